This is an optimization exercise on Yosys and OpenROAD, whose aim is small area, a short achievable clock period and few clock cycles, not a production implementation. Where RTL was checked, it was by simulation tests only, not by an equivalence proof against the original. The runs stand in the order in which they began. Some may have run side by side, so a run need not build on the results above it, and the first need not be the original design. Some runs may be left out. An edit can pass the tests and still lose a function that they never use. For runs 4 and 5, only the layout was checked, not whether the RTL still works.

**flow/design.v**
```verilog
module JAM (
input CLK,
input RST,
output reg [2:0] W,
output reg [2:0] J,
input [6:0] Cost,
output reg [3:0] MatchCount,
output reg [9:0] MinCost,
output reg Valid );
localparam IDLE  = 4'd0;
localparam RECV  = 4'd1;
localparam CALC  = 4'd2;
localparam TEMP   = 4'd3;
localparam SORT1 = 4'd5;
localparam SORT2 = 4'd6;
localparam SORT3 = 4'd7;
localparam SORT4 = 4'd8;
localparam OUT = 4'd9;
reg [3:0] ps, ns; 
reg [2:0] permu [0:7];  
reg [9:0] cost_acc;
wire flag;
reg [2:0] index_p;
reg [2:0] min_max;
reg [2:0] index_mm;
reg flag_fst_swap;
wire flag_done;
wire [9:0] cost_acc_temp;
reg [6:0] cost_arr [0:7][0:7];
reg [2:0] index_add;
always@(posedge CLK or posedge RST) begin
    if(RST) begin
        ps <= IDLE;
    end
    else begin
        ps <= ns;
    end
end
always@(*) begin
    case(ps)
    IDLE: ns = RECV;
    RECV: ns = ({W,J} == 6'd63) ? CALC : IDLE;
    CALC: ns = (index_add == 3'd6) ? TEMP : CALC;
    TEMP: ns = (flag_done) ? OUT : SORT1;
    SORT1: ns = (flag) ? SORT2 : SORT1;
    SORT2: ns = (index_mm == index_p) ? SORT3 : SORT2;
    SORT3: ns = SORT4;
    SORT4: ns = CALC;
    OUT: ns = OUT;
    default: ns = IDLE;
    endcase 
end
assign flag_done = (permu[0] == 3'd7 && permu[1] == 3'd6 && permu[2] == 3'd5 && permu[3] == 3'd4 && permu[4] == 3'd3 && permu[5] == 3'd2 && permu[6] == 3'd1) ? 1'd1 : 1'd0;
integer i;
always@(posedge CLK or posedge RST) begin
    if(RST) begin
        for (i = 0;i < 8;i = i + 1) begin
           permu[i] <= i; 
        end
    end
    else if(ps == SORT3)
    begin
        permu[index_p] <= permu[min_max];
        permu[min_max] <= permu[index_p];
    end
    else if(ps == SORT4)
    begin
        case (index_p)
            3'd0:
            begin
                permu[1] <= permu[7];
                permu[7] <= permu[1];
                permu[2] <= permu[6];
                permu[6] <= permu[2];
                permu[3] <= permu[5];
                permu[5] <= permu[3];
            end
            3'd1:
            begin
                permu[2] <= permu[7];
                permu[7] <= permu[2];
                permu[3] <= permu[6];
                permu[6] <= permu[3];
                permu[4] <= permu[5];
                permu[5] <= permu[4];
            end
            3'd2: 
            begin
                permu[3] <= permu[7];
                permu[7] <= permu[3];
                permu[6] <= permu[4];
                permu[4] <= permu[6];
            end
            3'd3: 
            begin
                permu[4] <= permu[7];
                permu[7] <= permu[4];
                permu[5] <= permu[6];
                permu[6] <= permu[5];
            end
            3'd4:
            begin 
                permu[5] <= permu[7];
                permu[7] <= permu[5];
            end
            3'd5:
            begin
                permu[6] <= permu[7];
                permu[7] <= permu[6];
            end 
        endcase
    end
end
always@(posedge CLK or posedge RST) begin
    if(RST) begin
        min_max <= 3'd7;
    end
    else if(ps == SORT2)
    begin
        if(flag_fst_swap)
        begin
            if(permu[index_mm] > permu[index_p] && permu[index_mm] <= permu[min_max])
            begin
                min_max <= index_mm;
            end
        end
        else
        begin
            if(permu[index_mm] > permu[index_p])
            begin
                min_max <= index_mm;
            end
        end
    end
    else if(ps == TEMP)
    begin
        min_max <= 3'd7;
    end
end
always@(posedge CLK or posedge RST) begin
    if(RST)
    begin
        flag_fst_swap <= 1'd0;
    end
    else if(ps == SORT2)
    begin
        if(permu[index_mm] > permu[index_p])
        begin
            flag_fst_swap <= 1'd1;
        end
    end
    else if(ps == TEMP)
    begin
        flag_fst_swap <= 1'd0;
    end
end
assign flag = (permu[index_p] > permu[index_p-1]) ? 1'd1 : 1'd0;
always@(posedge CLK or posedge RST) begin
    if(RST)
    begin
        index_p <= 3'd7;
    end
    else if(ps == SORT1)
    begin
        index_p <= index_p - 1'd1;
    end
    else if(ps == TEMP)
    begin
        index_p <= 3'd7;
    end
end
always@(posedge CLK or posedge RST) begin
    if(RST)
    begin
        index_mm <= 3'd7;
    end
    else if(ps == SORT2)
    begin
        index_mm <= index_mm - 1'd1;
    end
    else if(ps == TEMP)
    begin
        index_mm <= 3'd7;
    end
end
always@(posedge CLK or posedge RST) begin
    if(RST)
    begin
        {W,J} <= 6'd0;
    end
    else if(ps == RECV) 
    begin
        {W,J} <= {W,J} + 1'd1;
    end
    else if(ps == SORT1) 
    begin
        {W,J} <= 6'd0;
    end
end
integer m, n;
always@(posedge CLK or posedge RST) begin
    if(RST)
    begin
        for (m = 0;m < 8;m = m + 1) begin
            for (n = 0;n < 8;n = n + 1) begin
                cost_arr[m][n] <= 7'd0; 
            end
        end
    end
    else if(ps == RECV) 
    begin
        cost_arr[W][J] <= Cost;
    end
end
always@(posedge CLK or posedge RST) begin
    if(RST)
    begin
        index_add <= 2'd0;
    end
    else if(ps == CALC)
    begin
        index_add <= index_add + 2'd2;
    end
    else if(ps == TEMP)
    begin
        index_add <= 2'd0;
    end
end
always@(posedge CLK or posedge RST) begin
    if(RST) begin
        cost_acc <= 10'd0;
    end
    else if(ps == CALC)
    begin
        cost_acc <= cost_acc + cost_acc_temp;
    end
    else if(ps == TEMP)
    begin
        cost_acc <= 10'd0;
    end
end
assign cost_acc_temp = cost_arr[index_add][permu[index_add]] + cost_arr[index_add+1][permu[index_add+1]];
always@(posedge CLK or posedge RST) begin
    if(RST) begin
        MinCost <= {10{1'd1}};
    end
    else if(ps == TEMP)
    begin
        MinCost <= (MinCost > cost_acc) ? cost_acc : MinCost;
    end
end
always@(posedge CLK or posedge RST) begin
    if(RST) begin
        MatchCount <= 5'd1;
    end
    else if(ps == TEMP)
    begin
        if(MinCost > cost_acc)
        begin
            MatchCount <= 5'd1;
        end
        else if(MinCost == cost_acc)
        begin
            MatchCount <= MatchCount + 5'd1;
        end
    end
end
always@(posedge CLK or posedge RST) begin
    if(RST) begin
        Valid <= 1'd0;
    end
    else if(ps == OUT)
    begin
        Valid <= 1'd1;
    end
end
endmodule
```
**flow/run.sh**
```bash
#!/bin/bash
# synth_recipe.tcl (not shown) runs the flow's synth.tcl, then flattens the netlist and writes it again
# the make line also repeats each setting of config.mk as NAME=value (left out here)
make -C /OpenROAD-flow-scripts/flow DESIGN_CONFIG=/design/flow/config.mk WORK_HOME=/design/flow/orfs CLKGATE_MAP_FILE= SYNTH_SCRIPT=/design/flow/synth_recipe.tcl finish
```
**flow/config.mk**
```make
export PLATFORM = sky130hd
export DESIGN_NAME = JAM
export DESIGN_NICKNAME = JAM
export VERILOG_FILES = /design/flow/design.v
export SDC_FILE = /design/flow/constraint.sdc
export NUM_CORES = 4
export LEC_CHECK = 0
export CAP_MARGIN = 20
export CORE_MARGIN = 2
export CORE_UTILIZATION = 40
export SLEW_MARGIN = 20
```
**flow/constraint.sdc**
```tcl
create_clock -name core_clock -period 6.0 [get_ports {CLK}]
set_input_delay 1.2000 -clock core_clock [delete_from_list [all_inputs] [get_ports {CLK}]]
set_output_delay 1.2000 -clock core_clock [all_outputs]
set_load 0.01 [all_outputs]
```
==> results of run 1 <==
final cells by class:
cell class	count	area (um2)	area share, %
Tap cell	873	1090	3.55
Multi-Input combinational cell	1672	13200	43.0
Sequential cell	519	13000	42.3
Inverter	52	199	0.646
Clock inverter	19	267	0.866
Clock buffer	85	1710	5.56
Timing Repair Buffer	139	1260	4.09
per-layer routing:
metal	wire length [um]	track usage [%]
met3	8120	5.25
met4	3580	9.13
met1	40700	37.8
met5	16	0
met2	40700	39.5
registers in the layout, indices dropped and copies added, names as in the netlist, 2 cells and up:
signal	count
ps	4
index_mm	3
MatchCount	4
index_p	3
permu	24
cost_arr	448
MinCost	10
index_add	2
cost_acc	10
min_max	3
J	3
W	3
how the worst max path moves through the flow:
| stage | from | endpoint | slack [ns] | cells after the start |
|---|---|---|---|---|
| floorplan | RST | J[0]$_DFFE_PP0P_ | -2.22 | 1 |
| global placement | index_add[1]$_DFFE_PP0P_ | cost_acc[9]$_DFFE_PP0P_ | 0.24 | 22 |
| detailed placement | index_add[1]$_DFFE_PP0P_ | cost_acc[9]$_DFFE_PP0P_ | 0.24 | 21 |
| CTS | index_add[1]$_DFFE_PP0P_ | cost_acc[8]$_DFFE_PP0P_ | 0.19 | 22 |
| global route | index_add[2]$_DFFE_PP0P_ | cost_acc[9]$_DFFE_PP0P_ | 0.02 | 24 |
| finish | index_add[1]$_DFFE_PP0P_ | cost_acc[9]$_DFFE_PP0P_ | 0.28 | 24 |
per-stage QoR:
stage / area [um2] / setup TNS [ns]
after floorplan: 27200 / -1091.47
after global placement: 28700 / 0
after detailed placement: 28700 / 0
after CTS: 30700 / 0
after global routing: 30800 / 0
final: 30800 / 0
synthesized netlist by cell type (20+ instances only):
master	count	share of area, %
a211oi_1	20	0.55
a21oi_1	93	1.7
a221oi_1	38	1.2
a222oi_1	30	1.1
a22o_1	34	1.1
a22oi_1	70	1.9
a31oi_1	39	0.90
and3_1	21	0.48
buf_2	42	0.77
clkbuf_1	143	2.0
dfrtp_1	487	45
dfstp_2	32	3.1
ha_1	58	2.7
inv_1	50	0.69
mux2_2	479	20
mux2i_1	21	0.77
nand2_1	146	2.0
nand3_1	112	2.1
nand4_1	24	0.55
nor2_1	132	1.8
o21ai_0	77	1.4
cell families after synthesis:
group	synth area share (%)
xor gates and xnor gates	0.450
buffers and inverters	3.90
and+or+nand+nor	9.47
adders and majority gates	2.81
muxes	20.7
AOI/OAI and AO/OA	14.8
DFF	47.9
worst register-to-register path: cells and delay by family (launching register included):
kind,cells,cell delay (ns)
compound gates,10,2.12
fa+ha+maj,4,1.20
simple gates,5,1.01
buf+inv,3,0.52
flops,1,0.38
mux,1,0.29
xor+xnor,1,0.10
repair_timing:
item / in CTS / in global routing
gates resized for setup: 0 / 16
setup buffers: 0 / 1
setup endpoints to repair: 0 / 3
==> results.txt, run 1 <==
TritonRoute pass-1 iters=10; WL per Instance=27.7 um; hold path endpoint=Valid$_DFFE_PP0P_; final setup fails=0; Post-Place Worst Slack=0.238 ns; final core occ=45.8%; Critical Path Source Type=flip-flop; Max-Cap Viols=0; number of diodes=0; Setup CP Type=flip-flop to flip-flop; GRT overflow=0; Sink Count=519; Die ar.=70200 um2; WP buf/inv=3; Mapped Cells=2451; outcome=no timing/DRC/antenna violations; hold_buf cts=0; R2R setup slack=0.28 ns; final wirelength=93.2 mm; hpwl dp=61.6 mm; Synth Warn #=3; IO buf count=29; DRC viols=0; RSZ-0062 raised after global routing=false; number of synthesized flops with an enable pin=0; min-delay src=Valid$_DFFE_PP0P_; Vias=21335; nets@finish=2511; Reg2Reg Capture Point=cost_acc[9]$_DFFE_PP0P_; asr flop ratio synth=100%; Worst path slowest cell=fa_1; routability cong.=0.973; Overall Global Routing Usage=26.3%; crit-path most repeated cell=a21oi_1; Clk Tree Root Cell=clkbuf_16; Avg Inst Size Synth=11.1 um2; fill count=6187; Setup WS post-layout=0.279 ns; CTS Buffer Depth=3; Final Cycle Share=95.3%; mapped cell area=27200 um2; most common cell after layout, fill and taps aside=dfrtp_1; Antenna Nets Post-Route=0; CTS tree=yes; ys flop type=dfrtp_1; first-pass GRT wire length=140 mm; Die Y=265 um; Cell Chain, Critical Path=inv_1 -> ha_2 -> buf_6 -> a221o_1 -> o21ai_4 -> buf_12 -> a21oi_1 -> o21ai_0 -> nand3_1 -> a221oi_1 -> nand4_1 -> ha_1 -> fa_1 -> a21oi_1 -> nor2_1 -> nor2_1 -> o21bai_1 -> a21oi_1 -> xnor2_1 -> ha_1 -> or3_1 -> o221ai_1 -> o32ai_1 -> mux2_2; core box area=67300 um2; vias in the first global route=21223; layout cells sized above 1=30.9%; skew final=0.0411 ns; Slew Viols, Final=0; Cell variety after synth=85; worst-case reg-to-reg path depth=24; critical path required time=6.54 ns; hold depth=1; most frequent cells in the layout=dfrtp_1 (487), mux2_2 (479), nand2_1 (146), nor2_1 (130), nand3_1 (112); syn_nets=2520; Iteration-0 DRC Markers=2588; initial antenna violation count=1; worst-margin pin slew=1.11 ns; initial core utilization=40.5%; worst min path class=flip-flop to flip-flop; register area share after synthesis=47.9%; crit path capture type=flip-flop; Post-Place Cells=3253; Area Growth Syn to Fin=13.1%; Die Width=265 um; Slew HR=25.8%; largest net degree at the start of global routing=125; maximum fanout along the worst path=21; num rows=95; fin cells=3359; fmax=175 MHz; Reg clk slew, reported paths=0.07 ns; Worst EP arrival=6.26 ns; critical path's top delay family=compound AO/OA/AOI/OAI gates; FF+latch count, synth=519; Crit Reg-Reg Startpoint=index_add[1]$_DFFE_PP0P_; worst-case hold slack=0.466 ns; Final Hold Fails=0; IO Count=30; vias per inst=6.35; CP peak stage delay=0.46 ns; cts bufs inserted=58; htree depth=2; Final Critical Period=5.72 ns; clock latency on the worst-skew pair=0.65 ns
Testbench counts, summed over its fixed seeds: cycles 11,069,592.
Power of run 1 is not shown: the default activity estimate is doubtful for this run.
==> inputs of run 2 (changes only) <==
==> flow/design.v (replaced) <==
module JAM (
input CLK,
input RST,
output reg [2:0] W,
output reg [2:0] J,
input [6:0] Cost,
output reg [3:0] MatchCount,
output reg [9:0] MinCost,
output reg Valid );
localparam P1 = 2'd0, P2 = 2'd1, SRCH = 2'd2, START = 2'd3;
reg [1:0]  ph;
reg [2:0]  kd, jd;       
reg        sk;           
reg [7:0]  Ud;           
reg [10:0] Bd;           
reg [6:0]  cd;           
reg [9:0]  T;
reg        found;
reg [2:0]  js [0:6];     
reg [10:0] X  [0:6];     
reg [6:0]  r  [0:7];
reg [6:0]  c  [0:7];
wire [10:0] thr  = Bd + {4'd0, cd};
wire        hi   = |thr[10:7];
wire        le   = hi | (Cost <= thr[6:0]);
wire        lt   = hi | (Cost <  thr[6:0]);
wire        srch = (ph == SRCH) & ~Valid;
wire        ev   = srch & ~sk;
wire        leaf = (kd == 3'd7);
wire        desc = ev & le & ~leaf;
wire        hit  = ev & le & leaf;
wire        impr = hit & lt;
function [2:0] pe;        
    input [7:0] m;
    begin
        casez (m)
        8'b???????1: pe = 3'd0;
        8'b??????10: pe = 3'd1;
        8'b?????100: pe = 3'd2;
        8'b????1000: pe = 3'd3;
        8'b???10000: pe = 3'd4;
        8'b??100000: pe = 3'd5;
        8'b?1000000: pe = 3'd6;
        default:     pe = 3'd7;
        endcase
    end
endfunction
wire [7:0] ohj  = 8'd1 << jd;
wire [7:0] Uc   = Ud | ohj;
wire [2:0] fc   = pe(~Uc);
wire [7:0] sibm = ~Ud & (8'hFE << jd);
wire       hsib = |sibm;
wire [2:0] jsib = pe(sibm);
wire [2:0] kl   = kd - 3'd1;
wire [2:0] jl   = js[kl];
wire [7:0] Ul   = Ud & ~(8'd1 << jl);
wire [7:0] popm = ~Ul & (8'hFE << jl);
wire       hpop = |popm;
wire [2:0] jpop = pe(popm);
wire       k0   = (kd == 3'd0);
wire       lastd = (kd == 3'd7) & (jd == 3'd7);
reg [2:0] Wn, Jn;
always @(*) begin
    if (ph == P2 && lastd) begin
        Wn = 3'd7; Jn = 3'd7;
    end else if (ph == P1 || ph == P2) begin
        {Wn, Jn} = {kd, jd} + 6'd1;
    end else if (ph == START) begin
        Wn = 3'd0; Jn = 3'd0;
    end else if (hsib) begin
        Wn = kd; Jn = jsib;
    end else if (!k0) begin
        Wn = kl; Jn = hpop ? jpop : jl;
    end else begin
        Wn = 3'd7; Jn = 3'd7;
    end
end
always @(*) begin
    if (desc) begin
        W = kd + 3'd1; J = fc;
    end else begin
        W = Wn; J = Jn;
    end
end
wire [6:0] rmin = (Cost < cd) ? Cost : cd;
wire [6:0] val  = Cost - Bd[6:0];
wire [6:0] cmin = (val < cd) ? val : cd;
wire [9:0] s    = T - thr[9:0] + {3'd0, Cost};
wire [6:0] rnext = r[kd + 3'd1];
always @(posedge CLK or posedge RST) begin
    if (RST) begin
        ph <= P1;
        kd <= 3'd7;
        jd <= 3'd7;
        sk <= 1'b1;
        Valid <= 1'b0;
    end else if (!Valid) begin
        if (impr) begin
            sk <= 1'b1;
        end else begin
            kd <= W;
            jd <= J;
            sk <= 1'b0;
            case (ph)
            P1:    if (!sk && lastd) ph <= P2;
            P2:    if (lastd) begin ph <= START; sk <= 1'b1; end
            START: ph <= SRCH;
            default: begin
                if (!desc && !hsib) begin
                    if (!k0) sk <= !hpop;
                    else if (found) Valid <= 1'b1;
                    else begin ph <= START; sk <= 1'b1; end
                end
            end
            endcase
        end
    end
end
integer i;
always @(posedge CLK) begin
    if (!Valid) begin
        case (ph)
        P1: begin
            T <= 10'd15;
            found <= 1'b0;
            if (!sk) begin
                cd <= (jd == 3'd0) ? Cost : rmin;
                if (jd == 3'd7) begin
                    r[kd] <= rmin;
                    MinCost <= ((kd == 3'd0) ? 10'd0 : MinCost) + {3'd0, rmin};
                end
            end
            if (lastd) Bd <= {4'd0, rnext};
        end
        P2: begin
            cd <= c[J];
            c[jd] <= (kd == 3'd0) ? val : cmin;
            if (kd == 3'd7) MinCost <= MinCost + {3'd0, cmin};
            if (jd == 3'd7) Bd <= {4'd0, rnext};
        end
        START: begin
            cd <= c[J];
            Ud <= 8'd0;
            Bd <= {1'b0, T} + {4'd0, rnext};
        end
        default: begin
            cd <= c[J];
            if (hit) begin
                found <= 1'b1;
                MatchCount <= (lt | ~found) ? 4'd1 : MatchCount + 4'd1;
                if (lt) T <= s;
            end
            if (!impr) begin
                if (desc) begin
                    Ud <= Uc;
                    Bd <= thr - {4'd0, Cost} + {4'd0, rnext};
                    js[kd] <= jd;
                    X[kd] <= Bd - {1'b0, T};
                end else if (!hsib) begin
                    if (!k0) begin
                        Ud <= Ul;
                        Bd <= {1'b0, T} + X[kl];
                    end else begin
                        if (found) MinCost <= MinCost + T;
                        else T <= {T[8:0], 1'b1};
                    end
                end
            end
        end
        endcase
    end
end
endmodule
==> results.txt, run 2 <==
FF+latch count, synth=271 (-48%); Critical Path Source Type=flip-flop; count leader, synth=edfxtp_1; htree depth=1 (-1); WL per Instance=20.6 um (-26%); Worst EP arrival=4.61 ns (-1.65 ns); routability cong.=0.901 (-7.5%); post-synthesis simple-gate area fraction=9.79% (+0.32 points); Largest Register=X; main combinational cell family by area after synthesis=compound AO/OA/AOI/OAI gates; Die ar.=42900 um2 (-39%); skew final=0.0251 ns (-0.0160 ns); Final Critical Period=5.81 ns (+0.0873 ns); initial core utilization=40.5% (about the same); register area share after synthesis=49.0% (+1.2 points); maximum fanout along the worst path=6 (-71%); Vias=11484 (-46%); Slew HR=28.7% (+2.9 points); Compound-Gate Fraction of Synth Area=12.6% (-2.3 points); Final Hold Fails=0 (unchanged); CTS tree=yes; Max-Cap Viols=0 (unchanged); post-synth top area cell=edfxtp_1; GRT overflow=0 (unchanged); share of the synthesized area in the top cell type=47.4% (+2.7 points); Avg Inst Size Synth=11.6 um2 (+4.4%); Synth Area in Adders=11.9% (+9.1 points); Post-Synth XOR/XNOR Area=3.80% (+3.4 points); syn_nets=1579 (-37%); core box area=40800 um2 (-39%); Overall Global Routing Usage=19.7% (-6.6 points); Die Width=207 um (-22%); critical path required time=4.80 ns (-1.74 ns); Setup CP Type=flip-flop to output pin; Post-Place Cells=1997 (-39%); Area Growth Syn to Fin=14.8%; most frequent cells in the layout=edfxtp_1 (261), ha_1 (122), nor2_1 (120), a21oi_1 (109), inv_1 (100); hpwl dp=31.1 mm (-50%); Reg clk slew, reported paths=0.07 ns (about the same); final wirelength=42.5 mm (-54%); Area after DPL=17800 um2 (-38%); DRC viols=0 (unchanged); first-pass GRT wire length=66.7 mm (-53%); asr flop ratio synth=3.69% (-96 points); post-synthesis mux area share=9.10% (-12 points); Clk Tree Root Cell=clkbuf_16; most frequent cells after synthesis=edfxtp_1 (261), ha_1 (125), nor2_1 (122); Largest register FFs=77 (-83%); initial antenna violation count=0 (-1); Final Cycle Share=96.8% (+1.5 points); Die Y=207 um (-22%); Worst Setup SP=cd[0]$_DFFE_PP_; fill count=3709 (-40%); IO Count=30 (unchanged); vias per inst=5.57 (-12%); Cell variety after synth=73 (-14%); final core occ=46.4% (+0.69 points); worst-margin pin slew=1.06 ns (-0.0479 ns); Iteration-0 DRC Markers=974 (-62%); Crit Reg-Reg Startpoint=kd[0]$_DFFE_PP1P_; cell area after layout=19000 um2 (-38%); ys flop type=edfxtp_1; largest net degree at the start of global routing=31 (-75%); TritonRoute pass-1 iters=5 (-5); Synth area leaders=edfxtp_1 (47%), ha_1 (9.5%), mux4_2 (3.8%); vias in the first global route=11541 (-46%); Top Registers=X x77, c x56, r x56; Sink Count=271 (-48%); nets@finish=1662 (-34%); worst min path class=flip-flop to flip-flop; Synth Warn #=1 (-2); Slew Viols, Final=0 (unchanged); mapped cell area=16500 um2 (-39%); RSZ-0062 raised after global routing=true; CTS Buffer Depth=3 (unchanged); cts bufs inserted=30 (-48%); fmax=172 MHz (-1.5%); IO buf count=29 (unchanged); min-delay src=sk$_DFFE_PP1N_; Mapped Cells=1425 (-42%); final setup fails=0 (unchanged); crit path capture type=output pin; most common cell after layout, fill and taps aside=edfxtp_1; outcome=no timing/DRC/antenna violations; layout cells sized above 1=14.6% (-16 points); number of synthesized flops with an enable pin=261 (+261); fin cells=2063 (-39%); Antenna Nets Post-Route=0 (unchanged); number of diodes=0 (unchanged); clock latency on the worst-skew pair=0.59 ns (-0.06 ns); num rows=74 (-22%)
==> run 2: changes by cell type after synthesis, moves of 43 or more <==
cell / before / now
mux2_2: 479 / 25
nand2_1: 146 / 74
a22oi_1: 70 / 5
nand3_1: 112 / 17
ha_1: 58 / 125
clkbuf_1: 143 / 47
edfxtp_1: 0 / 261
xnor2_1: 8 / 51
inv_1: 50 / 100
dfrtp_1: 487 / 3
==> run 2: timing repair <==
action / in CTS / in global routing
buffers inserted: 4 / 7
gates resized for setup: 25 / 18
gates cloned: 0 / 0
endpoints found under the setup margin: 6 / 7
pin swaps: 6 / 9
hold buffers: 0 / 0
==> run 2: kinds of logic (layout without fill, tap and decap cells) <==
kind of cell | count (synthesis) | count (layout)
fa+ha+maj | 145 | 145
buf+inv | 161 | 267
simple gates | 340 | 340
xor+xnor | 70 | 70
compound gates | 326 | 326
mux | 112 | 112
flops | 271 | 271
==> run 2: area by class of cell <==
| type | count | area, um2 | area share (%) |
|---|---|---|---|
| sequential | 271 | 8100 | 42.7 |
| inverter | 101 | 379 | 2.00 |
| clock buffer | 35 | 769 | 4.06 |
| tap | 532 | 666 | 3.51 |
| timing repair buffer | 111 | 911 | 4.80 |
| clock inverter | 20 | 215 | 1.13 |
| multi-input combinational | 993 | 7920 | 41.8 |
==> run 2: worst paths after layout <==
kind	slack (ns)	end	depth (start not counted)
setup reg to reg	0.67	Bd[10]$_DFFE_PP_	16
max in group asynchronous	4.66	sk$_DFFE_PP1N_	2
setup / recovery	0.19	J[2]	21
min in group asynchronous	0.96	ph[0]$_DFFE_PP0P_	2
hold reg to reg	0.51	sk$_DFFE_PP1N_	2
hold / removal	0.51	sk$_DFFE_PP1N_	2
==> run 2: through the flow <==
step | setup slack, ns | setup TNS, ns | hold slack, ns
floorplan | 0.0447 | 0 | 0.477
global placement | -0.102 | -0.276 | 0.501
detailed placement | -0.201 | -0.483 | 0.500
CTS | 0.00121 | 0 | 0.511
global route | -0.0526 | -0.0969 | 0.540
finish | 0.192 | 0 | 0.511
==> run 2: layer usage <==
layer,track usage (%),part of all wire [%],vias up
li1,-,-,5455
met1,27.4,45,5638
met2,32.5,47,323
met3,2.68,5.4,68
met4,5.47,2.3,0
met5,0,0,-
==> run 2: critical path: stages, from the launching register on <==
cell	delay [ns]
edfxtp_1	0.44
ha_4	0.16
inv_1	0.04
fa_2	0.35
nor2b_1	0.12
o21ai_1	0.07
nand2_1	0.11
a21oi_1	0.09
o21bai_1	0.21
xor2_1	0.22
ha_2	0.34
buf_4	0.14
nand2_1	0.05
nor4_1	0.05
a211o_1	0.33
nor4_2	0.31
buf_4	0.20
nand2b_4	0.17
nor2_2	0.07
a211oi_2	0.28
buf_4	0.15
buf_4	0.11
Testbench counts for the RTL of run 2, summed over its fixed seeds: cycles 14,928.
Power of run 2 is not shown: default switching activity piles up to over one toggle a cycle in this logic, so the estimate is an artifact.
==> inputs of run 3 (changes only) <==
==> flow/design.v (replaced) <==
module JAM (
input CLK,
input RST,
output reg [2:0] W,
output reg [2:0] J,
input [6:0] Cost,
output reg [3:0] MatchCount,
output reg [9:0] MinCost,
output reg Valid );
localparam PRE = 2'd0, TAIL = 2'd1, SRCH = 2'd2, START = 2'd3;
reg [1:0]  ph;
reg [2:0]  kd, jd;       
reg        sk;           
reg [7:0]  Ud;           
reg [10:0] Bd;           
reg [6:0]  cd;           
reg [9:0]  T;            
reg        found;
reg [2:0]  js [0:6];     
reg [10:0] X  [0:6];     
reg [6:0]  r  [0:7];
reg [6:0]  c  [0:7];     
wire [10:0] thr  = Bd + {4'd0, cd};
wire [7:0]  dlt  = {1'b0, thr[6:0]} - {1'b0, Cost};
wire        hi   = |thr[10:7];
wire        le   = hi | ~dlt[7];
wire        lt   = hi | (~dlt[7] & |dlt[6:0]);
wire        srch = (ph == SRCH) & ~Valid;
wire        ev   = srch & ~sk;
wire        leaf = (kd == 3'd7);
wire        desc = ev & le & ~leaf;
wire        hit  = ev & le & leaf;
wire        impr = hit & lt;
function [2:0] pe;        
    input [7:0] m;
    begin
        casez (m)
        8'b???????1: pe = 3'd0;
        8'b??????10: pe = 3'd1;
        8'b?????100: pe = 3'd2;
        8'b????1000: pe = 3'd3;
        8'b???10000: pe = 3'd4;
        8'b??100000: pe = 3'd5;
        8'b?1000000: pe = 3'd6;
        default:     pe = 3'd7;
        endcase
    end
endfunction
wire [7:0] ohj  = 8'd1 << jd;
wire [7:0] Uc   = Ud | ohj;
wire [2:0] fc   = pe(~Uc);
wire [7:0] sibm = ~Ud & (8'hFE << jd);
wire       hsib = |sibm;
wire [2:0] jsib = pe(sibm);
wire [2:0] ka   = kd - 3'd1;
wire [2:0] ja   = js[ka];
wire [7:0] Ua   = Ud & ~(8'd1 << ja);
wire [7:0] pma  = ~Ua & (8'hFE << ja);
wire       hpa  = (kd != 3'd0) & |pma;
wire [2:0] kb   = kd - 3'd2;
wire [2:0] jb   = js[kb];
wire [7:0] Ub   = Ua & ~(8'd1 << jb);
wire [7:0] pmb  = ~Ub & (8'hFE << jb);
wire       hpb  = (kd[2:1] != 2'd0) & |pmb;
wire       endp = (kd == 3'd0) | ((kd == 3'd1) & ~hpa);    
wire       lastd = (kd == 3'd7) & (jd == 3'd7);
reg [2:0] Wn, Jn;
always @(*) begin
    if (ph == PRE) begin
        {Wn, Jn} = {kd, jd} + 6'd1;
    end else if (ph == TAIL) begin
        Wn = 3'd7; Jn = jd + 3'd1;
    end else if (ph == START) begin
        Wn = 3'd0; Jn = 3'd0;
    end else if (hsib) begin
        Wn = kd; Jn = pe(sibm);
    end else if (hpa) begin
        Wn = ka; Jn = pe(pma);
    end else if (hpb) begin
        Wn = kb; Jn = pe(pmb);
    end else if (!endp) begin
        Wn = kb; Jn = jb;
    end else begin
        Wn = 3'd7; Jn = 3'd7;
    end
end
always @(*) begin
    if (desc) begin
        W = kd + 3'd1; J = fc;
    end else begin
        W = Wn; J = Jn;
    end
end
wire [6:0]  rmin  = (Cost < cd) ? Cost : cd;
wire [6:0]  rowv  = (jd == 3'd0) ? Cost : rmin;           
wire [6:0]  val   = X[0][6:0] - Bd[6:0];                  
wire [6:0]  cmin  = (kd == 3'd1 && ph == PRE) ? val : ((val < c[0]) ? val : c[0]);
wire [9:0]  s     = (T - thr[9:0]) + {3'd0, Cost};
wire [6:0]  rnext = r[kd + 3'd1];
wire [10:0] xsel  = hpa ? X[ka] : X[kb];
wire [10:0] badd  = {1'b0, T} + ((ph == SRCH) ? xsel : {4'd0, rnext});
wire        colp  = (ph == TAIL) | (kd != 3'd0);         
wire        rowe  = (ph == PRE) & ~sk & (jd == 3'd7);     
wire [9:0]  madd  = (ph == SRCH) ? T : (rowe ? {3'd0, rowv} : {3'd0, cmin});
always @(posedge CLK or posedge RST) begin
    if (RST) begin
        ph <= PRE;
        kd <= 3'd7;
        jd <= 3'd7;
        sk <= 1'b1;
        Valid <= 1'b0;
    end else if (!Valid) begin
        if (impr) begin
            sk <= 1'b1;
        end else begin
            kd <= W;
            jd <= J;
            sk <= 1'b0;
            case (ph)
            PRE:   if (!sk && lastd) ph <= TAIL;
            TAIL:  if (jd == 3'd7) begin ph <= START; sk <= 1'b1; end
            START: ph <= SRCH;
            default: begin
                if (!desc && !hsib && !hpa && !hpb) begin
                    if (!endp) sk <= 1'b1;
                    else if (found) Valid <= 1'b1;
                    else begin ph <= START; sk <= 1'b1; end
                end
            end
            endcase
        end
    end
end
integer i;
always @(posedge CLK) begin
    if (!Valid) begin
        case (ph)
        PRE, TAIL: begin
            found <= 1'b0;
            if (!sk || ph == TAIL) begin
                if (ph == TAIL && jd == 3'd7) T <= 10'd15;
                else T[6:0] <= Cost;
                for (i = 0; i < 6; i = i + 1) X[i][6:0] <= X[i+1][6:0];
                X[6][6:0] <= T[6:0];
                cd <= rowv;
                for (i = 0; i < 7; i = i + 1) c[i] <= c[i+1];
                c[7] <= colp ? cmin : c[0];
                if (rowe) begin
                    r[kd] <= rowv;
                    Bd <= {4'd0, rowv};
                end
                if (rowe || (ph == TAIL))
                    MinCost <= ((kd == 3'd0 && ph == PRE) ? 10'd0 : MinCost) + madd;
            end
        end
        START: begin
            cd <= c[J];
            Ud <= 8'd0;
            Bd <= badd;
        end
        default: begin
            cd <= c[J];
            if (hit) begin
                found <= 1'b1;
                MatchCount <= (lt | ~found) ? 4'd1 : MatchCount + 4'd1;
                if (lt) T <= s;
            end
            if (!impr) begin
                if (desc) begin
                    Ud <= Uc;
                    Bd <= thr + {4'd0, rnext} - {4'd0, Cost};
                    js[kd] <= jd;
                    X[kd] <= Bd - {1'b0, T};
                end else if (!hsib) begin
                    Ud <= hpa ? Ua : Ub;
                    Bd <= badd;
                    if (endp) begin
                        if (found) MinCost <= MinCost + madd;
                        else T <= {T[8:0], 1'b1};
                    end
                end
            end
        end
        endcase
    end
end
endmodule
--- a/flow/config.mk
+++ b/flow/config.mk
@@ -8,4 +8,5 @@
 export CAP_MARGIN = 20
 export CORE_MARGIN = 2
 export CORE_UTILIZATION = 40
+export SETUP_SLACK_MARGIN = 2.0
 export SLEW_MARGIN = 20
==> results.txt, run 3 <==
routability cong.=0.937 (+4.1%); fmax=169 MHz (-1.6%); vias in the first global route=13923 (+21%); RSZ-0062 raised after global routing=true; register area share after synthesis=45.9% (-3.1 points); most frequent cells in the layout=edfxtp_1 (272), inv_1 (122), nor2_1 (122), buf_4 (121), a21oi_1 (109); R2R setup slack=0.33 ns (-0.34 ns); GRT overflow=0 (unchanged); worst-case reg-to-reg path depth=42 (+26); Final Cycle Share=98.4% (+1.6 points); Die Y=218 um (+5.3%); FF+latch count, synth=282 (+4.1%); nets@finish=1952 (+17%); Synth area leaders=edfxtp_1 (44%), mux4_2 (8.0%), ha_1 (7.0%); hold path endpoint=c[5][6]$_DFFE_PP_; Area Growth Syn to Fin=26.4%; Synth Warn #=2 (+1); mapped cell area=18400 um2 (+11%); number of synthesized flops with an enable pin=272 (+4.2%); Die ar.=47700 um2 (+11%); count leader, synth=edfxtp_1; CTS Buffer Depth=3 (unchanged); CTS tree=yes; Setup CP Type=flip-flop to output pin; most common cell after layout, fill and taps aside=edfxtp_1; Vias=14262 (+24%); first-pass GRT wire length=86.4 mm (+30%); initial antenna violation count=0 (unchanged); outcome=no timing/DRC/antenna violations; Largest Register=X; Area after DPL=20000 um2 (+12%); Setup WS post-layout=0.0980 ns (-0.0939 ns); final wirelength=57.9 mm (+36%); Reg clk slew, reported paths=0.07 ns (about the same); maximum fanout along the worst path=3 (-3); Sink Count=282 (+4.1%); Final Hold Fails=0 (unchanged); number of diodes=0 (unchanged); largest net degree at the start of global routing=60 (+94%); Cell Chain, Critical Path=ha_2 -> inv_2 -> fa_2 -> inv_2 -> a21oi_2 -> o21bai_1 -> a21oi_1 -> o21bai_1 -> a21o_1 -> nand2_2 -> nor2_2 -> xnor2_1 -> ha_2 -> nand3b_1 -> or4_4 -> o211ai_1 -> buf_4 -> nor2_4 -> or3_1 -> a21oi_1 -> a21oi_1 -> a21oi_2 -> a21oi_2 -> buf_2; post-synth top area cell=edfxtp_1; vias per inst=5.83 (+4.7%); hold_buf cts=0 (unchanged); Slew HR=35.9% (+7.2 points); hold depth=0 (-2); num rows=78 (+5.4%); worst-margin pin slew=0.959 ns (-0.102 ns); CP peak stage delay=0.45 ns (about the same); ys flop type=edfxtp_1; Max-Cap Viols=0 (unchanged); clock latency on the worst-skew pair=0.57 ns (-0.02 ns); core box area=45400 um2 (+11%); final core occ=51.1% (+4.7 points); critical path required time=4.80 ns (about the same); cts bufs inserted=35 (+17%); final setup fails=0 (unchanged); crit path capture type=output pin; Worst EP arrival=4.70 ns (+0.09 ns); Largest register FFs=88 (+14%); cell area after layout=23200 um2 (+22%); Iteration-0 DRC Markers=1370 (+41%); Final Critical Period=5.90 ns (+0.0939 ns); Reg2Reg Capture Point=Bd[10]$_DFFE_PP_; worst min path class=flip-flop to flip-flop; Clk Tree Root Cell=clkbuf_16; Top Registers=X x88, c x56, r x56; htree depth=2 (+1); Avg Inst Size Synth=11.2 um2 (-3.4%); skew final=0.0307 ns (+0.00559 ns); min-delay src=c[6][6]$_DFFE_PP_; share of the synthesized area in the top cell type=44.5% (-3.0 points); Overall Global Routing Usage=24.2% (+4.5 points); initial core utilization=40.5% (about the same); IO buf count=29 (unchanged); WL per Instance=23.7 um (+15%); DRC viols=0 (unchanged); Mapped Cells=1640 (+15%); fin cells=2447 (+19%); asr flop ratio synth=3.55% (-0.14 points); layout cells sized above 1=29.3% (+15 points); hpwl dp=40.3 mm (+30%); IO Count=30 (unchanged); syn_nets=1772 (+12%); Die Width=218 um (+5.3%); Post-Place Worst Slack=0.109 ns (+0.310 ns); most frequent cells after synthesis=edfxtp_1 (272), a21oi_1 (148), inv_1 (136); Crit Reg-Reg Startpoint=Bd[0]$_DFFE_PP_; Slew Viols, Final=0 (unchanged); TritonRoute pass-1 iters=6 (+1); Worst path slowest cell=or4_4; Critical Path Source Type=flip-flop; Post-Place Cells=2264 (+13%); Antenna Nets Post-Route=0 (unchanged); Cell variety after synth=90 (+23%)
## run 3: cell types whose count changed after synthesis, moves of 12 or more
cell,previous run,this run
inv_1,100,136
mux4_2,28,65
a21oi_1,110,148
buf_1,2,14
nand2_1,74,117
and3_1,2,16
ha_1,125,103
## run 3: area by class of cell
class / count / area, um2
Clock inverter: 25 / 228
Fill cell: 3993 / 22200
Multi-Input combinational cell: 1137 / 10000
Inverter: 140 / 536
Timing Repair Buffer: 224 / 2350
Clock buffer: 39 / 901
Sequential cell: 282 / 8430
Tap cell: 600 / 751
## run 3: critical path, delay by kind of cell (launching register included)
family                     cells  cell delay, ns
xor gates and xnor gates       1            0.13
and+or+nand+nor                6            1.08
adders and majority gates      3            0.74
buffers and inverters          4            0.41
AOI/OAI and AO/OA             10            1.40
DFF                            1            0.35
## run 3: cells by family after synthesis
logic type | after synthesis | share of synthesized area, %
buffers and inverters | 221 | 4.81
and+or+nand+nor | 403 | 10.2
AOI/OAI and AO/OA | 413 | 14.8
xor gates and xnor gates | 55 | 2.66
adders and majority gates | 123 | 9.20
muxes | 143 | 12.5
DFF | 282 | 45.9
## run 3: worst max path at each step
stage                                  from              endpoint  slack, ns
after floorplan           kd[0]$_DFFE_PP1P_      Bd[10]$_DFFE_PP_       0.04
final                       Bd[0]$_DFFE_PP_                  W[0]        0.1
after global placement              Cost[1]  MinCost[8]$_DFFE_PP_       0.13
after detailed placement    cd[1]$_DFFE_PP_                  J[0]       0.11
after global routing        Bd[0]$_DFFE_PP_                  W[0]      -0.16
after CTS                   cd[0]$_DFFE_PP_                  J[0]       0.05
## run 3: layer usage
metal  vias up  part of all wire (%)  GRT usage [%]  routed length (um)
met4         0                   4.0           9.23                2320
li1       6470                     -              -                   -
met3       126                   6.3           3.95                3650
met1      7121                    42           32.5               24400
met5         -                     0              0                   0
met2       545                    48           39.3               27500
## run 3: what timing repair did
action	CTS	global route
cloned	6	1
setup endpoints to repair	265	297
setup buffers	67	45
pin swaps	49	84
gates resized for setup	132	145
## run 3: stage by stage
step / setup TNS (ns) / hold WS, ns
global route: -0.517 / 0.443
finish: 0 / 0.438
floorplan: 0 / 0.419
CTS: 0 / 0.438
detailed placement: 0 / 0.434
global placement: 0 / 0.426
Testbench counts for the RTL of run 3, summed over its fixed seeds: cycles 12,906.
Power of run 3 is left out for the same reason.
==> inputs of run 4 (changes only) <==
==> flow/design.v (replaced) <==
module JAM (
input CLK,
input RST,
output reg [2:0] W,
output reg [2:0] J,
input [6:0] Cost,
output reg [3:0] MatchCount,
output reg [9:0] MinCost,
output reg Valid );
localparam PRE = 2'd0, SRCH = 2'd2;
reg [1:0]  ph;
reg        qc;           
reg [2:0]  kd, jd;
reg        sk;           
reg [7:0]  Ud;           
reg [10:0] Xd;           
reg [10:0] thr;          
reg [2:0]  Ws, Js;
reg [7:0]  Us;
reg [10:0] Xs;
reg        ss;           
reg        se;           
reg [9:0]  T;            
reg        found;
reg [2:0]  js [0:6];     
reg [10:0] X  [0:6];     
reg [6:0]  r  [0:7];
reg [6:0]  c  [0:7];     
function [2:0] pe;        
    input [7:0] m;
    begin
        casez (m)
        8'b???????1: pe = 3'd0;
        8'b??????10: pe = 3'd1;
        8'b?????100: pe = 3'd2;
        8'b????1000: pe = 3'd3;
        8'b???10000: pe = 3'd4;
        8'b??100000: pe = 3'd5;
        8'b?1000000: pe = 3'd6;
        default:     pe = 3'd7;
        endcase
    end
endfunction
wire        hi   = |thr[10:7];
wire [7:0]  dlt  = {1'b0, thr[6:0]} - {1'b0, Cost};
wire        le   = hi | ~dlt[7];
wire        lt   = hi | (~dlt[7] & |dlt[6:0]);
wire        ev   = (ph == SRCH) & ~Valid & ~sk;
wire        leaf = (kd == 3'd7);
wire        desc = ev & ~leaf & le;
wire        hit  = ev & leaf & le;
wire        impr = hit & lt;
wire [7:0]  Uc   = Ud | (8'd1 << jd);
wire [2:0]  fc   = pe(~Uc);
wire [2:0]  sf   = pe(~(Uc | (8'd1 << fc)));
wire [2:0]  kc   = kd + 3'd1;
always @(*) begin
    if (desc) begin
        W = kc; J = fc;
    end else begin
        W = Ws; J = Js;
    end
end
wire [6:0]  rn   = r[kc];
wire [10:0] thrc = thr + {4'd0, rn} + {4'd0, c[fc]} - {4'd0, Cost};
wire [10:0] Xc   = thr + {4'd0, rn} - {1'b0, T} - {4'd0, Cost};
wire [7:0]  sibm = ~Us & (8'hFE << Js);
wire        hs   = |sibm;
wire [2:0]  ka   = Ws - 3'd1;
wire [2:0]  ja   = js[ka];
wire [7:0]  Ua   = Us & ~(8'd1 << ja);
wire [7:0]  pma  = ~Ua & (8'hFE << ja);
wire        ha   = (Ws != 3'd0) & |pma;
wire [2:0]  kb   = Ws - 3'd2;
wire [2:0]  jb   = js[kb];
wire [7:0]  Ub   = Ua & ~(8'd1 << jb);
wire [7:0]  pmb  = ~Ub & (8'hFE << jb);
wire        hb   = (Ws[2:1] != 2'd0) & |pmb;
reg [2:0]  nW, nJ;
reg [7:0]  nU;
reg [10:0] nX;
reg        nss, nse;
always @(*) begin
    nss = 1'b0; nse = 1'b0;
    nW = Ws; nJ = pe(sibm); nU = Us; nX = Xs;
    if (!hs) begin
        if (ha) begin
            nW = ka; nJ = pe(pma); nU = Ua; nX = X[ka];
        end else begin
            nW = kb; nJ = hb ? pe(pmb) : jb; nU = Ub; nX = X[kb];
            if (!hb) begin
                if (Ws[2:1] == 2'd0 || Ws == 3'd2) nse = 1'b1;
                else nss = 1'b1;
            end
        end
    end
end
wire [10:0] thrs = {1'b0, T} + Xs + {4'd0, c[Js]};
wire [9:0]  s    = (T - thr[9:0]) + {3'd0, Cost};
wire [6:0]  q     = {qc, Ws, Js};
wire [6:0]  rowv  = (Js == 3'd2) ? T[6:0] : ((T[6:0] < thr[6:0]) ? T[6:0] : thr[6:0]);
wire        rowe  = (Js == 3'd1) & (q >= 7'd9) & ~qc | (q == 7'd65);           
wire [6:0]  val   = Xs[6:0] - r[7];                        
wire        row0  = (q >= 7'd10) & (q <= 7'd17);
wire [6:0]  cmin  = row0 ? val : ((val < c[0]) ? val : c[0]);
wire        colp  = (q >= 7'd10);
wire        fin   = (q >= 7'd66);                           
wire [9:0]  madd  = (ph == SRCH) ? T : (rowe ? {3'd0, rowv} : {3'd0, cmin});
wire        pend  = ~desc & ~impr & se;                   
always @(posedge CLK or posedge RST) begin
    if (RST) begin
        ph <= PRE;
        qc <= 1'b0;
        sk <= 1'b1;
        Ws <= 3'd0;
        Js <= 3'd0;
        Valid <= 1'b0;
    end else if (!Valid) begin
        case (ph)
        PRE: begin
            sk <= 1'b0;
            {qc, Ws, Js} <= {qc, Ws, Js} + 7'd1;
            if (q == 7'd73) begin
                ph <= SRCH;
                sk <= 1'b1;
                Ws <= 3'd0;
                Js <= 3'd0;
            end
        end
        default: begin
            if (desc) begin
                sk <= 1'b0;
                if (kd != 3'd6) begin
                    Ws <= kc; Js <= sf;
                end
            end else if (impr) begin
                sk <= 1'b1;
            end else if (se) begin
                if (found | hit) Valid <= 1'b1;
                else begin
                    sk <= 1'b1;
                    Ws <= 3'd0;
                    Js <= 3'd0;
                end
            end else begin
                sk <= ss;
                Ws <= nW; Js <= nJ;
            end
        end
        endcase
    end
end
integer i;
always @(posedge CLK) begin
    if (!Valid) begin
        case (ph)
        PRE: begin
            found <= 1'b0;
            if (!sk) begin
                T[6:0] <= Cost;
                for (i = 0; i < 6; i = i + 1) X[i][6:0] <= X[i+1][6:0];
                X[6][6:0] <= T[6:0];
                Xs[6:0] <= X[0][6:0];
                thr[6:0] <= rowv;
                for (i = 0; i < 7; i = i + 1) c[i] <= c[i+1];
                c[7] <= colp ? cmin : c[0];
                if (rowe) begin
                    for (i = 0; i < 7; i = i + 1) r[i] <= r[i+1];
                    r[7] <= rowv;
                end
                if (rowe || fin)
                    MinCost <= ((q == 7'd9) ? 10'd0 : MinCost) + madd;
            end
            if (q == 7'd73) begin
                T <= 10'd15;
                Us <= 8'd0;
                Xs <= {4'd0, r[0]};
                ss <= 1'b0;
                se <= 1'b0;
            end
        end
        default: begin
            if (hit) begin
                found <= 1'b1;
                MatchCount <= (lt | ~found) ? 4'd1 : MatchCount + 4'd1;
                if (lt) T <= s;
            end
            if (desc) begin
                kd <= kc; jd <= fc;
                Ud <= Uc; Xd <= Xc; thr <= thrc;
                js[kd] <= jd;
                X[kd] <= Xd;
                if (kd != 3'd6) begin
                    Us <= Uc; Xs <= Xc; ss <= 1'b0; se <= 1'b0;
                end
            end else if (impr) begin
            end else if (se) begin
                if (!(found | hit)) begin
                    T <= {T[8:0], 1'b1};
                    Us <= 8'd0;
                    Xs <= {4'd0, r[0]};
                    ss <= 1'b0;
                    se <= 1'b0;
                end else begin
                    MinCost <= MinCost + madd;
                end
            end else begin
                kd <= Ws; jd <= Js;
                Ud <= Us; Xd <= Xs; thr <= thrs;
                Us <= nU; Xs <= nX; ss <= nss; se <= nse;
            end
        end
        endcase
    end
end
endmodule
==> results.txt, run 4 <==
Slew Viols, Final=0 (unchanged); worst min path class=flip-flop to flip-flop; maximum fanout along the worst path=8 (+5); mapped cell area=20200 um2 (+10%); hpwl dp=44.5 mm (+10%); Overall Global Routing Usage=23.9% (-0.35 points); final setup fails=0 (unchanged); Clk Tree Root Cell=clkbuf_16; routability cong.=0.938 (about the same); initial antenna violation count=0 (unchanged); first-pass GRT wire length=96.4 mm (+12%); Reg clk slew, reported paths=0.07 ns (about the same); outcome=no timing/DRC/antenna violations; WL per Instance=24.1 um (+1.9%); Die Y=229 um (+4.9%); worst setup path endpoint=Xs[10]$_SDFFCE_PN0P_; RSZ-0062 raised after global routing=true; Largest register FFs=88 (unchanged); critical path required time=6.41 ns (+1.61 ns); number of diodes=0 (unchanged); htree depth=2 (unchanged); most common cell after layout, fill and taps aside=edfxtp_1; Sink Count=313 (+11%); layout cells sized above 1=27.7% (-1.6 points); Area Growth Syn to Fin=23.0%; Area after DPL=21800 um2 (+9.0%); Slew HR=32.9% (-3.0 points); count leader, synth=edfxtp_1; Antenna Nets Post-Route=0 (unchanged); share of the synthesized area in the top cell type=44.9% (+0.48 points); Worst Setup SP=kd[0]$_DFFE_PP_; Largest Register=X; ys flop type=edfxtp_1; FF+latch count, synth=313 (+11%); Avg Inst Size Synth=11.5 um2 (+2.5%); Synth Warn #=3 (+1); Synth area leaders=edfxtp_1 (45%), ha_1 (6.9%), mux4_2 (6.1%); Iteration-0 DRC Markers=1866 (+36%); post-synth top area cell=edfxtp_1; Cell variety after synth=88 (-2.2%); fmax=195 MHz (+15%); Setup CP Type=flip-flop to flip-flop; Max-Cap Viols=0 (unchanged); R2R setup slack=0.88 ns (+0.55 ns); Mapped Cells=1764 (+7.6%); GRT overflow=0 (unchanged); TritonRoute pass-1 iters=7 (+1); register area share after synthesis=46.2% (+0.31 points); cts bufs inserted=37 (+5.7%); largest net degree at the start of global routing=57 (-5.0%); setup TNS=0 ns (unchanged); most frequent cells after synthesis=edfxtp_1 (303), inv_1 (146), nand2_1 (131); initial core utilization=40.4% (-0.046 points); num rows=82 (+5.1%); IO buf count=29 (unchanged); asr flop ratio synth=3.19% (-0.35 points); DRC viols=0 (unchanged); hold_buf cts=0 (unchanged); vias per inst=6.04 (+3.6%); number of synthesized flops with an enable pin=303 (+11%); cell area after layout=24900 um2 (+7.3%); CTS tree=yes; clock latency on the worst-skew pair=0.56 ns (about the same); Crit Reg-Reg Startpoint=kd[0]$_DFFE_PP_; Die ar.=52400 um2 (+10%); skew final=0.0309 ns (+0.000160 ns); IO Count=30 (unchanged); Final Critical Period=5.12 ns (-0.780 ns); Die Width=229 um (+4.9%); final wirelength=63.2 mm (+9.2%); Final Cycle Share=85.4% (-13 points); nets@finish=2079 (+6.5%); Final Hold Fails=0 (unchanged); Critical Path Source Type=flip-flop; worst-case reg-to-reg path depth=24 (-43%); vias in the first global route=15859 (+14%); CTS Buffer Depth=3 (unchanged); crit path capture type=flip-flop; most frequent cells in the layout=edfxtp_1 (303), buf_4 (123), inv_1 (122), nand2_1 (118), a21oi_1 (99); Vias=15829 (+11%); worst-margin pin slew=1.00 ns (+0.0438 ns); fill count=4469 (+12%); core box area=50100 um2 (+10%); syn_nets=1918 (+8.2%); Worst EP arrival=5.53 ns (+0.83 ns); Top Registers=X x88, c x56, r x56; Reg2Reg Capture Point=Xs[10]$_SDFFCE_PN0P_
## run 4: cell types whose count changed after synthesis, sizes merged, moves of 11 or more
cell    before  now
a211oi      23   11
a21oi      149  131
a221oi       4   19
a222oi       0   35
a22o         1   12
and3        16    4
clkbuf      48   60
edfxtp     272  303
fa          20   33
nand2      117  131
nor2       134  107
nor3        34   21
o21ai       73   96
## run 4: worst min-delay path by stage
stage,cells past startpoint,start,end
final,0,r[5][2]$_DFFE_PP_,r[4][2]$_DFFE_PP_
after global routing,0,r[4][1]$_DFFE_PP_,r[3][1]$_DFFE_PP_
after CTS,0,r[5][2]$_DFFE_PP_,r[4][2]$_DFFE_PP_
after detailed placement,0,r[3][1]$_DFFE_PP_,r[2][1]$_DFFE_PP_
after global placement,0,r[6][2]$_DFFE_PP_,r[5][2]$_DFFE_PP_
after floorplan,0,r[3][0]$_DFFE_PP_,r[2][0]$_DFFE_PP_
## run 4: what timing repair did
| item | in CTS | in global routing |
|---|---|---|
| gates resized for setup | 205 | 95 |
| pin swaps | 72 | 54 |
| endpoints found under the setup margin | 269 | 104 |
| buffers inserted | 90 | 34 |
## run 4: metal layers
| layer | track usage, % | wire [um] |
|---|---|---|
| met5 | 0 | 0 |
| met1 | 33.3 | 27200 |
| met2 | 36.7 | 28500 |
| met4 | 10.1 | 2730 |
| met3 | 4.10 | 4720 |
## run 4: area by class of cell
cell class	instances	area [um2]	share of cell area (%)
Multi-Input combinational cell	1218	11100	44.6
Clock inverter	23	188	0.754
Sequential cell	313	9360	37.6
Tap cell	672	841	3.38
Clock buffer	41	941	3.78
Timing Repair Buffer	208	1880	7.54
Inverter	147	581	2.33
## run 4: cells by family after synthesis
family	synth area share (%)
muxes	11.0
buffers and inverters	4.72
adders and majority gates	10.2
xor gates and xnor gates	2.89
DFF	46.2
AOI/OAI and AO/OA	16.3
and+or+nand+nor	8.73
## run 4: worst max-delay path, cell delays in order (launching register included)
cell,delay [ns]
edfxtp_1,0.48
buf_6,0.18
buf_6,0.11
ha_4,0.20
a222oi_1,0.31
mux2i_1,0.16
a21o_1,0.21
ha_4,0.17
fa_2,0.35
a21o_1,0.17
a21o_1,0.20
a21oi_2,0.16
inv_1,0.07
a21oi_2,0.19
xnor2_2,0.15
inv_1,0.07
fa_1,0.52
inv_2,0.05
ha_4,0.16
a21oi_4,0.17
o21ai_4,0.08
a31oi_2,0.21
xor3_2,0.33
a2bb2oi_2,0.15
nor2_1,0.12
## run 4: stage by stage
step | hold WS, ns | utilization (%) | std cells | setup WS (ns)
after global routing | 0.458 | 49.7 | 2622 | 0.671
final | 0.446 | 49.7 | 2622 | 0.878
after detailed placement | 0.435 | 43.5 | 2434 | 0.414
after CTS | 0.448 | 48.4 | 2588 | 1.00
after floorplan | 0.425 | - | 1764 | 1.17
after global placement | 0.433 | 43.5 | 2434 | 0.459
Power of run 4 is not shown: the default activity estimate is doubtful for this run.
==> inputs of run 5 (changes only) <==
--- a/flow/config.mk
+++ b/flow/config.mk
@@ -8,5 +8,4 @@
 export CAP_MARGIN = 20
 export CORE_MARGIN = 2
 export CORE_UTILIZATION = 40
-export SETUP_SLACK_MARGIN = 2.0
 export SLEW_MARGIN = 20
==> results.txt, run 5 <==
outcome=no timing/DRC/antenna violations; Largest Register=X; syn_nets=1918 (unchanged); hpwl dp=45.3 mm (+1.9%); post-CTS setup buffers=0 (-100%); Die ar.=52400 um2 (unchanged); Crit Reg-Reg Startpoint=kd[1]$_DFFE_PP_; initial antenna violation count=0 (unchanged); FF+latch count, synth=313 (unchanged); RSZ-0062 raised after global routing=false; Vias=15159 (-4.2%); Critical Path Source Type=primary input; IO Count=30 (unchanged); crit path capture type=output pin; Slew Viols, Final=0 (unchanged); first-pass GRT wire length=92.5 mm (-4.1%); number of synthesized flops with an enable pin=303 (unchanged); critical path required time=4.80 ns (-1.61 ns); initial core utilization=40.4% (unchanged); asr flop ratio synth=3.19% (unchanged); hold path endpoint=r[1][1]$_DFFE_PP_; Setup CP Type=primary input to output pin; vias in the first global route=14919 (-5.9%); final setup fails=0 (unchanged); Overall Global Routing Usage=23.0% (-0.84 points); Synth area leaders=edfxtp_1 (45%), ha_1 (6.9%), mux4_2 (6.1%); num rows=82 (unchanged); Avg Inst Size Synth=11.5 um2 (unchanged); fill count=4631 (+3.6%); share of the synthesized area in the top cell type=44.9% (unchanged); worst-margin pin slew=0.982 ns (-0.0214 ns); htree depth=2 (unchanged); count leader, synth=edfxtp_1; Max-Cap Viols=0 (unchanged); layout cells sized above 1=12.8% (-15 points); Die Y=229 um (unchanged); Reg clk slew, reported paths=0.06 ns (about the same); Worst EP arrival=4.52 ns (-1.01 ns); DRC viols=0 (unchanged); post-CTS sizing=0 (-100%); Synth Warn #=3 (unchanged); min-delay src=r[2][1]$_DFFE_PP_; routability cong.=0.947 (+0.98%); Final Hold Fails=0 (unchanged); WL per Instance=24.2 um (+0.35%); register area share after synthesis=46.2% (unchanged); GRT overflow=0 (unchanged); nets@finish=1967 (-5.4%); most common cell after layout, fill and taps aside=edfxtp_1; Slew HR=34.6% (+1.7 points); Sink Count=313 (unchanged); most frequent cells after synthesis=edfxtp_1 (303), inv_1 (146), nand2_1 (131); CTS Buffer Depth=3 (unchanged); fmax=175 MHz (-10%); Final Cycle Share=95.3% (+9.9 points); Die Width=229 um (unchanged); GR Util met1=33.4% (+0.081 points); final wirelength=60.7 mm (-3.9%); cts bufs inserted=37 (unchanged); hold_buf cts=0 (unchanged); number of diodes=0 (unchanged); layer with the highest usage=met2; GR Layer Usage met3=3.73% (-0.37 points); Reg2Reg Capture Point=Xs[10]$_SDFFCE_PN0P_; core box area=50100 um2 (unchanged); mapped cell area=20200 um2 (unchanged); Clk Tree Root Cell=clkbuf_16; Top Registers=X x88, c x56, r x56; Area Growth Syn to Fin=12.1%; R2R setup slack=0.35 ns (-0.53 ns); post-synth top area cell=edfxtp_1; Antenna Nets Post-Route=0 (unchanged); skew final=0.0231 ns (-0.00772 ns); Final Critical Period=5.72 ns (+0.595 ns); largest net degree at the start of global routing=57 (unchanged); IO buf count=29 (unchanged); TritonRoute pass-1 iters=9 (+2); clock latency on the worst-skew pair=0.56 ns (about the same); maximum fanout along the worst path=13 (+5); setup TNS=0 ns (unchanged); vias per inst=6.04 (about the same); worst min path class=flip-flop to flip-flop; Mapped Cells=1764 (unchanged); most frequent cells in the layout=edfxtp_1 (303), inv_1 (145), nand2_1 (131), a21oi_1 (130), ha_1 (112); Largest register FFs=88 (unchanged); worst-case hold slack=0.444 ns (-0.00184 ns); hold depth=0 (unchanged); ys flop type=edfxtp_1; Cell variety after synth=88 (unchanged); Iteration-0 DRC Markers=2044 (+9.5%); CTS tree=yes; grt met2 use=35.2% (-1.5 points); worst-case reg-to-reg path depth=23 (-4.2%)
-- run 5: layout make-up --
cell class                      count  area [um2]  area share [%]
Tap cell                          672         841            3.71
Multi-Input combinational cell   1218        9990            44.0
Clock inverter                     21         210           0.926
Clock buffer                       43         948            4.18
Sequential cell                   313        9350            41.2
Inverter                          147         552            2.43
Timing Repair Buffer               96         793            3.50
-- run 5: worst max-delay path by stage --
stage | startpoint | endpoint | slack, ns | cells after the start
CTS | Cost[1] | W[0] | 0.40 | 10
finish | Cost[5] | J[0] | 0.28 | 11
floorplan | kd[0]$_DFFE_PP_ | Xs[10]$_SDFFCE_PN0P_ | 0.32 | 22
detailed placement | Cost[1] | W[0] | 0.40 | 10
global placement | Cost[3] | W[0] | 0.43 | 9
global route | kd[1]$_DFFE_PP_ | Xs[10]$_SDFFCE_PN0P_ | 0.0005 | 23
-- run 5: through the flow --
step                cell area [um2]  util (%)  setup slack (ns)  cells
floorplan                     20200         -             0.318   1764
global placement              21500      43.0             0.430   2446
detailed placement            21500      43.0             0.401   2446
CTS                           22700      45.3             0.402   2510
global route                  22700      45.3          0.000456   2510
finish                        22700      45.3             0.283   2510
-- run 5: metal layers --
metal | up-vias | wire length (um)
met1 | 7547 | 27100
li1 | 6814 | -
met2 | 692 | 27000
met5 | - | 0
met3 | 106 | 4650
met4 | 0 | 1960
-- run 5: cell families after synthesis --
kind of cell,after synthesis,synth area share [%]
flip-flops,313,46.2
adder cells (fa/ha/maj),145,10.2
buffers and inverters,233,4.72
multiplexers,150,11.0
AO/OA/AOI/OAI,481,16.3
AND/OR/NAND/NOR,379,8.73
XOR/XNOR,63,2.89
-- run 5: critical path: stages --
cell             delay, ns
clkdlybuf4s50_1       0.58
inv_1                 0.18
ha_1                  0.38
o21a_1                0.13
o21ai_0               0.07
a31oi_1               0.48
o31a_2                0.41
buf_4                 0.24
o21ai_0               0.10
o21ai_0               0.15
clkdlybuf4s50_1       0.59
Power of run 5 is not shown: the default activity estimate is doubtful for this run.
==> inputs of run 6 (changes only) <==
--- a/flow/design.v
+++ b/flow/design.v
@@ -13,8 +13,9 @@
 reg [2:0]  kd, jd;
 reg        sk;           
 reg [7:0]  Ud;           
-reg [10:0] Xd;           
 reg [10:0] thr;          
+reg [7:0]  ec;           
+reg [10:0] xt;           
 reg [2:0]  Ws, Js;
 reg [7:0]  Us;
 reg [10:0] Xs;
@@ -23,7 +24,7 @@
 reg [9:0]  T;            
 reg        found;
 reg [2:0]  js [0:6];     
-reg [10:0] X  [0:6];     
+reg [10:0] X  [1:6];     
 reg [6:0]  r  [0:7];
 reg [6:0]  c  [0:7];     
 function [2:0] pe;        
@@ -61,9 +62,22 @@
         W = Ws; J = Js;
     end
 end
-wire [6:0]  rn   = r[kc];
-wire [10:0] thrc = thr + {4'd0, rn} + {4'd0, c[fc]} - {4'd0, Cost};
-wire [10:0] Xc   = thr + {4'd0, rn} - {1'b0, T} - {4'd0, Cost};
+function [10:0] add3c;
+    input [10:0] a, b;
+    input [6:0]  k;
+    reg   [10:0] nk, sm, cy;
+    begin
+        nk = ~{4'd0, k};
+        sm = a ^ b ^ nk;
+        cy = (a & b) | (a & nk) | (b & nk);
+        add3c = sm + {cy[9:0], 1'b1};
+    end
+endfunction
+wire [10:0] thrc = add3c(thr, {3'd0, ec}, Cost);    
+wire [10:0] Xc   = add3c(thr, xt, Cost);            
+wire [6:0]  rc2  = r[kd + 3'd2];
+wire [7:0]  ecc  = {1'b0, rc2} + {1'b0, c[sf]};
+wire [10:0] xtc  = {4'd0, rc2} - {1'b0, T};
 wire [7:0]  sibm = ~Us & (8'hFE << Js);
 wire        hs   = |sibm;
 wire [2:0]  ka   = Ws - 3'd1;
@@ -72,6 +86,8 @@
 wire [7:0]  pma  = ~Ua & (8'hFE << ja);
 wire        ha   = (Ws != 3'd0) & |pma;
 wire [2:0]  kb   = Ws - 3'd2;
+wire [2:0]  kx   = ha ? ka : kb;
+wire [10:0] Xk   = (kx == 3'd0) ? {4'd0, r[0]} : X[kx];
 wire [2:0]  jb   = js[kb];
 wire [7:0]  Ub   = Ua & ~(8'd1 << jb);
 wire [7:0]  pmb  = ~Ub & (8'hFE << jb);
@@ -85,9 +101,9 @@
     nW = Ws; nJ = pe(sibm); nU = Us; nX = Xs;
     if (!hs) begin
         if (ha) begin
-            nW = ka; nJ = pe(pma); nU = Ua; nX = X[ka];
+            nW = ka; nJ = pe(pma); nU = Ua; nX = Xk;
         end else begin
-            nW = kb; nJ = hb ? pe(pmb) : jb; nU = Ub; nX = X[kb];
+            nW = kb; nJ = hb ? pe(pmb) : jb; nU = Ub; nX = Xk;
             if (!hb) begin
                 if (Ws[2:1] == 2'd0 || Ws == 3'd2) nse = 1'b1;
                 else nss = 1'b1;
@@ -96,6 +112,10 @@
     end
 end
 wire [10:0] thrs = {1'b0, T} + Xs + {4'd0, c[Js]};
+wire [2:0]  fs   = pe(~(Us | (8'd1 << Js)));
+wire [6:0]  rs1  = r[Ws + 3'd1];
+wire [7:0]  ecs  = {1'b0, rs1} + {1'b0, c[fs]};
+wire [10:0] xts  = {4'd0, rs1} - {1'b0, T};
 wire [9:0]  s    = (T - thr[9:0]) + {3'd0, Cost};
 wire [6:0]  q     = {qc, Ws, Js};
 wire [6:0]  rowv  = (Js == 3'd2) ? T[6:0] : ((T[6:0] < thr[6:0]) ? T[6:0] : thr[6:0]);
@@ -104,8 +124,9 @@
 wire        row0  = (q >= 7'd10) & (q <= 7'd17);
 wire [6:0]  cmin  = row0 ? val : ((val < c[0]) ? val : c[0]);
 wire        colp  = (q >= 7'd10);
-wire        fin   = (q >= 7'd66);                           
-wire [9:0]  madd  = (ph == SRCH) ? T : (rowe ? {3'd0, rowv} : {3'd0, cmin});
+wire        rowa  = (Js == 3'd2) & (q >= 7'd10) & (q <= 7'd66);   
+wire        fina  = (q >= 7'd67);                           
+wire [9:0]  madd  = (ph == SRCH) ? T : (rowa ? {3'd0, r[7]} : {3'd0, c[7]});
 wire        pend  = ~desc & ~impr & se;                   
 always @(posedge CLK or posedge RST) begin
     if (RST) begin
@@ -120,7 +141,7 @@
         PRE: begin
             sk <= 1'b0;
             {qc, Ws, Js} <= {qc, Ws, Js} + 7'd1;
-            if (q == 7'd73) begin
+            if (q == 7'd74) begin
                 ph <= SRCH;
                 sk <= 1'b1;
                 Ws <= 3'd0;
@@ -156,11 +177,12 @@
         case (ph)
         PRE: begin
             found <= 1'b0;
-            if (!sk) begin
+            if (!sk && q != 7'd74) begin
                 T[6:0] <= Cost;
-                for (i = 0; i < 6; i = i + 1) X[i][6:0] <= X[i+1][6:0];
+                for (i = 1; i < 6; i = i + 1) X[i][6:0] <= X[i+1][6:0];
                 X[6][6:0] <= T[6:0];
-                Xs[6:0] <= X[0][6:0];
+                Us[6:0] <= X[1][6:0];
+                Xs[6:0] <= Us[6:0];
                 thr[6:0] <= rowv;
                 for (i = 0; i < 7; i = i + 1) c[i] <= c[i+1];
                 c[7] <= colp ? cmin : c[0];
@@ -168,10 +190,10 @@
                     for (i = 0; i < 7; i = i + 1) r[i] <= r[i+1];
                     r[7] <= rowv;
                 end
-                if (rowe || fin)
-                    MinCost <= ((q == 7'd9) ? 10'd0 : MinCost) + madd;
-            end
-            if (q == 7'd73) begin
+            end
+            if (rowa || fina)
+                MinCost <= ((q == 7'd10) ? 10'd0 : MinCost) + madd;
+            if (q == 7'd74) begin
                 T <= 10'd15;
                 Us <= 8'd0;
                 Xs <= {4'd0, r[0]};
@@ -187,9 +209,9 @@
             end
             if (desc) begin
                 kd <= kc; jd <= fc;
-                Ud <= Uc; Xd <= Xc; thr <= thrc;
+                Ud <= Uc; thr <= thrc; ec <= ecc; xt <= xtc;
                 js[kd] <= jd;
-                X[kd] <= Xd;
+                if (kd != 3'd6) X[kc] <= Xc;
                 if (kd != 3'd6) begin
                     Us <= Uc; Xs <= Xc; ss <= 1'b0; se <= 1'b0;
                 end
@@ -206,7 +228,7 @@
                 end
             end else begin
                 kd <= Ws; jd <= Js;
-                Ud <= Us; Xd <= Xs; thr <= thrs;
+                Ud <= Us; thr <= thrs; ec <= ecs; xt <= xts;
                 Us <= nU; Xs <= nX; ss <= nss; se <= nse;
             end
         end
--- a/flow/config.mk
+++ b/flow/config.mk
@@ -8,4 +8,5 @@
 export CAP_MARGIN = 20
 export CORE_MARGIN = 2
 export CORE_UTILIZATION = 40
+export SETUP_SLACK_MARGIN = 2.0
 export SLEW_MARGIN = 20
==> results.txt, run 6 <==
vias per inst=6.19 (+2.4%); Max-Cap Viols=0 (unchanged); Avg Inst Size Synth=10.5 um2 (-8.5%); Die Width=238 um (+4.1%); Cell Chain, Critical Path=buf_12 -> inv_12 -> ha_4 -> nor2b_1 -> o21a_1 -> o21a_1 -> o31a_1 -> nor4_4 -> buf_4 -> or4_4 -> buf_6 -> buf_8 -> a21oi_4 -> buf_2; maximum fanout along the worst path=4 (-9); Final Critical Period=4.82 ns (-0.900 ns); ys flop type=edfxtp_1; final setup fails=0 (unchanged); initial antenna violation count=0 (unchanged); most frequent cells in the layout=edfxtp_1 (308), buf_4 (195), inv_1 (164), nand2_1 (157), nor2_1 (113); Reg clk slew, reported paths=0.06 ns (about the same); Setup CP Type=primary input to output pin; htree depth=2 (unchanged); Area Growth Syn to Fin=25.7%; WP buf/inv=6 (+2); GRT overflow=0 (unchanged); vias in the first global route=18027 (+21%); critical path required time=4.80 ns (about the same); Synth Warn #=3 (unchanged); CTS tree=yes; RSZ-0062 raised after global routing=true; TritonRoute pass-1 iters=9 (unchanged); core box area=54000 um2 (+7.9%); Largest register FFs=85 (-3.4%); Synth area leaders=edfxtp_1 (42%), ha_1 (7.5%), mux2_2 (4.5%); outcome=no timing/DRC/antenna violations; Clk Tree Root Cell=clkbuf_16; worst-margin pin slew=1.07 ns (+0.0868 ns); most common cell after layout, fill and taps aside=edfxtp_1; DRC viols=0 (unchanged); most frequent cells after synthesis=edfxtp_1 (308), inv_1 (183), nand2_1 (170); Die ar.=56800 um2 (+8.4%); IO Count=30 (unchanged); hold_buf cts=0 (unchanged); Worst path slowest cell=or4_4; Antenna Nets Post-Route=0 (unchanged); share of the synthesized area in the top cell type=42.1% (-2.9 points); IO buf count=29 (unchanged); Slew Viols, Final=0 (unchanged); num rows=85 (+3.7%); Cell variety after synth=93 (+5.7%); Largest Register=X; Top Registers=X x85, c x56, r x56; Mapped Cells=2093 (+19%); layout cells sized above 1=28.6% (+16 points); register area share after synthesis=43.2% (-3.0 points); critical path's top delay family=simple AND/OR/NAND/NOR gates; fmax=208 MHz (+19%); hpwl dp=54.4 mm (+20%); clock latency on the worst-skew pair=0.57 ns (about the same); WL per Instance=25.5 um (+5.5%); Final Hold Fails=0 (unchanged); mapped cell area=22000 um2 (+8.6%); Final Cycle Share=80.3% (-15 points); Overall Global Routing Usage=26.6% (+3.5 points); Sink Count=318 (+1.6%); final wirelength=77.5 mm (+28%); crit-path most repeated cell=o21a_1; number of synthesized flops with an enable pin=308 (+1.7%); routability cong.=0.938 (-0.95%); syn_nets=2271 (+18%); setup TNS=0 ns (unchanged); first-pass GRT wire length=114 mm (+23%); crit path capture type=output pin; asr flop ratio synth=3.14% (-0.050 points); Die Y=238 um (+4.1%); largest net degree at the start of global routing=68 (+19%); Critical Path Source Type=primary input; post-synth top area cell=edfxtp_1; worst min path class=flip-flop to flip-flop; nets@finish=2495 (+27%); initial core utilization=40.7% (+0.25 points); CTS Buffer Depth=3 (unchanged); Vias=18799 (+24%); Slew HR=28.5% (-6.0 points); skew final=0.0293 ns (+0.00620 ns); FF+latch count, synth=318 (+1.6%); Iteration-0 DRC Markers=2222 (+8.7%); count leader, synth=edfxtp_1; cts bufs inserted=38 (+2.7%); Worst EP arrival=3.62 ns (-0.90 ns); CP peak stage delay=0.60 ns (about the same)
-- run 6: changes by cell type in the layout (fill, tap and decap cells not counted), moves of 18 or more --
cell,before,now
mux4_2,55,12
a21oi_1,130,110
buf_6,0,38
mux2_2,27,85
a221o_1,1,19
ha_4,0,20
buf_4,67,195
inv_1,145,164
a21oi_2,1,36
nand2_1,131,157
o21ai_0,91,56
mux2i_1,62,41
-- run 6: cell type report --
| class | instances | area, um2 |
|---|---|---|
| Timing Repair Buffer | 280 | 2560 |
| Sequential cell | 318 | 9510 |
| Tap cell | 696 | 871 |
| Inverter | 184 | 733 |
| Fill cell | 4770 | 26400 |
| Clock buffer | 44 | 995 |
| Antenna cell | 1 | 2.50 |
| Multi-Input combinational cell | 1495 | 12800 |
| Clock inverter | 21 | 191 |
-- run 6: final timing paths --
kind                                   start  slack, ns                end  cells after the start
max                                  Cost[1]       1.18               W[0]                     14
min reg2reg                r[5][6]$_DFFE_PP_       0.47  r[4][6]$_DFFE_PP_                      0
max in group asynchronous                RST       4.53  Js[1]$_DFFE_PP0P_                      2
max reg2reg                 thr[0]$_DFFE_PP_       1.36   xt[10]$_DFFE_PP_                     25
min                        r[5][6]$_DFFE_PP_       0.47  r[4][6]$_DFFE_PP_                      0
min in group asynchronous                RST       1.10     qc$_DFFE_PP0P_                      2
-- run 6: cells by family after synthesis --
family          share of synthesized area (%)
compound gates                           18.4
simple gates                             11.1
flops                                    43.2
buf+inv                                  5.07
fa+ha+maj                                10.9
mux                                      8.23
xor+xnor                                 3.10
-- run 6: metal layers --
layer | track usage (%) | wire length [um] | vias to the layer above
li1 | - | - | 8318
met4 | 12.0 | 3570 | 0
met5 | 0 | 0 | -
met1 | 35.5 | 32000 | 9253
met3 | 4.14 | 5810 | 219
met2 | 42.6 | 36200 | 1009
-- run 6: metrics by stage --
step | worst slack [ns] | area [um2] | std cells | hold WS [ns] | util (%)
after floorplan | 1.21 | 22600 | 2093 | 0.443 | -
after global routing | 1.14 | 27600 | 3038 | 0.484 | 51.1
after detailed placement | 0.00416 | 23700 | 2790 | 0.460 | 43.9
after CTS | 1.23 | 26400 | 2960 | 0.461 | 48.9
after global placement | 0.0378 | 23700 | 2790 | 0.450 | 43.9
final | 1.18 | 27600 | 3039 | 0.472 | 51.1
-- run 6: timing repair --
| action | CTS | global route |
|---|---|---|
| resized for setup | 214 | 127 |
| setup endpoints to repair | 339 | 223 |
| hold endpoints to repair | 0 | 0 |
| buffers inserted | 103 | 74 |
| gates cloned | 2 | 4 |
| pin swaps | 74 | 92 |
Testbench counts for the RTL of run 6, summed over its fixed seeds: cycles 12,897.
Power of run 6 is not shown: the default activity estimate is doubtful for this run.
==> inputs of run 7 (changes only) <==
==> flow/design.v: back to that of run 3 <==
--- a/flow/config.mk
+++ b/flow/config.mk
@@ -8,5 +8,5 @@
 export CAP_MARGIN = 20
 export CORE_MARGIN = 2
 export CORE_UTILIZATION = 40
-export SETUP_SLACK_MARGIN = 2.0
+export SETUP_SLACK_MARGIN = 1.0
 export SLEW_MARGIN = 20
==> results.txt, run 7 <==
metal2 WL=26.7 mm (-26%); Die ar.=47700 um2 (-16%); IO Count=30 (unchanged); most frequent cells after synthesis=edfxtp_1 (272), a21oi_1 (148), inv_1 (136); met1 wire length=23.3 mm (-27%); num rows=78 (-8.2%); post-synth top area cell=edfxtp_1; worst-margin pin slew=0.858 ns (-0.211 ns); DRC viols=0 (unchanged); Avg Inst Size Synth=11.2 um2 (+6.7%); worst-case hold slack=0.442 ns (-0.0301 ns); Crit Reg-Reg Startpoint=cd[0]$_DFFE_PP_; share of the synthesized area in the top cell type=44.5% (+2.4 points); hold_buf cts=0 (unchanged); FF+latch count, synth=282 (-11%); DR top layer=met4; WL per Instance=23.0 um (-9.7%); IO buf count=29 (unchanged); CTS Buffer Depth=3 (unchanged); Final Critical Period=5.94 ns (+1.12 ns); Worst EP arrival=4.74 ns (+1.12 ns); Area Growth Syn to Fin=21.8%; most frequent cells in the layout=edfxtp_1 (272), buf_4 (136), inv_1 (127), nor2_1 (125), a21oi_1 (121); routability cong.=0.915 (-2.5%); Critical Path Source Type=flip-flop; Multi-input gate area=9730 um2 (-24%); Overall Global Routing Usage=23.0% (-3.5 points); fill count=4053 (-15%); initial core utilization=40.5% (-0.21 points); Max-Cap Viols=0 (unchanged); Top Registers=X x88, c x56, r x56; final setup fails=0 (unchanged); Reg clk slew, reported paths=0.06 ns (about the same); crit path capture type=output pin; layout cells sized above 1=25.9% (-2.7 points); Post-Place Worst Slack=0.126 ns (+0.122 ns); Largest Register=X; Mapped Cells=1640 (-22%); ys flop type=edfxtp_1; min-delay src=c[1][5]$_DFFE_PP_; TritonRoute pass-1 iters=5 (-4); Vias=13971 (-26%); cell area after layout=22400 um2 (-19%); Final Hold Fails=0 (unchanged); Slew HR=42.6% (+14 points); Area after DPL=19800 um2 (-17%); vias per inst=5.79 (-6.4%); count leader, synth=edfxtp_1; worst min path class=flip-flop to flip-flop; RSZ-0062 raised after global routing=true; vias in the first global route=13707 (-24%); Die Y=218 um (-8.4%); worst-case reg-to-reg path depth=38 (+52%); Sink Count=282 (-11%); Antenna Nets Post-Route=0 (unchanged); Synth Warn #=2 (-1); first-pass GRT wire length=83.2 mm (-27%); register area share after synthesis=45.9% (+2.7 points); fmax=168 MHz (-19%); Cell variety after synth=90 (-3.2%); met3 WL=3.56 mm (-39%); most common cell after layout, fill and taps aside=edfxtp_1; asr flop ratio synth=3.55% (+0.40 points); hpwl dp=39.6 mm (-27%); Slew Viols, Final=0 (unchanged); hold path endpoint=c[0][5]$_DFFE_PP_; Setup CP Type=flip-flop to output pin; number of synthesized flops with an enable pin=272 (-12%); hold depth=0 (unchanged); final wirelength=55.6 mm (-28%); core box area=45400 um2 (-16%); outcome=no timing/DRC/antenna violations; initial antenna violation count=1 (+1); CTS tree=yes; Reg area=8430 um2 (-11%); Iteration-0 DRC Markers=1137 (-49%); mapped cell area=18400 um2 (-16%); Synth area leaders=edfxtp_1 (44%), mux4_2 (8.0%), ha_1 (7.0%); R2R setup slack=0.34 ns (-1.02 ns); cts bufs inserted=31 (-18%); Largest register FFs=88 (+3.5%); nets@finish=1919 (-23%); Reg2Reg Capture Point=kd[0]$_DFFE_PP1P_; skew final=0.0273 ns (-0.00205 ns); critical path required time=4.80 ns (about the same); GRT overflow=0 (unchanged); clock latency on the worst-skew pair=0.59 ns (+0.02 ns); largest net degree at the start of global routing=70 (+2.9%); htree depth=1 (-1); Post-Place Cells=2256 (-19%); Clk Tree Root Cell=clkbuf_16; Setup WS post-layout=0.0634 ns (-1.12 ns); syn_nets=1772 (-22%); maximum fanout along the worst path=4 (unchanged); Die Width=218 um (-8.4%); fin cells=2413 (-21%); Final Cycle Share=98.9% (+19 points)
-- run 7: cell count changes after synthesis, sizes merged, moves of 17 or more --
| cell | delta |
|---|---|
| fa | -17 |
| ha | -29 |
| a221o | -17 |
| clkbuf | -24 |
| o21ai | -17 |
| nand3 | -27 |
| mux2 | -70 |
| edfxtp | -36 |
| nand2 | -54 |
| a222oi | -27 |
| a221oi | -17 |
| mux4 | +53 |
| a22oi | -20 |
| inv | -44 |
-- run 7: timing repair --
action | 4_1_cts | 5_1_grt
gates resized for setup | 95 | 89
gates cloned | 2 | 2
setup buffers | 50 | 44
endpoints found under the setup margin | 39 | 111
pin swaps | 28 | 72
-- run 7: how the worst max path moves through the flow --
stage,startpoint,end,slack (ns)
6_report,Bd[0]$_DFFE_PP_,J[2],0.06
5_1_grt,cd[1]$_DFFE_PP_,J[2],-0.1
4_1_cts,Bd[0]$_DFFE_PP_,J[0],-0.04
3_5_place_dp,cd[0]$_DFFE_PP_,J[2],0.13
3_3_place_gp,Cost[1],MinCost[8]$_DFFE_PP_,0.18
2_1_floorplan,kd[0]$_DFFE_PP1P_,Bd[10]$_DFFE_PP_,0.04
-- run 7: worst max-delay path, cell delays in order, from the launching register on --
cell and delay (ns):
edfxtp_1 0.36, ha_2 0.21, inv_2 0.04, fa_2 0.35, inv_2 0.07, a21oi_2 0.05
o21bai_2 0.16, a21oi_2 0.08, o21bai_1 0.18, a21o_1 0.15, nand2_2 0.09, xnor2_2 0.16
inv_1 0.09, ha_2 0.18, nand3b_1 0.12, or4_4 0.46, o211a_4 0.27, nand4_1 0.14
o21ai_2 0.09, or4_4 0.44, o32ai_4 0.22, inv_2 0.10, buf_6 0.14
-- run 7: metal layers --
metal	up-vias	track usage (%)
li1	6406	-
met1	6943	30.9
met2	513	38.3
met3	109	3.01
met4	0	8.55
met5	-	0
-- run 7: through the flow --
| step | utilization, % | TNS (ns) |
|---|---|---|
| 2_1_floorplan | - | 0 |
| 3_3_place_gp | 43.6 | 0 |
| 3_5_place_dp | 43.6 | 0 |
| 4_1_cts | 47.6 | -0.0789 |
| 5_1_grt | 49.3 | -0.184 |
| 6_report | 49.3 | 0 |
-- run 7: final cells by class --
type,count,share of cell area [%]
Timing Repair Buffer,194,7.95
Clock buffer,33,3.50
Clock inverter,23,1.61
Inverter,140,2.37
Multi-Input combinational cell,1138,43.5
Tap cell,600,3.36
Sequential cell,282,37.7
Antenna cell,3,0.0336
-- run 7: cells by family (layout without fill, tap and decap cells) --
family,Yosys count,in the layout,synth area share [%]
other cells,0,3,0
buf+inv,221,390,4.81
simple gates,403,403,10.2
fa+ha+maj,123,123,9.20
compound gates,413,414,14.8
mux,143,143,12.5
xor+xnor,55,55,2.66
flops,282,282,45.9
Testbench counts for the RTL of run 7, summed over its fixed seeds: cycles 12,906.
Power of run 7 is left out: the tool's default activity adds up to more than one toggle a clock period on the data nets, which glitch-free logic cannot reach.
==> inputs of run 8 (changes only) <==
==> flow/design.v (replaced) <==
module JAM (
input CLK,
input RST,
output reg [2:0] W,
output reg [2:0] J,
input [6:0] Cost,
output reg [3:0] MatchCount,
output reg [9:0] MinCost,
output reg Valid );
localparam PRE = 2'd0, SRCH = 2'd2;
reg [1:0]  ph;
reg        qc;           
reg [2:0]  kd, jd;
reg        sk;           
reg [7:0]  Ud;           
reg [10:0] thr;          
reg [6:0]  rn;           
reg [6:0]  cf;           
reg        rowa, fina;   
reg [2:0]  Ws, Js;
reg [7:0]  Us;
reg [10:0] Xs;
reg        ss;           
reg        se;           
reg [9:0]  T;            
reg        found;
reg [2:0]  js [0:6];     
reg [10:0] X  [1:6];     
reg [6:0]  r  [0:7];
reg [6:0]  c  [0:7];     
function [10:0] kadd;
    input [10:0] a, b;
    input        ci;
    reg   [10:0] g, p, gg, pp, cy;
    integer i, d;
    begin
        g = a & b;
        p = a ^ b;
        gg = g;
        pp = p;
        gg[0] = g[0] | (p[0] & ci);
        for (d = 1; d < 11; d = d * 2)
            for (i = 10; i >= d; i = i - 1) begin
                gg[i] = gg[i] | (pp[i] & gg[i-d]);
                pp[i] = pp[i] & pp[i-d];
            end
        cy = {gg[9:0], ci};
        kadd = p ^ cy;
    end
endfunction
function gt7;
    input [6:0] a, b;
    reg   [6:0] g, e;
    reg         g10, e10, g32, e32, g54, e54, g30, e30, g64;
    begin
        g = a & ~b;
        e = ~(a ^ b);
        g10 = g[1] | (e[1] & g[0]);  e10 = e[1] & e[0];
        g32 = g[3] | (e[3] & g[2]);  e32 = e[3] & e[2];
        g54 = g[5] | (e[5] & g[4]);  e54 = e[5] & e[4];
        g30 = g32 | (e32 & g10);
        g64 = g[6] | (e[6] & g54);   e30 = e32 & e10;
        gt7 = g64 | (e[6] & e54 & g30);
    end
endfunction
function [2:0] pe;        
    input [7:0] m;
    begin
        casez (m)
        8'b???????1: pe = 3'd0;
        8'b??????10: pe = 3'd1;
        8'b?????100: pe = 3'd2;
        8'b????1000: pe = 3'd3;
        8'b???10000: pe = 3'd4;
        8'b??100000: pe = 3'd5;
        8'b?1000000: pe = 3'd6;
        default:     pe = 3'd7;
        endcase
    end
endfunction
wire        hi   = |thr[10:7];
wire        le   = hi | ~gt7(Cost, thr[6:0]);
wire        lt   = hi | gt7(thr[6:0], Cost);
reg         dp, dl;      
wire        desc = dp & le;
wire        hit  = dl & le;
wire        impr = hit & lt;
wire [7:0]  Uc   = Ud | (8'd1 << jd);
wire [2:0]  fc   = pe(~Uc);
wire [2:0]  sf   = pe(~(Uc | (8'd1 << fc)));
wire [2:0]  kc   = kd + 3'd1;
always @(*) begin
    if (desc) begin
        W = kc; J = fc;
    end else begin
        W = Ws; J = Js;
    end
end
function [10:0] add4c;
    input [10:0] a, b, d;
    input [6:0]  k;
    reg   [10:0] nk, s1, c1, s2, c2;
    begin
        nk = ~{4'd0, k};
        s1 = a ^ b ^ d;
        c1 = {((a & b) | (a & d) | (b & d)), 1'b0};
        s2 = s1 ^ c1 ^ nk;
        c2 = {((s1 & c1) | (s1 & nk) | (c1 & nk)), 1'b1};
        add4c = kadd(s2, {c2[10:1], 1'b0}, 1'b1);
    end
endfunction
wire [10:0] thrc = add4c(thr, {4'd0, rn}, {4'd0, cf}, Cost);    
wire [10:0] Xc   = add4c(thr, {4'd0, rn}, ~{1'b0, T}, Cost) + 11'd1;   
wire [6:0]  rc2  = r[kd + 3'd2];
wire [6:0]  cc2  = c[sf];
wire [7:0]  sibm = ~Us & (8'hFE << Js);
wire        hs   = |sibm;
wire [2:0]  ka   = Ws - 3'd1;
wire [2:0]  ja   = js[ka];
wire [7:0]  Ua   = Us & ~(8'd1 << ja);
wire [7:0]  pma  = ~Ua & (8'hFE << ja);
wire        ha   = (Ws != 3'd0) & |pma;
wire [2:0]  kb   = Ws - 3'd2;
wire [2:0]  kx   = ha ? ka : kb;
wire [10:0] Xk   = (kx == 3'd0) ? {4'd0, r[0]} : X[kx];
wire [2:0]  jb   = js[kb];
wire [7:0]  Ub   = Ua & ~(8'd1 << jb);
wire [7:0]  pmb  = ~Ub & (8'hFE << jb);
wire        hb   = (Ws[2:1] != 2'd0) & |pmb;
reg [2:0]  nW, nJ;
reg [7:0]  nU;
reg [10:0] nX;
reg        nss, nse;
always @(*) begin
    nss = 1'b0; nse = 1'b0;
    nW = Ws; nJ = pe(sibm); nU = Us; nX = Xs;
    if (!hs) begin
        if (ha) begin
            nW = ka; nJ = pe(pma); nU = Ua; nX = Xk;
        end else begin
            nW = kb; nJ = hb ? pe(pmb) : jb; nU = Ub; nX = Xk;
            if (!hb) begin
                if (Ws[2:1] == 2'd0 || Ws == 3'd2) nse = 1'b1;
                else nss = 1'b1;
            end
        end
    end
end
wire [6:0]  cjs  = c[Js];
wire [10:0] ts1  = {1'b0, T} ^ Xs ^ {4'd0, cjs};
wire [10:0] tc1  = ({1'b0, T} & Xs) | ({1'b0, T} & {4'd0, cjs}) | (Xs & {4'd0, cjs});
wire [10:0] thrs = kadd(ts1, {tc1[9:0], 1'b0}, 1'b0);
wire [2:0]  fs   = pe(~(Us | (8'd1 << Js)));
wire [6:0]  rs1  = r[Ws + 3'd1];
wire [6:0]  cs1  = c[fs];
wire [10:0] ss1  = {1'b0, T} ^ ~thr ^ {4'd0, Cost};
wire [10:0] sc1  = ({1'b0, T} & ~thr) | ({1'b0, T} & {4'd0, Cost}) | (~thr & {4'd0, Cost});
wire [10:0] sfull = kadd(ss1, {sc1[9:0], 1'b0}, 1'b1);
wire [9:0]  s    = sfull[9:0];           
wire [6:0]  q     = {qc, Ws, Js};
wire [6:0]  rowv  = (Js == 3'd2) ? T[6:0] : ((T[6:0] < thr[6:0]) ? T[6:0] : thr[6:0]);
wire        rowe  = (Js == 3'd1) & (q >= 7'd9) & ~qc | (q == 7'd65);           
wire [6:0]  val   = Xs[6:0] - r[7];                        
wire        row0  = (q >= 7'd10) & (q <= 7'd17);
wire [6:0]  cmin  = row0 ? val : ((val < c[0]) ? val : c[0]);
wire        colp  = (q >= 7'd10);
wire [9:0]  madd  = (ph == SRCH) ? T : (rowa ? {3'd0, r[7]} : {3'd0, c[7]});
wire        pend  = ~desc & ~impr & se;                   
always @(posedge CLK or posedge RST) begin
    if (RST) begin
        dp <= 1'b0;
        dl <= 1'b0;
        ph <= PRE;
        qc <= 1'b0;
        sk <= 1'b1;
        Ws <= 3'd0;
        Js <= 3'd0;
        Valid <= 1'b0;
    end else if (!Valid) begin
        case (ph)
        PRE: begin
            sk <= 1'b0;
            dp <= 1'b0;
            dl <= 1'b0;
            {qc, Ws, Js} <= {qc, Ws, Js} + 7'd1;
            if (q == 7'd74) begin
                ph <= SRCH;
                sk <= 1'b1;
                Ws <= 3'd0;
                Js <= 3'd0;
            end
        end
        default: begin
            dp <= 1'b0;
            dl <= 1'b0;
            if (desc) begin
                sk <= 1'b0;
                dp <= (kc != 3'd7);
                dl <= (kc == 3'd7);
                if (kd != 3'd6) begin
                    Ws <= kc; Js <= sf;
                end
            end else if (impr) begin
                sk <= 1'b1;
            end else if (se) begin
                if (found | hit) Valid <= 1'b1;
                else begin
                    sk <= 1'b1;
                    Ws <= 3'd0;
                    Js <= 3'd0;
                end
            end else begin
                sk <= ss;
                dp <= ~ss & (Ws != 3'd7);
                dl <= ~ss & (Ws == 3'd7);
                Ws <= nW; Js <= nJ;
            end
        end
        endcase
    end
end
integer i;
always @(posedge CLK) begin
    if (!Valid) begin
        case (ph)
        PRE: begin
            found <= 1'b0;
            if (!sk && q != 7'd74) begin
                T[6:0] <= Cost;
                for (i = 1; i < 6; i = i + 1) X[i][6:0] <= X[i+1][6:0];
                X[6][6:0] <= T[6:0];
                Us[6:0] <= X[1][6:0];
                Xs[6:0] <= Us[6:0];
                thr[6:0] <= rowv;
                for (i = 0; i < 7; i = i + 1) c[i] <= c[i+1];
                c[7] <= colp ? cmin : c[0];
                if (rowe) begin
                    for (i = 0; i < 7; i = i + 1) r[i] <= r[i+1];
                    r[7] <= rowv;
                end
            end
            rowa <= (Js == 3'd1) & (q >= 7'd9) & (q <= 7'd65);
            fina <= (q >= 7'd66);
            if (rowa || fina)
                MinCost <= ((q == 7'd10) ? 10'd0 : MinCost) + madd;
            if (q == 7'd74) begin
                T <= 10'd15;
                Us <= 8'd0;
                Xs <= {4'd0, r[0]};
                ss <= 1'b0;
                se <= 1'b0;
            end
        end
        default: begin
            if (hit) begin
                found <= 1'b1;
                MatchCount <= (lt | ~found) ? 4'd1 : MatchCount + 4'd1;
                if (lt) T <= s;
            end
            if (desc) begin
                kd <= kc; jd <= fc;
                Ud <= Uc; thr <= thrc; rn <= rc2; cf <= cc2;
                js[kd] <= jd;
                if (kd != 3'd6) X[kc] <= Xc;
                if (kd != 3'd6) begin
                    Us <= Uc; Xs <= Xc; ss <= 1'b0; se <= 1'b0;
                end
            end else if (impr) begin
            end else if (se) begin
                if (!(found | hit)) begin
                    T <= {T[8:0], 1'b1};
                    Us <= 8'd0;
                    Xs <= {4'd0, r[0]};
                    ss <= 1'b0;
                    se <= 1'b0;
                end else begin
                    MinCost <= MinCost + madd;
                end
            end else begin
                kd <= Ws; jd <= Js;
                Ud <= Us; thr <= thrs; rn <= rs1; cf <= cs1;
                Us <= nU; Xs <= nX; ss <= nss; se <= nse;
            end
        end
        endcase
    end
end
endmodule
--- a/flow/config.mk
+++ b/flow/config.mk
@@ -8,5 +8,5 @@
 export CAP_MARGIN = 20
 export CORE_MARGIN = 2
 export CORE_UTILIZATION = 40
-export SETUP_SLACK_MARGIN = 1.0
+export SETUP_SLACK_MARGIN = 2.0
 export SLEW_MARGIN = 20
==> results.txt, run 8 <==
outcome=no timing/DRC/antenna violations; GRT overflow=0 (unchanged); Cell variety after synth=91 (+1.1%); CTS Buffer Depth=3 (unchanged); number of diodes=0 (-3); Avg Inst Size Synth=10.4 um2 (-7.0%); IO Count=30 (unchanged); hpwl dp=52.1 mm (+32%); CP peak stage delay=0.30 ns (-0.16 ns); initial core utilization=40.6% (+0.10 points); setup TNS=0 ns (unchanged); Vias=18112 (+30%); IO buf count=29 (unchanged); Die Y=238 um (+9.0%); Final Critical Period=4.23 ns (-1.71 ns); nets@finish=2418 (+26%); fin cells=2962 (+23%); Area Growth Syn to Fin=20.9%; vias in the first global route=17729 (+29%); Sink Count=317 (+12%); core box area=53900 um2 (+19%); crit-path most repeated cell=buf_6; Synth Warn #=3 (+1); Area after DPL=23300 um2 (+18%); ys flop type=edfxtp_1; Top Registers=X x85, c x56, r x56; htree depth=2 (+1); Reg clk slew, reported paths=0.06 ns (about the same); vias per inst=6.11 (+5.6%); final wirelength=73.6 mm (+32%); Critical Path Source Type=primary input; syn_nets=2283 (+29%); WP buf/inv=5 (unchanged); first-pass GRT wire length=110 mm (+33%); largest net degree at the start of global routing=57 (-19%); Iteration-0 DRC Markers=2423 (+110%); Slew Viols, Final=0 (unchanged); asr flop ratio synth=3.79% (+0.24 points); crit path capture type=output pin; fmax=237 MHz (+40%); skew final=0.0179 ns (-0.00943 ns); routability cong.=0.936 (+2.3%); number of synthesized flops with an enable pin=305 (+12%); Worst path slowest cell=a21o_2; Slew HR=21.3% (-21 points); most common cell after layout, fill and taps aside=edfxtp_1; Mapped Cells=2101 (+28%); Largest register FFs=85 (-3.4%); Post-Place Cells=2779 (+23%); mapped cell area=21900 um2 (+19%); clock latency on the worst-skew pair=0.56 ns (-0.03 ns); critical path required time=4.80 ns (about the same); FF+latch count, synth=317 (+12%); num rows=85 (+9.0%); fill count=4773 (+18%); worst-margin pin slew=1.18 ns (+0.323 ns); post-synth top area cell=edfxtp_1; Die ar.=56600 um2 (+19%); final setup fails=0 (unchanged); Synth area leaders=edfxtp_1 (42%), ha_1 (7.3%), mux2i_1 (5.2%); Die Width=238 um (+9.0%); most frequent cells in the layout=edfxtp_1 (305), inv_1 (175), nand2_1 (145), buf_4 (144), nor2_1 (129); Max-Cap Viols=0 (unchanged); RSZ-0062 raised after global routing=true; Antenna Nets Post-Route=0 (unchanged); DRC viols=0 (unchanged); Final Cycle Share=70.4% (-29 points); register area share after synthesis=43.2% (-2.6 points); Worst EP arrival=3.03 ns (-1.71 ns); Overall Global Routing Usage=25.7% (+2.7 points); maximum fanout along the worst path=5 (+1); TritonRoute pass-1 iters=9 (+4); Final Hold Fails=0 (unchanged); WL per Instance=24.9 um (+7.9%); Clk Tree Root Cell=clkbuf_16; critical path's top delay family=compound AO/OA/AOI/OAI gates; CTS tree=yes; hold_buf cts=0 (unchanged); Cell Chain, Critical Path=buf_12 -> inv_12 -> ha_4 -> and3b_1 -> o21a_1 -> o2111ai_1 -> a21o_2 -> and2_4 -> buf_6 -> buf_6 -> o21ai_4 -> buf_6; cell area after layout=26500 um2 (+18%); count leader, synth=edfxtp_1; Largest Register=X; worst min path class=flip-flop to flip-flop; layout cells sized above 1=20.3% (-5.6 points); most frequent cells after synthesis=edfxtp_1 (305), inv_1 (191), nand2_1 (159); share of the synthesized area in the top cell type=41.9% (-2.6 points); cts bufs inserted=39 (+26%); Setup CP Type=primary input to output pin; initial antenna violation count=0 (-1)
==> run 8: cell count changes in the layout (fill, tap and decap cells not counted), sizes merged, moves of 20 or more <==
cell    delta
inv       +49
a222oi    +22
ha        +24
edfxtp    +33
mux4      -47
nand3     +20
mux2i     +61
fa        +26
nand2     +44
o22ai     +22
o21ai     +70
a22oi     +38
==> run 8: kinds of logic after synthesis <==
kind of cell	count (synthesis)	synth area share, %
mux	153	8.15
simple gates	484	10.2
buf+inv	301	5.43
fa+ha+maj	173	11.5
flops	317	43.2
xor+xnor	60	2.40
compound gates	613	19.1
==> run 8: cell type report <==
type	count	area [um2]	share of cell area (%)
sequential	317	9470	35.8
tap	696	871	3.29
inverter	194	776	2.93
clock inverter	22	310	1.17
clock buffer	49	1060	3.99
timing repair inverter	1	8.76	0.0331
multi-input combinational	1485	12300	46.3
timing repair buffer	198	1720	6.48
==> run 8: per-layer routing <==
layer,GRT usage [%],routed length (um)
met1,34.7,30000
met2,41.0,33800
met3,4.16,6400
met4,11.2,3420
met5,0,0
==> run 8: final timing paths <==
check | to | cells after the start | slack [ns] | start
hold / removal | r[0][3]$_DFFE_PP_ | 0 | 0.48 | r[1][3]$_DFFE_PP_
setup reg to reg | thr[4]$_DFFE_PP_ | 22 | 1.97 | Js[1]$_DFFE_PP0P_
setup / recovery | W[1] | 12 | 1.77 | Cost[1]
hold reg to reg | r[0][3]$_DFFE_PP_ | 0 | 0.48 | r[1][3]$_DFFE_PP_
max in group asynchronous | Ws[2]$_DFFE_PP0P_ | 2 | 4.44 | RST
min in group asynchronous | Valid$_DFF_PP0_ | 2 | 1.15 | RST
==> run 8: repair_timing <==
action                                  4_1_cts  5_1_grt
cloned                                        2        1
setup buffers                                68       41
resized for setup                           187       85
pin swaps                                    43       37
endpoints found under the setup margin      422      191
==> run 8: through the flow <==
stage | setup slack, ns | hold WS (ns) | utilization [%]
after detailed placement | 0.434 | 0.462 | 43.1
after global placement | 0.465 | 0.458 | 43.1
after global routing | 1.74 | 0.483 | 49.1
after CTS | 1.74 | 0.476 | 47.8
final | 1.77 | 0.479 | 49.1
after floorplan | 1.96 | 0.444 | -
==> run 8: worst reg2reg max path: cells and delay by family, from the launching register on <==
family	cells	cell delay, ns
xor gates and xnor gates	1	0.05
AOI/OAI and AO/OA	7	1.19
adders and majority gates	4	1.07
DFF	1	0.46
and+or+nand+nor	3	0.37
buffers and inverters	7	0.64
Testbench counts for the RTL of run 8, summed over its fixed seeds: cycles 12,897.
Power of run 8 is not shown: the default activity estimate is doubtful for this run.
==> inputs of run 9 (changes only) <==
--- a/flow/config.mk
+++ b/flow/config.mk
@@ -5,8 +5,9 @@
 export SDC_FILE = /design/flow/constraint.sdc
 export NUM_CORES = 4
 export LEC_CHECK = 0
+export ABC_AREA = 1
 export CAP_MARGIN = 20
 export CORE_MARGIN = 2
-export CORE_UTILIZATION = 40
+export CORE_UTILIZATION = 60
 export SETUP_SLACK_MARGIN = 2.0
 export SLEW_MARGIN = 20
==> results.txt, run 9 <==
maximum fanout along the worst path=5 (unchanged); first-pass GRT wire length=105 mm (-4.9%); GRT overflow=0 (unchanged); Top Registers=X x87, c x56, r x56; Area Growth Syn to Fin=17.3%; Mapped Cells=2433 (+16%); IO buf count=29 (unchanged); Synth Area in Adders=11.8% (+0.38 points); Final Hold Fails=0 (unchanged); hpwl dp=51.0 mm (-2.0%); fmax=247 MHz (+4.4%); routability cong.=1.02 (+8.8%); outcome=no timing/DRC/antenna violations; Synth Warn #=3 (unchanged); cts bufs inserted=38 (-2.6%); cell area after layout=24800 um2 (-6.1%); crit path capture type=output pin; Slew HR=21.4% (+0.15 points); most frequent cells in the layout=nand2_1 (478), inv_1 (414), edfxtp_1 (307), o21ai_0 (194), nand3_1 (152); initial antenna violation count=1 (+1); CTS Buffer Depth=3 (unchanged); clock latency on the worst-skew pair=0.55 ns (about the same); Reg2Reg Capture Point=Xs[9]$_SDFFCE_PN0P_; FF+latch count, synth=319 (+0.63%); Die Y=192 um (-19%); critical path required time=4.80 ns (about the same); Vias=19284 (+6.5%); skew final=0.0176 ns (-0.000220 ns); Sink Count=319 (+0.63%); vias per inst=6.33 (+3.6%); final setup fails=0 (unchanged); initial core utilization=61.2% (+21 points); hold path endpoint=r[1][6]$_DFFE_PP_; htree depth=2 (unchanged); share of the synthesized area in the top cell type=43.5% (+1.7 points); mapped cell area=21200 um2 (-3.2%); Reg clk slew, reported paths=0.07 ns (about the same); nets@finish=2746 (+14%); Avg Inst Size Synth=8.71 um2 (-16%); most common cell after layout, fill and taps aside=nand2_1; worst-margin pin slew=1.17 ns (-0.00624 ns); main combinational cell family by area after synthesis=simple AND/OR/NAND/NOR gates; Worst EP arrival=2.85 ns (-0.18 ns); Slew Viols, Final=0 (unchanged); CTS tree=yes; number of synthesized flops with an enable pin=307 (+0.66%); WL per Instance=23.7 um (-4.5%); GR Util met1=51.2% (+16 points); layer with the highest usage=met2; IO Count=30 (unchanged); Compound-Gate Fraction of Synth Area=14.4% (-4.7 points); Max-Cap Viols=0 (unchanged); Largest Register=X; post-synthesis mux area share=0% (-8.2 points); DRC viols=0 (unchanged); hold_buf cts=0 (unchanged); setup TNS=0 ns (unchanged); Setup CP Type=primary input to output pin; Cell variety after synth=58 (-36%); hold depth=0 (unchanged); register area share after synthesis=44.9% (+1.7 points); Final Cycle Share=67.5% (-3.0 points); final wirelength=72.2 mm (-1.9%); vias in the first global route=18007 (+1.6%); min-delay src=r[2][6]$_DFFE_PP_; largest net degree at the start of global routing=57 (unchanged); GR Layer Usage met3=9.03% (+4.9 points); count leader, synth=nand2_1; worst-case reg-to-reg path depth=17 (-23%); Overall Global Routing Usage=38.4% (+13 points); Largest register FFs=87 (+2.4%); Die ar.=36800 um2 (-35%); post-synthesis simple-gate area fraction=17.4% (+7.2 points); Critical Path Source Type=primary input; layout cells sized above 1=13.8% (-6.5 points); RSZ-0062 raised after global routing=true; R2R setup slack=1.98 ns (about the same); syn_nets=2615 (+15%); post-synth top area cell=edfxtp_1; worst min path class=flip-flop to flip-flop; Iteration-0 DRC Markers=2585 (+6.7%); ys flop type=edfxtp_1; Die Width=192 um (-19%); Final Critical Period=4.05 ns (-0.177 ns); Clk Tree Root Cell=clkbuf_16; Synth area leaders=edfxtp_1 (44%), nand2_1 (8.6%), inv_1 (7.7%); most frequent cells after synthesis=nand2_1 (488), inv_1 (437), edfxtp_1 (307); fill count=2558 (-46%); grt met2 use=59.4% (+18 points); Crit Reg-Reg Startpoint=thr[3]$_DFFE_PP_; num rows=68 (-20%); Area after DPL=22200 um2 (-4.7%); asr flop ratio synth=3.76% (-0.024 points); Antenna Nets Post-Route=0 (unchanged); core box area=34600 um2 (-36%); Post-Synth XOR/XNOR Area=2.15% (-0.25 points); TritonRoute pass-1 iters=6 (-3)
-- run 9: cell count changes after synthesis, moves of 26 or more --
cell / before / now
inv_1: 191 / 437
a22oi_1: 43 / 8
and2_1: 33 / 4
nand2_1: 159 / 488
nand3_1: 35 / 153
nor2b_1: 26 / 0
mux2i_1: 113 / 0
o21ai_0: 140 / 219
clkbuf_1: 74 / 31
xnor2_1: 45 / 16
-- run 9: worst max path at each step --
| stage | startpoint | cells after the start | to |
|---|---|---|---|
| 5_1_grt | thr[3]$_DFFE_PP_ | 17 | Xs[9]$_SDFFCE_PN0P_ |
| 4_1_cts | Cost[5] | 12 | W[2] |
| 2_1_floorplan | Cost[1] | 10 | J[2] |
| 3_5_place_dp | Cost[2] | 10 | W[2] |
| 3_3_place_gp | Cost[2] | 10 | W[2] |
| 6_report | Cost[1] | 13 | J[1] |
-- run 9: final cells by class --
class                           count  area, um2  share of cell area (%)
Timing Repair Buffer              147       1240                    4.98
Timing Repair inverter              2       21.3                  0.0856
Multi-Input combinational cell   1610      10500                    42.3
Clock buffer                       44       1040                    4.18
Inverter                          446       1730                    6.96
Tap cell                          455        569                    2.29
Sequential cell                   319       9530                    38.4
Clock inverter                     21        204                   0.821
Antenna cell                        1       2.50                  0.0101
-- run 9: layer usage --
| metal | vias to the layer above | wire length, um |
|---|---|---|
| met5 | - | 0 |
| met4 | 0 | 3830 |
| met3 | 266 | 9110 |
| met2 | 1380 | 32400 |
| met1 | 9142 | 26900 |
| li1 | 8496 | - |
-- run 9: through the flow --
| step | setup WS, ns | std cells | utilization [%] | hold slack, ns |
|---|---|---|---|---|
| after CTS | 1.97 | 3008 | 69.7 | 0.449 |
| final | 1.95 | 3045 | 71.7 | 0.450 |
| after detailed placement | 0.0797 | 2906 | 64.0 | 0.433 |
| after global routing | 1.80 | 3044 | 71.7 | 0.466 |
| after floorplan | 1.89 | 2433 | - | 0.423 |
| after global placement | 0.0981 | 2906 | 64.0 | 0.434 |
-- run 9: repair_timing --
action | 4_1_cts | 5_1_grt
buffers inserted | 36 | 35
gates cloned | 1 | 1
setup endpoints to repair | 335 | 127
hold endpoints to repair | 0 | 0
resized for setup | 189 | 92
pin swaps | 19 | 31
-- run 9: logic make-up after synthesis --
logic type / Yosys count
compound gates: 514
xor+xnor: 52
fa+ha+maj: 173
buf+inv: 504
flops: 319
simple gates: 871
-- run 9: critical path, cell delays in order --
cell      delay (ns)
buf_8           0.10
inv_4           0.05
ha_4            0.19
a31o_4          0.23
nand3_2         0.06
a21boi_2        0.06
o21ai_4         0.23
nand2_4         0.16
buf_12          0.16
clkinv_8        0.06
o211ai_1        0.08
o21ai_1         0.09
buf_2           0.15
Power of run 9 is not shown: the default activity estimate is doubtful for this run.
==> inputs of run 10 (changes only) <==
--- a/flow/design.v
+++ b/flow/design.v
@@ -25,7 +25,10 @@
 reg [9:0]  T;            
 reg        found;
 reg [2:0]  js [0:6];     
-reg [10:0] X  [1:6];     
+reg [10:0] X  [0:6];     
+reg [2:0]  ord [0:7];    
+reg [3:0]  sky [0:7];    
+reg [9:0]  sm;           
 reg [6:0]  r  [0:7];
 reg [6:0]  c  [0:7];     
 function [10:0] kadd;
@@ -89,11 +92,14 @@
 wire [2:0]  fc   = pe(~Uc);
 wire [2:0]  sf   = pe(~(Uc | (8'd1 << fc)));
 wire [2:0]  kc   = kd + 3'd1;
+wire [2:0]  oc   = ord[kc];
+wire [2:0]  os   = (ph == PRE) ? Ws : ord[Ws];
+wire [6:0]  r0   = r[ord[0]];
 always @(*) begin
     if (desc) begin
-        W = kc; J = fc;
+        W = oc; J = fc;
     end else begin
-        W = Ws; J = Js;
+        W = os; J = Js;
     end
 end
 function [10:0] add4c;
@@ -111,7 +117,7 @@
 endfunction
 wire [10:0] thrc = add4c(thr, {4'd0, rn}, {4'd0, cf}, Cost);    
 wire [10:0] Xc   = add4c(thr, {4'd0, rn}, ~{1'b0, T}, Cost) + 11'd1;   
-wire [6:0]  rc2  = r[kd + 3'd2];
+wire [6:0]  rc2  = r[ord[kd + 3'd2]];
 wire [6:0]  cc2  = c[sf];
 wire [7:0]  sibm = ~Us & (8'hFE << Js);
 wire        hs   = |sibm;
@@ -122,7 +128,7 @@
 wire        ha   = (Ws != 3'd0) & |pma;
 wire [2:0]  kb   = Ws - 3'd2;
 wire [2:0]  kx   = ha ? ka : kb;
-wire [10:0] Xk   = (kx == 3'd0) ? {4'd0, r[0]} : X[kx];
+wire [10:0] Xk   = X[kx];
 wire [2:0]  jb   = js[kb];
 wire [7:0]  Ub   = Ua & ~(8'd1 << jb);
 wire [7:0]  pmb  = ~Ub & (8'hFE << jb);
@@ -151,7 +157,7 @@
 wire [10:0] tc1  = ({1'b0, T} & Xs) | ({1'b0, T} & {4'd0, cjs}) | (Xs & {4'd0, cjs});
 wire [10:0] thrs = kadd(ts1, {tc1[9:0], 1'b0}, 1'b0);
 wire [2:0]  fs   = pe(~(Us | (8'd1 << Js)));
-wire [6:0]  rs1  = r[Ws + 3'd1];
+wire [6:0]  rs1  = r[ord[Ws + 3'd1]];
 wire [6:0]  cs1  = c[fs];
 wire [10:0] ss1  = {1'b0, T} ^ ~thr ^ {4'd0, Cost};
 wire [10:0] sc1  = ({1'b0, T} & ~thr) | ({1'b0, T} & {4'd0, Cost}) | (~thr & {4'd0, Cost});
@@ -165,7 +171,9 @@
 wire [6:0]  cmin  = row0 ? val : ((val < c[0]) ? val : c[0]);
 wire        colp  = (q >= 7'd10);
 wire [9:0]  madd  = (ph == SRCH) ? T : (rowa ? {3'd0, r[7]} : {3'd0, c[7]});
-wire        pend  = ~desc & ~impr & se;                   
+wire [9:0]  rsum  = sm + {3'd0, T[6:0]};
+wire [9:0]  sprd  = rsum - {rowv, 3'd0};                  
+wire        srt   = (q >= 7'd66) & (q <= 7'd73);         
 always @(posedge CLK or posedge RST) begin
     if (RST) begin
         dp <= 1'b0;
@@ -234,9 +242,23 @@
                 thr[6:0] <= rowv;
                 for (i = 0; i < 7; i = i + 1) c[i] <= c[i+1];
                 c[7] <= colp ? cmin : c[0];
+                sm <= (Js == 3'd2) ? {3'd0, T[6:0]} : rsum;
                 if (rowe) begin
-                    for (i = 0; i < 7; i = i + 1) r[i] <= r[i+1];
+                    for (i = 0; i < 7; i = i + 1) begin
+                        r[i] <= r[i+1];
+                        sky[i] <= sky[i+1];
+                        ord[i] <= ord[i+1];
+                    end
                     r[7] <= rowv;
+                    sky[7] <= sprd[9:6];
+                    ord[7] <= Ws - 3'd1;
+                end
+                if (srt) begin
+                    for (i = 0; i < 7; i = i + 1)
+                        if ((i % 2) == q[0] && sky[i] < sky[i+1]) begin
+                            sky[i] <= sky[i+1]; sky[i+1] <= sky[i];
+                            ord[i] <= ord[i+1]; ord[i+1] <= ord[i];
+                        end
                 end
             end
             rowa <= (Js == 3'd1) & (q >= 7'd9) & (q <= 7'd65);
@@ -246,7 +268,8 @@
             if (q == 7'd74) begin
                 T <= 10'd15;
                 Us <= 8'd0;
-                Xs <= {4'd0, r[0]};
+                X[0] <= {4'd0, r0};
+                Xs <= {4'd0, r0};
                 ss <= 1'b0;
                 se <= 1'b0;
             end
@@ -270,7 +293,7 @@
                 if (!(found | hit)) begin
                     T <= {T[8:0], 1'b1};
                     Us <= 8'd0;
-                    Xs <= {4'd0, r[0]};
+                    Xs <= X[0];
                     ss <= 1'b0;
                     se <= 1'b0;
                 end else begin
==> results.txt, run 10 <==
outcome=no timing/DRC/antenna violations; worst min path class=flip-flop to flip-flop; final core occ=70.6% (-1.2 points); Avg Inst Size Synth=8.27 um2 (-5.0%); WL per Instance=23.5 um (-1.1%); Sink Count=386 (+21%); IO buf count=29 (unchanged); Vias=26292 (+36%); Reg area=11500 um2 (+21%); min-delay src=c[7][6]$_DFFE_PP_; RSZ-0062 raised after global routing=true; clock latency on the worst-skew pair=0.60 ns (+0.05 ns); final wirelength=96.7 mm (+34%); GRT overflow=0 (unchanged); Slew Viols, Final=0 (unchanged); vias in the first global route=25259 (+40%); Slew HR=20.0% (-1.4 points); most frequent cells in the layout=nand2_1 (650), inv_1 (569), edfxtp_1 (374), o21ai_0 (317), nor2_1 (202); Overall Global Routing Usage=39.8% (+1.4 points); initial core utilization=61.1% (-0.13 points); worst-margin pin slew=1.18 ns (+0.00863 ns); Final Hold Fails=0 (unchanged); Largest Register=X; IO Count=30 (unchanged); crit path capture type=output pin; Max-Cap Viols=0 (unchanged); number of synthesized flops with an enable pin=374 (+22%); cts bufs inserted=46 (+21%); fill count=3510 (+37%); Synth area leaders=edfxtp_1 (40%), nand2_1 (9.1%), inv_1 (8.1%); share of the synthesized area in the top cell type=40.4% (-3.1 points); num rows=78 (+15%); FF+latch count, synth=386 (+21%); Synth Warn #=5 (+2); mapped cell area=27800 um2 (+31%); Setup CP Type=flip-flop to output pin; Final Critical Period=4.18 ns (+0.128 ns); post-synth top area cell=edfxtp_1; Die Y=219 um (+14%); Largest register FFs=88 (+1.1%); Worst Setup SP=thr[3]$_DFFE_PP_; largest net degree at the start of global routing=96 (+68%); nets@finish=3703 (+35%); initial antenna violation count=6 (+5); CTS Buffer Depth=3 (unchanged); vias per inst=6.38 (+0.82%); core box area=45500 um2 (+31%); Area Growth Syn to Fin=15.6%; syn_nets=3580 (+37%); CTS tree=yes; hold_buf cts=0 (unchanged); Top Registers=X x88, c x56, r x56; layout cells sized above 1=12.4% (-1.4 points); DRC viols=0 (unchanged); htree depth=2 (unchanged); routability cong.=1.04 (+1.7%); Cell variety after synth=65 (+12%); hpwl dp=69.0 mm (+35%); first-pass GRT wire length=144 mm (+38%); Crit Reg-Reg Startpoint=Js[0]$_DFFE_PP0P_; ys flop type=edfxtp_1; TritonRoute pass-1 iters=6 (unchanged); fmax=239 MHz (-3.1%); Clk Tree Root Cell=clkbuf_16; critical path required time=4.80 ns (about the same); final setup fails=0 (unchanged); Critical Path Source Type=flip-flop; count leader, synth=nand2_1; most frequent cells after synthesis=nand2_1 (674), inv_1 (596), edfxtp_1 (374); Worst EP arrival=2.98 ns (+0.13 ns); Iteration-0 DRC Markers=3510 (+36%); most common cell after layout, fill and taps aside=nand2_1; Final Cycle Share=69.6% (+2.1 points); Die Width=219 um (+14%); Multi-input gate area=14400 um2 (+37%); register area share after synthesis=41.5% (-3.4 points); Mapped Cells=3357 (+38%); maximum fanout along the worst path=8 (+3); skew final=0.0245 ns (+0.00689 ns); Antenna Nets Post-Route=0 (unchanged); Reg clk slew, reported paths=0.06 ns (about the same); setup TNS=0 ns (unchanged); asr flop ratio synth=3.11% (-0.65 points); Die ar.=48000 um2 (+30%)
==> run 10: changes by cell type after synthesis, moves of 10 or more <==
cell | before | now
a211oi_1 | 7 | 22
a21oi_1 | 112 | 140
clkbuf_1 | 31 | 55
edfxtp_1 | 307 | 374
ha_1 | 127 | 167
inv_1 | 437 | 596
nand2_1 | 488 | 674
nand3_1 | 153 | 202
nand3_2 | 4 | 14
nor2_1 | 148 | 210
o211ai_1 | 20 | 31
o21ai_0 | 219 | 343
o221ai_1 | 7 | 52
o22ai_1 | 29 | 93
==> run 10: logic make-up (layout without fill, tap and decap cells) <==
family | after synthesis | count (layout) | share of synthesized area, %
flip-flops | 386 | 386 | 41.5
AO/OA/AOI/OAI | 807 | 807 | 17.4
adder cells (fa/ha/maj) | 214 | 214 | 10.9
AND/OR/NAND/NOR | 1182 | 1183 | 18.1
buffers and inverters | 708 | 867 | 10.2
XOR/XNOR | 60 | 60 | 1.89
other | 0 | 1 | 0
==> run 10: repair_timing <==
item,in CTS,in global routing
hold endpoints to repair,0,0
setup buffers,62,34
pin swaps,25,47
gates resized for setup,216,107
gates cloned,2,0
endpoints found under the setup margin,387,237
==> run 10: final timing paths <==
| kind | endpoint | slack, ns | depth (start not counted) |
|---|---|---|---|
| worst max-delay path | W[1] | 1.82 | 13 |
| worst min-delay path | c[6][6]$_DFFE_PP_ | 0.45 | 0 |
| worst min register to register | c[6][6]$_DFFE_PP_ | 0.45 | 0 |
| worst max register to register | thr[10]$_DFFE_PP_ | 1.94 | 21 |
| min in group asynchronous | dl$_DFFE_PP0N_ | 1.07 | 2 |
| max in group asynchronous | Js[1]$_DFFE_PP0P_ | 4.51 | 2 |
==> run 10: worst max-delay path: stages, from the launching register on <==
cell	delay [ns]
edfxtp_1	0.49
buf_4	0.18
buf_4	0.17
ha_4	0.30
nand3_2	0.08
nand2_2	0.07
nand2_2	0.05
a21o_4	0.26
nand2_8	0.15
inv_8	0.05
buf_12	0.15
o41ai_4	0.07
o311ai_4	0.17
buf_2	0.18
==> run 10: routing by layer <==
metal	part of all wire (%)	track usage, %
met1	37	50.6
met2	46	64.0
met3	11	6.89
met4	6.4	23.2
met5	0.028	0
==> run 10: metrics by stage <==
step / instance area [um2] / setup slack [ns] / hold WS (ns) / std cells
after detailed placement: 28700 / 0.238 / 0.434 / 3934
final: 32100 / 1.82 / 0.451 / 4118
after global placement: 28700 / 0.311 / 0.431 / 3934
after floorplan: 27800 / 1.71 / 0.420 / 3357
after CTS: 31400 / 1.90 / 0.452 / 4083
after global routing: 32100 / 1.74 / 0.459 / 4117
==> run 10: layout make-up <==
type                       count  area share (%)
multi-input combinational   2264            45.0
sequential                   386            35.9
inverter                     610            7.35
timing repair buffer         172            4.67
clock buffer                  52            3.72
tap                          600            2.34
clock inverter                33           0.967
antenna                        1         0.00780
Testbench counts for the RTL of run 10, summed over its fixed seeds: cycles 6,463.
Power of run 10 is not shown: the default activity estimate is doubtful for this run.
==> inputs of run 11 (changes only) <==
--- a/flow/design.v
+++ b/flow/design.v
@@ -27,8 +27,6 @@
 reg [2:0]  js [0:6];     
 reg [10:0] X  [0:6];     
 reg [2:0]  ord [0:7];    
-reg [3:0]  sky [0:7];    
-reg [9:0]  sm;           
 reg [6:0]  r  [0:7];
 reg [6:0]  c  [0:7];     
 function [10:0] kadd;
@@ -164,16 +162,28 @@
 wire [10:0] sfull = kadd(ss1, {sc1[9:0], 1'b0}, 1'b1);
 wire [9:0]  s    = sfull[9:0];           
 wire [6:0]  q     = {qc, Ws, Js};
-wire [6:0]  rowv  = (Js == 3'd2) ? T[6:0] : ((T[6:0] < thr[6:0]) ? T[6:0] : thr[6:0]);
+wire        tlt   = T[6:0] < thr[6:0];
+wire        teq   = T[6:0] == thr[6:0];
+wire [6:0]  rowv  = (Js == 3'd2) ? T[6:0] : (tlt ? T[6:0] : thr[6:0]);
 wire        rowe  = (Js == 3'd1) & (q >= 7'd9) & ~qc | (q == 7'd65);           
 wire [6:0]  val   = Xs[6:0] - r[7];                        
 wire        row0  = (q >= 7'd10) & (q <= 7'd17);
 wire [6:0]  cmin  = row0 ? val : ((val < c[0]) ? val : c[0]);
 wire        colp  = (q >= 7'd10);
 wire [9:0]  madd  = (ph == SRCH) ? T : (rowa ? {3'd0, r[7]} : {3'd0, c[7]});
+integer i;
+wire [9:0]  sm    = {cf[2:0], rn};
+wire        dup   = cf[3];
+reg  [4:0]  sky [0:7];
+always @(*) begin
+    for (i = 0; i < 6; i = i + 1) sky[i] = {Ud[i], X[i+1][10:7]};
+    sky[6] = {Ud[6], Xs[10:7]};
+    sky[7] = {Ud[7], thr[10:7]};
+end
 wire [9:0]  rsum  = sm + {3'd0, T[6:0]};
 wire [9:0]  sprd  = rsum - {rowv, 3'd0};                  
 wire        srt   = (q >= 7'd66) & (q <= 7'd73);         
+wire        dupv  = (Js == 3'd2) ? 1'b0 : (tlt ? 1'b0 : (teq | dup));
 always @(posedge CLK or posedge RST) begin
     if (RST) begin
         dp <= 1'b0;
@@ -227,7 +237,7 @@
         endcase
     end
 end
-integer i;
+reg [4:0] skn [0:7];
 always @(posedge CLK) begin
     if (!Valid) begin
         case (ph)
@@ -242,24 +252,37 @@
                 thr[6:0] <= rowv;
                 for (i = 0; i < 7; i = i + 1) c[i] <= c[i+1];
                 c[7] <= colp ? cmin : c[0];
-                sm <= (Js == 3'd2) ? {3'd0, T[6:0]} : rsum;
+                {cf[2:0], rn} <= (Js == 3'd2) ? {3'd0, T[6:0]} : rsum;
+                cf[3] <= dupv;
                 if (rowe) begin
                     for (i = 0; i < 7; i = i + 1) begin
                         r[i] <= r[i+1];
-                        sky[i] <= sky[i+1];
+                        skn[i] = sky[i+1];
                         ord[i] <= ord[i+1];
                     end
                     r[7] <= rowv;
-                    sky[7] <= sprd[9:6];
+                    skn[7] = {~dupv, sprd[9:6]};
                     ord[7] <= Ws - 3'd1;
+                end else begin
+                    for (i = 0; i < 8; i = i + 1) skn[i] = sky[i];
                 end
                 if (srt) begin
                     for (i = 0; i < 7; i = i + 1)
                         if ((i % 2) == q[0] && sky[i] < sky[i+1]) begin
-                            sky[i] <= sky[i+1]; sky[i+1] <= sky[i];
+                            skn[i] = sky[i+1]; skn[i+1] = sky[i];
                             ord[i] <= ord[i+1]; ord[i+1] <= ord[i];
                         end
                 end
+                if (rowe || srt) begin
+                    for (i = 0; i < 6; i = i + 1) begin
+                        Ud[i] <= skn[i][4];
+                        X[i+1][10:7] <= skn[i][3:0];
+                    end
+                    Ud[6] <= skn[6][4];
+                    Xs[10:7] <= skn[6][3:0];
+                    Ud[7] <= skn[7][4];
+                    thr[10:7] <= skn[7][3:0];
+                end
             end
             rowa <= (Js == 3'd1) & (q >= 7'd9) & (q <= 7'd65);
             fina <= (q >= 7'd66);
==> results.txt, run 11 <==
number of synthesized flops with an enable pin=332 (-11%); Largest Register=X; Area Growth Syn to Fin=17.6%; asr flop ratio synth=3.49% (+0.38 points); Sink Count=344 (-11%); final wirelength=111 mm (+14%); Final Cycle Share=72.0% (+2.4 points); Critical Path Source Type=flip-flop; Slew HR=22.4% (+2.4 points); vias in the first global route=26519 (+5.0%); fmax=231 MHz (-3.3%); setup TNS=0 ns (unchanged); hold_buf cts=0 (unchanged); Final Critical Period=4.32 ns (+0.145 ns); post-synth top area cell=edfxtp_1; skew final=0.0358 ns (+0.0113 ns); final setup fails=0 (unchanged); grt met2 use=67.4% (+3.4 points); Die Y=217 um (-1.2%); Largest register FFs=88 (unchanged); maximum fanout along the worst path=6 (-2); Avg Inst Size Synth=7.85 um2 (-5.1%); TritonRoute pass-1 iters=17 (+11); hpwl dp=77.9 mm (+13%); register area share after synthesis=37.9% (-3.6 points); IO buf count=29 (unchanged); nets@finish=3862 (+4.3%); Die Width=217 um (-1.2%); CTS Buffer Depth=3 (unchanged); fill count=3253 (-7.3%); Slew Viols, Final=0 (unchanged); fin cells=4250 (+3.2%); largest net degree at the start of global routing=73 (-24%); num rows=77 (-1.3%); worst min path class=flip-flop to flip-flop; RSZ-0062 raised after global routing=true; IO Count=30 (unchanged); Synth area leaders=edfxtp_1 (37%), nand2_1 (10%), ha_1 (8.4%); Setup CP Type=flip-flop to flip-flop; core box area=44400 um2 (-2.3%); Worst EP arrival=4.67 ns (+1.69 ns); final core occ=71.7% (+1.2 points); WL per Instance=26.0 um (+11%); cts bufs inserted=40 (-13%); Overall Global Routing Usage=44.6% (+4.8 points); most frequent cells in the layout=nand2_1 (726), inv_1 (548), edfxtp_1 (332), o21ai_0 (293), nor2_1 (222); initial core utilization=61.0% (about the same); mapped cell area=27100 um2 (-2.4%); crit path capture type=flip-flop; Final Hold Fails=0 (unchanged); ys flop type=edfxtp_1; syn_nets=3689 (+3.0%); Synth Warn #=6 (+1); GR Layer Usage met3=15.8% (+9.0 points); htree depth=2 (unchanged); Reg clk slew, reported paths=0.07 ns (about the same); Iteration-0 DRC Markers=5276 (+50%); Die ar.=46900 um2 (-2.3%); Max-Cap Viols=0 (unchanged); share of the synthesized area in the top cell type=36.8% (-3.7 points); count leader, synth=nand2_1; layer with the highest usage=met2; most common cell after layout, fill and taps aside=nand2_1; Cell variety after synth=68 (+4.6%); routability cong.=1.05 (+1.7%); vias per inst=6.70 (+4.9%); first-pass GRT wire length=157 mm (+8.9%); DRC viols=0 (unchanged); initial antenna violation count=3 (-3); FF+latch count, synth=344 (-11%); Mapped Cells=3452 (+2.8%); layout cells sized above 1=14.5% (+2.1 points); clock latency on the worst-skew pair=0.60 ns (about the same); GRT overflow=0 (unchanged); Antenna Nets Post-Route=0 (unchanged); worst-case hold slack=0.428 ns (-0.0234 ns); CTS tree=yes; Top Registers=X x88, c x56, r x56; critical path required time=6.34 ns (+1.54 ns); GR Util met1=55.9% (+5.3 points); Post-Place Cells=4031 (+2.5%); Clk Tree Root Cell=clkbuf_16; worst-margin pin slew=1.15 ns (-0.0286 ns); outcome=no timing/DRC/antenna violations; Vias=28456 (+8.2%); most frequent cells after synthesis=nand2_1 (757), inv_1 (587), edfxtp_1 (332)
-- run 11: cell count changes after synthesis, moves of 10 or more --
cell / previous run / this run
nand2_1: 674 / 757
edfxtp_1: 374 / 332
nor2_1: 210 / 237
a21oi_1: 140 / 166
ha_1: 167 / 181
o211ai_1: 31 / 45
o21ai_0: 343 / 329
nor3_1: 23 / 36
a211oi_1: 22 / 12
-- run 11: cell type report --
class	count	area, um2	share of cell area (%)
Multi-Input combinational cell	2411	15300	48.0
Clock inverter	20	238	0.746
Tap cell	592	741	2.32
Clock buffer	50	1050	3.29
Antenna cell	5	12.5	0.0393
Timing Repair Buffer	221	1840	5.78
Timing Repair inverter	3	30.0	0.0942
Sequential cell	344	10300	32.3
Inverter	604	2380	7.46
-- run 11: routing by layer --
metal	wire [um]	part of all wire (%)	vias to the layer above
met1	37800	34	13195
met5	0	0	-
met3	17900	16	619
li1	-	-	12125
met2	47000	43	2517
met4	7810	7.1	0
-- run 11: final timing paths --
path / depth (start not counted) / startpoint / end / slack, ns
max reg2reg: 23 / Js[0]$_DFFE_PP0P_ / thr[7]$_DFFE_PP_ / 1.68
min reg2reg: 0 / r[3][5]$_DFFE_PP_ / r[2][5]$_DFFE_PP_ / 0.43
max: 23 / Js[0]$_DFFE_PP0P_ / thr[7]$_DFFE_PP_ / 1.68
max in group asynchronous: 2 / RST / Js[2]$_DFFE_PP0P_ / 4.41
min in group asynchronous: 2 / RST / qc$_DFFE_PP0P_ / 1.09
min: 0 / r[3][5]$_DFFE_PP_ / r[2][5]$_DFFE_PP_ / 0.43
-- run 11: per-stage QoR --
step,setup WS (ns),area (um2)
2_1_floorplan,1.97,27200
3_3_place_gp,0.273,28200
3_5_place_dp,0.241,28200
4_1_cts,1.80,30700
5_1_grt,1.60,31900
6_report,1.68,31900
-- run 11: cell families after synthesis --
| family | Yosys count | share of synthesized area, % |
|---|---|---|
| simple gates | 1302 | 20.0 |
| compound gates | 819 | 18.2 |
| buf+inv | 700 | 10.2 |
| flops | 344 | 37.9 |
| fa+ha+maj | 228 | 11.8 |
| xor+xnor | 59 | 1.91 |
-- run 11: worst max-delay path: stages (launching register included) --
cell and delay (ns):
dfrtp_2 0.55, ha_4 0.23, inv_1 0.07, nor2_2 0.07, buf_6 0.14, a2111oi_4 0.35, o221ai_2 0.16, o21ai_2 0.11
fa_1 0.45, inv_2 0.08, ha_4 0.13, inv_2 0.05, fa_2 0.38, nor2_1 0.09, o21ai_1 0.09, nand2_1 0.09
nand2_2 0.07, nand2_2 0.10, a21oi_2 0.07, or2_4 0.24, buf_4 0.13, a32o_1 0.25, nand2_1 0.08, nand2_1 0.07
-- run 11: timing repair --
action	4_1_cts	5_1_grt
pin swaps	27	71
cloned	3	4
setup endpoints to repair	372	158
resized for setup	233	158
buffers inserted	67	69
Testbench counts for the RTL of run 11, summed over its fixed seeds: cycles 5,820.
Power of run 11 is not shown: the default activity estimate is doubtful for this run.
==> inputs of run 12 (changes only) <==
--- a/flow/design.v
+++ b/flow/design.v
@@ -22,7 +22,7 @@
 reg [10:0] Xs;
 reg        ss;           
 reg        se;           
-reg [9:0]  T;            
+reg [9:0]  Tn;           
 reg        found;
 reg [2:0]  js [0:6];     
 reg [10:0] X  [0:6];     
@@ -100,22 +100,23 @@
         W = os; J = Js;
     end
 end
-function [10:0] add4c;
+function [10:0] add4c;          
     input [10:0] a, b, d;
     input [6:0]  k;
+    input        c0;
     reg   [10:0] nk, s1, c1, s2, c2;
     begin
         nk = ~{4'd0, k};
         s1 = a ^ b ^ d;
-        c1 = {((a & b) | (a & d) | (b & d)), 1'b0};
+        c1 = {((a & b) | (a & d) | (b & d)), c0};
         s2 = s1 ^ c1 ^ nk;
-        c2 = {((s1 & c1) | (s1 & nk) | (c1 & nk)), 1'b1};
-        add4c = kadd(s2, {c2[10:1], 1'b0}, 1'b1);
+        c2 = (s1 & c1) | (s1 & nk) | (c1 & nk);
+        add4c = kadd(s2, {c2[9:0], 1'b0}, 1'b1);
     end
 endfunction
-wire [10:0] thrc = add4c(thr, {4'd0, rn}, {4'd0, cf}, Cost);    
-wire [10:0] Xc   = add4c(thr, {4'd0, rn}, ~{1'b0, T}, Cost) + 11'd1;   
-wire [6:0]  rc2  = r[ord[kd + 3'd2]];
+wire [10:0] thrc = add4c(thr, {4'd0, rn}, {4'd0, cf}, Cost, 1'b0);    
+wire [10:0] Xc   = add4c(thr, {4'd0, rn}, {1'b1, Tn}, Cost, kd != 3'd7);
+wire [6:0]  rc2  = (kd == 3'd6) ? 7'd0 : r[ord[kd + 3'd2]];
 wire [6:0]  cc2  = c[sf];
 wire [7:0]  sibm = ~Us & (8'hFE << Js);
 wire        hs   = |sibm;
@@ -151,26 +152,23 @@
     end
 end
 wire [6:0]  cjs  = c[Js];
-wire [10:0] ts1  = {1'b0, T} ^ Xs ^ {4'd0, cjs};
-wire [10:0] tc1  = ({1'b0, T} & Xs) | ({1'b0, T} & {4'd0, cjs}) | (Xs & {4'd0, cjs});
+wire [10:0] Tx   = {1'b0, ~Tn};
+wire [10:0] ts1  = Tx ^ Xs ^ {4'd0, cjs};
+wire [10:0] tc1  = (Tx & Xs) | (Tx & {4'd0, cjs}) | (Xs & {4'd0, cjs});
 wire [10:0] thrs = kadd(ts1, {tc1[9:0], 1'b0}, 1'b0);
 wire [2:0]  fs   = pe(~(Us | (8'd1 << Js)));
 wire [6:0]  rs1  = r[ord[Ws + 3'd1]];
 wire [6:0]  cs1  = c[fs];
-wire [10:0] ss1  = {1'b0, T} ^ ~thr ^ {4'd0, Cost};
-wire [10:0] sc1  = ({1'b0, T} & ~thr) | ({1'b0, T} & {4'd0, Cost}) | (~thr & {4'd0, Cost});
-wire [10:0] sfull = kadd(ss1, {sc1[9:0], 1'b0}, 1'b1);
-wire [9:0]  s    = sfull[9:0];           
 wire [6:0]  q     = {qc, Ws, Js};
-wire        tlt   = T[6:0] < thr[6:0];
-wire        teq   = T[6:0] == thr[6:0];
-wire [6:0]  rowv  = (Js == 3'd2) ? T[6:0] : (tlt ? T[6:0] : thr[6:0]);
+wire        tlt   = Tn[6:0] < thr[6:0];
+wire        teq   = Tn[6:0] == thr[6:0];
+wire [6:0]  rowv  = (Js == 3'd2) ? Tn[6:0] : (tlt ? Tn[6:0] : thr[6:0]);
 wire        rowe  = (Js == 3'd1) & (q >= 7'd9) & ~qc | (q == 7'd65);           
 wire [6:0]  val   = Xs[6:0] - r[7];                        
 wire        row0  = (q >= 7'd10) & (q <= 7'd17);
 wire [6:0]  cmin  = row0 ? val : ((val < c[0]) ? val : c[0]);
 wire        colp  = (q >= 7'd10);
-wire [9:0]  madd  = (ph == SRCH) ? T : (rowa ? {3'd0, r[7]} : {3'd0, c[7]});
+wire [9:0]  madd  = (ph == SRCH) ? ~Tn : (rowa ? {3'd0, r[7]} : {3'd0, c[7]});
 integer i;
 wire [9:0]  sm    = {cf[2:0], rn};
 wire        dup   = cf[3];
@@ -180,8 +178,8 @@
     sky[6] = {Ud[6], Xs[10:7]};
     sky[7] = {Ud[7], thr[10:7]};
 end
-wire [9:0]  rsum  = sm + {3'd0, T[6:0]};
-wire [9:0]  sprd  = rsum - {rowv, 3'd0};                  
+wire [9:0]  rsum  = sm + {3'd0, Tn[6:0]};
+wire [3:0]  sprd  = rsum[9:6] - rowv[6:3];               
 wire        srt   = (q >= 7'd66) & (q <= 7'd73);         
 wire        dupv  = (Js == 3'd2) ? 1'b0 : (tlt ? 1'b0 : (teq | dup));
 always @(posedge CLK or posedge RST) begin
@@ -244,15 +242,15 @@
         PRE: begin
             found <= 1'b0;
             if (!sk && q != 7'd74) begin
-                T[6:0] <= Cost;
+                Tn[6:0] <= Cost;
                 for (i = 1; i < 6; i = i + 1) X[i][6:0] <= X[i+1][6:0];
-                X[6][6:0] <= T[6:0];
+                X[6][6:0] <= Tn[6:0];
                 Us[6:0] <= X[1][6:0];
                 Xs[6:0] <= Us[6:0];
                 thr[6:0] <= rowv;
                 for (i = 0; i < 7; i = i + 1) c[i] <= c[i+1];
                 c[7] <= colp ? cmin : c[0];
-                {cf[2:0], rn} <= (Js == 3'd2) ? {3'd0, T[6:0]} : rsum;
+                {cf[2:0], rn} <= (Js == 3'd2) ? {3'd0, Tn[6:0]} : rsum;
                 cf[3] <= dupv;
                 if (rowe) begin
                     for (i = 0; i < 7; i = i + 1) begin
@@ -261,7 +259,7 @@
                         ord[i] <= ord[i+1];
                     end
                     r[7] <= rowv;
-                    skn[7] = {~dupv, sprd[9:6]};
+                    skn[7] = {~dupv, sprd};
                     ord[7] <= Ws - 3'd1;
                 end else begin
                     for (i = 0; i < 8; i = i + 1) skn[i] = sky[i];
@@ -289,7 +287,7 @@
             if (rowa || fina)
                 MinCost <= ((q == 7'd10) ? 10'd0 : MinCost) + madd;
             if (q == 7'd74) begin
-                T <= 10'd15;
+                Tn <= ~10'd15;
                 Us <= 8'd0;
                 X[0] <= {4'd0, r0};
                 Xs <= {4'd0, r0};
@@ -301,7 +299,7 @@
             if (hit) begin
                 found <= 1'b1;
                 MatchCount <= (lt | ~found) ? 4'd1 : MatchCount + 4'd1;
-                if (lt) T <= s;
+                if (lt) Tn <= Xc[9:0];
             end
             if (desc) begin
                 kd <= kc; jd <= fc;
@@ -314,7 +312,7 @@
             end else if (impr) begin
             end else if (se) begin
                 if (!(found | hit)) begin
-                    T <= {T[8:0], 1'b1};
+                    Tn <= {Tn[8:0], 1'b0};
                     Us <= 8'd0;
                     Xs <= X[0];
                     ss <= 1'b0;
==> results.txt, run 12 <==
IO Count=30 (unchanged); main combinational cell family by area after synthesis=simple AND/OR/NAND/NOR gates; initial core utilization=60.6% (-0.43 points); final core occ=70.1% (-1.7 points); skew final=0.0357 ns (-0.0000530 ns); mapped cell area=26000 um2 (-4.1%); core box area=42900 um2 (-3.4%); htree depth=2 (unchanged); Sink Count=344 (unchanged); Post-Synth XOR/XNOR Area=1.52% (-0.39 points); Die ar.=45000 um2 (-4.0%); Largest Register=X; Crit Reg-Reg Startpoint=Js[0]$_DFFE_PP0P_; CTS Buffer Depth=3 (unchanged); post-synth top area cell=edfxtp_1; Largest register FFs=88 (unchanged); hpwl dp=76.0 mm (-2.5%); most frequent cells in the layout=nand2_1 (728), inv_1 (491), edfxtp_1 (332), o21ai_0 (302), nor2_1 (205); final setup fails=0 (unchanged); cts bufs inserted=41 (+2.5%); num rows=76 (-1.3%); first-pass GRT wire length=153 mm (-2.7%); Reg clk slew, reported paths=0.06 ns (about the same); largest net degree at the start of global routing=57 (-22%); Area Growth Syn to Fin=15.6%; Final Hold Fails=0 (unchanged); Compound-Gate Fraction of Synth Area=19.0% (+0.85 points); Die Width=212 um (-2.0%); post-synthesis mux area share=0% (unchanged); syn_nets=3478 (-5.7%); Critical Path Source Type=flip-flop; Mapped Cells=3274 (-5.2%); critical path required time=6.30 ns (-0.04 ns); Slew Viols, Final=0 (unchanged); Final Cycle Share=71.0% (-1.1 points); Iteration-0 DRC Markers=5215 (-1.2%); WP buf/inv=2 (-3); post-synthesis simple-gate area fraction=20.0% (-0.042 points); Synth Area in Adders=10.6% (-1.3 points); worst-case hold slack=0.421 ns (-0.00697 ns); Synth Warn #=6 (unchanged); outcome=no timing/DRC/antenna violations; R2R setup slack=1.74 ns (+0.06 ns); most frequent cells after synthesis=nand2_1 (745), inv_1 (519), edfxtp_1 (332); DRC viols=0 (unchanged); worst-case reg-to-reg path depth=23 (unchanged); asr flop ratio synth=3.49% (unchanged); Avg Inst Size Synth=7.94 um2 (+1.1%); clock latency on the worst-skew pair=0.61 ns (about the same); Die Y=212 um (-2.0%); vias in the first global route=25140 (-5.2%); Worst Setup SP=Js[0]$_DFFE_PP0P_; IO buf count=29 (unchanged); Cell Chain, Critical Path=ha_4 -> ha_4 -> buf_6 -> nand2_4 -> o2111ai_4 -> a2111oi_4 -> a21oi_2 -> fa_1 -> ha_2 -> inv_2 -> fa_2 -> nor2_2 -> o21ai_2 -> nand2_1 -> nand2_1 -> nand2_1 -> a21oi_2 -> o21ai_1 -> a21oi_1 -> o21ai_1 -> o21ai_1 -> nand2_1 -> o21ai_1; worst min path class=flip-flop to flip-flop; register area share after synthesis=39.5% (+1.6 points); final wirelength=105 mm (-5.4%); hold_buf cts=0 (unchanged); worst-margin pin slew=1.24 ns (+0.0891 ns); Worst EP arrival=4.56 ns (-0.11 ns); Cell variety after synth=63 (-7.4%); crit path capture type=flip-flop; Synth area leaders=edfxtp_1 (38%), nand2_1 (11%), inv_1 (7.5%); fmax=235 MHz (+1.5%); count leader, synth=nand2_1; GRT overflow=0 (unchanged); Top Registers=X x88, c x56, r x56; setup TNS=0 ns (unchanged); CTS tree=yes; FF+latch count, synth=344 (unchanged); Overall Global Routing Usage=45.8% (+1.2 points); worst setup path endpoint=thr[9]$_DFFE_PP_; number of synthesized flops with an enable pin=332 (unchanged); WL per Instance=26.1 um (+0.22%); Final Critical Period=4.26 ns (-0.0631 ns); vias per inst=6.76 (+0.98%); Vias=27126 (-4.7%); CP peak stage delay=0.56 ns (about the same); TritonRoute pass-1 iters=9 (-8); critical path's top delay family=adder cells; routability cong.=1.07 (+1.9%); Clk Tree Root Cell=clkbuf_16; nets@finish=3599 (-6.8%); initial antenna violation count=4 (+1); maximum fanout along the worst path=5 (-1); Setup CP Type=flip-flop to flip-flop; path length in cells of the critical path=23 (unchanged); ys flop type=edfxtp_1; RSZ-0062 raised after global routing=true; Slew HR=16.4% (-5.9 points); Antenna Nets Post-Route=0 (unchanged); Max-Cap Viols=0 (unchanged); Reg2Reg Capture Point=thr[9]$_DFFE_PP_; Worst path slowest cell=fa_1; layout cells sized above 1=11.7% (-2.7 points); share of the synthesized area in the top cell type=38.4% (+1.6 points); most common cell after layout, fill and taps aside=nand2_1
==> run 12: cell types whose count changed in the layout (fill, tap and decap cells not counted), sizes merged, moves of 16 or more <==
cell	previous run	this run
o211ai	45	66
ha	181	154
nor2	242	223
xor2	47	31
buf	202	149
inv	589	514
nand2	773	757
==> run 12: worst min path at each step <==
stage                      start                 to  slack [ns]  cells after the start
6_report       r[3][0]$_DFFE_PP_  r[2][0]$_DFFE_PP_        0.42                      0
5_1_grt        r[3][0]$_DFFE_PP_  r[2][0]$_DFFE_PP_        0.43                      0
4_1_cts        r[3][0]$_DFFE_PP_  r[2][0]$_DFFE_PP_        0.43                      0
3_5_place_dp   c[4][1]$_DFFE_PP_  c[3][1]$_DFFE_PP_        0.43                      0
3_3_place_gp   r[6][6]$_DFFE_PP_  r[5][6]$_DFFE_PP_        0.43                      0
2_1_floorplan  c[2][0]$_DFFE_PP_  c[1][0]$_DFFE_PP_        0.43                      0
==> run 12: layout make-up <==
class | instances | area [um2]
clock inverter | 32 | 363
fill | 3348 | 12800
timing repair inverter | 2 | 12.5
inverter | 530 | 2070
antenna | 1 | 2.50
clock buffer | 42 | 1050
multi-input combinational | 2310 | 14100
timing repair buffer | 166 | 1420
sequential | 344 | 10300
tap | 585 | 732
==> run 12: worst register-to-register path, delay by kind of cell, from the launching register on <==
| family | cells | cell delay [ns] |
|---|---|---|
| buf+inv | 2 | 0.18 |
| compound gates | 10 | 1.31 |
| fa+ha+maj | 5 | 1.52 |
| simple gates | 6 | 0.48 |
| flops | 1 | 0.49 |
==> run 12: what timing repair did <==
item | CTS | global route
pin swaps | 25 | 31
endpoints found under the setup margin | 361 | 107
buffers inserted | 51 | 39
gates cloned | 2 | 1
gates resized for setup | 184 | 101
==> run 12: per-stage QoR <==
stage                     cells  setup WS [ns]  cell area [um2]
after global placement     3844          0.442            27000
after floorplan            3274           1.90            26100
after CTS                  3971           1.85            29300
final                      4012           1.74            30000
after detailed placement   3844          0.417            27000
after global routing       4011           1.58            30000
==> run 12: cell families after synthesis <==
group / after synthesis
simple gates: 1247
compound gates: 823
buf+inv: 620
flops: 344
fa+ha+maj: 195
xor+xnor: 45
==> run 12: layer usage <==
metal  routed length [um]  vias up  GRT usage [%]  part of all wire [%]
met4                 7300        4           25.7                   7.0
met1                36700    12478           59.7                    35
met5                   27        -              0                 0.026
met2                44200     2484           67.7                    42
met3                16300      604           14.1                    16
li1                     -    11556              -                     -
Testbench counts for the RTL of run 12, summed over its fixed seeds: cycles 5,693.
Power of run 12 is not shown: the default activity estimate is doubtful for this run.
==> inputs of run 13 (changes only) <==
--- a/flow/design.v
+++ b/flow/design.v
@@ -25,7 +25,7 @@
 reg [9:0]  Tn;           
 reg        found;
 reg [2:0]  js [0:6];     
-reg [10:0] X  [0:6];     
+reg [10:0] X  [1:6];     
 reg [2:0]  ord [0:7];    
 reg [6:0]  r  [0:7];
 reg [6:0]  c  [0:7];     
@@ -127,7 +127,7 @@
 wire        ha   = (Ws != 3'd0) & |pma;
 wire [2:0]  kb   = Ws - 3'd2;
 wire [2:0]  kx   = ha ? ka : kb;
-wire [10:0] Xk   = X[kx];
+wire [10:0] Xk   = (kx == 3'd0) ? {4'd0, r0} : X[kx];
 wire [2:0]  jb   = js[kb];
 wire [7:0]  Ub   = Ua & ~(8'd1 << jb);
 wire [7:0]  pmb  = ~Ub & (8'hFE << jb);
@@ -237,6 +237,19 @@
 end
 reg [4:0] skn [0:7];
 always @(posedge CLK) begin
+    if (ph == PRE) begin
+        thr[6:0] <= rowv;
+        {cf[2:0], rn} <= (Js == 3'd2) ? {3'd0, Tn[6:0]} : rsum;
+        cf[3] <= dupv;
+    end else if (desc) begin
+        kd <= kc; jd <= fc;
+        thr[6:0] <= thrc[6:0]; rn <= rc2; cf <= cc2;
+    end else begin
+        kd <= Ws; jd <= Js;
+        thr[6:0] <= thrs[6:0]; rn <= rs1; cf <= cs1;
+    end
+end
+always @(posedge CLK) begin
     if (!Valid) begin
         case (ph)
         PRE: begin
@@ -247,11 +260,8 @@
                 X[6][6:0] <= Tn[6:0];
                 Us[6:0] <= X[1][6:0];
                 Xs[6:0] <= Us[6:0];
-                thr[6:0] <= rowv;
                 for (i = 0; i < 7; i = i + 1) c[i] <= c[i+1];
                 c[7] <= colp ? cmin : c[0];
-                {cf[2:0], rn} <= (Js == 3'd2) ? {3'd0, Tn[6:0]} : rsum;
-                cf[3] <= dupv;
                 if (rowe) begin
                     for (i = 0; i < 7; i = i + 1) begin
                         r[i] <= r[i+1];
@@ -289,7 +299,6 @@
             if (q == 7'd74) begin
                 Tn <= ~10'd15;
                 Us <= 8'd0;
-                X[0] <= {4'd0, r0};
                 Xs <= {4'd0, r0};
                 ss <= 1'b0;
                 se <= 1'b0;
@@ -302,8 +311,7 @@
                 if (lt) Tn <= Xc[9:0];
             end
             if (desc) begin
-                kd <= kc; jd <= fc;
-                Ud <= Uc; thr <= thrc; rn <= rc2; cf <= cc2;
+                Ud <= Uc; thr[10:7] <= thrc[10:7];
                 js[kd] <= jd;
                 if (kd != 3'd6) X[kc] <= Xc;
                 if (kd != 3'd6) begin
@@ -314,15 +322,14 @@
                 if (!(found | hit)) begin
                     Tn <= {Tn[8:0], 1'b0};
                     Us <= 8'd0;
-                    Xs <= X[0];
+                    Xs <= {4'd0, r0};
                     ss <= 1'b0;
                     se <= 1'b0;
                 end else begin
                     MinCost <= MinCost + madd;
                 end
             end else begin
-                kd <= Ws; jd <= Js;
-                Ud <= Us; thr <= thrs; rn <= rs1; cf <= cs1;
+                Ud <= Us; thr[10:7] <= thrs[10:7];
                 Us <= nU; Xs <= nX; ss <= nss; se <= nse;
             end
         end
==> results.txt, run 13 <==
setup TNS=0 ns (unchanged); maximum fanout along the worst path=3 (-2); Synth Warn #=6 (unchanged); first-pass GRT wire length=147 mm (-4.1%); CTS tree=yes; IO buf count=29 (unchanged); post-synth top area cell=edfxtp_1; Mapped Cells=3201 (-2.2%); Reg clk slew, reported paths=0.06 ns (about the same); Slew HR=25.4% (+9.0 points); worst-case reg-to-reg path depth=13 (-43%); Largest Register=X; outcome=no timing/DRC/antenna violations; Final Hold Fails=0 (unchanged); cts bufs inserted=42 (+2.4%); hold path endpoint=c[6][4]$_DFFE_PP_; initial core utilization=60.9% (+0.31 points); mapped cell area=25600 um2 (-1.5%); IO Count=30 (unchanged); final setup fails=0 (unchanged); core box area=42000 um2 (-2.0%); Antenna Nets Post-Route=0 (unchanged); R2R setup slack=1.92 ns (+0.18 ns); final wirelength=100 mm (-4.2%); Largest register FFs=87 (-1.1%); critical path required time=4.80 ns (-1.50 ns); Setup CP Type=primary input to output pin; worst-margin pin slew=1.12 ns (-0.129 ns); Slew Viols, Final=0 (unchanged); Overall Global Routing Usage=44.2% (-1.6 points); WL per Instance=25.8 um (-1.0%); htree depth=2 (unchanged); cell area after layout=29700 um2 (-1.1%); hold_buf cts=0 (unchanged); Area after DPL=26400 um2 (-2.1%); layout cells sized above 1=13.0% (+1.2 points); min-delay src=c[7][4]$_DFFE_PP_; most common cell after layout, fill and taps aside=nand2_1; Die Width=211 um (-0.73%); GRT overflow=0 (unchanged); initial antenna violation count=1 (-3); vias per inst=6.74 (-0.24%); syn_nets=3402 (-2.2%); routability cong.=1.09 (+1.8%); Reg2Reg Capture Point=Tn[3]$_DFFE_PP_; number of synthesized flops with an enable pin=313 (-5.7%); DRC viols=0 (unchanged); register area share after synthesis=39.3% (-0.23 points); skew final=0.0458 ns (+0.0101 ns); vias in the first global route=24602 (-2.1%); Top Registers=X x87, c x56, r x56; fmax=244 MHz (+3.9%); CTS Buffer Depth=3 (unchanged); Final Critical Period=4.10 ns (-0.159 ns); worst min path class=flip-flop to flip-flop; clock latency on the worst-skew pair=0.62 ns (about the same); Cell variety after synth=63 (unchanged); Crit Reg-Reg Startpoint=Tn[1]$_DFFE_PP_; crit path capture type=output pin; most frequent cells after synthesis=nand2_1 (680), inv_1 (496), edfxtp_1 (313); ys flop type=edfxtp_1; Final Cycle Share=68.3% (-2.6 points); count leader, synth=nand2_1; nets@finish=3512 (-2.4%); Post-Place Worst Slack=0.465 ns (+0.0478 ns); TritonRoute pass-1 iters=10 (+1); most frequent cells in the layout=nand2_1 (666), inv_1 (470), edfxtp_1 (313), o21ai_0 (280), nand3_1 (218); Sink Count=343 (-0.29%); RSZ-0062 raised after global routing=true; asr flop ratio synth=3.50% (+0.010 points); Worst EP arrival=2.90 ns (-1.66 ns); Setup WS post-layout=1.90 ns (+0.159 ns); Synth area leaders=edfxtp_1 (37%), nand2_1 (10%), ha_1 (7.4%); final core occ=70.7% (+0.64 points); Max-Cap Viols=0 (unchanged); largest net degree at the start of global routing=57 (unchanged); Avg Inst Size Synth=8.00 um2 (+0.77%); hold depth=0 (unchanged); num rows=75 (-1.3%); Die ar.=44300 um2 (-1.4%); hpwl dp=70.7 mm (-6.9%); Iteration-0 DRC Markers=4451 (-15%); Critical Path Source Type=primary input; Clk Tree Root Cell=clkbuf_16; FF+latch count, synth=343 (-0.29%); Area Growth Syn to Fin=16.1%; Vias=26197 (-3.4%); fill count=3224 (-3.7%); share of the synthesized area in the top cell type=36.7% (-1.7 points); Die Y=211 um (-0.73%)
## run 13: cell types whose count changed after synthesis, sizes merged, moves of 17 or more
cell,before,now
nand3,198,232
inv,523,501
edfxtp,332,313
a21oi,161,141
clkbuf,52,69
o221ai,35,54
o211ai,66,49
o21ai,340,316
nand2,757,697
dfxtp,0,18
## run 13: cell type report
type / instances / area (um2) / share of cell area, %
multi-input combinational: 2250 / 14100 / 47.3
sequential: 343 / 10100 / 33.9
inverter: 507 / 1980 / 6.66
timing repair buffer: 166 / 1520 / 5.12
clock buffer: 53 / 1120 / 3.78
tap: 539 / 674 / 2.27
clock inverter: 24 / 268 / 0.901
timing repair inverter: 1 / 8.76 / 0.0295
antenna: 1 / 2.50 / 0.00842
## run 13: kinds of logic after synthesis
logic type / after synthesis / synth area share (%)
flip-flops: 343 / 39.3
AND/OR/NAND/NOR: 1221 / 20.1
buffers and inverters: 610 / 9.42
adder cells (fa/ha/maj): 192 / 10.6
XOR/XNOR: 52 / 1.84
AO/OA/AOI/OAI: 783 / 18.7
## run 13: repair_timing
item / in CTS / in global routing
pin swaps: 25 / 57
setup endpoints to repair: 246 / 120
gates cloned: 4 / 1
gates resized for setup: 209 / 123
setup buffers: 46 / 45
## run 13: worst max-delay path, stage by stage
cell and delay [ns]:
buf_12 0.11, inv_6 0.05, ha_4 0.20, a31o_4 0.24, nand3_2 0.06, nand2_2 0.05
nand3_2 0.08, nand3_4 0.12, nand2_4 0.12, nand2_8 0.09, inv_8 0.08, buf_12 0.11
nor2_2 0.05, a31oi_4 0.20, buf_6 0.13
## run 13: worst max path at each step
stage                      startpoint          endpoint  cells after the start  slack, ns
floorplan                     Cost[1]              J[0]                     14       1.98
global placement              Cost[1]              J[0]                     15       0.48
detailed placement            Cost[1]              J[0]                     15       0.46
CTS                   jd[1]$_DFFE_PP_              J[0]                      8       1.90
global route        Js[0]$_DFFE_PP0P_  thr[9]$_DFFE_PP_                     24       1.76
finish                        Cost[1]              J[0]                     15       1.90
## run 13: metrics by stage
step / hold slack, ns / cells
final: 0.441 / 3884
after CTS: 0.446 / 3837
after global routing: 0.449 / 3883
after floorplan: 0.426 / 3201
after global placement: 0.433 / 3710
after detailed placement: 0.435 / 3710
## run 13: routing by layer
| layer | vias to the layer above | routed length [um] | global-route usage (%) |
|---|---|---|---|
| met4 | 6 | 6750 | 26.0 |
| met5 | - | 184 | 0 |
| li1 | 11269 | - | - |
| met3 | 490 | 15600 | 15.4 |
| met1 | 12173 | 34900 | 55.6 |
| met2 | 2259 | 42800 | 65.9 |
Testbench counts for the RTL of run 13, summed over its fixed seeds: cycles 5,693.
Power of run 13 is not shown: the default activity estimate is doubtful for this run.
==> inputs of run 14 (changes only) <==
--- a/flow/config.mk
+++ b/flow/config.mk
@@ -8,6 +8,6 @@
 export ABC_AREA = 1
 export CAP_MARGIN = 20
 export CORE_MARGIN = 2
-export CORE_UTILIZATION = 60
+export CORE_UTILIZATION = 65
 export SETUP_SLACK_MARGIN = 2.0
 export SLEW_MARGIN = 20
==> results.txt, run 14 <==
Overall Global Routing Usage=47.4% (+3.2 points); Final Critical Period=4.12 ns (+0.0213 ns); DRC viols=0 (unchanged); final setup fails=0 (unchanged); Vias=26731 (+2.0%); IO buf count=29 (unchanged); fmax=243 MHz (-0.52%); Die Width=202 um (-3.8%); Slew HR=21.4% (-4.0 points); Largest Register=X; Final Cycle Share=68.7% (+0.35 points); CTS Buffer Depth=3 (unchanged); Final Hold Fails=0 (unchanged); Post-Place Worst Slack=0.478 ns (+0.0135 ns); Worst EP arrival=4.47 ns (+1.57 ns); CP peak stage delay=0.70 ns (+0.46 ns); vias per inst=6.94 (+2.9%); most common cell after layout, fill and taps aside=nand2_1; GRT overflow=0 (unchanged); number of diodes=0 (-1); Antenna Nets Post-Route=0 (unchanged); Die Y=202 um (-3.8%); num rows=72 (-4.0%); initial core utilization=66.1% (+5.2 points); htree depth=2 (unchanged); Iteration-0 DRC Markers=4970 (+12%); Critical Path Source Type=flip-flop; vias in the first global route=25135 (+2.2%); Max-Cap Viols=0 (unchanged); mapped cell area=25600 um2 (unchanged); FF+latch count, synth=343 (unchanged); Clk Tree Root Cell=clkbuf_16; Cell Chain, Critical Path=ha_1 -> nand2_1 -> nor2_1 -> a211oi_1 -> o21a_1 -> nor2_2 -> inv_1 -> nand2_1 -> o21ai_0 -> ha_1 -> nand2_1 -> nand2_1 -> a31oi_1 -> inv_1 -> xor2_1 -> nand2_1 -> nand2_1 -> nor2_1 -> o21ai_0 -> nand2_1; core box area=38700 um2 (-7.9%); post-synth top area cell=edfxtp_1; ys flop type=edfxtp_1; fill count=2711 (-16%); asr flop ratio synth=3.50% (unchanged); Synth Warn #=6 (unchanged); register area share after synthesis=39.3% (unchanged); setup TNS=0 ns (unchanged); Cell variety after synth=63 (unchanged); WL per Instance=26.2 um (+1.6%); Largest register FFs=87 (unchanged); final core occ=75.6% (+4.9 points); most frequent cells after synthesis=nand2_1 (680), inv_1 (496), edfxtp_1 (313); Setup WS post-layout=1.88 ns (-0.0213 ns); most frequent cells in the layout=nand2_1 (669), inv_1 (471), edfxtp_1 (313), o21ai_0 (282), nand3_1 (219); largest net degree at the start of global routing=57 (unchanged); IO Count=30 (unchanged); RSZ-0062 raised after global routing=true; worst min path class=flip-flop to flip-flop; TritonRoute pass-1 iters=11 (+1); initial antenna violation count=8 (+7); final wirelength=101 mm (+0.72%); Reg clk slew, reported paths=0.07 ns (about the same); hpwl dp=70.0 mm (-1.0%); Setup CP Type=flip-flop to flip-flop; worst-margin pin slew=1.18 ns (+0.0601 ns); Worst path slowest cell=edfxtp_1; syn_nets=3402 (unchanged); WP buf/inv=2 (-3); Area Growth Syn to Fin=14.4%; Top Registers=X x87, c x56, r x56; outcome=no timing/DRC/antenna violations; skew final=0.0410 ns (-0.00479 ns); routability cong.=1.07 (-2.3%); CTS tree=yes; Die ar.=41000 um2 (-7.5%); count leader, synth=nand2_1; crit path capture type=flip-flop; Slew Viols, Final=0 (unchanged); layout cells sized above 1=12.3% (-0.68 points); number of synthesized flops with an enable pin=313 (unchanged); crit-path most repeated cell=nand2_1; Avg Inst Size Synth=8.00 um2 (unchanged); critical path's top delay family=compound AO/OA/AOI/OAI gates; clock latency on the worst-skew pair=0.62 ns (about the same); share of the synthesized area in the top cell type=36.7% (unchanged); maximum fanout along the worst path=9 (+6); nets@finish=3503 (-0.26%); critical path required time=6.35 ns (+1.55 ns); cts bufs inserted=41 (-2.4%); Sink Count=343 (unchanged); Synth area leaders=edfxtp_1 (37%), nand2_1 (10%), ha_1 (7.4%); first-pass GRT wire length=147 mm (about the same); Mapped Cells=3201 (unchanged)
run 14: cell counts after synthesis:
No cell type changed its count.
run 14: path summary, 6_finish.rpt:
kind | start | cells past startpoint | slack [ns] | to
setup / recovery | Tn[5]$_DFFE_PP_ | 20 | 1.88 | thr[10]$_DFFE_PP_
hold / removal | c[7][6]$_DFFE_PP_ | 0 | 0.45 | c[6][6]$_DFFE_PP_
min in group asynchronous | RST | 2 | 0.96 | Ws[2]$_DFFE_PP0P_
setup reg to reg | Tn[5]$_DFFE_PP_ | 20 | 1.88 | thr[10]$_DFFE_PP_
hold reg to reg | c[7][6]$_DFFE_PP_ | 0 | 0.45 | c[6][6]$_DFFE_PP_
max in group asynchronous | RST | 2 | 4.59 | Ws[0]$_DFFE_PP0P_
run 14: logic make-up after synthesis:
kind of cell               Yosys count  synth area share [%]
AOI/OAI and AO/OA                  783                  18.7
xor gates and xnor gates            52                  1.84
adders and majority gates          192                  10.6
buffers and inverters              610                  9.42
DFF                                343                  39.3
and+or+nand+nor                   1221                  20.1
run 14: layout make-up:
cell class	count	area, um2	share of cell area [%]
multi-input combinational	2250	13900	47.4
sequential	343	10100	34.4
inverter	507	1960	6.70
timing repair buffer	158	1390	4.73
clock buffer	48	1050	3.59
tap	518	648	2.21
clock inverter	27	283	0.965
timing repair inverter	1	6.26	0.0213
run 14: layer usage:
layer,vias to the layer above,wire length [um],track usage (%),part of all wire [%]
li1,11259,-,-,-
met1,12155,32900,58.5,33
met2,2588,42800,71.4,42
met3,719,17300,18.3,17
met4,10,7770,26.6,7.7
met5,-,102,0,0.10
run 14: what timing repair did:
action,4_1_cts,5_1_grt
buffers inserted,54,33
hold buffers,0,0
resized for setup,192,100
pin swaps,21,34
gates cloned,3,2
endpoints found under the hold margin,0,0
endpoints found under the setup margin,261,122
run 14: stage by stage:
step,hold slack [ns],instances,instance area [um2]
after floorplan,0.426,3201,25600
after global placement,0.428,3685,26400
after detailed placement,0.432,3685,26400
after CTS,0.446,3817,28700
after global routing,0.453,3852,29300
final,0.449,3852,29300
Power of run 14 is not shown: the default activity estimate is doubtful for this run.
==> inputs of run 15 (changes only) <==
--- a/flow/design.v
+++ b/flow/design.v
@@ -116,8 +116,6 @@
 endfunction
 wire [10:0] thrc = add4c(thr, {4'd0, rn}, {4'd0, cf}, Cost, 1'b0);    
 wire [10:0] Xc   = add4c(thr, {4'd0, rn}, {1'b1, Tn}, Cost, kd != 3'd7);
-wire [6:0]  rc2  = (kd == 3'd6) ? 7'd0 : r[ord[kd + 3'd2]];
-wire [6:0]  cc2  = c[sf];
 wire [7:0]  sibm = ~Us & (8'hFE << Js);
 wire        hs   = |sibm;
 wire [2:0]  ka   = Ws - 3'd1;
@@ -157,8 +155,9 @@
 wire [10:0] tc1  = (Tx & Xs) | (Tx & {4'd0, cjs}) | (Xs & {4'd0, cjs});
 wire [10:0] thrs = kadd(ts1, {tc1[9:0], 1'b0}, 1'b0);
 wire [2:0]  fs   = pe(~(Us | (8'd1 << Js)));
-wire [6:0]  rs1  = r[ord[Ws + 3'd1]];
-wire [6:0]  cs1  = c[fs];
+wire [2:0]  rnx  = desc ? ord[kd + 3'd2] : ord[Ws + 3'd1];
+wire [6:0]  rnn  = (desc && kd == 3'd6) ? 7'd0 : r[rnx];
+wire [6:0]  cfn  = c[desc ? sf : fs];
 wire [6:0]  q     = {qc, Ws, Js};
 wire        tlt   = Tn[6:0] < thr[6:0];
 wire        teq   = Tn[6:0] == thr[6:0];
@@ -243,10 +242,10 @@
         cf[3] <= dupv;
     end else if (desc) begin
         kd <= kc; jd <= fc;
-        thr[6:0] <= thrc[6:0]; rn <= rc2; cf <= cc2;
+        thr[6:0] <= thrc[6:0]; rn <= rnn; cf <= cfn;
     end else begin
         kd <= Ws; jd <= Js;
-        thr[6:0] <= thrs[6:0]; rn <= rs1; cf <= cs1;
+        thr[6:0] <= thrs[6:0]; rn <= rnn; cf <= cfn;
     end
 end
 always @(posedge CLK) begin
--- a/flow/config.mk
+++ b/flow/config.mk
@@ -8,6 +8,6 @@
 export ABC_AREA = 1
 export CAP_MARGIN = 20
 export CORE_MARGIN = 2
-export CORE_UTILIZATION = 65
+export CORE_UTILIZATION = 60
 export SETUP_SLACK_MARGIN = 2.0
 export SLEW_MARGIN = 20
==> results.txt, run 15 <==
outcome=no timing/DRC/antenna violations; Antenna Nets Post-Route=0 (unchanged); Setup CP Type=flip-flop to flip-flop; post-synth top area cell=edfxtp_1; worst-case hold slack=0.448 ns (-0.00153 ns); hpwl dp=67.6 mm (-3.4%); initial antenna violation count=1 (-7); Final Critical Period=4.19 ns (+0.0689 ns); Post-Place Worst Slack=0.550 ns (+0.0723 ns); register area share after synthesis=39.1% (-0.14 points); Die ar.=43500 um2 (+6.0%); core box area=41000 um2 (+5.9%); Sink Count=335 (-2.3%); IO buf count=29 (unchanged); final wirelength=93.7 mm (-7.1%); IO Count=30 (unchanged); CTS tree=yes; ys flop type=edfxtp_1; maximum fanout along the worst path=29 (+20); num rows=74 (+2.8%); R2R setup slack=1.81 ns (-0.07 ns); Reg clk slew, reported paths=0.06 ns (about the same); Multi-input gate area=13600 um2 (-2.3%); hold path endpoint=r[4][5]$_DFFE_PP_; Final Hold Fails=0 (unchanged); syn_nets=3362 (-1.2%); FF+latch count, synth=335 (-2.3%); crit path capture type=flip-flop; Worst Setup SP=Ws[0]$_DFFE_PP0P_; worst min path class=flip-flop to flip-flop; hold depth=0 (unchanged); Iteration-0 DRC Markers=3684 (-26%); number of synthesized flops with an enable pin=305 (-2.6%); Vias=25036 (-6.3%); skew final=0.0234 ns (-0.0176 ns); Setup WS post-layout=1.81 ns (-0.0689 ns); Max-Cap Viols=0 (unchanged); vias in the first global route=23597 (-6.1%); first-pass GRT wire length=139 mm (-5.1%); Synth area leaders=edfxtp_1 (37%), nand2_1 (11%), ha_1 (7.5%); Die Y=208 um (+3.0%); most frequent cells after synthesis=nand2_1 (743), inv_1 (493), o21ai_0 (308); mapped cell area=25100 um2 (-2.0%); fill count=3266 (+20%); most common cell after layout, fill and taps aside=nand2_1; GRT overflow=0 (unchanged); routability cong.=1.06 (-1.1%); final setup fails=0 (unchanged); Clk Tree Root Cell=clkbuf_16; setup TNS=0 ns (unchanged); WP buf/inv=3 (+1); Area Growth Syn to Fin=14.7%; Reg area=9830 um2 (-2.4%); layout cells sized above 1=11.4% (-0.90 points); largest net degree at the start of global routing=81 (+42%); Final Cycle Share=69.8% (+1.1 points); TritonRoute pass-1 iters=8 (-3); Crit Reg-Reg Startpoint=Ws[0]$_DFFE_PP0P_; Worst EP arrival=4.72 ns (+0.25 ns); Slew Viols, Final=0 (unchanged); critical path's top delay family=compound AO/OA/AOI/OAI gates; Synth Warn #=6 (unchanged); Critical Path Source Type=flip-flop; Worst path slowest cell=o21ai_0; share of the synthesized area in the top cell type=36.5% (-0.19 points); Overall Global Routing Usage=42.3% (-5.1 points); min-delay src=r[5][5]$_DFFE_PP_; Reg2Reg Capture Point=rn[0]$_DFF_P_; Cell variety after synth=67 (+6.3%); CP peak stage delay=0.84 ns (+0.14 ns); count leader, synth=nand2_1; clock latency on the worst-skew pair=0.60 ns (-0.02 ns); worst-margin pin slew=1.13 ns (-0.0403 ns); Cell Chain, Critical Path=buf_4 -> ha_1 -> ha_1 -> inv_1 -> nand2_1 -> o22ai_1 -> a21oi_1 -> nand4_1 -> o21ai_0 -> o21ai_0 -> nand2_1 -> nor2_1 -> inv_1 -> o21ai_0 -> nor2_1 -> nand2_1 -> nand2_1 -> nand2_1; Die Width=208 um (+3.0%); nets@finish=3477 (-0.74%); worst-case reg-to-reg path depth=18 (-10%); final core occ=70.2% (-5.5 points); Top Registers=X x79, c x56, r x56; CTS Buffer Depth=3 (unchanged); Slew HR=24.3% (+3.0 points); cts bufs inserted=40 (-2.4%); RSZ-0062 raised after global routing=true; most frequent cells in the layout=nand2_1 (727), inv_1 (471), edfxtp_1 (305), o21ai_0 (290), nor2_1 (204); htree depth=2 (unchanged); DRC viols=0 (unchanged); Avg Inst Size Synth=7.94 um2 (-0.80%); fmax=239 MHz (-1.6%); initial core utilization=61.2% (-4.9 points); crit-path most repeated cell=nand2_1; critical path required time=6.53 ns (+0.18 ns); Largest Register=X; Largest register FFs=79 (-9.2%); Mapped Cells=3161 (-1.2%); WL per Instance=24.4 um (-6.8%); vias per inst=6.52 (-6.0%); hold_buf cts=0 (unchanged); asr flop ratio synth=3.58% (+0.084 points)
## run 15: routing by layer
| layer | vias up | GRT usage (%) | wire (um) |
|---|---|---|---|
| li1 | 11046 | - | - |
| met5 | - | 0 | 0 |
| met1 | 11704 | 53.4 | 33700 |
| met3 | 426 | 10.1 | 11900 |
| met4 | 0 | 27.1 | 7200 |
| met2 | 1860 | 65.4 | 41000 |
## run 15: cell families (layout without fill, tap and decap cells)
logic type | count (synthesis) | after routing | synth area share [%]
AOI/OAI and AO/OA | 741 | 741 | 17.8
xor gates and xnor gates | 52 | 52 | 1.92
adders and majority gates | 192 | 192 | 10.8
buffers and inverters | 602 | 746 | 9.40
DFF | 335 | 335 | 39.1
muxes | 1 | 1 | 0.0399
other | 0 | 1 | 0
and+or+nand+nor | 1238 | 1240 | 20.9
## run 15: worst register-to-register path, cell delays in order, from the launching register on
cell,delay (ns)
dfrtp_1,0.39
buf_4,0.40
ha_1,0.34
ha_1,0.32
inv_1,0.15
nand2_1,0.11
o22ai_1,0.21
a21oi_1,0.07
nand4_1,0.10
o21ai_0,0.15
o21ai_0,0.84
nand2_1,0.22
nor2_1,0.23
inv_1,0.16
o21ai_0,0.19
nor2_1,0.07
nand2_1,0.05
nand2_1,0.07
nand2_1,0.06
## run 15: worst max path at each step
stage | end | depth (start not counted)
2_1_floorplan | W[1] | 12
3_3_place_gp | W[1] | 13
3_5_place_dp | Us[1]$_DFFE_PP_ | 17
4_1_cts | W[1] | 15
5_1_grt | thr[9]$_DFFE_PP_ | 26
6_report | rn[0]$_DFF_P_ | 18
## run 15: cell type report
| type | instances | share of cell area [%] |
|---|---|---|
| flip-flops and latches | 335 | 34.2 |
| diodes | 1 | 0.00870 |
| repair buffers | 164 | 4.77 |
| multi-input cells | 2226 | 47.2 |
| clock inverters | 30 | 1.17 |
| well taps | 532 | 2.31 |
| inverters | 509 | 6.88 |
| clock buffers | 43 | 3.52 |
## run 15: what timing repair did
| action | CTS | global route |
|---|---|---|
| setup buffers | 55 | 45 |
| pin swaps | 30 | 30 |
| endpoints found under the setup margin | 360 | 170 |
| cloned | 2 | 0 |
| gates resized for setup | 168 | 72 |
## run 15: metrics by stage
stage               cell area (um2)  instances
detailed placement            26000       3664
floorplan                     25200       3161
global route                  28800       3839
global placement              26000       3664
finish                        28800       3840
CTS                           28100       3794
Testbench counts for the RTL of run 15, summed over its fixed seeds: cycles 5,693.
Power of run 15 is not shown: the default activity estimate is doubtful for this run.
==> inputs of run 16 (changes only) <==
--- a/flow/design.v
+++ b/flow/design.v
@@ -155,7 +155,7 @@
 wire [10:0] tc1  = (Tx & Xs) | (Tx & {4'd0, cjs}) | (Xs & {4'd0, cjs});
 wire [10:0] thrs = kadd(ts1, {tc1[9:0], 1'b0}, 1'b0);
 wire [2:0]  fs   = pe(~(Us | (8'd1 << Js)));
-wire [2:0]  rnx  = desc ? ord[kd + 3'd2] : ord[Ws + 3'd1];
+wire [2:0]  rnx  = ord[desc ? kd + 3'd2 : Ws + 3'd1];
 wire [6:0]  rnn  = (desc && kd == 3'd6) ? 7'd0 : r[rnx];
 wire [6:0]  cfn  = c[desc ? sf : fs];
 wire [6:0]  q     = {qc, Ws, Js};
==> results.txt, run 16 <==
Reg area=9920 um2 (+0.92%); layout cells sized above 1=12.3% (+0.95 points); Worst Setup SP=kd[0]$_DFFE_PP_; Slew HR=21.6% (-2.7 points); Slew Viols, Final=0 (unchanged); share of the synthesized area in the top cell type=37.3% (+0.79 points); clock latency on the worst-skew pair=0.58 ns (-0.02 ns); cts bufs inserted=39 (-2.5%); GR Layer Usage met3=10.0% (-0.083 points); maximum fanout along the worst path=12 (-59%); number of diodes=0 (-1); WP buf/inv=2 (-1); outcome=no timing/DRC/antenna violations; routability cong.=1.06 (about the same); DRC viols=0 (unchanged); Iteration-0 DRC Markers=3622 (-1.7%); number of synthesized flops with an enable pin=308 (+0.98%); Largest Register=X; IO buf count=29 (unchanged); CTS Buffer Depth=3 (unchanged); Sink Count=338 (+0.90%); mapped cell area=24800 um2 (-1.2%); Overall Global Routing Usage=41.5% (-0.77 points); final wirelength=92.0 mm (-1.8%); most frequent cells in the layout=nand2_1 (680), inv_1 (401), edfxtp_1 (308), o21ai_0 (299), nor2_1 (215); Worst EP arrival=2.85 ns (-1.87 ns); initial antenna violation count=2 (+1); Multi-input gate area=13500 um2 (-0.26%); worst-margin pin slew=1.17 ns (+0.0315 ns); fmax=247 MHz (+3.4%); Final Cycle Share=67.5% (-2.3 points); grt met2 use=63.6% (-1.7 points); most frequent cells after synthesis=nand2_1 (704), inv_1 (424), o21ai_0 (318); ys flop type=edfxtp_1; initial core utilization=60.7% (-0.43 points); CTS tree=yes; vias per inst=6.55 (+0.41%); Die Y=207 um (-0.57%); fill count=3251 (-0.46%); count leader, synth=nand2_1; worst min path class=flip-flop to flip-flop; vias in the first global route=23113 (-2.1%); layer with the highest usage=met2; htree depth=2 (unchanged); critical path required time=4.80 ns (-1.73 ns); Setup CP Type=flip-flop to output pin; worst-case reg-to-reg path depth=26 (+8); most common cell after layout, fill and taps aside=nand2_1; R2R setup slack=1.96 ns (+0.15 ns); asr flop ratio synth=3.55% (-0.032 points); Synth Warn #=6 (unchanged); Critical Path Source Type=flip-flop; GRT overflow=0 (unchanged); Clk Tree Root Cell=clkbuf_16; Largest register FFs=82 (+3.8%); Reg2Reg Capture Point=thr[10]$_DFFE_PP_; FF+latch count, synth=338 (+0.90%); final setup fails=0 (unchanged); Die Width=207 um (-0.57%); hold depth=0 (unchanged); Cell variety after synth=64 (-4.5%); RSZ-0062 raised after global routing=true; min-delay src=r[3][6]$_DFFE_PP_; Antenna Nets Post-Route=0 (unchanged); Crit Reg-Reg Startpoint=Js[0]$_DFFE_PP0P_; Worst path slowest cell=edfxtp_1; syn_nets=3300 (-1.8%); Final Critical Period=4.05 ns (-0.139 ns); first-pass GRT wire length=136 mm (-2.2%); Synth area leaders=edfxtp_1 (37%), nand2_1 (11%), ha_1 (7.6%); Area Growth Syn to Fin=15.2%; CP peak stage delay=0.51 ns (-0.33 ns); Final Hold Fails=0 (unchanged); Max-Cap Viols=0 (unchanged); Mapped Cells=3100 (-1.9%); Die ar.=43000 um2 (-1.1%); IO Count=30 (unchanged); post-synth top area cell=edfxtp_1; final core occ=69.9% (-0.21 points); crit path capture type=output pin; core box area=40800 um2 (-0.45%); hpwl dp=65.8 mm (-2.6%); hold path endpoint=r[2][6]$_DFFE_PP_; Reg clk slew, reported paths=0.06 ns (about the same); WL per Instance=24.5 um (+0.40%); critical path's top delay family=adder cells; num rows=74 (unchanged); setup TNS=0 ns (unchanged); largest net degree at the start of global routing=107 (+32%); Top Registers=X x82, c x56, r x56; Avg Inst Size Synth=8.00 um2 (+0.79%); nets@finish=3393 (-2.4%); Cell Chain, Critical Path=ha_1 -> ha_4 -> clkinvlp_4 -> nand2_1 -> o22ai_1 -> o41ai_1 -> o311ai_1 -> buf_2; GR Util met1=52.7% (-0.68 points); skew final=0.0223 ns (-0.00116 ns); TritonRoute pass-1 iters=11 (+3); register area share after synthesis=40.0% (+0.82 points); Vias=24581 (-1.8%)
-- run 16: worst max-delay path by stage --
stage / slack (ns) / endpoint / cells after the start
final: 1.95 / W[1] / 8
after global routing: 1.73 / thr[10]$_DFFE_PP_ / 26
after CTS: 1.96 / W[1] / 14
after detailed placement: 0.61 / W[1] / 16
after global placement: 0.63 / W[1] / 16
after floorplan: 2.00 / J[1] / 12
-- run 16: kinds of logic after synthesis --
group,count (synthesis),synth area share [%]
AO/OA/AOI/OAI,758,18.1
XOR/XNOR,42,1.48
flip-flops,338,40.0
buffers and inverters,554,8.86
AND/OR/NAND/NOR,1217,20.7
adder cells (fa/ha/maj),191,10.9
-- run 16: through the flow --
step / instances / instance area, um2 / worst slack [ns] / hold WS [ns]
global route: 3755 / 28600 / 1.73 / 0.458
finish: 3755 / 28600 / 1.95 / 0.446
CTS: 3706 / 27600 / 1.96 / 0.446
global placement: 3602 / 25700 / 0.625 / 0.431
detailed placement: 3602 / 25700 / 0.609 / 0.433
floorplan: 3100 / 24800 / 2.00 / 0.426
-- run 16: layer usage --
layer	vias up	wire (um)
li1	10853	-
met1	11442	33100
met2	1845	40300
met3	441	11200
met4	0	7430
met5	-	0
-- run 16: area by class of cell --
type / instances / area share, %
Inverter: 447 / 6.12
Multi-Input combinational cell: 2210 / 47.4
Clock buffer: 52 / 3.81
Sequential cell: 338 / 34.7
Clock inverter: 19 / 0.745
Timing Repair Buffer: 157 / 4.85
Tap cell: 532 / 2.33
-- run 16: repair_timing --
item / CTS / global route
cloned: 2 / 0
setup buffers: 31 / 48
pin swaps: 27 / 48
hold buffers: 0 / 0
gates resized for setup: 178 / 118
setup endpoints to repair: 191 / 108
Testbench counts for the RTL of run 16, summed over its fixed seeds: cycles 5,693.
Power of run 16 is not shown: the default activity estimate is doubtful for this run.

==> re-timing with driven ports <==
The flow's constraints put no driver on any port. The routed layouts listed below were extracted and timed again, unchanged, in two steps. Step 1 assumes that a clkbuf_16 drives the clock port and a buf_2 every other input. Step 2 moves the port delays by t, midway between the first and last clock arrival at a register: inputs arrive t later, outputs are due t later. That takes back most of the time a late clock gives input paths. Three values: ideal, step 1, step 2; two values: the first two.
| run | shift t [ns] | setup slack, ns | hold slack, ns | clock arrival spread, ns | worst register clock-pin slew, ns |
|---|---|---|---|---|---|
| run 1 | 0.694 | 0.279 / 0.279 / 0.279 | 0.466 / 0.466 / 0.466 | 0.046 / 0.046 | 0.07 / 0.07 |
| run 2 | 0.629 | 0.192 / 0.137 / -0.247 | 0.511 / 0.511 / 0.511 | 0.025 / 0.025 | 0.07 / 0.07 |
| run 3 | 0.615 | 0.098 / 0.043 / 0.266 | 0.438 / 0.438 / 0.438 | 0.031 / 0.031 | 0.07 / 0.07 |
| run 4 | 0.601 | 0.878 / 0.878 / 0.878 | 0.446 / 0.446 / 0.446 | 0.032 / 0.032 | 0.07 / 0.07 |
| run 5 | 0.603 | 0.283 / 0.258 / 0.258 | 0.444 / 0.444 / 0.444 | 0.024 / 0.023 | 0.07 / 0.07 |
| run 6 | 0.616 | 1.183 / 1.120 / 0.631 | 0.472 / 0.472 / 0.472 | 0.032 / 0.032 | 0.07 / 0.07 |
| run 7 | 0.633 | 0.063 / 0.007 / 0.345 | 0.442 / 0.442 / 0.442 | 0.027 / 0.028 | 0.07 / 0.07 |
| run 8 | 0.609 | 1.773 / 1.702 / 1.451 | 0.479 / 0.479 / 0.479 | 0.019 / 0.018 | 0.06 / 0.06 |
| run 9 | 0.599 | 1.951 / 1.910 / 1.556 | 0.450 / 0.450 / 0.450 | 0.022 / 0.022 | 0.07 / 0.07 |
| run 10 | 0.651 | 1.823 / 1.763 / 1.497 | 0.451 / 0.451 / 0.451 | 0.025 / 0.025 | 0.06 / 0.06 |
| run 11 | 0.643 | 1.678 / 1.678 / 1.295 | 0.428 / 0.428 / 0.428 | 0.037 / 0.037 | 0.07 / 0.07 |
| run 12 | 0.649 | 1.741 / 1.741 / 1.401 | 0.421 / 0.421 / 0.421 | 0.038 / 0.037 | 0.07 / 0.07 |
| run 13 | 0.657 | 1.900 / 1.838 / 1.449 | 0.441 / 0.441 / 0.441 | 0.046 / 0.046 | 0.07 / 0.07 |
| run 14 | 0.657 | 1.879 / 1.854 / 1.365 | 0.449 / 0.449 / 0.449 | 0.043 / 0.042 | 0.07 / 0.07 |
| run 15 | 0.649 | 1.810 / 1.798 / 1.338 | 0.448 / 0.448 / 0.448 | 0.025 / 0.025 | 0.07 / 0.07 |
| run 16 | 0.629 | 1.949 / 1.890 / 1.544 | 0.446 / 0.446 / 0.446 | 0.024 / 0.025 | 0.07 / 0.07 |
With both steps, setup timing fails in run 2, where it was met with ideal ports. For run 6, which loses most, drivers alone change the setup slack by -0.063 ns; drivers and shift together by -0.552 ns.
